What follows belongs to an exercise in optimizing a design on an open flow for a short achievable clock period and few clock cycles; a production flow would make more cautious choices. Where RTL was checked, it was by simulation tests only, not by an equivalence proof against the original. Order is by start time. A run may have started before the one above it ended, and the first run may already hold edits. Some runs may be left out. An edit can pass the tests and still lose a function that they never use. Function not checked in runs 2 and 4 to 6: the RTL went through the layout flow alone. Power and IR drop assume default switching activity.

==> design.v <==
module ControlUnit(
  input [10 : 0] OpCode,
  output Reg2Loc,
  output Branch,
  output MemRead,
  output MemtoReg,
  output [1:0]Aluop,
  output MemWrite,
  output AluSrc,
  output RegWrite
);
reg [8:0] outcome;
assign  {Reg2Loc ,AluSrc ,MemtoReg ,RegWrite ,MemRead ,MemWrite ,Branch } = outcome[8:2];
assign Aluop = outcome[1:0];
always @( OpCode )
casex(OpCode)
	11'b10001011000: outcome = 9'b000100010;  
	11'b11001011000: outcome = 9'b000100010;  
	11'b10001010000: outcome = 9'b000100010;  
	11'b10101010000: outcome = 9'b000100010;  
        11'b11111000010: outcome = 9'b011110000;
        11'b11111000000: outcome = 9'b110001000;
        11'b10110100xxx: outcome = 9'b101000101;
	default: outcome = 9'b000000000;
endcase
endmodule
module ALUControl (ALUOp, instruction, code);
    input [1:0] ALUOp;
    input [10:0] instruction;
    output reg [3:0] code;
    always @ (ALUOp, instruction) begin
        casex(ALUOp)
            2'b00: code = 4'b0010;
            2'bx1: code = 4'b0111;
            2'b1x: 
                casex(instruction)
                    11'b10001011000: code = 4'b0010;
                    11'b11001011000: code = 4'b0110;
                    11'b10001010000: code = 4'b0000;
                    11'b10101010000: code = 4'b0001;
                    default: code = 4'b0010;
                endcase
		default: code = 4'b0010;
        endcase
    end
endmodule 
module alu(
	input [63:0] A,B,   
        input [3:0] ALU_Sel, 
        output [63:0] ALU_Out,  
        output z  
	);
    	reg [63:0] ALU_Result;
    	assign ALU_Out = ALU_Result;
	reg z_Result;
	assign z = z_Result; 
    	always @(A,B,ALU_Sel)	
    	begin
        case(ALU_Sel) 
		4'b0000:  
        		ALU_Result = A & B ;
        	4'b0001:  
        		ALU_Result = A | B ;
        	4'b0010:  
           		ALU_Result = A + B;
         	4'b0110:  
           		ALU_Result = A - B;
         	4'b0111:  
           		ALU_Result = B;
          	4'b1100:  
           		ALU_Result = ~(A | B);
		default:
			ALU_Result = 64'b0;
        endcase
	if(ALU_Result == 64'b0)
	begin 
		z_Result = 1;
	end
	else
	begin
		z_Result = 0;
	end
    end
endmodule
module registerBank(register1 ,register2 ,register3 ,datain ,clk ,regwrite ,dataout1 ,dataout2);
input[4:0] register1;
input[4:0] register2;
input[4:0] register3;
input[63:0] datain;
input clk;
input regwrite;
output[63:0] dataout1;
output[63:0] dataout2;
reg [63:0] Bank [0:31];
always @ (posedge clk ) 
begin
	if (regwrite == 1'b1)
		Bank[register3] <= datain;
end
assign dataout1 = Bank[register1];
assign dataout2 = Bank[register2];
endmodule 
module SignExtend( extend, extended );
input[31:0] extend;
output[63:0] extended;
reg[63:0] extended;
always@(extend)
begin
    if (extend[31:26] == 6'b000101)  
	begin
        extended[25:0] = extend[25:0];
        extended[63:26] = {38{extended[25]}};
    end 
	else if (extend[31:24] == 8'b10110100) 
	begin 
        extended[18:0] = extend[23:5];
        extended[63:19] = {45{extended[18]}};
    end 
	else 
	begin 
        extended[8:0] = extend[20:12];
        extended[63:9] = {55{extended[8]}};
    end
end
endmodule 
module ShiftUnit #(parameter n = 64) (input_data, output_data);
    input [n - 1 : 0] input_data;
    output[n - 1 : 0] output_data;
    assign output_data = input_data << 2;
endmodule 
module adder(a,b,out);
	parameter size = 64;
	input [size - 1:0] a;
	input [size - 1:0] b;
	output [size - 1:0] out;
	assign out = a+b ;
endmodule 
module multiplexer(a,b,select,result);
	parameter size = 64;
    input [size -1:0] a;
    input [size -1:0] b;
    input select;
    output[size -1:0] result;
     assign result = (select)? b : a;
endmodule 
module pc(clk, rst, oldpc,newpc);
parameter size = 64;
input clk;
input rst;
input [size-1:0] oldpc;
output reg [size-1:0] newpc;
always @(posedge clk)
begin
if(rst)
	newpc<=0;
else
	newpc <= oldpc;
end
endmodule
module arm_core (
    input  wire        clk,
    input  wire        rst,
    output wire [63:0] imem_addr,
    input  wire [31:0] imem_rdata,
    output wire [63:0] dmem_addr,
    output wire [63:0] dmem_wdata,
    output wire        dmem_we,
    input  wire [63:0] dmem_rdata
);
wire [63:0] oldpc;
wire [63:0] newpc;
wire [31 : 0] instruction;
wire reg_to_loc;
wire branch;
wire mem_read;
wire mem_to_reg;
wire [1:0] Alu_Op;
wire mem_write;
wire alu_src;
wire reg_write;
wire [4 : 0] output_register_bank_multiplexer;
wire zero_alu;
wire [3 : 0] alu_opcode;
wire [63 : 0] output_pc_adder, output_data_memory, output_alu, reg_data_1, reg_data_2, output_alu_multiplexer, input_data_register, output_sign_extend, output_shift_unit, output_shift_unit_adder;
assign imem_addr = oldpc;
assign instruction = imem_rdata;
assign dmem_addr = output_alu;
assign dmem_wdata = reg_data_2;
assign dmem_we = mem_write;
assign output_data_memory = dmem_rdata;
pc pc0(clk,rst,newpc,oldpc);
adder adder0(oldpc,64'b100,output_pc_adder);
ControlUnit control_unit (instruction[31 : 21],reg_to_loc,branch,mem_read,mem_to_reg,Alu_Op,mem_write,alu_src,reg_write);
multiplexer #(.size(5)) RB_multiplexer(instruction[20 : 16],instruction[4 : 0],reg_to_loc,output_register_bank_multiplexer);
registerBank register_bank (instruction[9 : 5],output_register_bank_multiplexer,instruction[4 : 0],input_data_register,clk,reg_write,reg_data_1,reg_data_2);
multiplexer alu_multiplexer(reg_data_2,output_sign_extend,alu_src,output_alu_multiplexer);
alu alu1 (reg_data_1,output_alu_multiplexer,alu_opcode,output_alu,zero_alu);
ShiftUnit shift_unit (output_sign_extend,output_shift_unit);
SignExtend sign_extend (instruction,output_sign_extend);
adder shift_unit_adder(oldpc,output_shift_unit,output_shift_unit_adder);
multiplexer shift_unit_multiplexer (output_pc_adder,output_shift_unit_adder,branch & zero_alu,newpc);
multiplexer data_memory_multiplexer (output_alu,output_data_memory,mem_to_reg,input_data_register);
ALUControl alu_control_unit (Alu_Op,instruction[31 : 21],alu_opcode);
endmodule
==> run.sh <==
#!/bin/bash
# synth_recipe.tcl (not shown) runs the flow's synth.tcl, then flattens the netlist and writes it again
# the make line also repeats each setting of config.mk as NAME=value (left out here)
make -C /OpenROAD-flow-scripts/flow DESIGN_CONFIG=/design/flow/config.mk WORK_HOME=/design/flow/orfs CLKGATE_MAP_FILE= SYNTH_SCRIPT=/design/flow/synth_recipe.tcl finish
==> config.mk <==
export PLATFORM = sky130hd
export DESIGN_NAME = arm_core
export DESIGN_NICKNAME = arm_core
export VERILOG_FILES = /design/flow/design.v
export SDC_FILE = /design/flow/constraint.sdc
export NUM_CORES = 8
export LEC_CHECK = 0
export CAP_MARGIN = 20
export CORE_MARGIN = 2
export CORE_UTILIZATION = 40
export SETUP_SLACK_MARGIN = 1.0
export SLEW_MARGIN = 20
==> constraint.sdc <==
create_clock -name core_clock -period 18.0 [get_ports {clk}]
set_input_delay 3.6000 -clock core_clock [delete_from_list [all_inputs] [get_ports {clk}]]
set_output_delay 3.6000 -clock core_clock [all_outputs]
set_load 0.01 [all_outputs]
==> flow_summary.toml, run 1 <==
[floorplan]
rows = 200
core_region_area_sq_um = 296800
die_x_microns = 550.1
die_h_microns = 550.1
dieArea_sq_um = 302600
ios = 291
start_util = 0.4019

[routing]
wl_microns = 554100
route.detailed.drc = 0
vias = 102700
drt-initial-drc-count = 17710
drt-pass1-iter-count = 8
vias_per_cell = 6.885
routedWlPerCell_microns = 37.15
ant_nets = 0

[yosys]
avgSynthCellArea_sq_um = 12.26
synth.area.top_cells = "edfxtp_1 52%, mux4_2 12%, nand2_1 3.5%"
ys.flop_type = "edfxtp_1"
syn_area_sq_um = 119300
yosysTopAreaCell = "edfxtp_1"
synth-seq-cells = 2110
ys_async_sr_fraction = 0
yosys_warnings = 6
yosys.cell_types.count = 114
ys_seq_area_frac = 0.5260
postSynthCellCount = 9732
synth_edf_count = 2048
yosys.area.top_type_share = 0.5156

[cells_and_area]
drive_gt1_frac = 0.2503
instances_no_fill = 14920
syn_to_final_growth_pct = 20.51
final_common_cell = "edfxtp_1"
layout_common_cells = "2048 x edfxtp_1, 1259 x buf_4, 1119 x nand2_1, 643 x mux4_2, 547 x a211oi_1"
final_nets = 10980
n_fill_cell = 25860

[sta]
finalCriticalPeriod_ns = 16.66
finalCritPeriodShare = 0.9257
tightest_slew_ns = 1.199
fmax_mhz = 60.01
setup-violations-final = 0
slew_violations = 0
relSlewSlack = 0.1988
rsz0062_at_grt = "no"
clock_skew_ns = 0.1396
finalHoldViolations = 0

[place]
place_inst = 14430
place.detailed.hpwl_microns = 361900
io_buffers = 288
gp_congestion = 1.001

[worst_setup_path]
crit_slowest_cell = "or4b_2"
path_class = "input pin to flip-flop"
path_buf_inv = 11
crit_arrival_ns = 17.54
max_stage_delay_ns = 0.61
start_kind = "input pin"
cpMostUsedCell = "buf_4"
crit_required_ns = 18.88
worstPathMaxFanout = 25
critPathTopFamily = "simple AND/OR/NAND/NOR gates"
cp-end-kind = "flip-flop"

[cts]
cts.reportedPaths.clkPinSlew_ns = 0.06
cts-root-buf = "clkbuf_16"
cts_tree = "yes"
clkLatencyLatePin_ns = 0.96
clk_path_buf_depth = 4
clock_sinks = 2110
hold_buffers = 0
cts_buffers = 226
htreeDepth = 4

[min_path]
hp-class = "flip-flop to flip-flop"

[run]
maxCapViolations = 0

[power_and_ir_drop]
powerDensity_nw_per_um2 = 103.7
p_leak_uw = 0.05075
p_total_uw = 14900
peakVddDrop_mv = 0.09013

[run_status]
outcome = "no timing/DRC/antenna violations"

[global_route]
grt_pass1_vias = 96380
antenna_found_initial = 58
grt_overflow = 0
grt_max_degree = 134
grt.total_usage = 0.3542
grt_pass1_wl_microns = 757200
==> state kept, by name, summed over array words and instances (netlist names) <==
register            count
pc0.newpc              62
register_bank.Bank   2048
==> power by group <==
group          total, uW  switching, uW  internal, uW
combinational       3760           2530          1230
clock               4970           2100          2870
sequential          6170          0.905          6170
==> synth_stat cells (52+ instances only) <==
master	instances
o22ai_1	133
a21o_1	92
xnor2_1	85
mux2_2	88
edfxtp_1	2048
nand2b_1	466
buf_2	195
mux2i_1	227
o21ai_0	377
a22oi_1	222
nand3_1	416
a21oi_1	355
a211oi_1	554
nor2_1	339
ha_1	127
mux4_2	643
nand2_1	1122
a31oi_1	136
clkbuf_1	490
and3_1	289
buf_1	102
a311oi_1	76
dfxtp_1	62
xor2_1	78
nand4_1	73
buf_4	52
inv_1	88
==> layout make-up <==
type | instances | area [sq um] | share of cell area
Sequential cell | 2110 | 62740 | 0.4365
Inverter | 89 | 336.6 | 0.002341
Antenna cell | 42 | 105.1 | 0.0007311
Multi-Input combinational cell | 6668 | 53550 | 0.3725
Clock buffer | 251 | 5792 | 0.04029
Tap cell | 3939 | 4928 | 0.03429
Timing Repair Buffer | 1657 | 14400 | 0.1002
Clock inverter | 159 | 1893 | 0.01317
==> logic make-up after synthesis <==
| logic type | Yosys count | share of synthesized area |
|---|---|---|
| buffers and inverters | 956 | 0.03553 |
| other | 1 | 0.00003144 |
| flip-flops | 2110 | 0.5260 |
| AO/OA/AOI/OAI | 2400 | 0.1382 |
| multiplexers | 958 | 0.1488 |
| adder cells (fa/ha/maj) | 148 | 0.01525 |
| XOR/XNOR | 163 | 0.01197 |
| AND/OR/NAND/NOR | 2996 | 0.1243 |
==> timing repair <==
action                     in CTS  in global routing
pin swaps                       6                 51
resized for setup              21                105
gates cloned                    0                  2
setup endpoints to repair       7                 22
buffers inserted                3                 27
==> metal layers <==
layer,vias up,routed length [microns],track usage
met5,-,291,0
met4,40,39320,0.2212
met3,1875,89010,0.1353
met2,8883,231100,0.5061
met1,51310,194400,0.4513
li1,40590,-,-
==> tightest hold or removal path: cells and delay by family (launching register included) <==
kind / cells / cell delay [ns]
flip-flops: 1 / 0.35
AND/OR/NAND/NOR: 2 / 0.20
==> stage by stage <==
| step | utilization | setup TNS [ns] | setup slack [ns] | cell area (sq um) | hold slack [ns] |
|---|---|---|---|---|---|
| after floorplan | - | 0 | 0.9727 | 119400 | 0.5767 |
| after global placement | 0.4553 | -2.507 | -0.4735 | 135100 | 0.5551 |
| after detailed placement | 0.4553 | -2.233 | -0.4196 | 135100 | 0.5833 |
| after CTS | 0.4816 | 0 | 1.012 | 142900 | 0.5900 |
| after global routing | 0.4841 | 0 | 0.8997 | 143700 | 0.6208 |
| final | 0.4844 | 0 | 1.337 | 143800 | 0.5974 |
==> worst paths after layout <==
path	from	endpoint	slack, ns	cells after the start
setup reg to reg	register_bank.Bank[12][1]$_DFFE_PP_	pc0.newpc[63]$_SDFF_PP0_	5.36	55
setup / recovery	imem_rdata[25]	pc0.newpc[63]$_SDFF_PP0_	1.34	59
hold / removal	pc0.newpc[63]$_SDFF_PP0_	pc0.newpc[63]$_SDFF_PP0_	0.60	2
hold reg to reg	pc0.newpc[63]$_SDFF_PP0_	pc0.newpc[63]$_SDFF_PP0_	0.60	2
Testbench counts, summed over its fixed seeds: cycles 44,493.
==> inputs of run 2 (changes only) <==
--- a/design.v
+++ b/design.v
@@ -168,37 +168,145 @@
     input  wire [63:0] dmem_rdata
 );
-wire [63:0] oldpc;
-wire [63:0] newpc;
-wire [31 : 0] instruction;
-wire reg_to_loc;
-wire branch;
-wire mem_read;
-wire mem_to_reg;
-wire [1:0] Alu_Op;
-wire mem_write;
-wire alu_src;
-wire reg_write;
-wire [4 : 0] output_register_bank_multiplexer;
-wire zero_alu;
-wire [3 : 0] alu_opcode;
-wire [63 : 0] output_pc_adder, output_data_memory, output_alu, reg_data_1, reg_data_2, output_alu_multiplexer, input_data_register, output_sign_extend, output_shift_unit, output_shift_unit_adder;
-assign imem_addr = oldpc;
-assign instruction = imem_rdata;
-assign dmem_addr = output_alu;
-assign dmem_wdata = reg_data_2;
-assign dmem_we = mem_write;
-assign output_data_memory = dmem_rdata;
-pc pc0(clk,rst,newpc,oldpc);
-adder adder0(oldpc,64'b100,output_pc_adder);
-ControlUnit control_unit (instruction[31 : 21],reg_to_loc,branch,mem_read,mem_to_reg,Alu_Op,mem_write,alu_src,reg_write);
-multiplexer #(.size(5)) RB_multiplexer(instruction[20 : 16],instruction[4 : 0],reg_to_loc,output_register_bank_multiplexer);
-registerBank register_bank (instruction[9 : 5],output_register_bank_multiplexer,instruction[4 : 0],input_data_register,clk,reg_write,reg_data_1,reg_data_2);
-multiplexer alu_multiplexer(reg_data_2,output_sign_extend,alu_src,output_alu_multiplexer);
-alu alu1 (reg_data_1,output_alu_multiplexer,alu_opcode,output_alu,zero_alu);
-ShiftUnit shift_unit (output_sign_extend,output_shift_unit);
-SignExtend sign_extend (instruction,output_sign_extend);
-adder shift_unit_adder(oldpc,output_shift_unit,output_shift_unit_adder);
-multiplexer shift_unit_multiplexer (output_pc_adder,output_shift_unit_adder,branch & zero_alu,newpc);
-multiplexer data_memory_multiplexer (output_alu,output_data_memory,mem_to_reg,input_data_register);
-ALUControl alu_control_unit (Alu_Op,instruction[31 : 21],alu_opcode);
+localparam [10:0] OP_ADD  = 11'b10001011000;
+localparam [10:0] OP_SUB  = 11'b11001011000;
+localparam [10:0] OP_AND  = 11'b10001010000;
+localparam [10:0] OP_ORR  = 11'b10101010000;
+localparam [10:0] OP_LDUR = 11'b11111000010;
+localparam [10:0] OP_STUR = 11'b11111000000;
+localparam [7:0]  OP_CBZ  = 8'b10110100;
+reg  [63:2] pcF;
+reg         vD;
+reg  [31:0] irD;
+reg  [63:2] pcD, pc4D;
+reg         predD;
+reg  [18:0] poffD;
+reg         aluD, ldD, stD, cbzD;
+reg  [1:0]  fnD;             
+reg         vE, ldE, stE, weE;
+reg  [1:0]  fnE;
+reg  [4:0]  rdE;
+reg  [63:0] aE, bE, sE;
+reg         fAM, fAW, fBM, fBW, fSM, fSW;
+reg         weM, ldM;
+reg  [4:0]  rdM;
+reg  [63:0] resM, sdM;
+reg         zM;
+reg         stOut;
+reg         weW;
+reg  [4:0]  rdW;
+reg  [63:0] dataW;
+reg  [63:0] rf [0:31];
+reg  [31:0] zf;
+reg  [31:0] bv;
+reg  [11:7] btag [0:31];
+reg  [18:0] boff [0:31];
+assign imem_addr  = {pcF, 2'b00};
+assign dmem_addr  = resM;
+assign dmem_wdata = sdM;
+assign dmem_we    = stOut;
+wire [63:2] pc4F = pcF + 62'd1;
+wire [4:0]  biF  = pcF[6:2];
+wire        hitF = bv[biF] & (btag[biF] == pcF[11:7]);
+wire [18:0] offF = boff[biF];
+wire [63:2] tgtF = pcF + {{43{offF[18]}}, offF};
+wire [10:0] opF  = imem_rdata[31:21];
+wire        aluF = (opF == OP_ADD) | (opF == OP_SUB) | (opF == OP_AND) | (opF == OP_ORR);
+wire        ldF  = (opF == OP_LDUR);
+wire        stF  = (opF == OP_STUR);
+wire        cbzF = (imem_rdata[31:24] == OP_CBZ);
+wire [1:0]  fnF  = {~imem_rdata[24], imem_rdata[24] ? imem_rdata[30] : imem_rdata[29]};
+wire [4:0] rn = irD[9:5];
+wire [4:0] rm = irD[20:16];
+wire [4:0] rt = irD[4:0];
+wire [4:0] rb = aluD ? rm : rt;
+wire useA = aluD | ldD | stD;
+wire useB = aluD | stD;
+wire wE = vE & weE;
+wire wM = weM;
+wire wW = weW;
+wire stall_ld  = vE & ldE & ((useA & rdE == rn) | (useB & rdE == rb) | (cbzD & rdE == rt));
+wire stall_cbz = cbzD & wM & ldM & (rdM == rt) & ~(wE & rdE == rt);
+wire stallD    = vD & (stall_ld | stall_cbz);
+wire [63:0] rfA = (wW & rdW == rn) ? dataW : rf[rn];
+wire [63:0] rfB = (wW & rdW == rb) ? dataW : rf[rb];
+wire [63:0] immD = {{55{irD[20]}}, irD[20:12]};
+wire [63:2] tgtD = pcD + {{45{irD[23]}}, irD[23:5]};
+wire zE;
+wire zW = (dataW == 64'd0);
+wire zD = (wE & rdE == rt) ? zE :
+          (wM & rdM == rt) ? zM :
+          (wW & rdW == rt) ? zW : zf[rt];
+wire takenD   = cbzD & zD;
+wire redirect = vD & ~stallD & ((takenD != predD) | (takenD & (poffD != irD[23:5])));
+wire [63:2] redirPC = takenD ? tgtD : pc4D;
+wire [63:0] opA = fAM ? resM : fAW ? dataW : aE;
+wire [63:0] opB = fBM ? resM : fBW ? dataW : bE;
+wire [63:0] opS = fSM ? resM : fSW ? dataW : sE;
+wire [63:0] sumE = opA + (fnE[0] ? ~opB : opB) + {63'd0, fnE[0]};
+wire [63:0] resE = fnE[1] ? (fnE[0] ? (opA | opB) : (opA & opB)) : sumE;
+wire zAdd = (((opA ^ opB) ^ {(opA | opB), 1'b0}) == 64'd0);
+wire zSub = (opA == opB);
+wire zAnd = ((opA & opB) == 64'd0);
+wire zOrr = ((opA | opB) == 64'd0);
+assign zE = fnE[1] ? (fnE[0] ? zOrr : zAnd) : (fnE[0] ? zSub : zAdd);
+integer i;
+always @(posedge clk) begin
+    if (rst)            pcF <= 62'd0;
+    else if (redirect)  pcF <= redirPC;
+    else if (stallD)    pcF <= pcF;
+    else if (hitF)      pcF <= tgtF;
+    else                pcF <= pc4F;
+    if (rst | redirect) vD <= 1'b0;
+    else if (!stallD) begin
+        vD    <= 1'b1;
+        irD   <= imem_rdata;
+        pcD   <= pcF;
+        pc4D  <= pc4F;
+        predD <= hitF;
+        poffD <= offF;
+        aluD  <= aluF;
+        ldD   <= ldF;
+        stD   <= stF;
+        cbzD  <= cbzF;
+        fnD   <= fnF;
+    end
+    if (rst) bv <= 32'd0;
+    else if (vD & ~stallD & (cbzD | predD)) begin
+        if (takenD) begin
+            bv[pcD[6:2]]   <= 1'b1;
+            btag[pcD[6:2]] <= pcD[11:7];
+            boff[pcD[6:2]] <= irD[23:5];
+        end else if (predD)
+            bv[pcD[6:2]]   <= 1'b0;
+    end
+    vE  <= ~rst & vD & ~stallD & (aluD | ldD | stD);
+    ldE <= ldD;
+    stE <= stD;
+    weE <= aluD | ldD;
+    fnE <= aluD ? fnD : 2'b00;
+    rdE <= rt;
+    aE  <= rfA;
+    bE  <= aluD ? rfB : immD;
+    sE  <= rfB;
+    fAM <= wE & ~ldE & rdE == rn;
+    fAW <= ~(wE & rdE == rn) & wM & rdM == rn;
+    fBM <= aluD & wE & ~ldE & rdE == rm;
+    fBW <= aluD & ~(wE & rdE == rm) & wM & rdM == rm;
+    fSM <= wE & ~ldE & rdE == rt;
+    fSW <= ~(wE & rdE == rt) & wM & rdM == rt;
+    weM   <= ~rst & vE & weE;
+    ldM   <= ldE;
+    rdM   <= rdE;
+    resM  <= resE;
+    sdM   <= opS;
+    zM    <= zE;
+    stOut <= ~rst & vE & stE;
+    weW   <= ~rst & weM;
+    rdW   <= rdM;
+    dataW <= ldM ? dmem_rdata : resM;
+    if (weW) begin
+        rf[rdW] <= dataW;
+        zf[rdW] <= zW;
+    end
+end
 endmodule
==> flow/run.sh (new file) <==
#!/bin/bash
# Standard ORFS layout, with timing repair asked to aim for a large setup
# slack so that the design is optimised well below the design's period.
set -euo pipefail
MARGIN=${MARGIN:-13.3}
bash standard.sh SETUP_SLACK_MARGIN=$MARGIN finish > make_finish.log 2>&1
==> standard.sh (new file) <==
#!/bin/bash
# synth_recipe.tcl (not shown) runs the flow's synth.tcl, then flattens the netlist and writes it again
# the make line also repeats each setting of config.mk as NAME=value (left out here)
make -C /OpenROAD-flow-scripts/flow DESIGN_CONFIG=/design/flow/config.mk WORK_HOME=/design/flow/orfs CLKGATE_MAP_FILE= SYNTH_SCRIPT=/design/flow/synth_recipe.tcl "${@:-finish}"
--- a/config.mk
+++ b/config.mk
@@ -6,7 +6,7 @@
 export NUM_CORES = 8
 export LEC_CHECK = 0
+export ABC_CLOCK_PERIOD_IN_PS = 3000
 export CAP_MARGIN = 20
 export CORE_MARGIN = 2
 export CORE_UTILIZATION = 40
-export SETUP_SLACK_MARGIN = 1.0
 export SLEW_MARGIN = 20
removed: run.sh
==> run 2 against run 1 <==
Via count up 11%. Worst setup slack better by 10 ns. Critical path type is now flip-flop to flip-flop. Combinational power up 100%. Largest cell class unchanged. Die area up 40%. Area after synthesis up 40%.
==> flow_summary.toml, run 2 <==
[run_status]
outcome = "no timing/DRC/antenna violations"

[floorplan]
ios = 291
rows = 237
start_util = 0.4018
die_h_microns = 651.1
die_x_microns = 651.1
dieArea_sq_um = 424000
core_region_area_sq_um = 416900

[worst_setup_path]
crit_slowest_cell = "mux4_2"
worstPathMaxFanout = 7
rr_endpoint = "boff[29][0]$_DFFE_PP_"
cp-end-kind = "flip-flop"
r2r_cells = 32
crit_required_ns = 18.71
ff2ff_setup_slack_ns = 11.36
start_kind = "flip-flop"
cpMostUsedCell = "buf_12"
path_class = "flip-flop to flip-flop"
max_stage_delay_ns = 0.48
crit_arrival_ns = 7.35

[global_route]
use_met2 = 0.4410
grtUsageMet1 = 0.3823
grt_pass1_wl_microns = 868500
antenna_found_initial = 31
grt_overflow = 0
grt_max_degree = 94
grt_most_used_layer = "met2"
grt.total_usage = 0.2879
grt_pass1_vias = 111000
grtUsageMet3 = 0.07177

[cts]
clk_path_buf_depth = 4
cts-root-buf = "clkbuf_16"
hold_buffers = 0
cts_buffers = 378
cts_tree = "yes"
clkLatencyLatePin_ns = 1.04
htreeDepth = 5
cts.reportedPaths.clkPinSlew_ns = 0.06
clock_sinks = 3479

[yosys]
yosysTopAreaCell = "edfxtp_1"
ys.flop_type = "edfxtp_1"
ys_async_sr_fraction = 0
postSynthCellCount = 10860
yosys_warnings = 1
synth_edf_count = 3022
synth.most_common_cell = "edfxtp_1"
synth.area.top_cells = "edfxtp_1 54%, mux4_2 19%, dfxtp_1 5.5%"
yosys.area.top_type_share = 0.5418
synthTopCellsByCount = "3022 x edfxtp_1, 1386 x mux4_2, 1001 x nand2_1"
syn_area_sq_um = 167500
ys_seq_area_frac = 0.5964
avgSynthCellArea_sq_um = 15.42
yosys.cell_types.count = 109
synth-seq-cells = 3479

[cells_and_area]
drive_gt1_frac = 0.3268
instances_no_fill = 17590
layout_common_cells = "3022 x edfxtp_1, 1386 x mux4_2, 979 x nand2_1, 466 x buf_4, 418 x a21oi_1"
largest_reg_flops = 2048
syn_to_final_growth_pct = 21.67
final_nets = 12170
top_register = "rf"
final_common_cell = "edfxtp_1"
n_fill_cell = 34510

[power_and_ir_drop]
p_leak_uw = 0.06866
p_comb_frac = 0.298
power.net_switching_uw = 8585
peakVddDrop_mv = 0.1049
powerDensity_nw_per_um2 = 126.8
p_int_uw = 17260
switching_share = 0.3322
power.share.sequential = 0.396
clockPowerShare = 0.306

[sta]
tns_ns = 0
relSlewSlack = 0.1623
slew_violations = 0
finalCriticalPeriod_ns = 6.639
finalHoldViolations = 0
setup-violations-final = 0
clock_skew_ns = 0.1461
tightest_slew_ns = 1.248
rsz0062_at_grt = "yes"
fmax_mhz = 150.6
hold_ws_ns = 0.4325
finalCritPeriodShare = 0.3689

[routing]
wl_microns = 630500
ant_nets = 0
route.detailed.drc = 0
drt-initial-drc-count = 17350
vias = 114300
routedWlPerCell_microns = 35.85
drt-pass1-iter-count = 6
vias_per_cell = 6.499

[place]
gp_congestion = 0.9646
io_buffers = 288
place_inst = 16210
place.detailed.hpwl_microns = 366500

[min_path]
hp-class = "flip-flop to flip-flop"
hold_end = "stOut$_DFF_P_"
min-delay-start = "stE$_DFF_P_"
whs_path_depth = 1

[run]
maxCapViolations = 0
==> run 2: cell types whose count changed in the layout (fill, tap and decap cells not counted), moves of 178 or more <==
cell / previous run / this run
clkbuf_16: 229 / 407
edfxtp_1: 2048 / 3022
mux4_2: 643 / 1386
buf_4: 1259 / 466
dfxtp_1: 62 / 250
a22oi_1: 220 / 9
nand2b_1: 466 / 25
a211oi_1: 547 / 53
buf_6: 21 / 350
nand3_1: 412 / 205
and3_1: 285 / 95
==> run 2: through the flow <==
step	setup slack [ns]	utilization	total power [uW]	instance area, sq um
finish	11.36	0.4888	25850	203800
global route	11.22	0.4888	26540	203800
CTS	11.51	0.4826	25470	201200
detailed placement	7.747	0.4265	16690	177800
global placement	7.750	0.4261	16630	177700
floorplan	9.940	-	13980	168900
==> run 2: final cells by class <==
| class | instances | area [sq um] | share of cell area |
|---|---|---|---|
| Clock inverter | 213 | 2207 | 0.01083 |
| Multi-Input combinational cell | 6463 | 67680 | 0.3321 |
| Antenna cell | 26 | 65.06 | 0.0003193 |
| Inverter | 208 | 802.0 | 0.003935 |
| Tap cell | 5497 | 6878 | 0.03375 |
| Sequential cell | 3479 | 100500 | 0.4933 |
| Timing Repair inverter | 2 | 17.52 | 0.00008595 |
| Timing Repair Buffer | 1212 | 15330 | 0.07524 |
| Clock buffer | 487 | 10290 | 0.05048 |
==> run 2: kinds of logic (layout without fill, tap and decap cells) <==
logic type | count (synthesis) | count (layout) | synth area share
muxes | 1711 | 1711 | 0.2067
AOI/OAI and AO/OA | 1659 | 1661 | 0.06463
other | 1 | 28 | 0.00002239
xor gates and xnor gates | 391 | 391 | 0.02053
and+or+nand+nor | 2339 | 2372 | 0.06450
buffers and inverters | 956 | 2122 | 0.02271
DFF | 3479 | 3479 | 0.5964
adders and majority gates | 326 | 326 | 0.02449
==> run 2: worst max-delay path by stage <==
stage               startpoint                    end  cells past startpoint
floorplan            flip-flop         aluD$_DFFE_PP_                     27
global placement     flip-flop   pcF[55]$_SDFFE_PP0N_                     27
detailed placement   flip-flop   pcF[55]$_SDFFE_PP0N_                     27
CTS                  flip-flop   pcF[55]$_SDFFE_PP0N_                     29
global route         flip-flop   pcF[60]$_SDFFE_PP0N_                     30
finish               flip-flop  boff[29][0]$_DFFE_PP_                     32
==> run 2: power by group through the flow <==
| stage | Clock (uW) | Combinational, uW | Sequential (uW) |
|---|---|---|---|
| 3_5_place_dp | 0 | 6280 | 10400 |
| 4_1_cts | 7960 | 7300 | 10200 |
| 2_1_floorplan | 0 | 3560 | 10400 |
| 6_report | 7910 | 7700 | 10200 |
| 3_3_place_gp | 0 | 6220 | 10400 |
| 5_1_grt | 8280 | 8030 | 10200 |
==> run 2: per-layer routing <==
metal  up-vias  routed length (microns)
li1      45290                        -
met3      1522                    74330
met4        16                    38930
met2      8108                   282800
met1     59370                   234100
met5         -                      295
==> run 2: worst max-delay path: cells and delay by family (launching register included) <==
family | cells | cell delay [ns]
AOI/OAI and AO/OA | 4 | 1.07
adders and majority gates | 1 | 0.18
buffers and inverters | 17 | 2.29
DFF | 1 | 0.36
muxes | 2 | 0.93
and+or+nand+nor | 8 | 1.44
==> run 2: timing repair <==
item | in CTS | in global routing
pin swaps | 187 | 127
cloned | 113 | 22
setup buffers | 426 | 91
resized for setup | 2047 | 291
setup endpoints to repair | 1411 | 1329
==> inputs of run 3 (changes only) <==
--- a/design.v
+++ b/design.v
@@ -183,9 +183,13 @@
 reg         aluD, ldD, stD, cbzD;
 reg  [1:0]  fnD;             
-reg         vE, ldE, stE, weE;
+reg         vE, ldE, stE, weE, cbzE;
 reg  [1:0]  fnE;
 reg  [4:0]  rdE;
 reg  [63:0] aE, bE, sE;
 reg         fAM, fAW, fBM, fBW, fSM, fSW;
+reg         predE, offokE;
+reg  [63:2] tgtE, pc4E;
+reg  [11:2] pcE;
+reg  [18:0] offE;
 reg         weM, ldM;
 reg  [4:0]  rdM;
@@ -196,4 +200,5 @@
 reg  [4:0]  rdW;
 reg  [63:0] dataW;
+reg         zW;
 reg  [63:0] rf [0:31];
 reg  [31:0] zf;
@@ -201,4 +206,12 @@
 reg  [11:7] btag [0:31];
 reg  [18:0] boff [0:31];
+reg         bu_set, bu_clr;
+reg  [4:0]  bu_idx;
+reg  [11:7] bu_tag;
+reg  [18:0] bu_off;
+reg         bue_set, bue_clr;
+reg  [4:0]  bue_idx;
+reg  [11:7] bue_tag;
+reg  [18:0] bue_off;
 assign imem_addr  = {pcF, 2'b00};
 assign dmem_addr  = resM;
@@ -232,12 +245,11 @@
 wire [63:0] immD = {{55{irD[20]}}, irD[20:12]};
 wire [63:2] tgtD = pcD + {{45{irD[23]}}, irD[23:5]};
-wire zE;
-wire zW = (dataW == 64'd0);
-wire zD = (wE & rdE == rt) ? zE :
-          (wM & rdM == rt) ? zM :
+wire        offokD = (poffD == irD[23:5]);
+wire lateD  = cbzD & wE & (rdE == rt);
+wire zD = (wM & rdM == rt) ? zM :
           (wW & rdW == rt) ? zW : zf[rt];
-wire takenD   = cbzD & zD;
-wire redirect = vD & ~stallD & ((takenD != predD) | (takenD & (poffD != irD[23:5])));
-wire [63:2] redirPC = takenD ? tgtD : pc4D;
+wire takenD    = cbzD & zD;
+wire redirectD = vD & ~stallD & ~lateD & ((takenD != predD) | (takenD & ~offokD));
+wire [63:2] redirPCD = takenD ? tgtD : pc4D;
 wire [63:0] opA = fAM ? resM : fAW ? dataW : aE;
 wire [63:0] opB = fBM ? resM : fBW ? dataW : bE;
@@ -249,9 +261,13 @@
 wire zAnd = ((opA & opB) == 64'd0);
 wire zOrr = ((opA | opB) == 64'd0);
-assign zE = fnE[1] ? (fnE[0] ? zOrr : zAnd) : (fnE[0] ? zSub : zAdd);
-integer i;
+wire zE   = fnE[1] ? (fnE[0] ? zOrr : zAnd) : (fnE[0] ? zSub : zAdd);
+wire takenE    = zM;
+wire redirectE = vE & cbzE & ((takenE != predE) | (takenE & ~offokE));
+wire [63:2] redirPCE = takenE ? tgtE : pc4E;
+wire redirect = redirectE | redirectD;
 always @(posedge clk) begin
     if (rst)            pcF <= 62'd0;
-    else if (redirect)  pcF <= redirPC;
+    else if (redirectE) pcF <= redirPCE;
+    else if (redirectD) pcF <= redirPCD;
     else if (stallD)    pcF <= pcF;
     else if (hitF)      pcF <= tgtF;
@@ -271,28 +287,51 @@
         fnD   <= fnF;
     end
+    bu_set  <= ~rst & ~redirectE & vD & ~stallD & ~lateD & takenD;
+    bu_clr  <= ~rst & ~redirectE & vD & ~stallD & ~lateD & ~takenD & predD;
+    bu_idx  <= pcD[6:2];
+    bu_tag  <= pcD[11:7];
+    bu_off  <= irD[23:5];
+    bue_set <= ~rst & vE & cbzE & takenE;
+    bue_clr <= ~rst & vE & cbzE & ~takenE & predE;
+    bue_idx <= pcE[6:2];
+    bue_tag <= pcE[11:7];
+    bue_off <= offE;
     if (rst) bv <= 32'd0;
-    else if (vD & ~stallD & (cbzD | predD)) begin
-        if (takenD) begin
-            bv[pcD[6:2]]   <= 1'b1;
-            btag[pcD[6:2]] <= pcD[11:7];
-            boff[pcD[6:2]] <= irD[23:5];
-        end else if (predD)
-            bv[pcD[6:2]]   <= 1'b0;
+    else begin
+        if (bue_set) begin
+            bv[bue_idx]   <= 1'b1;
+            btag[bue_idx] <= bue_tag;
+            boff[bue_idx] <= bue_off;
+        end else if (bue_clr)
+            bv[bue_idx]   <= 1'b0;
+        if (bu_set) begin
+            bv[bu_idx]    <= 1'b1;
+            btag[bu_idx]  <= bu_tag;
+            boff[bu_idx]  <= bu_off;
+        end else if (bu_clr)
+            bv[bu_idx]    <= 1'b0;
     end
-    vE  <= ~rst & vD & ~stallD & (aluD | ldD | stD);
-    ldE <= ldD;
-    stE <= stD;
-    weE <= aluD | ldD;
-    fnE <= aluD ? fnD : 2'b00;
-    rdE <= rt;
-    aE  <= rfA;
-    bE  <= aluD ? rfB : immD;
-    sE  <= rfB;
-    fAM <= wE & ~ldE & rdE == rn;
-    fAW <= ~(wE & rdE == rn) & wM & rdM == rn;
-    fBM <= aluD & wE & ~ldE & rdE == rm;
-    fBW <= aluD & ~(wE & rdE == rm) & wM & rdM == rm;
-    fSM <= wE & ~ldE & rdE == rt;
-    fSW <= ~(wE & rdE == rt) & wM & rdM == rt;
+    vE     <= ~rst & ~redirectE & vD & ~stallD & (aluD | ldD | stD | lateD);
+    ldE    <= ldD;
+    stE    <= stD;
+    cbzE   <= cbzD;
+    weE    <= aluD | ldD;
+    fnE    <= aluD ? fnD : 2'b00;
+    rdE    <= rt;
+    aE     <= rfA;
+    bE     <= aluD ? rfB : immD;
+    sE     <= rfB;
+    fAM    <= wE & ~ldE & rdE == rn;
+    fAW    <= ~(wE & rdE == rn) & wM & rdM == rn;
+    fBM    <= aluD & wE & ~ldE & rdE == rm;
+    fBW    <= aluD & ~(wE & rdE == rm) & wM & rdM == rm;
+    fSM    <= wE & ~ldE & rdE == rt;
+    fSW    <= ~(wE & rdE == rt) & wM & rdM == rt;
+    predE  <= predD;
+    offokE <= offokD;
+    tgtE   <= tgtD;
+    pc4E   <= pc4D;
+    pcE    <= pcD[11:2];
+    offE   <= irD[23:5];
     weM   <= ~rst & vE & weE;
     ldM   <= ldE;
@@ -305,4 +344,5 @@
     rdW   <= rdM;
     dataW <= ldM ? dmem_rdata : resM;
+    zW    <= ldM ? (dmem_rdata == 64'd0) : zM;
     if (weW) begin
         rf[rdW] <= dataW;
==> run 3 against run 2 <==
Still clean on timing, DRC and antenna. First-iteration DRC count decreased by 1.6%. Maximum frequency rose by 16%. Critical path depth decreased by 8. Core utilization decreased by 0.71 points. Combinational power is 18% lower. Via count grew 9.9%. Highest routed layer unchanged.
==> flow_summary.toml, run 3 <==
[run_status]
outcome = "no timing/DRC/antenna violations"

[routing]
highest_layer = "met5"
drt-pass1-iter-count = 6
drt-initial-drc-count = 17070
wl_met2_microns = 318400
drt-met1-wl_microns = 254300
dr_wl_met3_microns = 77780
route.detailed.drc = 0
vias = 125600
wl_microns = 703000
vias_per_cell = 6.498
routedWlPerCell_microns = 36.36
ant_nets = 0

[yosys]
yosysTopAreaCell = "edfxtp_1"
synth.area.top_cells = "edfxtp_1 50%, mux4_2 17%, dfxtp_1 7.0%"
yosys_warnings = 1
yosys.cell_types.count = 91
ys_async_sr_fraction = 0
yosys.area.top_type_share = 0.4972
postSynthCellCount = 12260
synthTopCellsByCount = "3022 x edfxtp_1, 1398 x mux4_2, 1109 x nand2_1"
synth-seq-cells = 3664
ys_seq_area_frac = 0.5676
synth.most_common_cell = "edfxtp_1"
ys.flop_type = "edfxtp_1"
syn_area_sq_um = 182500
synth_edf_count = 3022
avgSynthCellArea_sq_um = 14.89

[cells_and_area]
syn_to_final_growth_pct = 20.14
drive_gt1_frac = 0.3692
multiInputGateArea_sq_um = 79280
register_area_sq_um = 104200
top_register = "rf"
final_nets = 13370
layout_common_cells = "3022 x edfxtp_1, 1398 x mux4_2, 1058 x nand2_1, 864 x mux2_2, 603 x buf_4"
instances_no_fill = 19340
largest_reg_flops = 2048
fin_util = 0.4817
final_common_cell = "edfxtp_1"
n_fill_cell = 38170

[global_route]
grt_overflow = 0
antenna_found_initial = 42
grt_max_degree = 83
grt_pass1_wl_microns = 968900
grt.total_usage = 0.2953
grt_pass1_vias = 122200

[floorplan]
dieArea_sq_um = 461700
die_x_microns = 679.5
die_h_microns = 679.5
start_util = 0.4009
rows = 248
ios = 291
core_region_area_sq_um = 455200

[run]
maxCapViolations = 0

[sta]
clock_skew_ns = 0.1224
finalCriticalPeriod_ns = 5.726
rsz0062_at_grt = "yes"
setup-violations-final = 0
fmax_mhz = 174.6
tns_ns = 0
finalHoldViolations = 0
finalCritPeriodShare = 0.3181
relSlewSlack = 0.1253
tightest_slew_ns = 1.312
layout_setup_ws_ns = 12.27
slew_violations = 0

[worst_setup_path]
crit_arrival_ns = 6.62
cpMostUsedCell = "buf_12"
start_kind = "flip-flop"
crit_required_ns = 18.89
crit_slowest_cell = "mux4_2"
path_class = "flip-flop to flip-flop"
critPathTopFamily = "compound AO/OA/AOI/OAI gates"
worstPathMaxFanout = 5
cp-end-kind = "flip-flop"
max_stage_delay_ns = 0.51
crit_chain = "buf_12 > buf_16 > buf_12 > buf_12 > clkbuf_16 > buf_12 > mux4_2 > mux4_2 > a211oi_4 > o31a_1 > inv_2 > ha_4 > nand2_4 > nor2_4 > nand3_2 > a21oi_4 > nand3_2 > a2111oi_4 > o221ai_4 > a211o_1 > nand2_2 > a21oi_2 > xnor2_1 > o21ai_1"
path_buf_inv = 7

[cts]
clkLatencyLatePin_ns = 1.06
cts-root-buf = "clkbuf_16"
cts.reportedPaths.clkPinSlew_ns = 0.06
cts_tree = "yes"
htreeDepth = 5
clock_sinks = 3664
clk_path_buf_depth = 4
cts_buffers = 395

[power_and_ir_drop]
peakVddDrop_mv = 0.08795
powerDensity_nw_per_um2 = 114.8
p_leak_uw = 0.07426

[place]
place.detailed.hpwl_microns = 395600
pre_cts_ws_ns = 9.431
io_buffers = 288
gp_congestion = 0.9672
place_inst = 17920

[min_path]
hp-class = "flip-flop to flip-flop"
## run 3: cell types whose count changed after synthesis, moves of 45 or more
cell	before	now
nor2_1	455	385
mux2i_1	206	268
nor2b_1	95	170
a21oi_1	469	424
nand2_1	1001	1109
and2_1	80	30
clkbuf_1	504	743
dfxtp_1	457	642
mux2_2	117	884
## run 3: power by group
group          internal (uW)  switching [uW]  leakage [uW]
clock network           4710            3570       0.00634
registers              10100             470        0.0328
logic                   2600            3740        0.0351
## run 3: worst paths after layout
kind                                          from  slack (ns)          endpoint  depth (start not counted)
worst max-delay path               offE[0]$_DFF_P_       12.27  resM[54]$_DFF_P_                         24
worst min-delay path            pc4D[45]$_DFFE_PP_        0.36  pc4E[45]$_DFF_P_                          0
worst max register to register     offE[0]$_DFF_P_       12.27  resM[54]$_DFF_P_                         24
worst min register to register  pc4D[45]$_DFFE_PP_        0.36  pc4E[45]$_DFF_P_                          0
## run 3: per-stage QoR
stage                     instance area (sq um)  power, uW  hold slack [ns]
after floorplan                          185500      13500           0.3290
after global placement                   193800      15560           0.3402
after detailed placement                 193800      15640           0.3475
after CTS                                216000      24840           0.3422
after global routing                     219200      25840           0.3684
final                                    219300      25170           0.3608
## run 3: what timing repair did
action | in CTS | in global routing
hold buffers | 0 | 0
cloned | 70 | 13
pin swaps | 217 | 254
gates resized for setup | 2040 | 340
buffers inserted | 403 | 137
endpoints found under the setup margin | 2161 | 608
## run 3: cells by family after synthesis
family,share of synthesized area
simple gates,0.06016
compound gates,0.06064
flops,0.5676
other cells,0.00002055
mux,0.2420
buf+inv,0.02545
xor+xnor,0.02138
fa+ha+maj,0.02268
## run 3: layer usage
layer / vias up / track usage
met3: 1784 / 0.06868
met1: 65120 / 0.3785
met5: - / 0
li1: 49980 / -
met4: 28 / 0.1824
met2: 8742 / 0.4554
## run 3: worst reg2reg max path: cells and delay by family (launching register included)
| family | cells | cell delay (ns) |
|---|---|---|
| mux | 2 | 0.98 |
| compound gates | 8 | 2.13 |
| buf+inv | 7 | 0.99 |
| flops | 1 | 0.43 |
| simple gates | 5 | 0.56 |
| xor+xnor | 1 | 0.20 |
| fa+ha+maj | 1 | 0.30 |
## run 3: final cells by class
cell class / instances / share of cell area
repair buffers: 1231 / 0.06517
diodes: 58 / 0.0006619
clock inverters: 201 / 0.009467
inverters: 225 / 0.003926
well taps: 6000 / 0.03424
multi-input cells: 7427 / 0.3616
flip-flops and latches: 3664 / 0.4752
clock buffers: 531 / 0.04979
Testbench counts for the RTL of run 3, summed over its fixed seeds: cycles 47,175.
==> inputs of run 4 (changes only) <==
--- a/design.v
+++ b/design.v
@@ -136,4 +136,27 @@
 	assign out = a+b ;
 endmodule 
+module ksadd #(parameter N = 64) (input [N-1:0] a, input [N-1:0] b, input cin, output [N-1:0] s);
+    localparam L = $clog2(N);
+    wire [N-1:0] p0 = a ^ b;
+    wire [N-1:0] g [0:L];
+    wire [N-1:0] p [0:L];
+    assign g[0] = (a & b) | {{(N-1){1'b0}}, cin & p0[0]};
+    assign p[0] = p0;
+    genvar k, i;
+    generate
+        for (k = 0; k < L; k = k + 1) begin : lvl
+            for (i = 0; i < N; i = i + 1) begin : bt
+                if (i >= (1 << k)) begin : op
+                    assign g[k+1][i] = g[k][i] | (p[k][i] & g[k][i - (1 << k)]);
+                    assign p[k+1][i] = p[k][i] & p[k][i - (1 << k)];
+                end else begin : pass
+                    assign g[k+1][i] = g[k][i];
+                    assign p[k+1][i] = p[k][i];
+                end
+            end
+        end
+    endgenerate
+    assign s = p0 ^ {g[L][N-2:0], cin};
+endmodule
 module multiplexer(a,b,select,result);
 	parameter size = 64;
@@ -177,22 +200,22 @@
 reg  [63:2] pcF;
 reg         vD;
+reg         fixV;            
+reg  [63:2] fixPC;
 reg  [31:0] irD;
 reg  [63:2] pcD, pc4D;
 reg         predD;
-reg  [18:0] poffD;
 reg         aluD, ldD, stD, cbzD;
 reg  [1:0]  fnD;             
-reg         vE, ldE, stE, weE, cbzE;
+reg         vE, ldE, stE, weE;
+reg         lateE, lAE, lBE;     
 reg  [1:0]  fnE;
 reg  [4:0]  rdE;
 reg  [63:0] aE, bE, sE;
-reg         fAM, fAW, fBM, fBW, fSM, fSW;
-reg         predE, offokE;
-reg  [63:2] tgtE, pc4E;
-reg  [11:2] pcE;
-reg  [18:0] offE;
 reg         weM, ldM;
+reg         lateM, lAM, lBM;
+reg  [1:0]  fnM;
+reg  [63:0] aM, bM;
 reg  [4:0]  rdM;
-reg  [63:0] resM, sdM;
+reg  [63:0] resM, addrM, sdM;
 reg         zM;
 reg         stOut;
@@ -200,20 +223,18 @@
 reg  [4:0]  rdW;
 reg  [63:0] dataW;
-reg         zW;
+reg         zWi, ldW;          
 reg  [63:0] rf [0:31];
 reg  [31:0] zf;
 reg  [31:0] bv;
 reg  [11:7] btag [0:31];
-reg  [18:0] boff [0:31];
+reg  [20:2] btlo [0:31];    
+reg  [1:0]  bsel [0:31];    
 reg         bu_set, bu_clr;
 reg  [4:0]  bu_idx;
 reg  [11:7] bu_tag;
-reg  [18:0] bu_off;
-reg         bue_set, bue_clr;
-reg  [4:0]  bue_idx;
-reg  [11:7] bue_tag;
-reg  [18:0] bue_off;
+reg  [20:2] bu_tlo;
+reg  [1:0]  bu_sel;
 assign imem_addr  = {pcF, 2'b00};
-assign dmem_addr  = resM;
+assign dmem_addr  = addrM;
 assign dmem_wdata = sdM;
 assign dmem_we    = stOut;
@@ -221,6 +242,10 @@
 wire [4:0]  biF  = pcF[6:2];
 wire        hitF = bv[biF] & (btag[biF] == pcF[11:7]);
-wire [18:0] offF = boff[biF];
-wire [63:2] tgtF = pcF + {{43{offF[18]}}, offF};
+wire [20:2]  tloF = btlo[biF];
+wire [1:0]   selF = bsel[biF];
+wire [63:21] phF = pcF[63:21];
+wire [63:21] phIncF = phF + 43'd1;
+wire [63:21] phDecF = phF - 43'd1;
+wire [63:2]  tgtF = {selF[0] ? phIncF : selF[1] ? phDecF : phF, tloF};
 wire [10:0] opF  = imem_rdata[31:21];
 wire        aluF = (opF == OP_ADD) | (opF == OP_SUB) | (opF == OP_AND) | (opF == OP_ORR);
@@ -229,4 +254,24 @@
 wire        cbzF = (imem_rdata[31:24] == OP_CBZ);
 wire [1:0]  fnF  = {~imem_rdata[24], imem_rdata[24] ? imem_rdata[30] : imem_rdata[29]};
+wire [63:0] opB  = fnE[0] ? ~bE : bE;
+wire [63:0] sumE;
+ksadd #(64) alu_add (.a(aE), .b(opB), .cin(fnE[0]), .s(sumE));
+wire [63:0] resE = fnE[1] ? (fnE[0] ? (aE | bE) : (aE & bE)) : sumE;
+wire zAdd = (((aE ^ bE) ^ {(aE | bE), 1'b0}) == 64'd0);
+wire zSub = (aE == bE);
+wire zAnd = ((aE & bE) == 64'd0);
+wire zOrr = ((aE | bE) == 64'd0);
+wire zE   = fnE[1] ? (fnE[0] ? zOrr : zAnd) : (fnE[0] ? zSub : zAdd);
+wire [63:0] laA  = lAM ? dataW : aM;
+wire [63:0] laB  = lBM ? dataW : bM;
+wire [63:0] laBs = fnM[0] ? ~laB : laB;
+wire [63:0] sumL;
+ksadd #(64) late_add (.a(laA), .b(laBs), .cin(fnM[0]), .s(sumL));
+wire [63:0] resL = fnM[1] ? (fnM[0] ? (laA | laB) : (laA & laB)) : sumL;
+wire zlAdd = (((laA ^ laB) ^ {(laA | laB), 1'b0}) == 64'd0);
+wire zlSub = (laA == laB);
+wire zlAnd = ((laA & laB) == 64'd0);
+wire zlOrr = ((laA | laB) == 64'd0);
+wire zL    = fnM[1] ? (fnM[0] ? zlOrr : zlAnd) : (fnM[0] ? zlSub : zlAdd);
 wire [4:0] rn = irD[9:5];
 wire [4:0] rm = irD[20:16];
@@ -238,47 +283,55 @@
 wire wM = weM;
 wire wW = weW;
-wire stall_ld  = vE & ldE & ((useA & rdE == rn) | (useB & rdE == rb) | (cbzD & rdE == rt));
+wire pE  = vE & (ldE | lateE);
+wire pA  = pE & rdE == rn;
+wire pB  = pE & rdE == rb;
+wire pT  = pE & rdE == rt;
+wire lateD     = aluD & (pA | pB);
+wire stall_ld  = ((ldD | stD) & pA) | (stD & pB) | (cbzD & pT);
 wire stall_cbz = cbzD & wM & ldM & (rdM == rt) & ~(wE & rdE == rt);
-wire stallD    = vD & (stall_ld | stall_cbz);
-wire [63:0] rfA = (wW & rdW == rn) ? dataW : rf[rn];
-wire [63:0] rfB = (wW & rdW == rb) ? dataW : rf[rb];
+wire vDe       = vD & ~fixV;
+wire stallD    = vDe & (stall_ld | stall_cbz);
+wire [63:0] intM = lateM ? resL : resM;
+wire        mA = wM & rdM == rn;
+wire        mB = wM & rdM == rb;
+wire [63:0] erlA = (mA & ~ldM) ? intM : (wW & rdW == rn) ? dataW : rf[rn];
+wire [63:0] erlB = (mB & ~ldM) ? intM : (wW & rdW == rb) ? dataW : rf[rb];
 wire [63:0] immD = {{55{irD[20]}}, irD[20:12]};
-wire [63:2] tgtD = pcD + {{45{irD[23]}}, irD[23:5]};
-wire        offokD = (poffD == irD[23:5]);
-wire lateD  = cbzD & wE & (rdE == rt);
-wire zD = (wM & rdM == rt) ? zM :
+wire [63:0] valA = eA ? resE : (mA & ldM) ? dmem_rdata : erlA;
+wire [63:0] valB = eB ? resE : (mB & ldM) ? dmem_rdata : erlB;
+wire [63:0] valBI = (aluD & eB) ? resE : (aluD & mB & ldM) ? dmem_rdata : aluD ? erlB : immD;
+wire        eA = wE & rdE == rn;
+wire        eB = wE & rdE == rb;
+wire [18:0] tloD;
+wire        tcD;
+ksadd #(20) tgt_lo_D (.a({1'b0, pcD[20:2]}), .b({1'b0, irD[23:5]}), .cin(1'b0), .s({tcD, tloD}));
+wire [63:21] phD = pcD[63:21];
+wire [63:21] phIncD = phD + 43'd1;
+wire [63:21] phDecD = phD - 43'd1;
+wire [1:0]   selD = (tcD == irD[23]) ? 2'b00 : tcD ? 2'b01 : 2'b10;
+wire [63:2]  tgtD = {selD[0] ? phIncD : selD[1] ? phDecD : phD, tloD};
+wire         tgtokD = (pcF == tgtD);
+wire zW = ldW ? (dataW == 64'd0) : zWi;
+wire zD = (wE & rdE == rt) ? zE :
+          (wM & rdM == rt) ? (lateM ? zL : zM) :
           (wW & rdW == rt) ? zW : zf[rt];
 wire takenD    = cbzD & zD;
-wire redirectD = vD & ~stallD & ~lateD & ((takenD != predD) | (takenD & ~offokD));
-wire [63:2] redirPCD = takenD ? tgtD : pc4D;
-wire [63:0] opA = fAM ? resM : fAW ? dataW : aE;
-wire [63:0] opB = fBM ? resM : fBW ? dataW : bE;
-wire [63:0] opS = fSM ? resM : fSW ? dataW : sE;
-wire [63:0] sumE = opA + (fnE[0] ? ~opB : opB) + {63'd0, fnE[0]};
-wire [63:0] resE = fnE[1] ? (fnE[0] ? (opA | opB) : (opA & opB)) : sumE;
-wire zAdd = (((opA ^ opB) ^ {(opA | opB), 1'b0}) == 64'd0);
-wire zSub = (opA == opB);
-wire zAnd = ((opA & opB) == 64'd0);
-wire zOrr = ((opA | opB) == 64'd0);
-wire zE   = fnE[1] ? (fnE[0] ? zOrr : zAnd) : (fnE[0] ? zSub : zAdd);
-wire takenE    = zM;
-wire redirectE = vE & cbzE & ((takenE != predE) | (takenE & ~offokE));
-wire [63:2] redirPCE = takenE ? tgtE : pc4E;
-wire redirect = redirectE | redirectD;
+wire redirect  = vDe & ~stallD & (takenD != predD);
+wire [63:2] redirPC = takenD ? tgtD : pc4D;
 always @(posedge clk) begin
     if (rst)            pcF <= 62'd0;
-    else if (redirectE) pcF <= redirPCE;
-    else if (redirectD) pcF <= redirPCD;
+    else if (fixV)      pcF <= fixPC;
+    else if (redirect)  pcF <= redirPC;
     else if (stallD)    pcF <= pcF;
     else if (hitF)      pcF <= tgtF;
     else                pcF <= pc4F;
-    if (rst | redirect) vD <= 1'b0;
-    else if (!stallD) begin
-        vD    <= 1'b1;
+    vD    <= ~(rst | redirect | fixV);
+    fixV  <= ~rst & vDe & ~stallD & takenD & predD & ~tgtokD;
+    fixPC <= tgtD;
+    if (!stallD) begin
         irD   <= imem_rdata;
         pcD   <= pcF;
         pc4D  <= pc4F;
         predD <= hitF;
-        poffD <= offF;
         aluD  <= aluF;
         ldD   <= ldF;
@@ -287,62 +340,49 @@
         fnD   <= fnF;
     end
-    bu_set  <= ~rst & ~redirectE & vD & ~stallD & ~lateD & takenD;
-    bu_clr  <= ~rst & ~redirectE & vD & ~stallD & ~lateD & ~takenD & predD;
-    bu_idx  <= pcD[6:2];
-    bu_tag  <= pcD[11:7];
-    bu_off  <= irD[23:5];
-    bue_set <= ~rst & vE & cbzE & takenE;
-    bue_clr <= ~rst & vE & cbzE & ~takenE & predE;
-    bue_idx <= pcE[6:2];
-    bue_tag <= pcE[11:7];
-    bue_off <= offE;
+    bu_set <= ~rst & vDe & ~stallD & takenD;
+    bu_clr <= ~rst & vDe & ~stallD & ~takenD & predD;
+    bu_idx <= pcD[6:2];
+    bu_tag <= pcD[11:7];
+    bu_tlo <= tloD;
+    bu_sel <= selD;
     if (rst) bv <= 32'd0;
-    else begin
-        if (bue_set) begin
-            bv[bue_idx]   <= 1'b1;
-            btag[bue_idx] <= bue_tag;
-            boff[bue_idx] <= bue_off;
-        end else if (bue_clr)
-            bv[bue_idx]   <= 1'b0;
-        if (bu_set) begin
-            bv[bu_idx]    <= 1'b1;
-            btag[bu_idx]  <= bu_tag;
-            boff[bu_idx]  <= bu_off;
-        end else if (bu_clr)
-            bv[bu_idx]    <= 1'b0;
-    end
-    vE     <= ~rst & ~redirectE & vD & ~stallD & (aluD | ldD | stD | lateD);
+    else if (bu_set) begin
+        bv[bu_idx]   <= 1'b1;
+        btag[bu_idx] <= bu_tag;
+        btlo[bu_idx] <= bu_tlo;
+        bsel[bu_idx] <= bu_sel;
+    end else if (bu_clr)
+        bv[bu_idx]   <= 1'b0;
+    vE     <= ~rst & vDe & ~stallD & (aluD | ldD | stD);
+    lateE  <= lateD;
+    lAE    <= pA;
+    lBE    <= pB;
     ldE    <= ldD;
     stE    <= stD;
-    cbzE   <= cbzD;
     weE    <= aluD | ldD;
     fnE    <= aluD ? fnD : 2'b00;
     rdE    <= rt;
-    aE     <= rfA;
-    bE     <= aluD ? rfB : immD;
-    sE     <= rfB;
-    fAM    <= wE & ~ldE & rdE == rn;
-    fAW    <= ~(wE & rdE == rn) & wM & rdM == rn;
-    fBM    <= aluD & wE & ~ldE & rdE == rm;
-    fBW    <= aluD & ~(wE & rdE == rm) & wM & rdM == rm;
-    fSM    <= wE & ~ldE & rdE == rt;
-    fSW    <= ~(wE & rdE == rt) & wM & rdM == rt;
-    predE  <= predD;
-    offokE <= offokD;
-    tgtE   <= tgtD;
-    pc4E   <= pc4D;
-    pcE    <= pcD[11:2];
-    offE   <= irD[23:5];
+    aE     <= valA;
+    bE     <= valBI;
+    sE     <= valB;
     weM   <= ~rst & vE & weE;
     ldM   <= ldE;
     rdM   <= rdE;
-    resM  <= resE;
-    sdM   <= opS;
+    addrM <= resE;
+    if (weE & ~ldE & ~lateE) resM <= resE;
+    lateM <= lateE;
+    lAM   <= lAE;
+    lBM   <= lBE;
+    fnM   <= fnE;
+    aM    <= aE;
+    bM    <= bE;
+    sdM   <= sE;
     zM    <= zE;
     stOut <= ~rst & vE & stE;
     weW   <= ~rst & weM;
     rdW   <= rdM;
-    dataW <= ldM ? dmem_rdata : resM;
-    zW    <= ldM ? (dmem_rdata == 64'd0) : zM;
+    dataW <= ldM ? dmem_rdata : intM;
+    zWi   <= lateM ? zL : zM;
+    ldW   <= ldM;
     if (weW) begin
         rf[rdW] <= dataW;
==> flow/run.sh (replaced) <==
#!/bin/bash
# Standard ORFS layout, with two changes:
# * timing repair aims for a large setup slack, so that the design is
#   optimised well below the design's period (the SDC is unchanged);
# * synthesis leaves adders to ABC instead of mapping them to full- and
#   half-adder cells (ADDER_MAP_FILE empty); registers are unaffected.
set -euo pipefail
MARGIN=${MARGIN:-13.3}
bash standard.sh SETUP_SLACK_MARGIN=$MARGIN ADDER_MAP_FILE= finish > make_finish.log 2>&1
==> run 4 against run 3 <==
Largest power group unchanged. Die area increased by 8.3%. Power shrank 12%. Synthesized cell count rose by 39%. Global-route usage is 3.0 points higher. Clock skew rose by 0.0032 ns. Non-clock buffer count grew 325. Clock power rose by 2%. Still clean. Worst hold slack got worse by 0.045 ns. Wire length increased by 21%. Combinational power down about 40%. Core utilization increased by 0.39 points. First-iteration DRC count up 42%.
==> flow_summary.toml, run 4 <==
[run_status]
outcome = "no timing/DRC/antenna violations"

[global_route]
grt_pass1_vias = 149000
grt.total_usage = 0.3248
antenna_found_initial = 49
grt_max_degree = 125
use_met2 = 0.4848
grtUsageMet3 = 0.07188
grt_most_used_layer = "met2"
grt_pass1_wl_microns = 1162000
grt_overflow = 0
grtUsageMet1 = 0.4140

[cells_and_area]
fin_area_sq_um = 239300
top_register = "rf"
instances_no_fill = 24550
largest_reg_flops = 2048
drive_gt1_frac = 0.2539
final_nets = 17780
layout_common_cells = "3131 x edfxtp_1, 2875 x nand2_1, 933 x mux4_2, 919 x nor2_1, 857 x buf_4"
final_common_cell = "edfxtp_1"
syn_to_final_growth_pct = 21.06
n_fill_cell = 42930

[worst_setup_path]
start_kind = "flip-flop"
ff2ff_setup_slack_ns = 12.77
path_class = "flip-flop to output pin"
crit_required_ns = 14.40
worstPathMaxFanout = 3
cp-end-kind = "output pin"
crit_arrival_ns = 1.66

[power_and_ir_drop]
peakVddDrop_mv = 0.09816
p_total_uw = 22280
p_leak_uw = 0.08249
powerDensity_nw_per_um2 = 93.07

[sta]
setup-violations-final = 0
slew_violations = 0
rsz0062_at_grt = "yes"
hold_ws_ns = 0.3160
tns_ns = 0
tightest_slew_ns = 1.248
fmax_mhz = 190.1
relSlewSlack = 0.1641
finalCriticalPeriod_ns = 5.259
finalHoldViolations = 0
clock_skew_ns = 0.1256
finalCritPeriodShare = 0.2922

[yosys]
syn_area_sq_um = 197700
yosys_warnings = 3
yosysTopAreaCell = "edfxtp_1"
synth-seq-cells = 3861
ys.flop_type = "edfxtp_1"
synth_edf_count = 3131
synth.area.top_cells = "edfxtp_1 48%, mux4_2 11%, dfxtp_1 7.4%"
avgSynthCellArea_sq_um = 11.59
synthTopCellsByCount = "3131 x edfxtp_1, 2919 x nand2_1, 1025 x nor2_1"
synth.most_common_cell = "edfxtp_1"
yosys.area.top_type_share = 0.4755
ys_seq_area_frac = 0.5494
ys_async_sr_fraction = 0
postSynthCellCount = 17060
yosys.cell_types.count = 124

[run]
maxCapViolations = 0

[routing]
vias = 161800
route.detailed.drc = 0
drt-initial-drc-count = 24210
wl_microns = 849200
routedWlPerCell_microns = 34.59
vias_per_cell = 6.593
ant_nets = 0
drt-pass1-iter-count = 8

[floorplan]
die_x_microns = 707.1
start_util = 0.4011
rows = 258
ios = 291
core_region_area_sq_um = 492900
die_h_microns = 707.1
dieArea_sq_um = 499900

[cts]
cts_buffers = 403
cts-root-buf = "clkbuf_16"
cts.reportedPaths.clkPinSlew_ns = 0.06
htreeDepth = 5
clk_path_buf_depth = 4
clkLatencyLatePin_ns = 1.06
clock_sinks = 3861
cts_tree = "yes"

[place]
io_buffers = 288
place.detailed.hpwl_microns = 510700
placed_area_sq_um = 208200
place_inst = 22990
gp_congestion = 1.073

[min_path]
hp-class = "flip-flop to flip-flop"
## run 4: cell count changes in the layout (fill, tap and decap cells not counted), moves of 110 or more
| cell | before | now |
|---|---|---|
| a21oi_1 | 356 | 596 |
| mux2_2 | 864 | 88 |
| and3_1 | 114 | 329 |
| ha_1 | 245 | 0 |
| nor2_1 | 328 | 919 |
| nand2_1 | 1058 | 2875 |
| buf_4 | 603 | 857 |
| a211oi_1 | 51 | 161 |
| a311oi_1 | 66 | 434 |
| mux4_2 | 1398 | 933 |
| o21ai_0 | 248 | 473 |
| nand3_1 | 207 | 721 |
| nor3_1 | 52 | 242 |
## run 4: area by class of cell
type	instances	area, sq um	area share
Sequential cell	3861	109100	0.4559
Multi-Input combinational cell	11620	90800	0.3794
Timing Repair Buffer	1556	17090	0.07141
Clock buffer	509	10860	0.04539
Tap cell	6500	8133	0.03398
Clock inverter	235	2321	0.009697
Inverter	238	952.2	0.003978
Antenna cell	26	65.06	0.0002718
Timing Repair inverter	1	8.758	0.00003659
## run 4: path summary, 6_finish.rpt
kind              cells past startpoint                 from              end
setup / recovery                      2  pcF[2]$_SDFFE_PP0N_     imem_addr[2]
hold reg to reg                       0       sE[21]$_DFF_P_  sdM[21]$_DFF_P_
hold / removal                        0       sE[21]$_DFF_P_  sdM[21]$_DFF_P_
setup reg to reg                     26          lBM$_DFF_P_   bE[57]$_DFF_P_
## run 4: timing repair
action / in CTS / in global routing
resized for setup: 2439 / 788
setup endpoints to repair: 1112 / 513
setup buffers: 449 / 240
hold buffers: 0 / 0
gates cloned: 86 / 15
pin swaps: 252 / 382
## run 4: metal layers
layer | routed length (microns) | vias up
li1 | - | 66470
met1 | 306000 | 81080
met2 | 364700 | 11390
met3 | 97370 | 2867
met4 | 80880 | 34
met5 | 262 | -
## run 4: power breakdown
group          switching [uW]  total, uW  internal [uW]
logic                    2340       3800           1460
clock network            3720       8490           4760
registers                 256       9990           9730
total                    6320      22300          16000
## run 4: cell families after synthesis
family / after synthesis / share of synthesized area
AND/OR/NAND/NOR: 6090 / 0.1376
multiplexers: 1363 / 0.1291
flip-flops: 3861 / 0.5494
adder cells (fa/ha/maj): 52 / 0.002633
other: 1 / 0.00001897
AO/OA/AOI/OAI: 3435 / 0.1195
XOR/XNOR: 655 / 0.02905
buffers and inverters: 1599 / 0.03263
## run 4: critical path, cell delays in order, from the launching register on
cell and delay [ns]:
dfxtp_4 0.35, buf_12 0.14, buf_6 0.12
## run 4: metrics by stage
| step | util | setup slack [ns] |
|---|---|---|
| after global placement | 0.4221 | 10.01 |
| after detailed placement | 0.4223 | 10.01 |
| after CTS | 0.4738 | 12.70 |
| after global routing | 0.4855 | 12.72 |
| final | 0.4856 | 12.74 |
| after floorplan | - | 11.70 |
==> inputs of run 5 (changes only) <==
--- a/design.v
+++ b/design.v
@@ -199,4 +199,5 @@
 localparam [7:0]  OP_CBZ  = 8'b10110100;
 reg  [63:2] pcF;
+reg  [63:2] pcOut;           
 reg         vD;
 reg         fixV;            
@@ -235,5 +236,5 @@
 reg  [20:2] bu_tlo;
 reg  [1:0]  bu_sel;
-assign imem_addr  = {pcF, 2'b00};
+assign imem_addr  = {pcOut, 2'b00};
 assign dmem_addr  = addrM;
 assign dmem_wdata = sdM;
@@ -326,4 +327,10 @@
     else if (hitF)      pcF <= tgtF;
     else                pcF <= pc4F;
+    if (rst)            pcOut <= 62'd0;
+    else if (fixV)      pcOut <= fixPC;
+    else if (redirect)  pcOut <= redirPC;
+    else if (stallD)    pcOut <= pcF;
+    else if (hitF)      pcOut <= tgtF;
+    else                pcOut <= pc4F;
     vD    <= ~(rst | redirect | fixV);
     fixV  <= ~rst & vDe & ~stallD & takenD & predD & ~tgtokD;
==> run 5 against run 4 <==
Still clean. First-iteration DRC count grew 1.7%. Cell count grew 0.14%. Die area is essentially flat. Power grew 0.90%. Largest cell class unchanged. Highest routed layer unchanged.
==> flow_summary.toml, run 5 <==
[run_status]
outcome = "no timing/DRC/antenna violations"

[power_and_ir_drop]
p_leak_uw = 0.08210
p_total_uw = 22480
peakVddDrop_mv = 0.09688
powerDensity_nw_per_um2 = 94.50

[worst_setup_path]
crit_chain = "or2_4 > buf_12 > buf_4 > buf_12 > bufbuf_16 > a221oi_2 > nand2_1 > nor4_1 > nand4_1 > o31ai_2 > a31oi_1 > o32a_1 > o41ai_4 > buf_12 > a31oi_4 > xor2_4 > buf_6 > o21ai_4 > buf_12 > o21ai_4 > buf_12 > clkbuf_16 > a211oi_1 > nor3_1"
start_kind = "flip-flop"
crit_required_ns = 18.85
cpMostUsedCell = "buf_12"
ff2ff_setup_slack_ns = 12.41
critPathTopFamily = "compound AO/OA/AOI/OAI gates"
crit_start = "lBM$_DFF_P_"
crit_arrival_ns = 6.43
rr_endpoint = "pcOut[39]$_SDFFE_PP0P_"
max_stage_delay_ns = 0.59
r2r_cells = 24
cp-endpoint = "pcOut[39]$_SDFFE_PP0P_"
cp_num_cells = 24
r2r-start = "lBM$_DFF_P_"
worstPathMaxFanout = 18
crit_slowest_cell = "a221oi_2"
path_class = "flip-flop to flip-flop"
path_buf_inv = 9
cp-end-kind = "flip-flop"

[routing]
drt-initial-drc-count = 24620
routedWlPerCell_microns = 35.88
vias_per_cell = 6.581
ant_nets = 0
route.detailed.drc = 0
vias = 161800
wl_microns = 882000
drt-pass1-iter-count = 13

[yosys]
yosys.area.top_type_share = 0.4759
yosys_warnings = 3
synth_edf_count = 3131
synthTopCellsByCount = "3131 x edfxtp_1, 2952 x nand2_1, 1250 x nand3_1"
yosysTopAreaCell = "edfxtp_1"
ys_seq_area_frac = 0.5498
syn_area_sq_um = 197600
synth-seq-cells = 3861
yosys.cell_types.count = 132
postSynthCellCount = 17180
ys_async_sr_fraction = 0
synth.area.top_cells = "edfxtp_1 48%, mux4_2 10%, dfxtp_1 7.4%"
synth.most_common_cell = "edfxtp_1"
avgSynthCellArea_sq_um = 11.50
ys.flop_type = "edfxtp_1"

[global_route]
grt_overflow = 0
grt_pass1_vias = 147800
grt_max_degree = 147
antenna_found_initial = 58
grt_pass1_wl_microns = 1189000
grt.total_usage = 0.3361

[cells_and_area]
fin_util = 0.4825
syn_to_final_growth_pct = 20.37
n_fill_cell = 43420
final_nets = 17800
largest_reg_flops = 2048
top_register = "rf"
final_common_cell = "edfxtp_1"
layout_common_cells = "3131 x edfxtp_1, 2922 x nand2_1, 1233 x nand3_1, 919 x mux4_2, 831 x nor2_1"
drive_gt1_frac = 0.2453
fin_area_sq_um = 237800

[floorplan]
start_util = 0.4008
die_h_microns = 706.8
ios = 291
core_region_area_sq_um = 492900
dieArea_sq_um = 499600
rows = 258
die_x_microns = 706.8

[cts]
clock_sinks = 3861
htreeDepth = 5
clkLatencyLatePin_ns = 1.07
cts.reportedPaths.clkPinSlew_ns = 0.06
cts-root-buf = "clkbuf_16"
cts_buffers = 407
hold_buffers = 0
clk_path_buf_depth = 4
cts_tree = "yes"

[sta]
tns_ns = 0
slew_violations = 0
hold_ws_ns = 0.3239
finalHoldViolations = 0
finalCritPeriodShare = 0.3104
fmax_mhz = 179.0
finalCriticalPeriod_ns = 5.587
clock_skew_ns = 0.1531
tightest_slew_ns = 1.276
relSlewSlack = 0.1445
rsz0062_at_grt = "yes"
setup-violations-final = 0

[place]
place.detailed.hpwl_microns = 537300
placed_area_sq_um = 208200
io_buffers = 288
gp_congestion = 1.027

[run]
maxCapViolations = 0

[min_path]
min-delay-start = "sE[11]$_DFF_P_"
hp-class = "flip-flop to flip-flop"
[run 5: cell types whose count changed after synthesis, sizes merged, moves of 56 or more]
cell    delta
nand3    +503
buf       +56
a21oi     -68
and3     -140
nor2      -83
a311oi    -97
[run 5: repair_timing]
item / CTS / global route
resized for setup: 2161 / 834
endpoints found under the setup margin: 1597 / 903
cloned: 63 / 35
pin swaps: 165 / 311
buffers inserted: 307 / 273
[run 5: layout make-up]
type / count / area (sq um) / area share
sequential: 3861 / 109100 / 0.4587
multi-input combinational: 11700 / 89190 / 0.3750
timing repair buffer: 1503 / 16850 / 0.07085
clock buffer: 511 / 10920 / 0.04593
tap: 6500 / 8133 / 0.03420
clock inverter: 241 / 2619 / 0.01101
inverter: 232 / 928.4 / 0.003904
antenna: 36 / 90.09 / 0.0003788
[run 5: stage by stage]
step	setup slack (ns)	std cells
after CTS	12.62	24240
after floorplan	12.45	17180
after detailed placement	9.190	23110
after global placement	9.142	23110
final	12.41	24580
after global routing	12.43	24550
[run 5: cell families after synthesis]
group | count (synthesis) | synth area share
multiplexers | 1357 | 0.1283
flip-flops | 3861 | 0.5498
buffers and inverters | 1629 | 0.03382
other | 1 | 0.00001898
AO/OA/AOI/OAI | 3193 | 0.1102
AND/OR/NAND/NOR | 6450 | 0.1470
adder cells (fa/ha/maj) | 50 | 0.002558
XOR/XNOR | 637 | 0.02828
[run 5: worst min path at each step]
stage / endpoint / slack (ns) / cells past startpoint
after floorplan: lAM$_DFF_P_ / 0.31 / 0
after detailed placement: sdM[14]$_DFF_P_ / 0.31 / 0
after global placement: sdM[43]$_DFF_P_ / 0.31 / 0
after global routing: sdM[35]$_DFF_P_ / 0.33 / 0
after CTS: sdM[14]$_DFF_P_ / 0.33 / 0
final: sdM[11]$_DFF_P_ / 0.32 / 0
[run 5: worst register-to-register path, cell delays in order (launching register included)]
cell and delay, ns:
dfxtp_4 0.40, or2_4 0.28, buf_12 0.14, buf_4 0.13
buf_12 0.12, bufbuf_16 0.31, a221oi_2 0.60, nand2_1 0.25
nor4_1 0.32, nand4_1 0.17, o31ai_2 0.30, a31oi_1 0.10
o32a_1 0.30, o41ai_4 0.09, buf_12 0.18, a31oi_4 0.17
xor2_4 0.22, buf_6 0.15, o21ai_4 0.13, buf_12 0.17
o21ai_4 0.08, buf_12 0.17, clkbuf_16 0.17, a211oi_1 0.32
nor3_1 0.12
[run 5: power by group]
group | internal, uW | total, uW | switching [uW]
Sequential | 9730 | 9980 | 256
Combinational | 1410 | 3800 | 2390
Clock | 4910 | 8690 | 3780
Total | 16000 | 22500 | 6430
[run 5: routing by layer]
layer  routed length [microns]  track usage  share of wire
met3                    100200      0.07553           0.11
met1                    323400       0.4339           0.37
met2                    377800       0.4982           0.43
met5                       177            0        0.00020
met4                     80410       0.2446          0.091
==> inputs of run 6 (changes only) <==
--- a/design.v
+++ b/design.v
@@ -214,5 +214,5 @@
 reg  [63:0] aE, bE, sE;
 reg         weM, ldM;
-reg         lateM, lAM, lBM;
+reg         lateM;
 reg  [1:0]  fnM;
 reg  [63:0] aM, bM;
@@ -264,6 +264,6 @@
 wire zOrr = ((aE | bE) == 64'd0);
 wire zE   = fnE[1] ? (fnE[0] ? zOrr : zAnd) : (fnE[0] ? zSub : zAdd);
-wire [63:0] laA  = lAM ? dataW : aM;
-wire [63:0] laB  = lBM ? dataW : bM;
+wire [63:0] laA  = aM;
+wire [63:0] laB  = bM;
 wire [63:0] laBs = fnM[0] ? ~laB : laB;
 wire [63:0] sumL;
@@ -379,9 +379,7 @@
     if (weE & ~ldE & ~lateE) resM <= resE;
     lateM <= lateE;
-    lAM   <= lAE;
-    lBM   <= lBE;
     fnM   <= fnE;
-    aM    <= aE;
-    bM    <= bE;
+    aM    <= lAE ? (ldM ? dmem_rdata : intM) : aE;
+    bM    <= lBE ? (ldM ? dmem_rdata : intM) : bE;
     sdM   <= sE;
     zM    <= zE;
==> run 6 against run 5 <==
Global-route usage shrank 2.4 points. Highest routed layer unchanged. Synthesized cell count down 0.87%. Design area shrank 3.0%. Flip-flop and latch count is 2 lower. Non-clock buffer count down 319. Worst setup slack improved by 0.32 ns. Wire length fell by 7.8%. Critical path type is now flip-flop to output pin. Die area down 0.81%. Clock power grew 0.6%. Maximum frequency up 6.0%. Still clean on timing, DRC and antenna. Sequential share of layout area grew 1.5 points. Sequential power hardly changed.
==> flow_summary.toml, run 6 <==
[run_status]
outcome = "no timing/DRC/antenna violations"

[yosys]
synth.most_common_cell = "edfxtp_1"
avgSynthCellArea_sq_um = 11.51
yosysTopAreaCell = "edfxtp_1"
synth_edf_count = 3131
yosys.area.top_type_share = 0.4798
synthSimpleGateAreaFrac = 0.1407
ys_seq_area_frac = 0.5542
synth.area.top_cells = "edfxtp_1 48%, mux4_2 11%, dfxtp_1 7.4%"
synth_fa_ha_area_frac = 0.001009
syn_area_sq_um = 196000
yosys_warnings = 3
postSynthCellCount = 17030
synth-seq-cells = 3859
ys_async_sr_fraction = 0
ys.flop_type = "edfxtp_1"
yosys.cell_types.count = 118
muxShareOfSynthArea = 0.1226
synth_top_family_by_area = "simple AND/OR/NAND/NOR gates"
synth-compound-area-share = 0.1175
synth_xor_area_frac = 0.02963
synthTopCellsByCount = "3131 x edfxtp_1, 2902 x nand2_1, 1075 x clkbuf_1"

[worst_setup_path]
crit_required_ns = 14.40
critPathTopFamily = "flip-flops"
path_class = "flip-flop to output pin"
crit_arrival_ns = 1.67
path_buf_inv = 2
crit_slowest_cell = "dfxtp_4"
cp-end-kind = "output pin"
crit_chain = "buf_12 > buf_6"
worstPathMaxFanout = 2
start_kind = "flip-flop"
max_stage_delay_ns = 0.36

[routing]
ant_nets = 0
routedWlPerCell_microns = 33.79
route.detailed.drc = 0
vias_per_cell = 6.487
drt-pass1-iter-count = 7
wl_microns = 813100
vias = 156100
drt-initial-drc-count = 23650

[cts]
htreeDepth = 5
clock_sinks = 3859
clkLatencyLatePin_ns = 1.08
clk_path_buf_depth = 4
cts-root-buf = "clkbuf_16"
cts_buffers = 403
cts.reportedPaths.clkPinSlew_ns = 0.07
cts_tree = "yes"

[run]
maxCapViolations = 0

[power_and_ir_drop]
switching_share = 0.2805
power.share.sequential = 0.454
clockPowerShare = 0.393
power.net_switching_uw = 6237
p_comb_frac = 0.153
p_int_uw = 16000
peakVddDrop_mv = 0.1124
p_leak_uw = 0.07908
powerDensity_nw_per_um2 = 96.41

[sta]
rsz0062_at_grt = "yes"
setup-violations-final = 0
clock_skew_ns = 0.1646
tns_ns = 0
finalCritPeriodShare = 0.2928
finalHoldViolations = 0
relSlewSlack = 0.1317
tightest_slew_ns = 1.297
finalCriticalPeriod_ns = 5.270
hold_ws_ns = 0.3212
slew_violations = 0
fmax_mhz = 189.7

[cells_and_area]
final_nets = 17270
final_common_cell = "edfxtp_1"
fin_util = 0.4719
layout_common_cells = "3131 x edfxtp_1, 2885 x nand2_1, 920 x mux4_2, 885 x nor2_1, 808 x nand3_1"
n_fill_cell = 43190
top_register = "rf"
syn_to_final_growth_pct = 17.70
largest_reg_flops = 2048
drive_gt1_frac = 0.2162

[place]
place.detailed.hpwl_microns = 494900
io_buffers = 288
gp_congestion = 1.014

[floorplan]
die_h_microns = 703.9
ios = 291
dieArea_sq_um = 495500
rows = 257
die_x_microns = 703.9
start_util = 0.4009
core_region_area_sq_um = 488800

[global_route]
grt_overflow = 0
grt_max_degree = 167
antenna_found_initial = 64
grt_pass1_wl_microns = 1117000
grt_pass1_vias = 143800
grt.total_usage = 0.3120

[min_path]
hp-class = "flip-flop to flip-flop"
## run 6: cell count changes in the layout (fill, tap and decap cells not counted), moves of 65 or more
cell	before	now
o21ai_0	470	600
dfxtp_2	163	255
nand3_1	1233	808
buf_6	294	229
a21oi_1	534	675
dfxtp_1	498	389
buf_4	798	626
and3_1	195	322
## run 6: logic make-up (layout without fill, tap and decap cells)
kind of cell / after synthesis / count (layout)
adders and majority gates: 19 / 19
AOI/OAI and AO/OA: 3414 / 3415
DFF: 3859 / 3859
muxes: 1237 / 1243
other: 1 / 66
xor gates and xnor gates: 662 / 662
and+or+nand+nor: 6138 / 6140
buffers and inverters: 1698 / 2183
## run 6: power by group through the flow
| stage | combinational [uW] | sequential, uW | clock, uW |
|---|---|---|---|
| floorplan | 1870 | 10000 | 0 |
| global placement | 2870 | 10200 | 0 |
| detailed placement | 2880 | 10200 | 0 |
| CTS | 3130 | 10100 | 8790 |
| global route | 3510 | 10100 | 9130 |
| finish | 3400 | 10100 | 8740 |
## run 6: timing repair
| item | in CTS | in global routing |
|---|---|---|
| pin swaps | 89 | 162 |
| cloned | 56 | 20 |
| resized for setup | 1991 | 478 |
| setup buffers | 207 | 131 |
| hold buffers | 0 | 0 |
| endpoints found under the setup margin | 1317 | 575 |
## run 6: metrics by stage
| step | setup WS, ns | cell area [sq um] | power, uW | std cells |
|---|---|---|---|---|
| global placement | 10.56 | 205900 | 13120 | 22820 |
| floorplan | 12.36 | 196400 | 11880 | 17030 |
| finish | 12.73 | 230600 | 22240 | 24060 |
| CTS | 12.70 | 227000 | 21990 | 23850 |
| detailed placement | 10.60 | 205900 | 13130 | 22820 |
| global route | 12.71 | 230600 | 22750 | 24040 |
## run 6: layout make-up
type                            instances  area [sq um]  area share
Inverter                              241         949.7    0.004117
Tap cell                             6475          8102     0.03513
Sequential cell                      3859        109200      0.4736
Clock inverter                        274          3037     0.01317
Timing Repair Buffer                 1184         13420     0.05816
Multi-Input combinational cell      11480         85080      0.3689
Antenna cell                           64         160.2   0.0006944
Clock buffer                          484         10680     0.04628
## run 6: per-layer routing
layer | track usage | vias to the layer above | routed length [microns]
met1 | 0.4017 | 78080 | 296300
met3 | 0.07179 | 2371 | 94060
li1 | - | 64930 | -
met4 | 0.2107 | 22 | 66840
met2 | 0.4706 | 10680 | 355700
met5 | 0 | - | 158
## run 6: path summary, 6_finish.rpt
kind / from / cells after the start / slack, ns / to
setup reg to reg: fnM[0]$_DFF_P_ / 20 / 13.12 / bE[31]$_DFF_P_
setup / recovery: pcOut[2]$_SDFFE_PP0N_ / 2 / 12.73 / imem_addr[2]
hold / removal: sE[18]$_DFF_P_ / 0 / 0.32 / sdM[18]$_DFF_P_
hold reg to reg: sE[18]$_DFF_P_ / 0 / 0.32 / sdM[18]$_DFF_P_
## run 6: worst reg2reg max path: stages (launching register included)
cell and delay [ns]:
dfxtp_4 0.40, buf_12 0.16, buf_16 0.15, or2b_1 0.17, o22ai_2 0.08, a22oi_2 0.21, o21ai_2 0.10, a221o_1 0.41
buf_6 0.15, o21ai_4 0.30, a211o_4 0.25, a21boi_1 0.10, or4b_4 0.50, o21a_1 0.13, o2111ai_2 0.26, o211ai_1 0.13
a21boi_2 0.18, buf_6 0.19, o211ai_1 0.63, o21a_1 0.25, a21o_1 0.11
==> inputs of run 7 (changes only) <==
--- a/design.v
+++ b/design.v
@@ -137,5 +137,5 @@
 endmodule 
 module ksadd #(parameter N = 64) (input [N-1:0] a, input [N-1:0] b, input cin, output [N-1:0] s);
-    localparam L = $clog2(N);
+    localparam L = (N <= 2) ? 1 : (N <= 4) ? 2 : (N <= 8) ? 3 : (N <= 16) ? 4 : (N <= 32) ? 5 : (N <= 64) ? 6 : 7;
     wire [N-1:0] p0 = a ^ b;
     wire [N-1:0] g [0:L];
@@ -225,10 +225,8 @@
 reg  [63:0] dataW;
 reg         zWi, ldW;          
-reg  [63:0] rf [0:31];
+reg  [32*64-1:0] rf;         
 reg  [31:0] zf;
 reg  [31:0] bv;
-reg  [11:7] btag [0:31];
-reg  [20:2] btlo [0:31];    
-reg  [1:0]  bsel [0:31];    
+reg  [32*26-1:0] btb;
 reg         bu_set, bu_clr;
 reg  [4:0]  bu_idx;
@@ -242,7 +240,8 @@
 wire [63:2] pc4F = pcF + 62'd1;
 wire [4:0]  biF  = pcF[6:2];
-wire        hitF = bv[biF] & (btag[biF] == pcF[11:7]);
-wire [20:2]  tloF = btlo[biF];
-wire [1:0]   selF = bsel[biF];
+wire [25:0]  bentF = btb[biF*26 +: 26];
+wire        hitF = bv[biF] & (bentF[25:21] == pcF[11:7]);
+wire [20:2]  tloF = bentF[20:2];
+wire [1:0]   selF = bentF[1:0];
 wire [63:21] phF = pcF[63:21];
 wire [63:21] phIncF = phF + 43'd1;
@@ -296,6 +295,6 @@
 wire        mA = wM & rdM == rn;
 wire        mB = wM & rdM == rb;
-wire [63:0] erlA = (mA & ~ldM) ? intM : (wW & rdW == rn) ? dataW : rf[rn];
-wire [63:0] erlB = (mB & ~ldM) ? intM : (wW & rdW == rb) ? dataW : rf[rb];
+wire [63:0] erlA = (mA & ~ldM) ? intM : (wW & rdW == rn) ? dataW : rf[rn*64 +: 64];
+wire [63:0] erlB = (mB & ~ldM) ? intM : (wW & rdW == rb) ? dataW : rf[rb*64 +: 64];
 wire [63:0] immD = {{55{irD[20]}}, irD[20:12]};
 wire [63:0] valA = eA ? resE : (mA & ldM) ? dmem_rdata : erlA;
@@ -320,4 +319,5 @@
 wire redirect  = vDe & ~stallD & (takenD != predD);
 wire [63:2] redirPC = takenD ? tgtD : pc4D;
+integer i;
 always @(posedge clk) begin
     if (rst)            pcF <= 62'd0;
@@ -353,12 +353,10 @@
     bu_tlo <= tloD;
     bu_sel <= selD;
-    if (rst) bv <= 32'd0;
-    else if (bu_set) begin
-        bv[bu_idx]   <= 1'b1;
-        btag[bu_idx] <= bu_tag;
-        btlo[bu_idx] <= bu_tlo;
-        bsel[bu_idx] <= bu_sel;
-    end else if (bu_clr)
-        bv[bu_idx]   <= 1'b0;
+    for (i = 0; i < 32; i = i + 1)
+        if (rst || (bu_idx == i && (bu_set || bu_clr))) bv[i] <= ~rst & bu_set;
+    for (i = 0; i < 32; i = i + 1)
+        if (weW && rdW == i) rf[i*64 +: 64] <= dataW;
+    for (i = 0; i < 32; i = i + 1)
+        if (bu_set && bu_idx == i) btb[i*26 +: 26] <= {bu_tag, bu_tlo, bu_sel};
     vE     <= ~rst & vDe & ~stallD & (aluD | ldD | stD);
     lateE  <= lateD;
@@ -391,5 +389,4 @@
     ldW   <= ldM;
     if (weW) begin
-        rf[rdW] <= dataW;
         zf[rdW] <= zW;
     end
==> run 7 against run 6 <==
Highest routed layer unchanged. Critical path type unchanged. Register-to-register slack hardly changed. Design area hardly changed. Sequential power hardly changed. Clock-buffer cell count is 31 higher. Die area hardly changed. Sequential share of layout area is 0.12 points higher. Cell count is 0.62% lower. Non-clock buffer count is 14 lower. Wire length is 1.0% higher. Synthesized cell count is 0.77% lower. Global-route usage is 0.25 points higher.
==> flow_summary.toml, run 7 <==
[floorplan]
die_x_microns = 704.0
die_h_microns = 704.0
core_region_area_sq_um = 489100
start_util = 0.4007
ios = 291
dieArea_sq_um = 495600
rows = 257

[worst_setup_path]
cp-end-kind = "output pin"
path_class = "flip-flop to output pin"
crit_arrival_ns = 1.68
start_kind = "flip-flop"
r2r-start = "bE[48]$_DFF_P_"
ff2ff_setup_slack_ns = 13.13
r2r_cells = 18
worstPathMaxFanout = 2
rr_endpoint = "pcOut[26]$_SDFFE_PP0P_"
crit_required_ns = 14.40

[cts]
cts.reportedPaths.clkPinSlew_ns = 0.06
cts_tree = "yes"
clock_sinks = 3849
clkLatencyLatePin_ns = 1.07
clk_path_buf_depth = 4
htreeDepth = 5
cts_buffers = 405
cts-root-buf = "clkbuf_16"

[place]
io_buffers = 288
gp_congestion = 1.024
pre_cts_ws_ns = 10.27
place_inst = 22660
place.detailed.hpwl_microns = 490800
placed_area_sq_um = 205800

[cells_and_area]
top_register = "rf"
fin_area_sq_um = 230600
final_nets = 17140
layout_common_cells = "3163 x edfxtp_1, 2811 x nand2_1, 1034 x nand3_1, 919 x mux4_2, 838 x nor2_1"
final_common_cell = "edfxtp_1"
drive_gt1_frac = 0.2238
syn_to_final_growth_pct = 17.64
instances_no_fill = 23910
largest_reg_flops = 2048

[routing]
route.detailed.drc = 0
vias = 156800
vias_per_cell = 6.557
ant_nets = 0
drt-met1-wl_microns = 300200
wl_met2_microns = 356900
drt-pass1-iter-count = 7
drt-initial-drc-count = 23770
highest_layer = "met5"
routedWlPerCell_microns = 34.35
dr_wl_met3_microns = 96110
wl_microns = 821400

[yosys]
synth_edf_count = 3163
yosys.cell_types.count = 137
yosys_warnings = 3
ys.flop_type = "edfxtp_1"
postSynthCellCount = 16900
ys_seq_area_frac = 0.5547
yosys.area.top_type_share = 0.4846
yosysTopAreaCell = "edfxtp_1"
synth-seq-cells = 3849
synth.area.top_cells = "edfxtp_1 48%, mux4_2 11%, dfxtp_1 7.0%"
avgSynthCellArea_sq_um = 11.60
synth.most_common_cell = "edfxtp_1"
syn_area_sq_um = 196000
ys_async_sr_fraction = 0
synthTopCellsByCount = "3163 x edfxtp_1, 2823 x nand2_1, 1046 x nand3_1"

[global_route]
grt.total_usage = 0.3145
grt_overflow = 0
antenna_found_initial = 61
grt_pass1_vias = 143300
grt_pass1_wl_microns = 1123000
grt_max_degree = 124

[sta]
setup-violations-final = 0
slew_violations = 0
fmax_mhz = 189.5
finalCritPeriodShare = 0.2932
finalHoldViolations = 0
rsz0062_at_grt = "yes"
relSlewSlack = 0.1146
finalCriticalPeriod_ns = 5.278
layout_setup_ws_ns = 12.72
tightest_slew_ns = 1.320
tns_ns = 0
clock_skew_ns = 0.1472

[min_path]
hp-class = "flip-flop to flip-flop"
whs_path_depth = 0
min-delay-start = "sE[19]$_DFF_P_"
hold_end = "sdM[19]$_DFF_P_"

[power_and_ir_drop]
peakVddDrop_mv = 0.08879
power.share.sequential = 0.447
switching_share = 0.2901
p_int_uw = 16300
powerDensity_nw_per_um2 = 99.56
power.net_switching_uw = 6660
p_comb_frac = 0.172
clockPowerShare = 0.380
p_total_uw = 22960
p_leak_uw = 0.07924

[run]
maxCapViolations = 0

[run_status]
outcome = "no timing/DRC/antenna violations"
run 7: changes by cell type in the layout (fill, tap and decap cells not counted), moves of 26 or more:
cell	before	now
a211oi_1	212	185
a21oi_1	675	574
a22oi_1	105	69
a311oi_1	390	357
and3_1	322	270
dfxtp_1	389	290
dfxtp_2	255	296
edfxtp_1	3131	3163
nand2_1	2885	2811
nand3_1	808	1034
nor2_1	885	838
o21ai_0	600	543
o21bai_1	15	48
xor2_1	271	245
run 7: what timing repair did:
item | 4_1_cts | 5_1_grt
pin swaps | 95 | 137
resized for setup | 1901 | 506
cloned | 52 | 32
setup buffers | 209 | 157
endpoints found under the setup margin | 911 | 545
hold buffers | 0 | 0
run 7: cells by family after synthesis:
logic type	share of synthesized area
fa+ha+maj	0.0008746
buf+inv	0.03466
simple gates	0.1435
flops	0.5547
other cells	0.00001913
mux	0.1226
compound gates	0.1138
xor+xnor	0.02978
run 7: area by class of cell:
cell class	count	area, sq um
diodes	39	97.59
clock buffers	515	10930
clock inverters	246	2745
fillers	43120	258500
inverters	246	973.4
multi-input cells	11370	85050
flip-flops and latches	3849	109500
well taps	6475	8102
repair buffers	1170	13210
run 7: layer usage:
layer,GRT usage,vias to the layer above
met5,0.0001923,-
met4,0.2065,10
met3,0.06924,2450
met2,0.4705,11130
met1,0.4127,78640
li1,-,64560
run 7: critical path, cell delays in order (launching register included):
cell     delay [ns]
dfxtp_4        0.37
buf_16         0.14
buf_6          0.11
run 7: how the worst max path moves through the flow:
stage,start,endpoint,depth (start not counted)
floorplan,weW$_DFF_P_,rf[1024]$_DFFE_PP_,3
global placement,pcOut[2]$_SDFFE_PP0P_,pcOut[42]$_SDFFE_PP0P_,16
detailed placement,pcOut[2]$_SDFFE_PP0P_,pcOut[42]$_SDFFE_PP0P_,16
CTS,pcOut[5]$_SDFFE_PP0P_,imem_addr[5],2
global route,pcOut[5]$_SDFFE_PP0P_,imem_addr[5],2
finish,pcOut[5]$_SDFFE_PP0P_,imem_addr[5],2
run 7: power by group through the flow:
stage	clock, uW	combinational, uW	sequential [uW]
floorplan	0	2210	10100
global placement	0	3330	10400
detailed placement	0	3340	10400
CTS	8770	3630	10200
global route	9110	4080	10300
finish	8730	3960	10300
run 7: metrics by stage:
step / util / hold slack [ns]
2_1_floorplan: - / 0.3096
3_3_place_gp: 0.4204 / 0.3119
3_5_place_dp: 0.4208 / 0.3128
4_1_cts: 0.4626 / 0.2641
5_1_grt: 0.4713 / 0.2610
6_report: 0.4714 / 0.2846
Testbench counts for the RTL of run 7, summed over its fixed seeds: cycles 46,001.
==> inputs of run 8 (changes only) <==
--- a/design.v
+++ b/design.v
@@ -83,4 +83,21 @@
     end
 endmodule
+module alu64 (
+    input  wire [63:0] a,
+    input  wire [63:0] b,
+    input  wire [1:0]  fn,
+    output wire [63:0] res,
+    output wire        z
+);
+    wire [63:0] bs = fn[0] ? ~b : b;
+    wire [63:0] sum;
+    ksadd #(64) add (.a(a), .b(bs), .cin(fn[0]), .s(sum));
+    assign res = fn[1] ? (fn[0] ? (a | b) : (a & b)) : sum;
+    wire zAdd = (((a ^ b) ^ {(a | b), 1'b0}) == 64'd0);
+    wire zSub = (a == b);
+    wire zAnd = ((a & b) == 64'd0);
+    wire zOrr = ((a | b) == 64'd0);
+    assign z = fn[1] ? (fn[0] ? zOrr : zAnd) : (fn[0] ? zSub : zAdd);
+endmodule
 module registerBank(register1 ,register2 ,register3 ,datain ,clk ,regwrite ,dataout1 ,dataout2);
 input[4:0] register1;
@@ -198,31 +215,67 @@
 localparam [10:0] OP_STUR = 11'b11111000000;
 localparam [7:0]  OP_CBZ  = 8'b10110100;
+function [22:0] predec(input [31:0] w);
+    reg alu, ld, st;
+    begin
+        alu = (w[31:21] == OP_ADD) | (w[31:21] == OP_SUB) |
+              (w[31:21] == OP_AND) | (w[31:21] == OP_ORR);
+        ld  = (w[31:21] == OP_LDUR);
+        st  = (w[31:21] == OP_STUR);
+        predec = {alu ? 2'b01 : ld ? 2'b10 : st ? 2'b11 : 2'b00,
+                  alu ? {~w[24], w[24] ? w[30] : w[29]} : 2'b00,
+                  w[20:12], w[9:5], w[4:0]};
+    end
+endfunction
+function pair_ok(input [22:0] p0, input [22:0] p1);
+    reg alu0, ld0, alu1, ld1, st1, rnHit, rmHit, rtHit, rdHit;
+    begin
+        alu0  = (p0[22:21] == 2'b01);
+        ld0   = (p0[22:21] == 2'b10);
+        alu1  = (p1[22:21] == 2'b01);
+        ld1   = (p1[22:21] == 2'b10);
+        st1   = (p1[22:21] == 2'b11);
+        rnHit = (p1[22:21] != 2'b00) & (p1[9:5] == p0[4:0]);
+        rmHit = alu1 & (p1[18:14] == p0[4:0]);
+        rtHit = st1 & (p1[4:0] == p0[4:0]);
+        rdHit = (alu1 | ld1) & (p1[4:0] == p0[4:0]);
+        pair_ok = ~(p0[22] & p1[22]) & ~((alu0 | ld0) & rdHit) &
+                  ~(ld0 & (rnHit | rmHit | rtHit)) & ~(alu0 & (ld1 | st1) & rnHit);
+    end
+endfunction
+function [63:0] zterm(input [1:0] fn, input [63:0] a, input [63:0] b);
+    zterm = fn[1] ? (fn[0] ? (a | b) : (a & b)) :
+                    (fn[0] ? (a ^ b) : ((a ^ b) ^ {(a | b), 1'b0}));
+endfunction
 reg  [63:2] pcF;
-reg  [63:2] pcOut;           
+reg  [63:2] pcOut;
 reg         vD;
 reg         fixV;            
 reg  [63:2] fixPC;
 reg  [31:0] irD;
-reg  [63:2] pcD, pc4D;
+reg  [22:0] p0D, p1D;
+reg         cbzD, v1D;
+reg  [63:2] pcD, pc4D, pc8D;
 reg         predD;
-reg         aluD, ldD, stD, cbzD;
-reg  [1:0]  fnD;             
-reg         vE, ldE, stE, weE;
-reg         lateE, lAE, lBE;     
-reg  [1:0]  fnE;
-reg  [4:0]  rdE;
-reg  [63:0] aE, bE, sE;
-reg         weM, ldM;
-reg         lateM;
-reg  [1:0]  fnM;
-reg  [63:0] aM, bM;
-reg  [4:0]  rdM;
-reg  [63:0] resM, addrM, sdM;
-reg         zM;
+reg         vE0, vE1;
+reg         weE0, weE1, ldE0, ldE1, stE0, stE1, lateE0, lateE1;
+reg  [1:0]  fnE0, fnE1;
+reg  [4:0]  rdE0, rdE1;
+reg  [63:0] aE0, bE0, aE1, bE1, sE;
+reg         mlE;             
+reg         lAE0, lBE0, lAE1, lBE1;    
+reg         nAE0, nBE0, nAE1, nBE1;    
+reg         xAE1, xBE1, xSE;           
+reg         weM0, weM1, ldM0, ldM1, lateM0, lateM1;
+reg  [4:0]  rdM0, rdM1;
+reg  [63:0] resM0, resM1, aM0, bM0, aM1, bM1;
+reg  [1:0]  fnM0, fnM1;
+reg         zM0, zM1;
+reg  [63:0] addrM, sdM;
 reg         stOut;
-reg         weW;
-reg  [4:0]  rdW;
-reg  [63:0] dataW;
-reg         zWi, ldW;          
+reg         weW0, weW1;
+reg  [4:0]  rdW0, rdW1;
+reg  [63:0] dataW0, dataW1;
+reg         zW0, zW1;           
+reg  [63:0] tE0, tE1, tM0, tM1;  
 reg  [32*64-1:0] rf;         
 reg  [31:0] zf;
@@ -234,4 +287,15 @@
 reg  [20:2] bu_tlo;
 reg  [1:0]  bu_sel;
+reg  [31:0] sv;
+reg  [32*37-1:0] sc;          
+reg  [63:21] sH;
+reg         su_we;
+reg  [4:0]  su_idx;
+reg  [20:7] su_tag;
+reg  [63:21] su_hi;
+reg  [22:0] su_word;
+reg         prevV;
+reg  [22:0] prevP;
+reg  [63:2] prevPC, prevNext;
 assign imem_addr  = {pcOut, 2'b00};
 assign dmem_addr  = addrM;
@@ -239,4 +303,5 @@
 assign dmem_we    = stOut;
 wire [63:2] pc4F = pcF + 62'd1;
+wire [63:2] pc8F = pcF + 62'd2;
 wire [4:0]  biF  = pcF[6:2];
 wire [25:0]  bentF = btb[biF*26 +: 26];
@@ -248,59 +313,64 @@
 wire [63:21] phDecF = phF - 43'd1;
 wire [63:2]  tgtF = {selF[0] ? phIncF : selF[1] ? phDecF : phF, tloF};
-wire [10:0] opF  = imem_rdata[31:21];
-wire        aluF = (opF == OP_ADD) | (opF == OP_SUB) | (opF == OP_AND) | (opF == OP_ORR);
-wire        ldF  = (opF == OP_LDUR);
-wire        stF  = (opF == OP_STUR);
+wire [36:0] sentF = sc[biF*37 +: 37];
+wire        dualF = sv[biF] & (sentF[36:23] == pcF[20:7]) & (sH == pcF[63:21]) & ~hitF;
 wire        cbzF = (imem_rdata[31:24] == OP_CBZ);
-wire [1:0]  fnF  = {~imem_rdata[24], imem_rdata[24] ? imem_rdata[30] : imem_rdata[29]};
-wire [63:0] opB  = fnE[0] ? ~bE : bE;
-wire [63:0] sumE;
-ksadd #(64) alu_add (.a(aE), .b(opB), .cin(fnE[0]), .s(sumE));
-wire [63:0] resE = fnE[1] ? (fnE[0] ? (aE | bE) : (aE & bE)) : sumE;
-wire zAdd = (((aE ^ bE) ^ {(aE | bE), 1'b0}) == 64'd0);
-wire zSub = (aE == bE);
-wire zAnd = ((aE & bE) == 64'd0);
-wire zOrr = ((aE | bE) == 64'd0);
-wire zE   = fnE[1] ? (fnE[0] ? zOrr : zAnd) : (fnE[0] ? zSub : zAdd);
-wire [63:0] laA  = aM;
-wire [63:0] laB  = bM;
-wire [63:0] laBs = fnM[0] ? ~laB : laB;
-wire [63:0] sumL;
-ksadd #(64) late_add (.a(laA), .b(laBs), .cin(fnM[0]), .s(sumL));
-wire [63:0] resL = fnM[1] ? (fnM[0] ? (laA | laB) : (laA & laB)) : sumL;
-wire zlAdd = (((laA ^ laB) ^ {(laA | laB), 1'b0}) == 64'd0);
-wire zlSub = (laA == laB);
-wire zlAnd = ((laA & laB) == 64'd0);
-wire zlOrr = ((laA | laB) == 64'd0);
-wire zL    = fnM[1] ? (fnM[0] ? zlOrr : zlAnd) : (fnM[0] ? zlSub : zlAdd);
-wire [4:0] rn = irD[9:5];
-wire [4:0] rm = irD[20:16];
-wire [4:0] rt = irD[4:0];
-wire [4:0] rb = aluD ? rm : rt;
-wire useA = aluD | ldD | stD;
-wire useB = aluD | stD;
-wire wE = vE & weE;
-wire wM = weM;
-wire wW = weW;
-wire pE  = vE & (ldE | lateE);
-wire pA  = pE & rdE == rn;
-wire pB  = pE & rdE == rb;
-wire pT  = pE & rdE == rt;
-wire lateD     = aluD & (pA | pB);
-wire stall_ld  = ((ldD | stD) & pA) | (stD & pB) | (cbzD & pT);
-wire stall_cbz = cbzD & wM & ldM & (rdM == rt) & ~(wE & rdE == rt);
-wire vDe       = vD & ~fixV;
-wire stallD    = vDe & (stall_ld | stall_cbz);
-wire [63:0] intM = lateM ? resL : resM;
-wire        mA = wM & rdM == rn;
-wire        mB = wM & rdM == rb;
-wire [63:0] erlA = (mA & ~ldM) ? intM : (wW & rdW == rn) ? dataW : rf[rn*64 +: 64];
-wire [63:0] erlB = (mB & ~ldM) ? intM : (wW & rdW == rb) ? dataW : rf[rb*64 +: 64];
-wire [63:0] immD = {{55{irD[20]}}, irD[20:12]};
-wire [63:0] valA = eA ? resE : (mA & ldM) ? dmem_rdata : erlA;
-wire [63:0] valB = eB ? resE : (mB & ldM) ? dmem_rdata : erlB;
-wire [63:0] valBI = (aluD & eB) ? resE : (aluD & mB & ldM) ? dmem_rdata : aluD ? erlB : immD;
-wire        eA = wE & rdE == rn;
-wire        eB = wE & rdE == rb;
+wire [63:0] resE0, resE1;
+wire        zE0 = ~|tE0;
+wire        zE1 = ~|tE1;
+alu64 alu_e0 (.a(aE0), .b(bE0), .fn(fnE0), .res(resE0), .z());
+alu64 alu_e1 (.a(aE1), .b(bE1), .fn(fnE1), .res(resE1), .z());
+wire [63:0] resL0, resL1;
+wire        zL0 = ~|tM0;
+wire        zL1 = ~|tM1;
+alu64 alu_l0 (.a(aM0), .b(bM0), .fn(fnM0), .res(resL0), .z());
+alu64 alu_l1 (.a(aM1), .b(bM1), .fn(fnM1), .res(resL1), .z());
+wire [63:0] intM0 = lateM0 ? resL0 : resM0;
+wire [63:0] intM1 = lateM1 ? resL1 : resM1;
+wire [63:0] mval0 = ldM0 ? dmem_rdata : intM0;
+wire [63:0] mval1 = ldM1 ? dmem_rdata : intM1;
+wire [63:0] laA0 = lAE0 ? (nAE0 ? mval1 : mval0) : aE0;
+wire [63:0] laB0 = lBE0 ? (nBE0 ? mval1 : mval0) : bE0;
+wire [63:0] laA1 = xAE1 ? resE0 : lAE1 ? (nAE1 ? mval1 : mval0) : aE1;
+wire [63:0] laB1 = xBE1 ? resE0 : lBE1 ? (nBE1 ? mval1 : mval0) : bE1;
+wire vDe = vD & ~fixV;
+wire [1:0] cls0 = p0D[22:21];
+wire [1:0] cls1 = p1D[22:21];
+wire alu0 = cls0 == 2'b01, ld0 = cls0 == 2'b10, st0 = cls0 == 2'b11;
+wire alu1 = cls1 == 2'b01, ld1 = cls1 == 2'b10, st1 = cls1 == 2'b11;
+wire [4:0] rn0 = p0D[9:5], rd0 = p0D[4:0], rm0 = p0D[18:14];
+wire [4:0] rn1 = p1D[9:5], rd1 = p1D[4:0], rm1 = p1D[18:14];
+wire [4:0] rb0 = alu0 ? rm0 : rd0;
+wire [4:0] rb1 = alu1 ? rm1 : rd1;
+wire [63:0] imm0 = {{55{p0D[18]}}, p0D[18:10]};
+wire [63:0] imm1 = {{55{p1D[18]}}, p1D[18:10]};
+wire wE0 = vE0 & weE0, wE1 = vE1 & weE1;
+wire pE0 = wE0 & (ldE0 | lateE0);    
+wire pE1 = wE1 & (ldE1 | lateE1);
+wire pA0 = ((pE0 & rdE0 == (rn0)) | (pE1 & rdE1 == (rn0))), pB0 = ((pE0 & rdE0 == (rb0)) | (pE1 & rdE1 == (rb0)));
+wire pA1 = ((pE0 & rdE0 == (rn1)) | (pE1 & rdE1 == (rn1))), pB1 = ((pE0 & rdE0 == (rb1)) | (pE1 & rdE1 == (rb1)));
+wire pT0 = ((pE0 & rdE0 == (rd0)) | (pE1 & rdE1 == (rd0)));
+wire late0 = alu0 & (pA0 | pB0);
+wire xA1 = v1D & alu0 & alu1 & (rn1 == rd0);
+wire xB1 = v1D & alu0 & alu1 & (rm1 == rd0);
+wire xS1 = v1D & alu0 & st1 & (rd1 == rd0);
+wire late1 = alu1 & (pA1 | pB1 | xA1 | xB1);
+wire stall0 = ((ld0 | st0) & pA0) | (st0 & pB0) | (cbzD & pT0) |
+              (cbzD & ~((wE0 & rdE0 == (rd0)) | (wE1 & rdE1 == (rd0))) &
+               (((weM0 & rdM0 == (rd0)) & ldM0) | ((weM1 & rdM1 == (rd0)) & ldM1)));
+wire stall1 = ((ld1 | st1) & pA1) | (st1 & pB1 & ~xS1) | (late0 & (xA1 | xB1 | xS1));
+wire stallD = vDe & (stall0 | (v1D & stall1));
+wire [63:0] valA0 = ((wE0 & rdE0 == (rn0)) ? resE0 : (wE1 & rdE1 == (rn0)) ? resE1 : 
+                   (weM0 & rdM0 == (rn0)) ? mval0 : (weM1 & rdM1 == (rn0)) ? mval1 : 
+                   (weW0 & rdW0 == (rn0)) ? dataW0 : (weW1 & rdW1 == (rn0)) ? dataW1 : rf[(rn0)*64 +: 64]);
+wire [63:0] valB0 = ((wE0 & rdE0 == (rb0)) ? resE0 : (wE1 & rdE1 == (rb0)) ? resE1 : 
+                   (weM0 & rdM0 == (rb0)) ? mval0 : (weM1 & rdM1 == (rb0)) ? mval1 : 
+                   (weW0 & rdW0 == (rb0)) ? dataW0 : (weW1 & rdW1 == (rb0)) ? dataW1 : rf[(rb0)*64 +: 64]);
+wire [63:0] valA1 = ((wE0 & rdE0 == (rn1)) ? resE0 : (wE1 & rdE1 == (rn1)) ? resE1 : 
+                   (weM0 & rdM0 == (rn1)) ? mval0 : (weM1 & rdM1 == (rn1)) ? mval1 : 
+                   (weW0 & rdW0 == (rn1)) ? dataW0 : (weW1 & rdW1 == (rn1)) ? dataW1 : rf[(rn1)*64 +: 64]);
+wire [63:0] valB1 = ((wE0 & rdE0 == (rb1)) ? resE0 : (wE1 & rdE1 == (rb1)) ? resE1 : 
+                   (weM0 & rdM0 == (rb1)) ? mval0 : (weM1 & rdM1 == (rb1)) ? mval1 : 
+                   (weW0 & rdW0 == (rb1)) ? dataW0 : (weW1 & rdW1 == (rb1)) ? dataW1 : rf[(rb1)*64 +: 64]);
 wire [18:0] tloD;
 wire        tcD;
@@ -312,11 +382,11 @@
 wire [63:2]  tgtD = {selD[0] ? phIncD : selD[1] ? phDecD : phD, tloD};
 wire         tgtokD = (pcF == tgtD);
-wire zW = ldW ? (dataW == 64'd0) : zWi;
-wire zD = (wE & rdE == rt) ? zE :
-          (wM & rdM == rt) ? (lateM ? zL : zM) :
-          (wW & rdW == rt) ? zW : zf[rt];
+wire zD = (wE0 & rdE0 == (rd0)) ? zE0 : (wE1 & rdE1 == (rd0)) ? zE1 :
+          (weM0 & rdM0 == (rd0)) ? (lateM0 ? zL0 : zM0) : (weM1 & rdM1 == (rd0)) ? (lateM1 ? zL1 : zM1) :
+          (weW0 & rdW0 == (rd0)) ? zW0 : (weW1 & rdW1 == (rd0)) ? zW1 : zf[rd0];
 wire takenD    = cbzD & zD;
 wire redirect  = vDe & ~stallD & (takenD != predD);
 wire [63:2] redirPC = takenD ? tgtD : pc4D;
+wire go = vDe & ~stallD;     
 integer i;
 always @(posedge clk) begin
@@ -325,4 +395,5 @@
     else if (redirect)  pcF <= redirPC;
     else if (stallD)    pcF <= pcF;
+    else if (dualF)     pcF <= pc8F;
     else if (hitF)      pcF <= tgtF;
     else                pcF <= pc4F;
@@ -330,64 +401,123 @@
     else if (fixV)      pcOut <= fixPC;
     else if (redirect)  pcOut <= redirPC;
-    else if (stallD)    pcOut <= pcF;
+    else if (stallD)    pcOut <= pcOut;
+    else if (dualF)     pcOut <= pcOut + 62'd2;
     else if (hitF)      pcOut <= tgtF;
-    else                pcOut <= pc4F;
+    else                pcOut <= pcOut + 62'd1;
     vD    <= ~(rst | redirect | fixV);
-    fixV  <= ~rst & vDe & ~stallD & takenD & predD & ~tgtokD;
+    fixV  <= ~rst & go & takenD & predD & ~tgtokD;
     fixPC <= tgtD;
     if (!stallD) begin
         irD   <= imem_rdata;
+        p0D   <= predec(imem_rdata);
+        cbzD  <= cbzF;
+        p1D   <= sentF[22:0];
+        v1D   <= dualF;
         pcD   <= pcF;
         pc4D  <= pc4F;
-        predD <= hitF;
-        aluD  <= aluF;
-        ldD   <= ldF;
-        stD   <= stF;
-        cbzD  <= cbzF;
-        fnD   <= fnF;
+        pc8D  <= pc8F;
+        predD <= hitF & ~dualF;
     end
-    bu_set <= ~rst & vDe & ~stallD & takenD;
-    bu_clr <= ~rst & vDe & ~stallD & ~takenD & predD;
+    bu_set <= ~rst & go & takenD;
+    bu_clr <= ~rst & go & ~takenD & predD;
     bu_idx <= pcD[6:2];
     bu_tag <= pcD[11:7];
     bu_tlo <= tloD;
     bu_sel <= selD;
-    for (i = 0; i < 32; i = i + 1)
+    for (i = 0; i < 32; i = i + 1) begin
         if (rst || (bu_idx == i && (bu_set || bu_clr))) bv[i] <= ~rst & bu_set;
-    for (i = 0; i < 32; i = i + 1)
-        if (weW && rdW == i) rf[i*64 +: 64] <= dataW;
-    for (i = 0; i < 32; i = i + 1)
         if (bu_set && bu_idx == i) btb[i*26 +: 26] <= {bu_tag, bu_tlo, bu_sel};
-    vE     <= ~rst & vDe & ~stallD & (aluD | ldD | stD);
-    lateE  <= lateD;
-    lAE    <= pA;
-    lBE    <= pB;
-    ldE    <= ldD;
-    stE    <= stD;
-    weE    <= aluD | ldD;
-    fnE    <= aluD ? fnD : 2'b00;
-    rdE    <= rt;
-    aE     <= valA;
-    bE     <= valBI;
-    sE     <= valB;
-    weM   <= ~rst & vE & weE;
-    ldM   <= ldE;
-    rdM   <= rdE;
-    addrM <= resE;
-    if (weE & ~ldE & ~lateE) resM <= resE;
-    lateM <= lateE;
-    fnM   <= fnE;
-    aM    <= lAE ? (ldM ? dmem_rdata : intM) : aE;
-    bM    <= lBE ? (ldM ? dmem_rdata : intM) : bE;
-    sdM   <= sE;
-    zM    <= zE;
-    stOut <= ~rst & vE & stE;
-    weW   <= ~rst & weM;
-    rdW   <= rdM;
-    dataW <= ldM ? dmem_rdata : intM;
-    zWi   <= lateM ? zL : zM;
-    ldW   <= ldM;
-    if (weW) begin
-        zf[rdW] <= zW;
+    end
+    if (rst) prevV <= 1'b0;
+    else if (go) begin
+        prevV    <= 1'b1;
+        prevP    <= v1D ? p1D : p0D;
+        prevPC   <= v1D ? pc4D : pcD;
+        prevNext <= v1D ? pc8D : pc4D;
+    end
+    su_we   <= ~rst & go & prevV & (pcD == prevNext) & ~cbzD & pair_ok(prevP, p0D);
+    su_idx  <= prevPC[6:2];
+    su_tag  <= prevPC[20:7];
+    su_hi   <= prevPC[63:21];
+    su_word <= p0D;
+    for (i = 0; i < 32; i = i + 1) begin
+        if (rst || (su_we && (su_idx == i || su_hi != sH)))
+            sv[i] <= ~rst & (su_idx == i);
+        if (su_we && su_idx == i) sc[i*37 +: 37] <= {su_tag, su_word};
+    end
+    if (su_we) sH <= su_hi;
+    vE0    <= ~rst & go & (alu0 | ld0 | st0);
+    vE1    <= ~rst & go & v1D & ~takenD & (alu1 | ld1 | st1);
+    weE0   <= alu0 | ld0;
+    weE1   <= alu1 | ld1;
+    ldE0   <= ld0;
+    ldE1   <= ld1;
+    stE0   <= st0;
+    stE1   <= st1;
+    lateE0 <= late0;
+    lateE1 <= late1;
+    fnE0   <= p0D[20:19];
+    fnE1   <= p1D[20:19];
+    rdE0   <= rd0;
+    rdE1   <= rd1;
+    aE0    <= valA0;
+    bE0    <= alu0 ? valB0 : imm0;
+    aE1    <= valA1;
+    bE1    <= alu1 ? valB1 : imm1;
+    tE0    <= zterm(p0D[20:19], valA0, valB0);
+    tE1    <= zterm(p1D[20:19], valA1, valB1);
+    sE     <= st0 ? valB0 : valB1;
+    mlE    <= v1D & (ld1 | st1);
+    lAE0   <= pA0;
+    lBE0   <= pB0;
+    lAE1   <= pA1;
+    lBE1   <= pB1;
+    nAE0   <= pE1 & rdE1 == rn0;
+    nBE0   <= pE1 & rdE1 == rb0;
+    nAE1   <= pE1 & rdE1 == rn1;
+    xAE1   <= xA1;
+    xBE1   <= xB1;
+    xSE    <= xS1;
+    nBE1   <= pE1 & rdE1 == rb1;
+    weM0   <= ~rst & vE0 & weE0;
+    weM1   <= ~rst & vE1 & weE1;
+    ldM0   <= ldE0;
+    ldM1   <= ldE1;
+    lateM0 <= lateE0;
+    lateM1 <= lateE1;
+    rdM0   <= rdE0;
+    rdM1   <= rdE1;
+    if (weE0 & ~ldE0 & ~lateE0) resM0 <= resE0;
+    if (weE1 & ~ldE1 & ~lateE1) resM1 <= resE1;
+    zM0    <= zE0;
+    zM1    <= zE1;
+    fnM0   <= fnE0;
+    fnM1   <= fnE1;
+    aM0    <= laA0;
+    bM0    <= laB0;
+    aM1    <= laA1;
+    bM1    <= laB1;
+    tM0    <= zterm(fnE0, laA0, laB0);
+    tM1    <= zterm(fnE1, laA1, laB1);
+    addrM  <= mlE ? resE1 : resE0;
+    sdM    <= xSE ? resE0 : sE;
+    stOut  <= ~rst & ((vE0 & stE0) | (vE1 & stE1));
+    weW0   <= ~rst & weM0;
+    weW1   <= ~rst & weM1;
+    rdW0   <= rdM0;
+    rdW1   <= rdM1;
+    dataW0 <= mval0;
+    dataW1 <= mval1;
+    zW0    <= ldM0 ? (dmem_rdata == 64'd0) : lateM0 ? zL0 : zM0;
+    zW1    <= ldM1 ? (dmem_rdata == 64'd0) : lateM1 ? zL1 : zM1;
+    for (i = 0; i < 32; i = i + 1) begin
+        if (weW0 && rdW0 == i) begin
+            rf[i*64 +: 64] <= dataW0;
+            zf[i]          <= zW0;
+        end
+        if (weW1 && rdW1 == i) begin
+            rf[i*64 +: 64] <= dataW1;
+            zf[i]          <= zW1;
+        end
     end
 end
==> flow/run.sh (replaced) <==
#!/bin/bash
# Standard ORFS layout, with three changes:
# * timing repair aims for a large setup slack, so that the design is
#   optimised well below the design's period (the SDC is unchanged);
# * synthesis leaves adders to ABC instead of mapping them to full- and
#   half-adder cells (ADDER_MAP_FILE empty); registers are unaffected;
# * after global placement, the flip-flops that drive only an output port's
#   buffer are moved next to that buffer (io_flops.tcl).
set -euo pipefail
MARGIN=${MARGIN:-13.3}
bash standard.sh SETUP_SLACK_MARGIN=$MARGIN ADDER_MAP_FILE= \
  POST_GLOBAL_PLACE_TCL=$PWD/flow/io_flops.tcl finish > make_finish.log 2>&1
==> flow/io_flops.tcl (new file) <==
# POST_GLOBAL_PLACE hook: move each flip-flop that drives only an output
# port's buffer (dmem_addr, dmem_wdata, dmem_we) next to that buffer, which
# global placement put by its pin. Detailed placement legalizes them later.
set block [ord::get_db_block]
set moved 0
foreach bt [$block getBTerms] {
  if {![regexp {^dmem_(addr|wdata|we)} [$bt getName]]} continue
  set pnet [$bt getNet]
  if {$pnet eq "NULL"} continue
  set buf ""
  foreach it [$pnet getITerms] {
    if {[$it isOutputSignal]} { set buf [$it getInst] }
  }
  if {$buf eq ""} continue
  set inet ""
  foreach it [$buf getITerms] {
    if {[$it isInputSignal] && [$it getNet] ne "NULL"} { set inet [$it getNet] }
  }
  if {$inet eq ""} continue
  if {[llength [$inet getITerms]] != 2} continue
  set ff ""
  foreach it [$inet getITerms] {
    if {[$it isOutputSignal]} { set ff [$it getInst] }
  }
  if {$ff eq "" || ![string match "*dfxtp*" [[$ff getMaster] getName]]} continue
  set loc [$buf getLocation]
  $ff setLocation [lindex $loc 0] [lindex $loc 1]
  incr moved
}
puts "io_flops: moved $moved flip-flops next to their output buffers"
==> run 8 against run 7 <==
Combinational power grew to 8.9 times the previous value. Via count is 150% higher. Area after synthesis is 99% higher. Synthesized cell count is 120% higher.
==> flow_summary.toml, run 8 <==
[yosys]
yosys_warnings = 3
synth_edf_count = 4701
syn_area_sq_um = 389800
yosys.area.top_type_share = 0.3622
yosys.cell_types.count = 138
synthTopCellsByCount = "4701 x edfxtp_1, 4457 x nand2_1, 2695 x clkbuf_1"
avgSynthCellArea_sq_um = 10.59
yosysTopAreaCell = "edfxtp_1"
ys_async_sr_fraction = 0
ys.flop_type = "edfxtp_1"
postSynthCellCount = 36820
synth-seq-cells = 6144
synth.most_common_cell = "edfxtp_1"
synth.area.top_cells = "edfxtp_1 36%, mux4_2 12%, dfxtp_1 7.4%"
ys_seq_area_frac = 0.4363

[worst_setup_path]
path_class = "flip-flop to flip-flop"
r2r_cells = 25
cp-end-kind = "flip-flop"
worstPathMaxFanout = 6
crit_required_ns = 19.01
crit_arrival_ns = 6.80
start_kind = "flip-flop"

[cts]
cts_buffers = 725
clock_sinks = 6144
cts-root-buf = "clkbuf_16"
clk_path_buf_depth = 5
clkLatencyLatePin_ns = 1.22
cts.reportedPaths.clkPinSlew_ns = 0.07
htreeDepth = 6
cts_tree = "yes"

[cells_and_area]
layout_common_cells = "4701 x edfxtp_1, 4180 x nand2_1, 2396 x buf_4, 2379 x mux2_2, 2151 x mux4_2"
top_register = "rf"
n_fill_cell = 83370
final_common_cell = "edfxtp_1"
largest_reg_flops = 2048
final_nets = 38800
fin_util = 0.5258
syn_to_final_growth_pct = 31.05
drive_gt1_frac = 0.3977

[place]
place.detailed.hpwl_microns = 1530000
io_buffers = 288

[power_and_ir_drop]
p_leak_uw = 0.1790
power.net_switching_uw = 30450
peakVddDrop_mv = 0.1139
power.share.sequential = 0.265
powerDensity_nw_per_um2 = 134.4
switching_share = 0.4437
clockPowerShare = 0.224
p_total_uw = 68630
p_int_uw = 38180
p_comb_frac = 0.511

[global_route]
grt_pass1_wl_microns = 3214000
grt.total_usage = 0.4828
antenna_found_initial = 325
grt_overflow = 0
grt_pass1_vias = 344300
grt_max_degree = 115

[routing]
drt-pass1-iter-count = 14
vias = 386300
routedWlPerCell_microns = 47.39
ant_nets = 0
drt-initial-drc-count = 74500
wl_microns = 2495000
vias_per_cell = 7.335
route.detailed.drc = 0

[sta]
finalCritPeriodShare = 0.3214
finalHoldViolations = 0
relSlewSlack = 0.03579
tightest_slew_ns = 1.446
tns_ns = 0
setup-violations-final = 0
clock_skew_ns = 0.1782
fmax_mhz = 172.9
finalCriticalPeriod_ns = 5.785
slew_violations = 0
rsz0062_at_grt = "yes"

[floorplan]
rows = 362
dieArea_sq_um = 982300
die_x_microns = 991.1
die_h_microns = 991.1
start_util = 0.4012
core_region_area_sq_um = 971500
ios = 291

[run]
maxCapViolations = 0

[min_path]
whs_path_depth = 0
hp-class = "flip-flop to flip-flop"

[run_status]
outcome = "no timing/DRC/antenna violations"
[run 8: cell types whose count changed after synthesis, moves of 718 or more]
| cell | previous run | this run |
|---|---|---|
| nand3_1 | 1046 | 1764 |
| edfxtp_1 | 3163 | 4701 |
| a21oi_1 | 641 | 1792 |
| nand2_1 | 2823 | 4457 |
| dfxtp_1 | 686 | 1443 |
| nor2_1 | 926 | 2340 |
| mux2_2 | 111 | 2445 |
| clkbuf_1 | 1035 | 2695 |
| o21ai_0 | 581 | 1701 |
| mux4_2 | 919 | 2151 |
[run 8: cells by family (layout without fill, tap and decap cells)]
logic type               after synthesis  after routing  share of synthesized area
AND/OR/NAND/NOR                    11380          11400                     0.1324
AO/OA/AOI/OAI                       7892           7892                     0.1357
flip-flops                          6144           6144                     0.4363
multiplexers                        5383           5393                     0.2151
buffers and inverters               4518           6962                    0.04580
XOR/XNOR                            1190           1190                    0.02674
adder cells (fa/ha/maj)              307            307                   0.007890
other                                  1            454                0.000009621
[run 8: final timing paths]
kind / slack, ns / start / end
max: 12.22 / fnM1[0]$_DFF_P_ / tE1[41]$_DFF_P_
min: 0.30 / prevPC[16]$_DFFE_PP_ / su_tag[16]$_DFF_P_
max reg2reg: 12.22 / fnM1[0]$_DFF_P_ / tE1[41]$_DFF_P_
min reg2reg: 0.30 / prevPC[16]$_DFFE_PP_ / su_tag[16]$_DFF_P_
[run 8: area by class of cell]
class | instances | area (sq um) | area share
multi-input cells | 26180 | 234400 | 0.4589
repair buffers | 4855 | 60640 | 0.1187
repair inverters | 16 | 289.0 | 0.0005658
diodes | 452 | 1131 | 0.002214
well taps | 12920 | 16170 | 0.03165
inverters | 779 | 3477 | 0.006807
flip-flops and latches | 6144 | 170900 | 0.3347
clock inverters | 373 | 4006 | 0.007843
clock buffers | 939 | 19760 | 0.03869
[run 8: metal layers]
| layer | wire length [microns] | up-vias | global-route usage |
|---|---|---|---|
| met5 | 5379 | - | 0.01423 |
| met4 | 285400 | 162 | 0.4146 |
| met3 | 402300 | 11040 | 0.2312 |
| met2 | 967300 | 38310 | 0.6491 |
| met1 | 835100 | 192200 | 0.5727 |
| li1 | - | 144600 | - |
[run 8: per-stage QoR]
stage          setup slack (ns)  hold slack [ns]  instances  instance area (sq um)
3_3_place_gp              9.261           0.3233      47690                 410800
4_1_cts                   12.51           0.2938      51370                 491100
3_5_place_dp              9.491           0.3269      47710                 411300
2_1_floorplan             11.79           0.3233      36820                 392900
6_report                  12.22           0.3021      52660                 510800
5_1_grt                   12.29           0.3039      52400                 510200
[run 8: power by group through the flow]
stage	clock network (uW)	logic, uW	registers (uW)
floorplan	0	13300	16900
detailed placement	0	24000	18300
finish	15400	35100	18200
global route	15800	34700	18200
global placement	0	23800	18300
CTS	15300	30600	18000
[run 8: repair_timing]
action,in CTS,in global routing
pin swaps,1296,1340
hold endpoints to repair,0,0
resized for setup,7524,2506
buffers inserted,2003,763
hold buffers,0,0
setup endpoints to repair,2070,1484
cloned,343,65
[run 8: worst max-delay path: stages, from the launching register on]
cell and delay (ns):
dfxtp_4 0.37, buf_12 0.15, buf_8 0.12, buf_16 0.12, or3_4 0.36, a222oi_1 0.41, buf_4 0.25, buf_6 0.11
buf_6 0.10, nand4_1 0.15, o31ai_4 0.41, buf_6 0.16, o31ai_4 0.07, nand2b_1 0.16, buf_4 0.14, a221o_1 0.27
xnor2_2 0.12, nor3b_2 0.27, o31ai_4 0.15, a32oi_2 0.38, buf_12 0.22, clkinvlp_4 0.24, o221ai_4 0.22, buf_12 0.19
a31oi_2 0.11, o32ai_1 0.31
Testbench counts for the RTL of run 8, summed over its fixed seeds: cycles 37,777.
==> inputs of run 9 (changes only) <==
--- a/design.v
+++ b/design.v
@@ -244,6 +244,5 @@
 endfunction
 function [63:0] zterm(input [1:0] fn, input [63:0] a, input [63:0] b);
-    zterm = fn[1] ? (fn[0] ? (a | b) : (a & b)) :
-                    (fn[0] ? (a ^ b) : ((a ^ b) ^ {(a | b), 1'b0}));
+    zterm = fn[1] ? (fn[0] ? (a | b) : (a & b)) : (a ^ b);
 endfunction
 reg  [63:2] pcF;
@@ -357,6 +356,8 @@
 wire late1 = alu1 & (pA1 | pB1 | xA1 | xB1);
 wire stall0 = ((ld0 | st0) & pA0) | (st0 & pB0) | (cbzD & pT0) |
+              (cbzD & (((wE0 & rdE0 == (rd0)) & fnE0 == 2'b00) | ((wE1 & rdE1 == (rd0)) & fnE1 == 2'b00))) |
               (cbzD & ~((wE0 & rdE0 == (rd0)) | (wE1 & rdE1 == (rd0))) &
-               (((weM0 & rdM0 == (rd0)) & ldM0) | ((weM1 & rdM1 == (rd0)) & ldM1)));
+               (((weM0 & rdM0 == (rd0)) & (ldM0 | (lateM0 & fnM0 == 2'b00))) |
+                ((weM1 & rdM1 == (rd0)) & (ldM1 | (lateM1 & fnM1 == 2'b00)))));
 wire stall1 = ((ld1 | st1) & pA1) | (st1 & pB1 & ~xS1) | (late0 & (xA1 | xB1 | xS1));
 wire stallD = vDe & (stall0 | (v1D & stall1));
@@ -364,13 +365,19 @@
                    (weM0 & rdM0 == (rn0)) ? mval0 : (weM1 & rdM1 == (rn0)) ? mval1 : 
                    (weW0 & rdW0 == (rn0)) ? dataW0 : (weW1 & rdW1 == (rn0)) ? dataW1 : rf[(rn0)*64 +: 64]);
-wire [63:0] valB0 = ((wE0 & rdE0 == (rb0)) ? resE0 : (wE1 & rdE1 == (rb0)) ? resE1 : 
-                   (weM0 & rdM0 == (rb0)) ? mval0 : (weM1 & rdM1 == (rb0)) ? mval1 : 
-                   (weW0 & rdW0 == (rb0)) ? dataW0 : (weW1 & rdW1 == (rb0)) ? dataW1 : rf[(rb0)*64 +: 64]);
+wire [63:0] valB0 = ((alu0 & (wE0 & rdE0 == (rb0))) ? resE0 : (alu0 & (wE1 & rdE1 == (rb0))) ? resE1 : 
+                   (alu0 & (weM0 & rdM0 == (rb0))) ? mval0 : (alu0 & (weM1 & rdM1 == (rb0))) ? mval1 : 
+                   (alu0 & (weW0 & rdW0 == (rb0))) ? dataW0 : (alu0 & (weW1 & rdW1 == (rb0))) ? dataW1 : 
+                   alu0 ? rf[(rb0)*64 +: 64] : imm0);
 wire [63:0] valA1 = ((wE0 & rdE0 == (rn1)) ? resE0 : (wE1 & rdE1 == (rn1)) ? resE1 : 
                    (weM0 & rdM0 == (rn1)) ? mval0 : (weM1 & rdM1 == (rn1)) ? mval1 : 
                    (weW0 & rdW0 == (rn1)) ? dataW0 : (weW1 & rdW1 == (rn1)) ? dataW1 : rf[(rn1)*64 +: 64]);
-wire [63:0] valB1 = ((wE0 & rdE0 == (rb1)) ? resE0 : (wE1 & rdE1 == (rb1)) ? resE1 : 
-                   (weM0 & rdM0 == (rb1)) ? mval0 : (weM1 & rdM1 == (rb1)) ? mval1 : 
-                   (weW0 & rdW0 == (rb1)) ? dataW0 : (weW1 & rdW1 == (rb1)) ? dataW1 : rf[(rb1)*64 +: 64]);
+wire [63:0] valB1 = ((alu1 & (wE0 & rdE0 == (rb1))) ? resE0 : (alu1 & (wE1 & rdE1 == (rb1))) ? resE1 : 
+                   (alu1 & (weM0 & rdM0 == (rb1))) ? mval0 : (alu1 & (weM1 & rdM1 == (rb1))) ? mval1 : 
+                   (alu1 & (weW0 & rdW0 == (rb1))) ? dataW0 : (alu1 & (weW1 & rdW1 == (rb1))) ? dataW1 : 
+                   alu1 ? rf[(rb1)*64 +: 64] : imm1);
+wire [4:0]  rS    = st0 ? rd0 : rd1;       
+wire [63:0] valS  = ((wE0 & rdE0 == (rS)) ? resE0 : (wE1 & rdE1 == (rS)) ? resE1 : 
+                   (weM0 & rdM0 == (rS)) ? mval0 : (weM1 & rdM1 == (rS)) ? mval1 : 
+                   (weW0 & rdW0 == (rS)) ? dataW0 : (weW1 & rdW1 == (rS)) ? dataW1 : rf[(rS)*64 +: 64]);
 wire [18:0] tloD;
 wire        tcD;
@@ -462,10 +469,10 @@
     rdE1   <= rd1;
     aE0    <= valA0;
-    bE0    <= alu0 ? valB0 : imm0;
+    bE0    <= valB0;
     aE1    <= valA1;
-    bE1    <= alu1 ? valB1 : imm1;
+    bE1    <= valB1;
     tE0    <= zterm(p0D[20:19], valA0, valB0);
     tE1    <= zterm(p1D[20:19], valA1, valB1);
-    sE     <= st0 ? valB0 : valB1;
+    sE     <= valS;
     mlE    <= v1D & (ld1 | st1);
     lAE0   <= pA0;
@@ -490,6 +497,6 @@
     if (weE0 & ~ldE0 & ~lateE0) resM0 <= resE0;
     if (weE1 & ~ldE1 & ~lateE1) resM1 <= resE1;
-    zM0    <= zE0;
-    zM1    <= zE1;
+    zM0    <= (fnE0 == 2'b00) ? (resE0 == 64'd0) : zE0;
+    zM1    <= (fnE1 == 2'b00) ? (resE1 == 64'd0) : zE1;
     fnM0   <= fnE0;
     fnM1   <= fnE1;
@@ -509,6 +516,8 @@
     dataW0 <= mval0;
     dataW1 <= mval1;
-    zW0    <= ldM0 ? (dmem_rdata == 64'd0) : lateM0 ? zL0 : zM0;
-    zW1    <= ldM1 ? (dmem_rdata == 64'd0) : lateM1 ? zL1 : zM1;
+    zW0    <= ldM0 ? (dmem_rdata == 64'd0) :
+              lateM0 ? ((fnM0 == 2'b00) ? (resL0 == 64'd0) : zL0) : zM0;
+    zW1    <= ldM1 ? (dmem_rdata == 64'd0) :
+              lateM1 ? ((fnM1 == 2'b00) ? (resL1 == 64'd0) : zL1) : zM1;
     for (i = 0; i < 32; i = i + 1) begin
         if (weW0 && rdW0 == i) begin
--- a/config.mk
+++ b/config.mk
@@ -7,6 +7,6 @@
 export LEC_CHECK = 0
 export ABC_CLOCK_PERIOD_IN_PS = 3000
-export CAP_MARGIN = 20
+export CAP_MARGIN = 35
 export CORE_MARGIN = 2
 export CORE_UTILIZATION = 40
-export SLEW_MARGIN = 20
+export SLEW_MARGIN = 35
==> run 9 against run 8 <==
The run now fails in 5_1_grt. Area after synthesis up 4.5%. Synthesized cell count grew 13%.
==> flow_summary.toml, run 9 <==
[yosys]
yosysTopAreaCell = "edfxtp_1"
synth.area.top_cells = "edfxtp_1 35%, mux4_2 9.6%, dfxtp_1 7.1%"
yosys.cell_types.count = 125
synth-seq-cells = 6144
avgSynthCellArea_sq_um = 9.790
ys_seq_area_frac = 0.4173
ys.flop_type = "edfxtp_1"
yosys_warnings = 3
syn_area_sq_um = 407500
yosys.area.top_type_share = 0.3464
synthTopCellsByCount = "6642 x nand2_1, 4701 x edfxtp_1, 3431 x clkbuf_1"
ys_async_sr_fraction = 0
postSynthCellCount = 41630
synth_edf_count = 4701
synth.most_common_cell = "nand2_1"

[floorplan]
start_util = 0.4014
die_h_microns = 1013
ios = 291
rows = 370
die_x_microns = 1013

[place]
place.detailed.hpwl_microns = 1504000
io_buffers = 288
pre_cts_ws_ns = 9.873

[global_route]
grt_overflow = 1
grt.total_usage = 0.4700
grt_max_degree = 128

[cts]
clk_path_buf_depth = 5
cts_buffers = 720
clock_sinks = 6144
htreeDepth = 6
cts-root-buf = "clkbuf_16"

[run_status]
failing_step = "5_1_grt"
error = "[ERROR GRT-0232] Routing congestion too high. Check the congestion heatmap in the GUI."
outcome = "aborted with a tool error"
[run 9: changes by cell type after synthesis, moves of 267 or more]
cell,before,now
a211oi_1,674,1322
a21oi_1,1792,2194
a311oi_1,425,1107
a31oi_1,352,619
and3_1,408,710
clkbuf_1,2695,3431
mux2i_1,787,1165
mux4_2,2151,1734
nand2_1,4457,6642
[run 9: how the worst max path moves through the flow]
stage	slack, ns	cells past startpoint	to
after CTS	11.78	26	zM0$_DFF_P_
after detailed placement	9.87	22	tE0[51]$_DFF_P_
after global placement	9.70	22	tE0[48]$_DFF_P_
after floorplan	11.83	4	rf[0]$_DFFE_PP_
[run 9: power groups by stage]
stage	Clock [uW]	Combinational (uW)	Sequential [uW]
after floorplan	0	19800	17200
after global placement	0	33200	18800
after CTS	15200	41300	18600
after detailed placement	0	33500	18800
[run 9: per-stage QoR]
step / std cells / hold WS (ns) / util / instance area (sq um) / total power (uW)
floorplan: 41630 / 0.3233 / - / 410600 / 36930
global placement: 52490 / 0.3239 / 0.4211 / 427500 / 51980
detailed placement: 52550 / 0.3269 / 0.4230 / 429500 / 52360
CTS: 55850 / 0.3379 / 0.4938 / 501300 / 75050
[run 9: kinds of logic after synthesis]
family,share of synthesized area
simple gates,0.1503
fa+ha+maj,0.009254
compound gates,0.1556
buf+inv,0.04930
mux,0.1922
flops,0.4173
other cells,0.000009202
xor+xnor,0.02596
[run 9: repair_timing]
| action | CTS |
|---|---|
| setup buffers | 1664 |
| setup endpoints to repair | 2144 |
| gates cloned | 318 |
| pin swaps | 1052 |
| hold buffers | 0 |
| gates resized for setup | 6795 |
[run 9: layer usage]
metal,global-route usage,GRT overflow
met1,0.5395,0
met2,0.6364,0
met3,0.2412,1
met4,0.4094,0
met5,0.03103,0
Testbench counts for the RTL of run 9, summed over its fixed seeds: cycles 37,780.
==> inputs of run 10 (changes only) <==
==> design.v (replaced) <==
module ControlUnit(
  input [10 : 0] OpCode,
  output Reg2Loc,
  output Branch,
  output MemRead,
  output MemtoReg,
  output [1:0]Aluop,
  output MemWrite,
  output AluSrc,
  output RegWrite
);
reg [8:0] outcome;
assign  {Reg2Loc ,AluSrc ,MemtoReg ,RegWrite ,MemRead ,MemWrite ,Branch } = outcome[8:2];
assign Aluop = outcome[1:0];
always @( OpCode )
casex(OpCode)
	11'b10001011000: outcome = 9'b000100010;  
	11'b11001011000: outcome = 9'b000100010;  
	11'b10001010000: outcome = 9'b000100010;  
	11'b10101010000: outcome = 9'b000100010;  
        11'b11111000010: outcome = 9'b011110000;
        11'b11111000000: outcome = 9'b110001000;
        11'b10110100xxx: outcome = 9'b101000101;
	default: outcome = 9'b000000000;
endcase
endmodule
module ALUControl (ALUOp, instruction, code);
    input [1:0] ALUOp;
    input [10:0] instruction;
    output reg [3:0] code;
    always @ (ALUOp, instruction) begin
        casex(ALUOp)
            2'b00: code = 4'b0010;
            2'bx1: code = 4'b0111;
            2'b1x: 
                casex(instruction)
                    11'b10001011000: code = 4'b0010;
                    11'b11001011000: code = 4'b0110;
                    11'b10001010000: code = 4'b0000;
                    11'b10101010000: code = 4'b0001;
                    default: code = 4'b0010;
                endcase
		default: code = 4'b0010;
        endcase
    end
endmodule 
module alu(
	input [63:0] A,B,   
        input [3:0] ALU_Sel, 
        output [63:0] ALU_Out,  
        output z  
	);
    	reg [63:0] ALU_Result;
    	assign ALU_Out = ALU_Result;
	reg z_Result;
	assign z = z_Result; 
    	always @(A,B,ALU_Sel)	
    	begin
        case(ALU_Sel) 
		4'b0000:  
        		ALU_Result = A & B ;
        	4'b0001:  
        		ALU_Result = A | B ;
        	4'b0010:  
           		ALU_Result = A + B;
         	4'b0110:  
           		ALU_Result = A - B;
         	4'b0111:  
           		ALU_Result = B;
          	4'b1100:  
           		ALU_Result = ~(A | B);
		default:
			ALU_Result = 64'b0;
        endcase
	if(ALU_Result == 64'b0)
	begin 
		z_Result = 1;
	end
	else
	begin
		z_Result = 0;
	end
    end
endmodule
module registerBank(register1 ,register2 ,register3 ,datain ,clk ,regwrite ,dataout1 ,dataout2);
input[4:0] register1;
input[4:0] register2;
input[4:0] register3;
input[63:0] datain;
input clk;
input regwrite;
output[63:0] dataout1;
output[63:0] dataout2;
reg [63:0] Bank [0:31];
always @ (posedge clk ) 
begin
	if (regwrite == 1'b1)
		Bank[register3] <= datain;
end
assign dataout1 = Bank[register1];
assign dataout2 = Bank[register2];
endmodule 
module SignExtend( extend, extended );
input[31:0] extend;
output[63:0] extended;
reg[63:0] extended;
always@(extend)
begin
    if (extend[31:26] == 6'b000101)  
	begin
        extended[25:0] = extend[25:0];
        extended[63:26] = {38{extended[25]}};
    end 
	else if (extend[31:24] == 8'b10110100) 
	begin 
        extended[18:0] = extend[23:5];
        extended[63:19] = {45{extended[18]}};
    end 
	else 
	begin 
        extended[8:0] = extend[20:12];
        extended[63:9] = {55{extended[8]}};
    end
end
endmodule 
module ShiftUnit #(parameter n = 64) (input_data, output_data);
    input [n - 1 : 0] input_data;
    output[n - 1 : 0] output_data;
    assign output_data = input_data << 2;
endmodule 
module adder(a,b,out);
	parameter size = 64;
	input [size - 1:0] a;
	input [size - 1:0] b;
	output [size - 1:0] out;
	assign out = a+b ;
endmodule 
module ksadd #(parameter N = 64) (input [N-1:0] a, input [N-1:0] b, input cin, output [N-1:0] s);
    localparam L = (N <= 2) ? 1 : (N <= 4) ? 2 : (N <= 8) ? 3 : (N <= 16) ? 4 : (N <= 32) ? 5 : (N <= 64) ? 6 : 7;
    wire [N-1:0] p0 = a ^ b;
    wire [N-1:0] g [0:L];
    wire [N-1:0] p [0:L];
    assign g[0] = (a & b) | {{(N-1){1'b0}}, cin & p0[0]};
    assign p[0] = p0;
    genvar k, i;
    generate
        for (k = 0; k < L; k = k + 1) begin : lvl
            for (i = 0; i < N; i = i + 1) begin : bt
                if (i >= (1 << k)) begin : op
                    assign g[k+1][i] = g[k][i] | (p[k][i] & g[k][i - (1 << k)]);
                    assign p[k+1][i] = p[k][i] & p[k][i - (1 << k)];
                end else begin : pass
                    assign g[k+1][i] = g[k][i];
                    assign p[k+1][i] = p[k][i];
                end
            end
        end
    endgenerate
    assign s = p0 ^ {g[L][N-2:0], cin};
endmodule
module multiplexer(a,b,select,result);
	parameter size = 64;
    input [size -1:0] a;
    input [size -1:0] b;
    input select;
    output[size -1:0] result;
     assign result = (select)? b : a;
endmodule 
module pc(clk, rst, oldpc,newpc);
parameter size = 64;
input clk;
input rst;
input [size-1:0] oldpc;
output reg [size-1:0] newpc;
always @(posedge clk)
begin
if(rst)
	newpc<=0;
else
	newpc <= oldpc;
end
endmodule
module arm_core (
    input  wire        clk,
    input  wire        rst,
    output wire [63:0] imem_addr,
    input  wire [31:0] imem_rdata,
    output wire [63:0] dmem_addr,
    output wire [63:0] dmem_wdata,
    output wire        dmem_we,
    input  wire [63:0] dmem_rdata
);
localparam [10:0] OP_ADD  = 11'b10001011000;
localparam [10:0] OP_SUB  = 11'b11001011000;
localparam [10:0] OP_AND  = 11'b10001010000;
localparam [10:0] OP_ORR  = 11'b10101010000;
localparam [10:0] OP_LDUR = 11'b11111000010;
localparam [10:0] OP_STUR = 11'b11111000000;
localparam [7:0]  OP_CBZ  = 8'b10110100;
reg  [63:2] pcF;
reg  [63:2] pcOut;
reg         vD;
reg         fixV;            
reg  [63:2] fixPC;
reg  [31:0] irD;
reg  [63:2] pcD, pc4D;
reg         predD;
reg         aluD, ldD, stD, cbzD;
reg  [1:0]  fnD;             
reg         vE, ldE, stE, weE;
reg         lateE, lAE, lBE;     
reg  [1:0]  fnE;
reg  [4:0]  rdE;
reg  [63:0] aE, bE, sE;
reg         weM, ldM;
reg         lateM;
reg  [1:0]  fnM;
reg  [63:0] aM, bM;
reg  [4:0]  rdM;
reg  [63:0] resM, addrM, sdM;
reg         zM;
reg         stOut;
reg         weW;
reg  [4:0]  rdW;
reg  [63:0] dataW;
reg         zWi, ldW;          
reg  [32*64-1:0] rf;         
reg  [31:0] zf;
reg  [31:0] bv;
reg  [32*26-1:0] btb;
reg         bu_set, bu_clr;
reg  [4:0]  bu_idx;
reg  [11:7] bu_tag;
reg  [20:2] bu_tlo;
reg  [1:0]  bu_sel;
assign imem_addr  = {pcOut, 2'b00};
assign dmem_addr  = addrM;
assign dmem_wdata = sdM;
assign dmem_we    = stOut;
wire [63:2] pc4F = pcF + 62'd1;
wire [4:0]  biF  = pcF[6:2];
wire [25:0]  bentF = btb[biF*26 +: 26];
wire        hitF = bv[biF] & (bentF[25:21] == pcF[11:7]);
wire [20:2]  tloF = bentF[20:2];
wire [1:0]   selF = bentF[1:0];
wire [63:21] phF = pcF[63:21];
wire [63:21] phIncF = phF + 43'd1;
wire [63:21] phDecF = phF - 43'd1;
wire [63:2]  tgtF = {selF[0] ? phIncF : selF[1] ? phDecF : phF, tloF};
wire [10:0] opF  = imem_rdata[31:21];
wire        aluF = (opF == OP_ADD) | (opF == OP_SUB) | (opF == OP_AND) | (opF == OP_ORR);
wire        ldF  = (opF == OP_LDUR);
wire        stF  = (opF == OP_STUR);
wire        cbzF = (imem_rdata[31:24] == OP_CBZ);
wire [1:0]  fnF  = {~imem_rdata[24], imem_rdata[24] ? imem_rdata[30] : imem_rdata[29]};
wire [63:0] opB  = fnE[0] ? ~bE : bE;
wire [63:0] sumE;
ksadd #(64) alu_add (.a(aE), .b(opB), .cin(fnE[0]), .s(sumE));
wire [63:0] resE = fnE[1] ? (fnE[0] ? (aE | bE) : (aE & bE)) : sumE;
wire zAdd = (((aE ^ bE) ^ {(aE | bE), 1'b0}) == 64'd0);
wire zSub = (aE == bE);
wire zAnd = ((aE & bE) == 64'd0);
wire zOrr = ((aE | bE) == 64'd0);
wire zE   = fnE[1] ? (fnE[0] ? zOrr : zAnd) : (fnE[0] ? zSub : zAdd);
wire [63:0] laA  = aM;
wire [63:0] laB  = bM;
wire [63:0] laBs = fnM[0] ? ~laB : laB;
wire [63:0] sumL;
ksadd #(64) late_add (.a(laA), .b(laBs), .cin(fnM[0]), .s(sumL));
wire [63:0] resL = fnM[1] ? (fnM[0] ? (laA | laB) : (laA & laB)) : sumL;
wire zlAdd = (((laA ^ laB) ^ {(laA | laB), 1'b0}) == 64'd0);
wire zlSub = (laA == laB);
wire zlAnd = ((laA & laB) == 64'd0);
wire zlOrr = ((laA | laB) == 64'd0);
wire zL    = fnM[1] ? (fnM[0] ? zlOrr : zlAnd) : (fnM[0] ? zlSub : zlAdd);
wire [4:0] rn = irD[9:5];
wire [4:0] rm = irD[20:16];
wire [4:0] rt = irD[4:0];
wire [4:0] rb = aluD ? rm : rt;
wire useA = aluD | ldD | stD;
wire useB = aluD | stD;
wire wE = vE & weE;
wire wM = weM;
wire wW = weW;
wire pE  = vE & (ldE | lateE);
wire pA  = pE & rdE == rn;
wire pB  = pE & rdE == rb;
wire pT  = pE & rdE == rt;
wire lateD     = aluD & (pA | pB);
wire stall_ld  = ((ldD | stD) & pA) | (stD & pB) | (cbzD & pT);
wire stall_cbz = cbzD & wM & ldM & (rdM == rt) & ~(wE & rdE == rt);
wire vDe       = vD & ~fixV;
wire stallD    = vDe & (stall_ld | stall_cbz);
wire [63:0] intM = lateM ? resL : resM;
wire        mA = wM & rdM == rn;
wire        mB = wM & rdM == rb;
wire [63:0] erlA = (mA & ~ldM) ? intM : (wW & rdW == rn) ? dataW : rf[rn*64 +: 64];
wire [63:0] erlB = (mB & ~ldM) ? intM : (wW & rdW == rb) ? dataW : rf[rb*64 +: 64];
wire [63:0] immD = {{55{irD[20]}}, irD[20:12]};
wire [63:0] valA = eA ? resE : (mA & ldM) ? dmem_rdata : erlA;
wire [63:0] valB = eB ? resE : (mB & ldM) ? dmem_rdata : erlB;
wire [63:0] valBI = (aluD & eB) ? resE : (aluD & mB & ldM) ? dmem_rdata : aluD ? erlB : immD;
wire        eA = wE & rdE == rn;
wire        eB = wE & rdE == rb;
wire [18:0] tloD;
wire        tcD;
ksadd #(20) tgt_lo_D (.a({1'b0, pcD[20:2]}), .b({1'b0, irD[23:5]}), .cin(1'b0), .s({tcD, tloD}));
wire [63:21] phD = pcD[63:21];
wire [63:21] phIncD = phD + 43'd1;
wire [63:21] phDecD = phD - 43'd1;
wire [1:0]   selD = (tcD == irD[23]) ? 2'b00 : tcD ? 2'b01 : 2'b10;
wire [63:2]  tgtD = {selD[0] ? phIncD : selD[1] ? phDecD : phD, tloD};
wire         tgtokD = (pcF == tgtD);
wire zW = ldW ? (dataW == 64'd0) : zWi;
wire zD = (wE & rdE == rt) ? zE :
          (wM & rdM == rt) ? (lateM ? zL : zM) :
          (wW & rdW == rt) ? zW : zf[rt];
wire takenD    = cbzD & zD;
wire redirect  = vDe & ~stallD & (takenD != predD);
wire [63:2] redirPC = takenD ? tgtD : pc4D;
integer i;
always @(posedge clk) begin
    if (rst)            pcF <= 62'd0;
    else if (fixV)      pcF <= fixPC;
    else if (redirect)  pcF <= redirPC;
    else if (stallD)    pcF <= pcF;
    else if (hitF)      pcF <= tgtF;
    else                pcF <= pc4F;
    if (rst)            pcOut <= 62'd0;
    else if (fixV)      pcOut <= fixPC;
    else if (redirect)  pcOut <= redirPC;
    else if (stallD)    pcOut <= pcOut;
    else if (hitF)      pcOut <= tgtF;
    else                pcOut <= pcOut + 62'd1;
    vD    <= ~(rst | redirect | fixV);
    fixV  <= ~rst & vDe & ~stallD & takenD & predD & ~tgtokD;
    fixPC <= tgtD;
    if (!stallD) begin
        irD   <= imem_rdata;
        pcD   <= pcF;
        pc4D  <= pc4F;
        predD <= hitF;
        aluD  <= aluF;
        ldD   <= ldF;
        stD   <= stF;
        cbzD  <= cbzF;
        fnD   <= fnF;
    end
    bu_set <= ~rst & vDe & ~stallD & takenD;
    bu_clr <= ~rst & vDe & ~stallD & ~takenD & predD;
    bu_idx <= pcD[6:2];
    bu_tag <= pcD[11:7];
    bu_tlo <= tloD;
    bu_sel <= selD;
    for (i = 0; i < 32; i = i + 1)
        if (rst || (bu_idx == i && (bu_set || bu_clr))) bv[i] <= ~rst & bu_set;
    for (i = 0; i < 32; i = i + 1)
        if (weW && rdW == i) rf[i*64 +: 64] <= dataW;
    for (i = 0; i < 32; i = i + 1)
        if (bu_set && bu_idx == i) btb[i*26 +: 26] <= {bu_tag, bu_tlo, bu_sel};
    vE     <= ~rst & vDe & ~stallD & (aluD | ldD | stD);
    lateE  <= lateD;
    lAE    <= pA;
    lBE    <= pB;
    ldE    <= ldD;
    stE    <= stD;
    weE    <= aluD | ldD;
    fnE    <= aluD ? fnD : 2'b00;
    rdE    <= rt;
    aE     <= valA;
    bE     <= valBI;
    sE     <= valB;
    weM   <= ~rst & vE & weE;
    ldM   <= ldE;
    rdM   <= rdE;
    addrM <= resE;
    if (weE & ~ldE & ~lateE) resM <= resE;
    lateM <= lateE;
    fnM   <= fnE;
    aM    <= lAE ? (ldM ? dmem_rdata : intM) : aE;
    bM    <= lBE ? (ldM ? dmem_rdata : intM) : bE;
    sdM   <= sE;
    zM    <= zE;
    stOut <= ~rst & vE & stE;
    weW   <= ~rst & weM;
    rdW   <= rdM;
    dataW <= ldM ? dmem_rdata : intM;
    zWi   <= lateM ? zL : zM;
    ldW   <= ldM;
    if (weW) begin
        zf[rdW] <= zW;
    end
end
endmodule
--- a/config.mk
+++ b/config.mk
@@ -7,6 +7,6 @@
 export LEC_CHECK = 0
 export ABC_CLOCK_PERIOD_IN_PS = 3000
-export CAP_MARGIN = 35
+export CAP_MARGIN = 20
 export CORE_MARGIN = 2
 export CORE_UTILIZATION = 40
-export SLEW_MARGIN = 35
+export SLEW_MARGIN = 20
==> run 10 against run 9 <==
Now clean on timing, DRC and antenna. Synthesized cell count down 64%. Area after synthesis down 52%.
==> flow_summary.toml, run 10 <==
[cells_and_area]
top_register = "rf"
final_nets = 15420
drive_gt1_frac = 0.3010
fin_util = 0.4793
largest_reg_flops = 2048
syn_to_final_growth_pct = 19.15
final_common_cell = "edfxtp_1"
layout_common_cells = "3163 x edfxtp_1, 1432 x mux4_2, 1282 x nand2_1, 918 x nor2_1, 718 x buf_4"

[power_and_ir_drop]
power.share.sequential = 0.457
p_leak_uw = 0.07821
switching_share = 0.2836
power.net_switching_uw = 6429
powerDensity_nw_per_um2 = 97.12
p_int_uw = 16240
p_comb_frac = 0.171
peakVddDrop_mv = 0.09003
clockPowerShare = 0.372

[yosys]
synth.area.top_cells = "edfxtp_1 48%, mux4_2 16%, dfxtp_1 7.6%"
synth_xor_area_frac = 0.03322
ys_async_sr_fraction = 0
syn_area_sq_um = 195800
avgSynthCellArea_sq_um = 13.15
synth.most_common_cell = "edfxtp_1"
postSynthCellCount = 14900
muxShareOfSynthArea = 0.1781
synthSimpleGateAreaFrac = 0.09561
synth_fa_ha_area_frac = 0.0008689
ys_seq_area_frac = 0.5614
synth_top_family_by_area = "multiplexers"
ys.flop_type = "edfxtp_1"
synthTopCellsByCount = "3163 x edfxtp_1, 1432 x mux4_2, 1346 x nand2_1"
yosysTopAreaCell = "edfxtp_1"
synth-seq-cells = 3911
yosys.cell_types.count = 117
yosys.area.top_type_share = 0.4850
synth-compound-area-share = 0.09952
synth_edf_count = 3163
yosys_warnings = 3

[sta]
clock_skew_ns = 0.07710
relSlewSlack = 0.2400
tightest_slew_ns = 1.140
setup-violations-final = 0
slew_violations = 0
finalCriticalPeriod_ns = 5.158
rsz0062_at_grt = "yes"
tns_ns = 0
finalCritPeriodShare = 0.2865
fmax_mhz = 193.9
layout_setup_ws_ns = 12.84
finalHoldViolations = 0

[cts]
clk_path_buf_depth = 4
clkLatencyLatePin_ns = 1.02
cts-root-buf = "clkbuf_16"
cts_buffers = 403
hold_buffers = 0
htreeDepth = 5
cts_tree = "yes"
cts.reportedPaths.clkPinSlew_ns = 0.07
clock_sinks = 3911

[min_path]
hp-class = "flip-flop to flip-flop"

[worst_setup_path]
path_buf_inv = 1
start_kind = "flip-flop"
crit_slowest_cell = "dfxtp_4"
crit_arrival_ns = 1.56
path_class = "flip-flop to output pin"
critPathTopFamily = "flip-flops"
worstPathMaxFanout = 2
ff2ff_setup_slack_ns = 12.89
max_stage_delay_ns = 0.39
cp-end-kind = "output pin"
crit_required_ns = 14.40
crit_chain = "buf_8"

[floorplan]
start_util = 0.4023
die_h_microns = 703.7
core_region_area_sq_um = 486900
ios = 291
die_x_microns = 703.7
dieArea_sq_um = 495200
rows = 256

[global_route]
use_met2 = 0.4320
grt_overflow = 0
grt_pass1_vias = 133900
grtUsageMet1 = 0.4196
grt_max_degree = 123
grt_most_used_layer = "met2"
grt_pass1_wl_microns = 1047000
grtUsageMet3 = 0.07336
grt.total_usage = 0.2960
antenna_found_initial = 59

[routing]
wl_microns = 765000
vias = 145200
drt-pass1-iter-count = 8
vias_per_cell = 6.547
drt-initial-drc-count = 23100
routedWlPerCell_microns = 34.50
route.detailed.drc = 0
ant_nets = 0

[run]
maxCapViolations = 0

[place]
io_buffers = 288
pre_cts_ws_ns = 10.95
place.detailed.hpwl_microns = 468900

[run_status]
outcome = "no timing/DRC/antenna violations"
[run 10: repair_timing]
| item | CTS | global route |
|---|---|---|
| setup buffers | 293 | 219 |
| pin swaps | 197 | 284 |
| gates cloned | 50 | 13 |
| gates resized for setup | 2219 | 810 |
| endpoints found under the setup margin | 994 | 681 |
[run 10: area by class of cell]
class / instances / area [sq um]
fill: 41730 / 253500
sequential: 3911 / 110800
multi-input combinational: 9459 / 86310
timing repair buffer: 1280 / 13740
clock buffer: 541 / 11110
tap: 6450 / 8070
clock inverter: 210 / 2062
inverter: 265 / 1089
antenna: 56 / 140.1
timing repair inverter: 2 / 20.02
[run 10: cell families (layout without fill, tap and decap cells)]
group           count (synthesis)  after routing
xor+xnor                      742            742
mux                          1683           1687
buf+inv                      1531           2298
other cells                     1             58
fa+ha+maj                      16             16
simple gates                 4064           4065
compound gates               2947           2947
flops                        3911           3911
[run 10: per-layer routing]
metal | routed length, microns | vias to the layer above
met2 | 328400 | 10040
met4 | 40820 | 22
met5 | 159 | -
met1 | 298500 | 74520
li1 | - | 58980
met3 | 97040 | 1628
[run 10: path summary, 6_finish.rpt]
path	start	to	cells after the start
worst max-delay path	pcOut[51]$_SDFFE_PP0P_	imem_addr[51]	1
worst max register to register	bE[16]$_DFF_P_	pcF[10]$_SDFFE_PP0P_	19
worst min-delay path	sE[17]$_DFF_P_	sdM[17]$_DFF_P_	0
worst min register to register	sE[17]$_DFF_P_	sdM[17]$_DFF_P_	0
[run 10: per-stage QoR]
stage	cell area, sq um	instances	hold WS, ns	total power [uW]
after floorplan	195900	14900	0.3096	12400
after global placement	206000	20790	0.3101	13740
after detailed placement	206000	20790	0.3121	13750
after CTS	227700	21890	0.3305	22370
after global routing	233300	22150	0.3380	23250
final	233400	22170	0.3306	22660
[run 10: power groups by stage]
| stage | registers (uW) | clock network, uW | logic, uW |
|---|---|---|---|
| floorplan | 10300 | 0 | 2130 |
| global placement | 10600 | 0 | 3180 |
| detailed placement | 10500 | 0 | 3220 |
| CTS | 10300 | 8520 | 3510 |
| global route | 10400 | 8850 | 4030 |
| finish | 10400 | 8440 | 3860 |
Testbench counts for the RTL of run 10, summed over its fixed seeds: cycles 46,001.
==> inputs of run 11 (changes only) <==
--- a/design.v
+++ b/design.v
@@ -198,4 +198,7 @@
 localparam [10:0] OP_STUR = 11'b11111000000;
 localparam [7:0]  OP_CBZ  = 8'b10110100;
+function [63:0] zterm(input [1:0] fn, input [63:0] a, input [63:0] b);
+    zterm = fn[1] ? (fn[0] ? (a | b) : (a & b)) : (a ^ b);
+endfunction
 reg  [63:2] pcF;
 reg  [63:2] pcOut;
@@ -224,5 +227,7 @@
 reg  [4:0]  rdW;
 reg  [63:0] dataW;
-reg         zWi, ldW;          
+reg         zWr;               
+reg         zWa;               
+reg  [63:0] tE, tM;            
 reg  [32*64-1:0] rf;         
 reg  [31:0] zf;
@@ -258,9 +263,5 @@
 ksadd #(64) alu_add (.a(aE), .b(opB), .cin(fnE[0]), .s(sumE));
 wire [63:0] resE = fnE[1] ? (fnE[0] ? (aE | bE) : (aE & bE)) : sumE;
-wire zAdd = (((aE ^ bE) ^ {(aE | bE), 1'b0}) == 64'd0);
-wire zSub = (aE == bE);
-wire zAnd = ((aE & bE) == 64'd0);
-wire zOrr = ((aE | bE) == 64'd0);
-wire zE   = fnE[1] ? (fnE[0] ? zOrr : zAnd) : (fnE[0] ? zSub : zAdd);
+wire zE   = ~|tE;
 wire [63:0] laA  = aM;
 wire [63:0] laB  = bM;
@@ -269,9 +270,5 @@
 ksadd #(64) late_add (.a(laA), .b(laBs), .cin(fnM[0]), .s(sumL));
 wire [63:0] resL = fnM[1] ? (fnM[0] ? (laA | laB) : (laA & laB)) : sumL;
-wire zlAdd = (((laA ^ laB) ^ {(laA | laB), 1'b0}) == 64'd0);
-wire zlSub = (laA == laB);
-wire zlAnd = ((laA & laB) == 64'd0);
-wire zlOrr = ((laA | laB) == 64'd0);
-wire zL    = fnM[1] ? (fnM[0] ? zlOrr : zlAnd) : (fnM[0] ? zlSub : zlAdd);
+wire zL    = ~|tM;
 wire [4:0] rn = irD[9:5];
 wire [4:0] rm = irD[20:16];
@@ -289,8 +286,11 @@
 wire lateD     = aluD & (pA | pB);
 wire stall_ld  = ((ldD | stD) & pA) | (stD & pB) | (cbzD & pT);
-wire stall_cbz = cbzD & wM & ldM & (rdM == rt) & ~(wE & rdE == rt);
+wire stall_cbz = (cbzD & wE & (rdE == rt) & (fnE == 2'b00)) |
+                 (cbzD & wM & (ldM | (lateM & fnM == 2'b00)) & (rdM == rt) & ~(wE & rdE == rt));
 wire vDe       = vD & ~fixV;
 wire stallD    = vDe & (stall_ld | stall_cbz);
 wire [63:0] intM = lateM ? resL : resM;
+wire [63:0] laAn = lAE ? (ldM ? dmem_rdata : intM) : aE;
+wire [63:0] laBn = lBE ? (ldM ? dmem_rdata : intM) : bE;
 wire        mA = wM & rdM == rn;
 wire        mB = wM & rdM == rb;
@@ -312,7 +312,8 @@
 wire [63:2]  tgtD = {selD[0] ? phIncD : selD[1] ? phDecD : phD, tloD};
 wire         tgtokD = (pcF == tgtD);
-wire zW = ldW ? (dataW == 64'd0) : zWi;
+wire zMv = lateM ? zL : (fnM == 2'b00) ? (resM == 64'd0) : zM;
+wire zW  = zWa ? (dataW == 64'd0) : zWr;
 wire zD = (wE & rdE == rt) ? zE :
-          (wM & rdM == rt) ? (lateM ? zL : zM) :
+          (wM & rdM == rt) ? zMv :
           (wW & rdW == rt) ? zW : zf[rt];
 wire takenD    = cbzD & zD;
@@ -371,4 +372,5 @@
     bE     <= valBI;
     sE     <= valB;
+    tE     <= zterm(aluD ? fnD : 2'b00, valA, valBI);
     weM   <= ~rst & vE & weE;
     ldM   <= ldE;
@@ -378,6 +380,7 @@
     lateM <= lateE;
     fnM   <= fnE;
-    aM    <= lAE ? (ldM ? dmem_rdata : intM) : aE;
-    bM    <= lBE ? (ldM ? dmem_rdata : intM) : bE;
+    aM    <= laAn;
+    bM    <= laBn;
+    tM    <= zterm(fnE, laAn, laBn);
     sdM   <= sE;
     zM    <= zE;
@@ -386,6 +389,6 @@
     rdW   <= rdM;
     dataW <= ldM ? dmem_rdata : intM;
-    zWi   <= lateM ? zL : zM;
-    ldW   <= ldM;
+    zWr   <= ldM ? (dmem_rdata == 64'd0) : lateM ? zL : zMv;
+    zWa   <= ~ldM & lateM & (fnM == 2'b00);
     if (weW) begin
         zf[rdW] <= zW;
==> run 11 against run 10 <==
Via count increased by 1.7%. Clock-buffer cell count shrank 37. Sequential power is 4% higher. Area after synthesis grew 2.9%. Cell count up 3.7%. Wire length fell by 0.48%. Synthesized cell count up 3.1%. Maximum frequency about the same. Critical path type unchanged.
==> flow_summary.toml, run 11 <==
[yosys]
synth.area.top_cells = "edfxtp_1 47%, mux4_2 16%, dfxtp_1 8.7%"
synth.most_common_cell = "edfxtp_1"
yosys_warnings = 3
synth-seq-cells = 4039
synth_edf_count = 3163
ys.flop_type = "edfxtp_1"
avgSynthCellArea_sq_um = 13.13
yosys.area.top_type_share = 0.4713
syn_area_sq_um = 201500
ys_async_sr_fraction = 0
yosys.cell_types.count = 151
yosysTopAreaCell = "edfxtp_1"
synthTopCellsByCount = "3163 x edfxtp_1, 1431 x mux4_2, 1292 x nand2_1"
ys_seq_area_frac = 0.5583
postSynthCellCount = 15350

[cts]
clock_sinks = 4039
clk_path_buf_depth = 4
cts_buffers = 413
htreeDepth = 5
cts_tree = "yes"
hold_buffers = 0
cts-root-buf = "clkbuf_16"
clkLatencyLatePin_ns = 1.09
cts.reportedPaths.clkPinSlew_ns = 0.06

[routing]
routedWlPerCell_microns = 33.12
route.detailed.drc = 0
drt-pass1-iter-count = 8
wl_microns = 761300
vias_per_cell = 6.424
ant_nets = 0
vias = 147700
drt-initial-drc-count = 21470

[sta]
rsz0062_at_grt = "yes"
tightest_slew_ns = 1.364
clock_skew_ns = 0.1294
setup-violations-final = 0
finalCritPeriodShare = 0.2864
layout_setup_ws_ns = 12.84
hold_ws_ns = 0.3253
fmax_mhz = 194.0
finalCriticalPeriod_ns = 5.156
finalHoldViolations = 0
tns_ns = 0
relSlewSlack = 0.08227
slew_violations = 0

[worst_setup_path]
crit_slowest_cell = "dfxtp_4"
max_stage_delay_ns = 0.40
rr_endpoint = "tE[58]$_DFF_P_"
crit_chain = "buf_6"
path_class = "flip-flop to output pin"
crit_required_ns = 14.40
cp-end-kind = "output pin"
worstPathMaxFanout = 2
path_buf_inv = 1
critPathTopFamily = "flip-flops"
crit_arrival_ns = 1.56
r2r_cells = 20
ff2ff_setup_slack_ns = 12.86
start_kind = "flip-flop"
r2r-start = "fnM[0]$_DFF_P_"

[floorplan]
rows = 260
core_region_area_sq_um = 501600
ios = 291
start_util = 0.4017
die_h_microns = 713.8
die_x_microns = 713.8
dieArea_sq_um = 509500

[power_and_ir_drop]
peakVddDrop_mv = 0.09004
switching_share = 0.2798
powerDensity_nw_per_um2 = 98.51
power.net_switching_uw = 6623
p_leak_uw = 0.08062
clockPowerShare = 0.377
power.share.sequential = 0.454
p_int_uw = 17040
p_comb_frac = 0.169

[global_route]
grt_overflow = 0
antenna_found_initial = 80
grt_pass1_vias = 135800
grt.total_usage = 0.2842
grt_max_degree = 122
grt_pass1_wl_microns = 1043000

[place]
pre_cts_ws_ns = 10.67
place_inst = 21450
placed_area_sq_um = 211700
place.detailed.hpwl_microns = 455600
io_buffers = 288

[cells_and_area]
layout_common_cells = "3163 x edfxtp_1, 1431 x mux4_2, 1243 x nand2_1, 1061 x nor2_1, 714 x buf_4"
largest_reg_flops = 2048
final_nets = 15960
syn_to_final_growth_pct = 19.20
final_common_cell = "edfxtp_1"
instances_no_fill = 22990
drive_gt1_frac = 0.2996
top_register = "rf"
fin_area_sq_um = 240200

[min_path]
whs_path_depth = 0
min-delay-start = "sE[10]$_DFF_P_"
hold_end = "sdM[10]$_DFF_P_"
hp-class = "flip-flop to flip-flop"

[run_status]
outcome = "no timing/DRC/antenna violations"

[run]
maxCapViolations = 0
[run 11: routing by layer]
metal / vias up / wire length, microns / global-route usage
met5: - / 183 / 0
met4: 28 / 51950 / 0.1605
met3: 1703 / 90600 / 0.06918
met2: 9586 / 337900 / 0.4284
met1: 75390 / 280700 / 0.3769
li1: 60980 / - / -
[run 11: cell type report]
class	count	area, sq um
Multi-Input combinational cell	9761	89230
Tap cell	6681	8359
Inverter	336	1340
Timing Repair Buffer	1311	13960
Sequential cell	4039	113200
Clock buffer	504	11020
Timing Repair inverter	1	7.507
Clock inverter	268	2925
Fill cell	43220	261400
Antenna cell	89	222.7
[run 11: cells by family after synthesis]
| kind of cell | synth area share |
|---|---|
| adders and majority gates | 0.009785 |
| AOI/OAI and AO/OA | 0.1001 |
| xor gates and xnor gates | 0.02611 |
| muxes | 0.1793 |
| and+or+nand+nor | 0.09403 |
| buffers and inverters | 0.03227 |
| other | 0.00001861 |
| DFF | 0.5583 |
[run 11: timing repair]
item | 4_1_cts | 5_1_grt
setup endpoints to repair | 993 | 553
setup buffers | 364 | 242
pin swaps | 224 | 357
gates resized for setup | 2070 | 876
endpoints found under the hold margin | 0 | 0
gates cloned | 44 | 25
[run 11: power by group through the flow]
stage	Sequential [uW]	Combinational (uW)	Clock, uW
3_3_place_gp	10900	3220	0
6_report	10800	4000	8910
5_1_grt	10800	4190	9330
3_5_place_dp	10900	3260	0
4_1_cts	10700	3610	8980
2_1_floorplan	10700	2230	0
[run 11: worst max path at each step]
stage / end / cells after the start / start / slack (ns)
floorplan: rf[128]$_DFFE_PP_ / 3 / weW$_DFF_P_ / 11.62
detailed placement: pcF[31]$_SDFFE_PP0P_ / 17 / pcF[2]$_SDFFE_PP0P_ / 10.67
finish: imem_addr[34] / 1 / pcOut[34]$_SDFFE_PP0P_ / 12.84
global placement: pcF[31]$_SDFFE_PP0P_ / 17 / pcF[2]$_SDFFE_PP0P_ / 10.65
global route: imem_addr[5] / 1 / pcOut[5]$_SDFFE_PP0P_ / 12.82
CTS: imem_addr[59] / 1 / pcOut[59]$_SDFFE_PP0P_ / 12.78
[run 11: per-stage QoR]
stage	util	power, uW
after floorplan	-	12890
after global placement	0.4219	14160
after detailed placement	0.4221	14190
after CTS	0.4662	23320
after global routing	0.4788	24300
final	0.4789	23670
Testbench counts for the RTL of run 11, summed over its fixed seeds: cycles 46,004.

## re-timing with driven ports
No port has a modelled driver above. Below, the same layouts with a new extraction and two added sets of constraints. Step 1 (the two cells are an assumption about what drives the block):
set clk [get_ports {clk}]
set_driving_cell -lib_cell sky130_fd_sc_hd__clkbuf_16 $clk
set_driving_cell -lib_cell sky130_fd_sc_hd__buf_2 [delete_from_list [all_inputs] $clk]
Step 2, shift: input delay + t, output delay - t, t = (earliest + latest rising clock arrival at the registers) / 2. This alone moves slack from input paths to output paths. Three values: ideal, step 1, step 2; two values: the first two.
| run | t (ns) | setup WS [ns] | hold slack, ns | latest minus earliest clock arrival (ns) | cell pins on the clock port's net |
|---|---|---|---|---|---|
| run 1 | 0.994 | 1.337 / 1.401 / 0.407 | 0.597 / 0.597 / 0.597 | 0.140 / 0.139 | 1 |
| run 2 | 1.100 | 11.361 / 11.361 / 11.361 | 0.432 / 0.432 / 0.432 | 0.146 / 0.146 | 1 |
| run 3 | 1.118 | 12.274 / 12.274 / 11.897 | 0.361 / 0.361 / 0.361 | 0.126 / 0.126 | 1 |
| run 4 | 1.115 | 12.741 / 12.628 / 11.872 | 0.316 / 0.316 / 0.316 | 0.137 / 0.137 | 1 |
| run 5 | 1.127 | 12.413 / 12.413 / 11.761 | 0.324 / 0.324 / 0.324 | 0.157 / 0.157 | 1 |
| run 6 | 1.143 | 12.730 / 12.584 / 12.170 | 0.321 / 0.321 / 0.321 | 0.182 / 0.182 | 1 |
| run 7 | 1.119 | 12.722 / 12.598 / 12.077 | 0.285 / 0.285 / 0.285 | 0.149 / 0.149 | 1 |
| run 8 | 1.294 | 12.215 / 12.215 / 11.359 | 0.302 / 0.302 / 0.302 | 0.186 / 0.186 | 1 |
| run 10 | 1.112 | 12.842 / 12.714 / 12.188 | 0.331 / 0.331 / 0.331 | 0.078 / 0.078 | 1 |
| run 11 | 1.151 | 12.844 / 12.724 / 12.088 | 0.325 / 0.325 / 0.325 | 0.134 / 0.135 | 1 |
After both steps every run listed still meets setup and hold. For run 1, which loses most, drivers alone change the setup slack by +0.064 ns; drivers and shift together by -0.930 ns.
